This design comes from an exercise in tuning for small area on the open sky130 flow, not from production work.
Function was checked by simulation only, so behaviour that the tests miss may differ from the original.
Order is by start time. A run may have started before the one above it ended, and the first run may already hold edits.
Some runs may be left out. An edit can pass the tests and still lose a function that they never use.
Power figures rest on the tool's default switching activity, not on a simulated workload.

==> design/flow/design.v <==
`timescale 1ns / 1ps
module top(input clk, rst, reset, start_stop, mode, edit_shift, inc, output reg buzzer, output [0:6] seg,output [3:0] digit,output reg [4:0] mode_value);
reg [1:0] edit_place;
reg [5:0] seconds,minutes;
reg [4:0] hours;
reg [5:0] seconds_temp,minutes_temp;
reg [4:0] hours_temp;
reg [5:0] al_minutes;
reg [4:0] al_hours;
reg [4:0] day_temp;
reg [3:0] month_temp;
wire [3:0] ones,tens,hundreds,thousands;
parameter clock = 0;
parameter edit =1;
parameter timer =2; 
parameter stop_watch=3;
parameter alarm=4;
parameter tm_stop=0;
parameter tm_start=1;
parameter sw_stop=0;
parameter sw_start=1;
parameter alarm_off=0;
parameter alarm_on=1;
reg tm_state, tm_nstate;
reg sw_state, sw_nstate;
reg alarm_state, alarm_nstate;
reg [2:0] state , nstate ;   
reg trigger;
reg sclk;
reg [6:0] count;
reg[31:0] scount;
reg[31:0] a_count;
digits digits_1(clk,reset,rst,state,seconds,minutes,hours,ones,tens,hundreds,thousands);
seven_seg seven_seg_1(clk,reset,rst,state,start_stop,inc,tm_state,sw_state,alarm_state,scount,edit_place,ones,tens,hundreds,thousands,seg,digit);
 always @(posedge clk) begin
     if(rst) begin
         count<=0;
         sclk<=1'b0;
     end
     else if(count==99) begin 
         count<=0;
         sclk<=~sclk;
     end 
     else count<=count+7'd1;
 end
 always @(posedge clk) begin
	if(rst) begin
		seconds_temp<=0;
		minutes_temp<=0;
		hours_temp<=0;
		buzzer<=0;
		a_count<=0;
	end
	else begin
	if(state==edit) begin
		if(edit_place==0 || edit_place==1) begin
			if (reset==1 && scount==31) begin
				hours_temp<=hours;
				minutes_temp<=minutes;
				seconds_temp<=seconds;
			end
			else if (inc==1 && scount==31) begin
				hours_temp<=hours;
				minutes_temp<=minutes;
			end
		end
	end
	if(sclk==1'b1 && count==0) begin  
		seconds_temp<=seconds_temp + 1; 
		if(seconds_temp==59) begin 
			seconds_temp<=0;  
			minutes_temp<=minutes_temp + 1;
			if(minutes_temp==59) begin 
				minutes_temp<=0; 
				hours_temp<=hours_temp + 1; 
			   if(hours_temp==23) begin  
					hours_temp<=0; 
				end 
			end
		end     
	end
	if(hours_temp==al_hours && minutes_temp==al_minutes && alarm_state==alarm_on) begin
		if(seconds_temp==0)
			buzzer<=1;
		else if(start_stop && buzzer==1) begin
			if(a_count<30)
				a_count<=a_count + 1;
			else if(start_stop && a_count==30) begin
				buzzer<=0;
				a_count<=a_count + 1;
			end
			else
				a_count<=a_count + 1;		
		end
		else
			a_count<=0;
	end
	else begin
		a_count<=0;
		buzzer<=0;
	end
	end
 end
always @(posedge clk) begin
    if(rst)
        mode_value<=5'b10000;
    else if(state==clock)
        mode_value<=5'b10000;
    else if(state==edit)
        mode_value<=5'b01000;
    else if(state==timer)
        mode_value<=5'b00100;
    else if(state==stop_watch)
        mode_value<=5'b00010;
	else if(state==alarm)
        mode_value<=5'b00001;
end
always@(posedge clk) begin
	if(rst) begin
		day_temp<=1;
		month_temp<=1;
	end
	else begin
	if(state==edit) begin
		if(edit_place==2 || edit_place==3) begin
			if (reset==1 && scount==31) begin
				day_temp<=hours;
				month_temp<=minutes;
			end
			else if (inc==1 && scount==31) begin
				day_temp<=hours;
				month_temp<=minutes;
			end
		end
	end
	if(seconds_temp==59 && minutes_temp==59 && hours_temp==23 && sclk==1 && count==99) begin
		day_temp<=day_temp + 1;
		if(month_temp==2 && day_temp==28) begin
			day_temp<=1;
			month_temp<=month_temp + 1;
		end
		else if(day_temp== (30+((month_temp & 1)^(month_temp>7)))) begin 
			day_temp<=1;
			month_temp<=month_temp + 1;
			if(month_temp==12) 
				month_temp<=1;
		end
	end
	end
end
always @(posedge(clk)) begin
	if(rst) begin
		state<=clock;
		nstate<=clock;
		trigger<=0;
		scount<=0;
		seconds<=0;
		minutes<=0;
		hours<=0;
		edit_place<=0;
		tm_state<=tm_stop;
		tm_nstate<=tm_stop;
		sw_state<=sw_stop;
		sw_nstate<=sw_stop;
		alarm_state<=alarm_off;
		alarm_nstate<=alarm_off;
		al_minutes<=0;
		al_hours<=0;
	end
	else
	case(state)
	clock: begin
		if(mode) begin
            if(scount<30)  
                scount<=scount+1;
            else begin
                if(mode && scount==30) begin  
			nstate<=edit;
			trigger<=1; 
                    	scount<=scount+1;
                end
                else begin
			nstate<=nstate;
                    	scount<=scount+1;
                end
            end
        end
		else if(alarm_state==alarm_on && start_stop) begin
			if(scount<30)
					scount<=scount + 1;
				else begin
					hours<=al_hours;
					minutes<=al_minutes;
				end
		end
		else if(inc) begin 
			if(scount<30)
				scount<=scount + 1;
			else begin
				hours<=day_temp;
				minutes<=month_temp;
			end
		end
		else begin
		    scount<=0;
			state<=nstate;
			hours<=hours_temp;
			minutes<=minutes_temp;
			seconds<=seconds_temp;
			alarm_state<=alarm_nstate;
		end
	end
	edit: begin
		if(trigger) begin
			edit_place<=0;
			trigger<=0;
		end
		if(reset) begin 
			if(scount<30)  
				scount<=scount+1;
			else begin
				if(reset && scount==30) begin  
					if(edit_place==0 || edit_place==1) begin
						seconds<=0;
						minutes<=0;
						hours<=0;
					end
					else begin
						hours<=1;
						minutes<=1;
					end
					scount<=scount+1;
				end
				else begin
					scount<=scount+1;
				end
			end
		end
		else if(mode) begin
			if(scount<30)  
				scount<=scount+1;
			else begin
				if(mode && scount==30) begin  
					nstate<=timer;
					scount<=scount+1;
				end
				else begin
					nstate<=nstate;
					scount<=scount+1;
					trigger<=1;
				end
			end
		end
		else if(edit_shift) begin
			if(scount<30)  
				scount<=scount+1;
			else begin
				if(edit_shift && scount==30) begin  
					scount<=scount+1;
					if(edit_place<3)
						edit_place<=edit_place + 1;
					else
						edit_place<=0;
				end
				else begin
					scount<=scount+1;
					edit_place<=edit_place;
				end
			end
		end
		else if(inc) begin
			if(scount<30)  
				scount<=scount+1;
			else begin
				if(inc && scount==30) begin  
					if(edit_place==0) begin  
						if(minutes<59)
							minutes<=minutes+1;
						else
							minutes<=0;
					end
					else if(edit_place==1) begin  
						if(hours<23)
							hours<=hours+1;
						else
							hours<=0;
					end 
					else if(edit_place==2) begin  
						if(minutes<12)
							minutes<=minutes + 1;
						else
							minutes<=1;
					end
					else if(edit_place==3) begin  
						if(minutes==2) begin
							if(hours<28)
								hours<=hours + 1;
							else
								hours<=1;
						end
						else begin
							if(hours < (30+((month_temp & 1)^(month_temp>7))))
								hours<=hours + 1;
							else
								hours<=1;
						end
					end
					scount<=scount+1;
				end
				else begin
					scount<=scount+1;
				end
			end
		end
		else begin
			if(edit_place==0 || edit_place==1) begin
				if(minutes!=minutes_temp || hours!=hours_temp) begin
					minutes<=minutes_temp;
					hours<=hours_temp;
				end
			end
			else begin
				if(minutes!=month_temp || hours!=day_temp) begin
					minutes<=month_temp;
					hours<=day_temp;
				end
			end
			scount<=0;
			if (nstate==timer)
				trigger<=1;
			state<=nstate;
		end
	  end
	timer: begin
		if(trigger) begin
			edit_place<=0;
			minutes<=0;
			seconds<=0;
			trigger<=0;
		end
		case(tm_state)
			tm_stop: begin
				if(reset == 1'b1) begin 
					if(scount<30)  
						scount<=scount+1;
					else begin
						if(reset && scount==30) begin  
							seconds<=0;
							minutes<=0;
							scount<=scount+1;
						end
						else begin
							seconds<=seconds;
							minutes<=minutes;
							scount<=scount+1;
						end
					end
				end
				else if(mode) begin
					if(scount<30)  
						scount<=scount+1;
					else begin
						if(mode && scount==30) begin   
							nstate<=stop_watch;
							trigger<=1;
							scount<=scount+1;
						end
						else begin
							nstate<=nstate;
							scount<=scount+1;
						end
					end
				end
				else if(inc) begin
					if(scount<30)  
						scount<=scount+1;
					else begin
						if(inc && scount==30) begin  
							if(edit_place==1) begin
								if(minutes<60)
									minutes<=minutes+1;
								else
									minutes<=0;
							end 
							else begin
								if(seconds<59)
									seconds<=seconds+1;
								else
									seconds<=0;
							end
							scount<=scount+1;
						end
						else begin
							scount<=scount+1;
							minutes<=minutes;
							seconds<=seconds;
						end
					end
				end
				else if(edit_shift) begin
					if(scount<30)  
						scount<=scount+1;
					else begin
						if(edit_shift && scount==30) begin  
							scount<=scount+1;
							if(edit_place<1)
								edit_place<=edit_place + 1;
							else
								edit_place<=0;
						end
						else begin
							edit_place<=edit_place;
							scount<=scount+1;
						end
					end
				end
				else if(start_stop) begin
					if(scount<30)  
						scount<=scount+1;
					else begin
						if(start_stop && scount==30) begin  
							tm_nstate<=tm_start;
							scount<=scount+1;
						end
						else begin
							tm_nstate<=tm_nstate;
							scount<=scount+1;
						end
					end
				end
				else begin
					scount<=0;
					if (nstate==stop_watch)
						trigger<=1;
					state<=nstate;
					tm_state<=tm_nstate;
				end
			end
			tm_start: begin
				if(start_stop) begin
					if(scount<30)  
						scount<=scount+1;
					else begin
						if(start_stop && scount==30) begin  
							tm_nstate<=tm_stop;
							scount<=scount+1;
						end
						else begin
							tm_nstate<=tm_nstate;
							scount<=scount+1;
						end
					end
				end
				else begin
					scount<=0;
					tm_state<=tm_nstate;
					if(sclk==1'b1 && count==0 && tm_nstate==tm_start) begin  
						if(minutes>0) begin
							if(seconds>0) 
								seconds<=seconds-1;
							else begin
								minutes<=minutes-1;
								seconds<=6'd59;
							end
						end
						else begin
							if(seconds==0) begin
							    tm_nstate<=tm_stop;
								seconds<=seconds;
								minutes<=minutes;
							end
							else
								seconds<=seconds-1;
						end		
					end
				end
			end
			default: begin
				tm_state<=tm_stop;
				seconds<=seconds;
				minutes<=minutes;
			end
		endcase
		end
		stop_watch: begin
			if(trigger) begin
				edit_place<=0;
				minutes<=0;
				seconds<=0;
				trigger<=0;
			end
			case(sw_state)
			sw_stop: begin
				if(reset == 1'b1) begin 
					if(scount<30)  
						scount<=scount+1;
					else begin
						if(reset && scount==30) begin  
							seconds<=0;
							minutes<=0;
							scount<=scount+1;
						end
						else begin
							seconds<=seconds;
							minutes<=minutes;
							scount<=scount+1;
						end
					end
				end
				else if(mode) begin
					if(scount<30)  
						scount<=scount+1;
					else begin
						if(mode && scount==30) begin   
							nstate<=alarm;
							scount<=scount+1;
						end
						else begin
							nstate<=nstate;
							scount<=scount+1;
							trigger<=1;
						end
					end
				end
				else if(start_stop) begin
					if(scount<30)  
						scount<=scount+1;
					else begin
						if(start_stop && scount==30) begin  
							sw_nstate<=sw_start;
							scount<=scount+1;
						end
						else begin
							sw_nstate<=sw_nstate;
							scount<=scount+1;
						end
					end
				end
				else begin
					scount<=0;
					if (nstate==alarm)
						trigger<=1;
					state<=nstate;
					sw_state<=sw_nstate;
				end
			end
			sw_start: begin
				if(start_stop) begin
					if(scount<30)  
						scount<=scount+1;
					else begin
						if(start_stop && scount==30) begin  
							sw_nstate<=sw_stop;
							scount<=scount+1;
						end
						else begin
							sw_nstate<=sw_nstate;
							scount<=scount+1;
						end
					end
				end
				else begin
					scount<=0;
					sw_state<=sw_nstate;
					if(sclk==1'b1 && count==0 && sw_nstate==sw_start) begin  
						if(minutes<59) begin
							if(seconds<59) 
								seconds<=seconds+1;
							else begin
								minutes<=minutes+1;
								seconds<=6'd00;
							end
						end
						else begin
							if(seconds==6'd59) begin
							    sw_nstate<=sw_stop;
								seconds<=seconds;
								minutes<=minutes;
							end
							else
								seconds<=seconds+1;
						end		
					end
				end
			end
			default: begin
				sw_state<=sw_stop;
				seconds<=seconds;
				minutes<=minutes;
			end
			endcase
		end
		alarm: begin
			if(trigger) begin
				edit_place<=0;
				minutes<=al_minutes;
				hours  <=al_hours;
				trigger<=0;
			end
			case(alarm_state)
				alarm_off: begin
					if(mode) begin
						if(scount<30)  
							scount<=scount+1;
						else begin
							if(mode && scount==30) begin   
								nstate<=clock;
								scount<=scount+1;
							end
							else begin
								nstate<=nstate;
								scount<=scount+1;
							end
						end
					end
					else if(start_stop) begin
						if(scount<30)  
							scount<=scount+1;
						else begin
							if(start_stop && scount==30) begin  
								alarm_nstate<=alarm_on;
								scount<=scount+1;
							end
							else begin
								alarm_nstate<=alarm_nstate;
								scount<=scount+1;
							end
						end
					end
					else if(inc) begin
						if(scount<30)  
							scount<=scount+1;
						else begin
							if(inc && scount==30) begin  
								if(edit_place==1) begin
									if(hours<23)
										hours<=hours+1;
									else
										hours<=0;
								end 
								else if(edit_place==0) begin
									if(minutes<59)
										minutes<=minutes+1;
									else
										minutes<=0;
								end
								scount<=scount+1;
							end
							else begin
								scount<=scount+1;
							end
						end
					end
					else if(edit_shift) begin
						if(scount<30)  
							scount<=scount+1;
						else begin
							if(edit_shift && scount==30) begin  
								scount<=scount+1;
								if(edit_place<1)
									edit_place<=edit_place + 1;
								else
									edit_place<=0;
							end
							else begin
								edit_place<=edit_place;
								scount<=scount+1;
							end
						end
					end
					else begin
						scount<=0;
						al_minutes<=minutes;
						al_hours<=hours;
						state<=nstate;
						alarm_state<=alarm_nstate;
					end
				end
				alarm_on: begin
					if(mode) begin
						if(scount<30)  
							scount<=scount+1;
						else begin
							if(mode && scount==30) begin   
								nstate<=clock;
								scount<=scount+1;
							end
							else begin
								nstate<=nstate;
								scount<=scount+1;
							end
						end
					end
					else if(start_stop) begin
						if(scount<30)  
							scount<=scount+1;
						else begin
							if(start_stop && scount==30) begin  
								alarm_nstate<=alarm_off;
								scount<=scount+1;
							end
							else begin
								alarm_nstate<=alarm_nstate;
								scount<=scount+1;
							end
						end
					end
					else begin
						scount<=0;
						state<=nstate;
						alarm_state<=alarm_nstate;
					end
				end
			endcase
		end
		default: begin
			state<=clock;
			seconds<=seconds;
			minutes<=minutes;
			hours<=hours;
		end
	endcase
end
endmodule
`timescale 1ns / 1ps
module digits(
    input clk,
    input reset,
    input rst,
	input [2:0] state,
    input [5:0] seconds, minutes,
    input [4:0] hours,
    output reg [3:0] ones,
    output reg [3:0] tens,
    output reg [3:0] hundreds,
    output reg [3:0] thousands
    );
    always @(posedge clk or posedge reset)
    begin
        if (reset) begin
            ones <= 0;
            tens <= 0;
            hundreds <= 0;
            thousands <= 0;
        end 
        else if (rst) begin
            ones <= 0;
            tens <= 0;
            hundreds <= 0;
            thousands <= 0;
        end
        else begin
			if(state==0 || state==1 || state==4) begin
				ones <= minutes % 10;
				tens <= minutes / 10;
				hundreds <= hours % 10;
				thousands <= hours / 10;
			end
			else if(state==2 || state==3) begin
				ones <= seconds % 10;
				tens <= seconds / 10;
				hundreds <= minutes % 10;
				thousands <= minutes / 10;
			end
        end
    end
endmodule
`timescale 1ns / 1ps
module seven_seg(
    input clk_100MHz,
    input reset,
    input rst,
    input [2:0] state,
    input start_stop,
    input inc,
    input tm_state,
	input sw_state,
	input alarm_state,
	input [31:0] scount,
    input [1:0] edit_place,
    input [3:0] ones,
    input [3:0] tens,
    input [3:0] hundreds,
    input [3:0] thousands,
    output reg [0:6] seg,       
    output reg [3:0] digit     
    );
    parameter ZERO  = 7'b000_0001;  
    parameter ONE   = 7'b100_1111;  
    parameter TWO   = 7'b001_0010;  
    parameter THREE = 7'b000_0110;  
    parameter FOUR  = 7'b100_1100;  
    parameter FIVE  = 7'b010_0100; 
    parameter SIX   = 7'b010_0000;  
    parameter SEVEN = 7'b000_1111;
    parameter EIGHT = 7'b000_0000;  
    parameter NINE  = 7'b000_0100;  
    reg [1:0] digit_select;      
    reg [1:0] digit_timer;      
     reg sclk;
     reg [5:0] count;
     always @(posedge clk_100MHz) begin
          if(rst) begin
              count<=0;
              sclk<=1'b0;
          end
          else if(count==49) begin 
              count<=0;
              sclk<=~sclk;
          end 
          else count<=count+6'd1;
     end
    always @(posedge clk_100MHz or posedge reset) begin
        if(reset) begin
            digit_select <= 0;
            digit_timer <= 0; 
        end
        else if(rst) begin
            digit_select <= 0;
            digit_timer <= 0;
        end
        else                                         
            if(digit_timer == 3 ) begin 
                digit_timer <= 0;                    
                digit_select <=  digit_select + 1;
            end
            else
                digit_timer <=  digit_timer + 1;
    end
    always @* begin
        case(digit_select) 
            2'b00 : digit = 4'b1110;  
            2'b01 : digit = 4'b1101;  
            2'b10 : digit = 4'b1011;  
            2'b11 : digit = 4'b0111;  
        endcase
    end
    always @*
        case(digit_select)
            2'b00 : begin 
						if(state==0 && alarm_state==1 && start_stop && scount>29) begin  
                            if(sclk==1'b0) begin
                                seg=7'b111_1111;
                            end
                            else begin
                                case(ones)
                                    4'b0000 : seg = ZERO;
                                    4'b0001 : seg = ONE;
                                    4'b0010 : seg = TWO;
                                    4'b0011 : seg = THREE;
                                    4'b0100 : seg = FOUR;
                                    4'b0101 : seg = FIVE;
                                    4'b0110 : seg = SIX;
                                    4'b0111 : seg = SEVEN;
                                    4'b1000 : seg = EIGHT;
                                    4'b1001 : seg = NINE;
                                default : seg = 7'b111_1111;
                                endcase
                            end
                        end
						else if(state==0 && inc && scount>29) begin  
                            if(sclk==1'b0) begin
                                seg=7'b111_1111;
                            end
                            else begin
                                case(ones)
                                    4'b0000 : seg = ZERO;
                                    4'b0001 : seg = ONE;
                                    4'b0010 : seg = TWO;
                                    4'b0011 : seg = THREE;
                                    4'b0100 : seg = FOUR;
                                    4'b0101 : seg = FIVE;
                                    4'b0110 : seg = SIX;
                                    4'b0111 : seg = SEVEN;
                                    4'b1000 : seg = EIGHT;
                                    4'b1001 : seg = NINE;
                                default : seg = 7'b111_1111;
                                endcase
                            end
                        end
                        else if(state==1  && edit_place==0) begin
                            if(sclk==1'b0) begin
                                seg=7'b111_1111;
                            end
                            else begin
                                case(ones)
                                    4'b0000 : seg = ZERO;
                                    4'b0001 : seg = ONE;
                                    4'b0010 : seg = TWO;
                                    4'b0011 : seg = THREE;
                                    4'b0100 : seg = FOUR;
                                    4'b0101 : seg = FIVE;
                                    4'b0110 : seg = SIX;
                                    4'b0111 : seg = SEVEN;
                                    4'b1000 : seg = EIGHT;
                                    4'b1001 : seg = NINE;
                                default : seg = 7'b111_1111;
                                endcase
                            end
                        end
                        else if(state==1  && edit_place==2) begin
                            if(sclk==1'b0) begin
                                seg=7'b111_1111;
                            end
                            else begin
                                case(ones)
                                    4'b0000 : seg = ZERO;
                                    4'b0001 : seg = ONE;
                                    4'b0010 : seg = TWO;
                                    4'b0011 : seg = THREE;
                                    4'b0100 : seg = FOUR;
                                    4'b0101 : seg = FIVE;
                                    4'b0110 : seg = SIX;
                                    4'b0111 : seg = SEVEN;
                                    4'b1000 : seg = EIGHT;
                                    4'b1001 : seg = NINE;
                                default : seg = 7'b111_1111;
                                endcase
                            end
                        end
                        else if(state==2 && tm_state==0 &&  edit_place==0) begin
                            if(sclk==1'b0) begin
                                seg=7'b111_1111;
                            end
                            else begin
                                case(ones)
                                    4'b0000 : seg = ZERO;
                                    4'b0001 : seg = ONE;
                                    4'b0010 : seg = TWO;
                                    4'b0011 : seg = THREE;
                                    4'b0100 : seg = FOUR;
                                    4'b0101 : seg = FIVE;
                                    4'b0110 : seg = SIX;
                                    4'b0111 : seg = SEVEN;
                                    4'b1000 : seg = EIGHT;
                                    4'b1001 : seg = NINE;
                                default : seg = 7'b111_1111;
                                endcase
                            end
                        end
						else if(state==3 && sw_state==0) begin
                            if(sclk==1'b0) begin
                                seg=7'b111_1111;
                            end
                            else begin
                                case(ones)
                                    4'b0000 : seg = ZERO;
                                    4'b0001 : seg = ONE;
                                    4'b0010 : seg = TWO;
                                    4'b0011 : seg = THREE;
                                    4'b0100 : seg = FOUR;
                                    4'b0101 : seg = FIVE;
                                    4'b0110 : seg = SIX;
                                    4'b0111 : seg = SEVEN;
                                    4'b1000 : seg = EIGHT;
                                    4'b1001 : seg = NINE;
                                default : seg = 7'b111_1111;
                                endcase
                            end
                        end
						else if(state==4 && alarm_state==0 &&  edit_place==0) begin
                            if(sclk==1'b0) begin
                                seg=7'b111_1111;
                            end
                            else begin
                                case(ones)
                                    4'b0000 : seg = ZERO;
                                    4'b0001 : seg = ONE;
                                    4'b0010 : seg = TWO;
                                    4'b0011 : seg = THREE;
                                    4'b0100 : seg = FOUR;
                                    4'b0101 : seg = FIVE;
                                    4'b0110 : seg = SIX;
                                    4'b0111 : seg = SEVEN;
                                    4'b1000 : seg = EIGHT;
                                    4'b1001 : seg = NINE;
                                default : seg = 7'b111_1111;
                                endcase
                            end
                        end
                        else begin
                            case(ones)
                                4'b0000 : seg = ZERO;
                                4'b0001 : seg = ONE;
                                4'b0010 : seg = TWO;
                                4'b0011 : seg = THREE;
                                4'b0100 : seg = FOUR;
                                4'b0101 : seg = FIVE;
                                4'b0110 : seg = SIX;
                                4'b0111 : seg = SEVEN;
                                4'b1000 : seg = EIGHT;
                                4'b1001 : seg = NINE;
                                default : seg = 7'b111_1111;
                            endcase
                        end
            end               
            2'b01 : begin      
						if(state==0 && alarm_state==1 && start_stop && scount>29) begin
                            if(sclk==1'b0) begin
                                seg=7'b111_1111;
                            end
                            else begin
                                case(tens)
                                    4'b0000 : seg = ZERO;
                                    4'b0001 : seg = ONE;
                                    4'b0010 : seg = TWO;
                                    4'b0011 : seg = THREE;
                                    4'b0100 : seg = FOUR;
                                    4'b0101 : seg = FIVE;
                                    4'b0110 : seg = SIX;
                                    4'b0111 : seg = SEVEN;
                                    4'b1000 : seg = EIGHT;
                                    4'b1001 : seg = NINE;
                                default : seg = 7'b111_1111;
                                endcase
                            end
                        end
						else if(state==0 && inc && scount>29) begin  
                            if(sclk==1'b0) begin
                                seg=7'b111_1111;
                            end
                            else begin
                                case(tens)
                                    4'b0000 : seg = ZERO;
                                    4'b0001 : seg = ONE;
                                    4'b0010 : seg = TWO;
                                    4'b0011 : seg = THREE;
                                    4'b0100 : seg = FOUR;
                                    4'b0101 : seg = FIVE;
                                    4'b0110 : seg = SIX;
                                    4'b0111 : seg = SEVEN;
                                    4'b1000 : seg = EIGHT;
                                    4'b1001 : seg = NINE;
                                default : seg = 7'b111_1111;
                                endcase
                            end
                        end
                        else if(state==1 && edit_place==0) begin
                            if(sclk==1'b0) begin
                                seg=7'b111_1111;
                            end
                            else begin
                                case(tens)
                                    4'b0000 : seg = ZERO;
                                    4'b0001 : seg = ONE;
                                    4'b0010 : seg = TWO;
                                    4'b0011 : seg = THREE;
                                    4'b0100 : seg = FOUR;
                                    4'b0101 : seg = FIVE;
                                    4'b0110 : seg = SIX;
                                    4'b0111 : seg = SEVEN;
                                    4'b1000 : seg = EIGHT;
                                    4'b1001 : seg = NINE;
                                default : seg = 7'b111_1111;
                                endcase
                            end
                        end
                        else if(state==1  && edit_place==2) begin
                            if(sclk==1'b0) begin
                                seg=7'b111_1111;
                            end
                            else begin
                                case(tens)
                                    4'b0000 : seg = ZERO;
                                    4'b0001 : seg = ONE;
                                    4'b0010 : seg = TWO;
                                    4'b0011 : seg = THREE;
                                    4'b0100 : seg = FOUR;
                                    4'b0101 : seg = FIVE;
                                    4'b0110 : seg = SIX;
                                    4'b0111 : seg = SEVEN;
                                    4'b1000 : seg = EIGHT;
                                    4'b1001 : seg = NINE;
                                default : seg = 7'b111_1111;
                                endcase
                            end
                        end
                        else if(state==2 && tm_state==0 && edit_place==0) begin
                            if(sclk==1'b0) begin
                                seg=7'b111_1111;
                            end
                            else begin
                                case(tens)
                                    4'b0000 : seg = ZERO;
                                    4'b0001 : seg = ONE;
                                    4'b0010 : seg = TWO;
                                    4'b0011 : seg = THREE;
                                    4'b0100 : seg = FOUR;
                                    4'b0101 : seg = FIVE;
                                    4'b0110 : seg = SIX;
                                    4'b0111 : seg = SEVEN;
                                    4'b1000 : seg = EIGHT;
                                    4'b1001 : seg = NINE;
                                default : seg = 7'b111_1111;
                                endcase
                            end
                        end
						else if(state==3 && sw_state==0) begin
                            if(sclk==1'b0) begin
                                seg=7'b111_1111;
                            end
                            else begin
                                case(tens)
                                    4'b0000 : seg = ZERO;
                                    4'b0001 : seg = ONE;
                                    4'b0010 : seg = TWO;
                                    4'b0011 : seg = THREE;
                                    4'b0100 : seg = FOUR;
                                    4'b0101 : seg = FIVE;
                                    4'b0110 : seg = SIX;
                                    4'b0111 : seg = SEVEN;
                                    4'b1000 : seg = EIGHT;
                                    4'b1001 : seg = NINE;
                                default : seg = 7'b111_1111;
                                endcase
                            end
                        end
						else if(state==4 && alarm_state==0 &&  edit_place==0) begin
                            if(sclk==1'b0) begin
                                seg=7'b111_1111;
                            end
                            else begin
                                case(tens)
                                    4'b0000 : seg = ZERO;
                                    4'b0001 : seg = ONE;
                                    4'b0010 : seg = TWO;
                                    4'b0011 : seg = THREE;
                                    4'b0100 : seg = FOUR;
                                    4'b0101 : seg = FIVE;
                                    4'b0110 : seg = SIX;
                                    4'b0111 : seg = SEVEN;
                                    4'b1000 : seg = EIGHT;
                                    4'b1001 : seg = NINE;
                                default : seg = 7'b111_1111;
                                endcase
                            end
                        end
                        else begin
                            case(tens)
                                4'b0000 : seg = ZERO;
                                4'b0001 : seg = ONE;
                                4'b0010 : seg = TWO;
                                4'b0011 : seg = THREE;
                                4'b0100 : seg = FOUR;
                                4'b0101 : seg = FIVE;
                                4'b0110 : seg = SIX;
                                4'b0111 : seg = SEVEN;
                                4'b1000 : seg = EIGHT;
                                4'b1001 : seg = NINE;
                                default : seg = 7'b111_1111;
                            endcase
                        end
                    end
            2'b10 : begin   
		    if(state==0 && alarm_state==1 && start_stop && scount>29) begin  
                            if(sclk==1'b0) begin
                                seg=7'b111_1111;
                            end
                            else begin
                                case(hundreds)
                                    4'b0000 : seg = ZERO;
                                    4'b0001 : seg = ONE;
                                    4'b0010 : seg = TWO;
                                    4'b0011 : seg = THREE;
                                    4'b0100 : seg = FOUR;
                                    4'b0101 : seg = FIVE;
                                    4'b0110 : seg = SIX;
                                    4'b0111 : seg = SEVEN;
                                    4'b1000 : seg = EIGHT;
                                    4'b1001 : seg = NINE;
                                default : seg = 7'b111_1111;
                                endcase
                            end
                        end
						else if(state==0 && inc && scount>29) begin  
                            if(sclk==1'b0) begin
                                seg=7'b111_1111;
                            end
                            else begin
                                case(hundreds)
                                    4'b0000 : seg = ZERO;
                                    4'b0001 : seg = ONE;
                                    4'b0010 : seg = TWO;
                                    4'b0011 : seg = THREE;
                                    4'b0100 : seg = FOUR;
                                    4'b0101 : seg = FIVE;
                                    4'b0110 : seg = SIX;
                                    4'b0111 : seg = SEVEN;
                                    4'b1000 : seg = EIGHT;
                                    4'b1001 : seg = NINE;
                                default : seg = 7'b111_1111;
                                endcase
                            end
                        end
                        else if(state==1  && edit_place==1) begin
                            if(sclk==1'b0) begin
                                seg=7'b111_1111;
                            end
                            else begin
                                case(hundreds)
                                    4'b0000 : seg = ZERO;
                                    4'b0001 : seg = ONE;
                                    4'b0010 : seg = TWO;
                                    4'b0011 : seg = THREE;
                                    4'b0100 : seg = FOUR;
                                    4'b0101 : seg = FIVE;
                                    4'b0110 : seg = SIX;
                                    4'b0111 : seg = SEVEN;
                                    4'b1000 : seg = EIGHT;
                                    4'b1001 : seg = NINE;
                                default : seg = 7'b111_1111;
                                endcase
                            end
                        end
                        else if(state==1  && edit_place==3) begin
                            if(sclk==1'b0) begin
                                seg=7'b111_1111;
                            end
                            else begin
                                case(hundreds)
                                    4'b0000 : seg = ZERO;
                                    4'b0001 : seg = ONE;
                                    4'b0010 : seg = TWO;
                                    4'b0011 : seg = THREE;
                                    4'b0100 : seg = FOUR;
                                    4'b0101 : seg = FIVE;
                                    4'b0110 : seg = SIX;
                                    4'b0111 : seg = SEVEN;
                                    4'b1000 : seg = EIGHT;
                                    4'b1001 : seg = NINE;
                                default : seg = 7'b111_1111;
                                endcase
                            end
                        end
                        else if(state==2 && tm_state==0 && edit_place==1) begin
                            if(sclk==1'b0) begin
                                seg=7'b111_1111;
                            end
                            else begin
                                case(hundreds)
                                    4'b0000 : seg = ZERO;
                                    4'b0001 : seg = ONE;
                                    4'b0010 : seg = TWO;
                                    4'b0011 : seg = THREE;
                                    4'b0100 : seg = FOUR;
                                    4'b0101 : seg = FIVE;
                                    4'b0110 : seg = SIX;
                                    4'b0111 : seg = SEVEN;
                                    4'b1000 : seg = EIGHT;
                                    4'b1001 : seg = NINE;
                                default : seg = 7'b111_1111;
                                endcase
                            end
                        end
			else if(state==3 && sw_state==0) begin
                            if(sclk==1'b0) begin
                                seg=7'b111_1111;
                            end
                            else begin
                                case(hundreds)
                                    4'b0000 : seg = ZERO;
                                    4'b0001 : seg = ONE;
                                    4'b0010 : seg = TWO;
                                    4'b0011 : seg = THREE;
                                    4'b0100 : seg = FOUR;
                                    4'b0101 : seg = FIVE;
                                    4'b0110 : seg = SIX;
                                    4'b0111 : seg = SEVEN;
                                    4'b1000 : seg = EIGHT;
                                    4'b1001 : seg = NINE;
                                default : seg = 7'b111_1111;
                                endcase
                            end
                        end
			else if(state==4 && alarm_state==0 && edit_place==1) begin
                            if(sclk==1'b0) begin
                                seg=7'b111_1111;
                            end
                            else begin
                                case(hundreds)
                                    4'b0000 : seg = ZERO;
                                    4'b0001 : seg = ONE;
                                    4'b0010 : seg = TWO;
                                    4'b0011 : seg = THREE;
                                    4'b0100 : seg = FOUR;
                                    4'b0101 : seg = FIVE;
                                    4'b0110 : seg = SIX;
                                    4'b0111 : seg = SEVEN;
                                    4'b1000 : seg = EIGHT;
                                    4'b1001 : seg = NINE;
                                default : seg = 7'b111_1111;
                                endcase
                            end
                        end
                        else begin
                            case(hundreds)
                                4'b0000 : seg = ZERO;
                                4'b0001 : seg = ONE;
                                4'b0010 : seg = TWO;
                                4'b0011 : seg = THREE;
                                4'b0100 : seg = FOUR;
                                4'b0101 : seg = FIVE;
                                4'b0110 : seg = SIX;
                                4'b0111 : seg = SEVEN;
                                4'b1000 : seg = EIGHT;
                                4'b1001 : seg = NINE;
                                default : seg = 7'b111_1111;
                            endcase
                        end
                    end
            2'b11 : begin     
			if(state==0 && alarm_state==1 && start_stop && scount>29) begin  
                            if(sclk==1'b0) begin
                                seg=7'b111_1111;
                            end
                            else begin
                                case(thousands)
                                    4'b0000 : seg = ZERO;
                                    4'b0001 : seg = ONE;
                                    4'b0010 : seg = TWO;
                                    4'b0011 : seg = THREE;
                                    4'b0100 : seg = FOUR;
                                    4'b0101 : seg = FIVE;
                                    4'b0110 : seg = SIX;
                                    4'b0111 : seg = SEVEN;
                                    4'b1000 : seg = EIGHT;
                                    4'b1001 : seg = NINE;
                                default : seg = 7'b111_1111;
                                endcase
                            end
                        end
			else if(state==0 && inc && scount>29) begin  
                            if(sclk==1'b0) begin
                                seg=7'b111_1111;
                            end
                            else begin
                                case(thousands)
                                    4'b0000 : seg = ZERO;
                                    4'b0001 : seg = ONE;
                                    4'b0010 : seg = TWO;
                                    4'b0011 : seg = THREE;
                                    4'b0100 : seg = FOUR;
                                    4'b0101 : seg = FIVE;
                                    4'b0110 : seg = SIX;
                                    4'b0111 : seg = SEVEN;
                                    4'b1000 : seg = EIGHT;
                                    4'b1001 : seg = NINE;
                                default : seg = 7'b111_1111;
                                endcase
                            end
                        end
                        else if(state==1  && edit_place==1) begin
                            if(sclk==1'b0) begin
                                seg=7'b111_1111;
                            end
                            else begin
                                case(thousands)
                                    4'b0000 : seg = ZERO;
                                    4'b0001 : seg = ONE;
                                    4'b0010 : seg = TWO;
                                    4'b0011 : seg = THREE;
                                    4'b0100 : seg = FOUR;
                                    4'b0101 : seg = FIVE;
                                    4'b0110 : seg = SIX;
                                    4'b0111 : seg = SEVEN;
                                    4'b1000 : seg = EIGHT;
                                    4'b1001 : seg = NINE;
                                default : seg = 7'b111_1111;
                                endcase
                            end
                        end
                        else if(state==1  && edit_place==3) begin
                            if(sclk==1'b0) begin
                                seg=7'b111_1111;
                            end
                            else begin
                                case(thousands)
                                    4'b0000 : seg = ZERO;
                                    4'b0001 : seg = ONE;
                                    4'b0010 : seg = TWO;
                                    4'b0011 : seg = THREE;
                                    4'b0100 : seg = FOUR;
                                    4'b0101 : seg = FIVE;
                                    4'b0110 : seg = SIX;
                                    4'b0111 : seg = SEVEN;
                                    4'b1000 : seg = EIGHT;
                                    4'b1001 : seg = NINE;
                                default : seg = 7'b111_1111;
                                endcase
                            end
                        end
                        else if(state==2 && tm_state==0 && edit_place==1) begin
                            if(sclk==1'b0) begin
                                seg=7'b111_1111;
                            end
                            else begin
                                case(thousands)
                                    4'b0000 : seg = ZERO;
                                    4'b0001 : seg = ONE;
                                    4'b0010 : seg = TWO;
                                    4'b0011 : seg = THREE;
                                    4'b0100 : seg = FOUR;
                                    4'b0101 : seg = FIVE;
                                    4'b0110 : seg = SIX;
                                    4'b0111 : seg = SEVEN;
                                    4'b1000 : seg = EIGHT;
                                    4'b1001 : seg = NINE;
                                default : seg = 7'b111_1111;
                                endcase
                            end
                        end
			else if(state==3 && sw_state==0) begin
                            if(sclk==1'b0) begin
                                seg=7'b111_1111;
                            end
                            else begin
                                case(thousands)
                                    4'b0000 : seg = ZERO;
                                    4'b0001 : seg = ONE;
                                    4'b0010 : seg = TWO;
                                    4'b0011 : seg = THREE;
                                    4'b0100 : seg = FOUR;
                                    4'b0101 : seg = FIVE;
                                    4'b0110 : seg = SIX;
                                    4'b0111 : seg = SEVEN;
                                    4'b1000 : seg = EIGHT;
                                    4'b1001 : seg = NINE;
                                default : seg = 7'b111_1111;
                                endcase
                            end
                        end
			else if(state==4 && alarm_state==0 && edit_place==1) begin
                            if(sclk==1'b0) begin
                                seg=7'b111_1111;
                            end
                            else begin
                                case(thousands)
                                    4'b0000 : seg = ZERO;
                                    4'b0001 : seg = ONE;
                                    4'b0010 : seg = TWO;
                                    4'b0011 : seg = THREE;
                                    4'b0100 : seg = FOUR;
                                    4'b0101 : seg = FIVE;
                                    4'b0110 : seg = SIX;
                                    4'b0111 : seg = SEVEN;
                                    4'b1000 : seg = EIGHT;
                                    4'b1001 : seg = NINE;
                                default : seg = 7'b111_1111;
                                endcase
                            end
                        end
                        else begin
                            case(thousands)
                                4'b0000 : seg = ZERO;
                                4'b0001 : seg = ONE;
                                4'b0010 : seg = TWO;
                                4'b0011 : seg = THREE;
                                4'b0100 : seg = FOUR;
                                4'b0101 : seg = FIVE;
                                4'b0110 : seg = SIX;
                                4'b0111 : seg = SEVEN;
                                4'b1000 : seg = EIGHT;
                                4'b1001 : seg = NINE;
                                default : seg = 7'b111_1111;
                            endcase
                        end
                    end
        endcase
endmodule
==> design/flow/run.sh <==
#!/bin/bash
# synth_recipe.tcl (not shown) runs the flow's synth.tcl, then flattens the netlist and writes it again
# the make line also repeats each setting of config.mk as NAME=value (left out here)
make -C /OpenROAD-flow-scripts/flow DESIGN_CONFIG=/design/flow/config.mk WORK_HOME=/design/flow/orfs CLKGATE_MAP_FILE= SYNTH_SCRIPT=/design/flow/synth_recipe.tcl finish
==> design/flow/config.mk <==
export PLATFORM = sky130hd
export DESIGN_NAME = top
export DESIGN_NICKNAME = top
export VERILOG_FILES = /design/flow/design.v
export SDC_FILE = /design/flow/constraint.sdc
export NUM_CORES = 4
export LEC_CHECK = 0
export CAP_MARGIN = 20
export CORE_MARGIN = 2
export CORE_UTILIZATION = 40
export SLEW_MARGIN = 20
==> design/flow/constraint.sdc <==
create_clock -name core_clock -period 10.0 [get_ports {clk}]
set_input_delay 2.0000 -clock core_clock [delete_from_list [all_inputs] [get_ports {clk}]]
set_output_delay 2.0000 -clock core_clock [all_outputs]
set_load 0.01 [all_outputs]
==> flow_metrics.env, run 1 <==
export IMPL_run_status="timing/DRC/antenna clean"
export IMPL_cts_htree_levels=4
export IMPL_fin_crit_sh_pct=75.83
export IMPL_synth_seq_cells=172
export IMPL_syn_cell_area_sq_um=14080
export IMPL_final_max_slew_viol_count=0
export IMPL_grt_antenna_before_repair=0
export IMPL_crit_path_slowest_cell="clkdlybuf4s50_1"
export IMPL_worstPathCellList="clkdlybuf4s50_1 > buf_4 > nand2_1 > nand2b_1 > o311a_1 > nor2_1 > a21oi_1 > a21o_1 > a221oi_1 > a22oi_1 > clkdlybuf4s50_1"
export IMPL_multi_input_area_sq_um=9699
export IMPL_p_per_area_nw_per_um2=102.6
export IMPL_drt_iter0_drc=1365
export IMPL_layout_area_overhead_vs_synth_pct=7.942
export IMPL_root_buffer_selected_by_cts="clkbuf_16"
export IMPL_routed_wire_length_per_instance_um=20.66
export IMPL_ioPinCount=24
export IMPL_tightestPinTransition_ns=1.088
export IMPL_vias=14770
export IMPL_slowest_delay_ns=0.57
export IMPL_placeableCoreArea_sq_um=34630
export IMPL_relSlewSlack_pct=26.78
export IMPL_drv_cap=0
export IMPL_grt_setup_unrepaired="false"
export IMPL_synth_cell_type_count=85
export IMPL_fmax_mhz=131.9
export IMPL_wl_mm=48.50
export IMPL_finClkSkew_ns=0.01364
export IMPL_insertedDiodeCount=0
export IMPL_postSynthNetCount=2031
export IMPL_hp_class="register to register"
export IMPL_clkLatencyLatePin_ns=0.47
export IMPL_detail_route_first_pass_iterations=5
export IMPL_hpwl_mm=34.98
export IMPL_sinks_on_clock_net=172
export IMPL_grt_overflow=0
export IMPL_post_layout_minimum_cycle_time_ns=7.583
export IMPL_cp_end_kind="primary output"
export IMPL_synth_main_ff_cell="dfxtp_1"
export IMPL_grtUsageTotal_pct=26.70
export IMPL_die_x_um=191.7
export IMPL_crit_buf_inv=3
export IMPL_number_of_warnings_issued_by_yosys=3
export IMPL_setup_repair_bufs_after_cts=0
export IMPL_holdWs_ns=0.4321
export IMPL_critical_path_startpoint_type="input pin"
export IMPL_regToRegSetupSlack_ns=5.88
export IMPL_power_ir_vdd_worst_mv=0.1213
export IMPL_setup_tns_ns=0
export IMPL_finalWeightedCongestion=0.9697
export IMPL_number_of_global_route_vias_before_repair=14000
export IMPL_final_layout_size_suffix_gt1_share_pct=5.335
export IMPL_chipHeight_um=191.7
export IMPL_critPathMostFrequentCell="clkdlybuf4s50_1"
export IMPL_final_setup_viol_count=0
export IMPL_die_area_sq_um=36730
export IMPL_antenna_left=0
export IMPL_initial_core_util_pct=40.67
export IMPL_clk_pin_slew_ns=0.07
export IMPL_placement_rows=68
export IMPL_tritoncts="done"
export IMPL_grt_pass1_wl_mm=77.58
export IMPL_asyncSetResetFlopFracSynth_pct=10.47
export IMPL_crit_required_ns=8.00
export IMPL_final_nets=1962
export IMPL_critPathArrivalTime_ns=5.58
export IMPL_power_static_leakage_nw=5.482
export IMPL_crit_type="input pin to primary output"
export IMPL_synth_cells=1950
export IMPL_syn_area_per_cell_sq_um=7.223
export IMPL_crit_path_max_fanout=22
export IMPL_cts_root_to_sink_buffers=2
export IMPL_ff_latch_area_sq_um=3533
export IMPL_cts_buffer_count=17
export IMPL_maximum_number_of_pins_on_one_net_before_global_route_repair=53
export IMPL_cts_repair_resized=0
export IMPL_finalHoldViolations=0
export IMPL_drt_vias_per_instance=6.291
export IMPL_post_route_drc_count=0
export IMPL_count_of_flip_flops_with_a_built_in_enable_after_synthesis=0
export IMPL_filler_cells=3523
export IMPL_cts_hold_fix_buffers=0
export IMPL_synth_sequential_area_ratio_pct=25.09
export IMPL_path_delay_family="buffers and inverters"
export IMPL_port_buffers=23
==> final timing paths <==
check,startpoint,end,cells after the start
max in group asynchronous,reset,digits_1.tens[1],4
worst min-delay path,seven_seg_1.digit_timer[0],seven_seg_1.digit_timer[0],1
worst min register to register,seven_seg_1.digit_timer[0],seven_seg_1.digit_timer[0],1
worst max-delay path,start_stop,seg[1],11
worst max register to register,scount[5],month_temp[3],7
min in group asynchronous,reset,digits_1.thousands[0],4
==> Yosys cell counts (all sizes together) (22+ instances only) <==
library cell,n,share of area (%)
xor2,49,3.0
o21ai,133,4.7
ha,74,6.6
a21oi,162,5.8
nand2,177,4.7
clkbuf,129,3.4
a31oi,41,1.8
mux2i,42,3.0
nor3,56,2.1
a211oi,22,1.2
nor2,234,6.3
o211ai,25,1.3
nand4,30,1.3
nand3,73,2.6
nor4,35,1.6
inv,80,2.1
dfxtp,154,22
xnor2,44,2.7
==> worst reg2reg max path, stage by stage, from the launching register on <==
cell	delay [ns]
dfxtp_1	0.37
nor4_1	0.42
nand4_1	0.69
or4b_2	1.03
nor2_1	0.81
mux2_2	0.42
a22oi_1	0.18
nor2_1	0.06
==> placed cells by master, fill, tap and decap left out, drive strengths merged, types with 8 or more instances in the layout <==
master	count
clkbuf	19
clkdlybuf4s50	22
nor2	234
o211ai	25
a211o	8
o2111ai	11
a31oi	41
a21o	12
a211oi	22
inv	84
a22oi	12
nor3	56
and2	15
nor3b	18
xor2	49
nor4	35
nand4	30
nand3	73
nand2	177
buf	32
dfrtp	18
o21ai	133
mux2i	42
o22ai	11
and4	8
xnor2	44
dfxtp	154
or2	14
or4	11
and3	21
or3	21
nor2b	15
ha	74
a221oi	12
o31ai	13
nand2b	17
a311oi	9
a21oi	162
==> sequential cells by signal, indices dropped and copies added (netlist names), 3 cells and up <==
| name | count |
|---|---|
| digits_1.ones | 4 |
| mode_value | 5 |
| scount | 32 |
| minutes | 6 |
| hours | 5 |
| digits_1.tens | 3 |
| day_temp | 5 |
| state | 3 |
| al_hours | 5 |
| digits_1.thousands | 3 |
| hours_temp | 5 |
| digits_1.hundreds | 4 |
| seconds | 6 |
| count | 7 |
| seconds_temp | 6 |
| month_temp | 4 |
| nstate | 3 |
| a_count | 32 |
| minutes_temp | 6 |
| seven_seg_1.count | 6 |
| al_minutes | 6 |
==> report_power, final <==
group | internal [mW] | switching (mW) | leakage [nW]
clock network | 0.427 | 0.310 | 0.305
registers | 0.691 | 0.00915 | 1.49
logic | 0.0422 | 0.0803 | 3.69
==> cell type report <==
| type | instances | share of cell area, % |
|---|---|---|
| clock buffers | 19 | 2.913 |
| inverters | 83 | 2.049 |
| multi-input cells | 1553 | 63.80 |
| well taps | 455 | 3.745 |
| clock inverters | 12 | 1.226 |
| flip-flops and latches | 172 | 23.24 |
| repair buffers | 54 | 3.029 |
==> per-stage QoR <==
| step | power [mW] | instances | util (%) | instance area [sq um] | setup slack, ns |
|---|---|---|---|---|---|
| final | 1.560 | 2348 | 43.90 | 15200 | 2.417 |
| after detailed placement | 0.8359 | 2317 | 42.09 | 14570 | 2.482 |
| after global placement | 0.8351 | 2317 | 42.09 | 14570 | 2.432 |
| after global routing | 1.608 | 2348 | 43.90 | 15200 | 2.132 |
| after CTS | 1.570 | 2348 | 43.90 | 15200 | 2.474 |
| after floorplan | 0.7929 | 1950 | - | 14080 | 4.154 |
==> layer usage <==
layer	global-route usage, %	up-vias	wire, um
met1	34.40	7043	20620
met2	43.27	645	22370
met4	13.55	0	2071
met3	4.075	128	3437
met5	0	-	0
li1	-	6955	-
==> cells by family (layout without fill, tap and decap cells) <==
family / count (synthesis) / count (layout) / synth area share, %
XOR/XNOR: 93 / 93 / 5.783
AO/OA/AOI/OAI: 565 / 565 / 25.98
multiplexers: 48 / 48 / 3.464
buffers and inverters: 225 / 168 / 6.121
AND/OR/NAND/NOR: 772 / 772 / 26.92
adder cells (fa/ha/maj): 75 / 75 / 6.645
flip-flops: 172 / 172 / 25.09
==> run 2: changes to the inputs <==
==> design/flow/design.v (replaced) <==
`timescale 1ns / 1ps
module top(input clk, rst, reset, start_stop, mode, edit_shift, inc, output reg buzzer, output [0:6] seg,output [3:0] digit,output [4:0] mode_value);
reg [1:0] edit_place;
reg [5:0] seconds,minutes;
reg [4:0] hours;
reg [5:0] seconds_temp,minutes_temp;
reg [4:0] hours_temp;
reg [5:0] al_minutes;
reg [4:0] al_hours;
reg [4:0] day_temp;
reg [3:0] month_temp;
parameter clock = 0;
parameter edit =1;
parameter timer =2; 
parameter stop_watch=3;
parameter alarm=4;
parameter tm_stop=0;
parameter tm_start=1;
parameter sw_stop=0;
parameter sw_start=1;
parameter alarm_off=0;
parameter alarm_on=1;
reg tm_state, tm_nstate;
reg sw_state, sw_nstate;
reg alarm_state, alarm_nstate;
reg [2:0] state;
reg adv, chg;
reg trigger;
wire [2:0] state_nx = (state==alarm) ? clock : state + 3'd1;
wire [2:0] nstate = adv ? state_nx : state;
wire [2:0] state_pv = (state==clock) ? alarm : state - 3'd1;
wire [2:0] mstate = chg ? state_pv : state;
assign mode_value = {mstate==clock, mstate==edit, mstate==timer, mstate==stop_watch, mstate==alarm};
reg sclk;
reg [6:0] count;
reg [5:0] scount;
wire [5:0] sc_inc = scount + {5'd0, ~scount[5]};
wire lt30 = scount < 6'd30;
wire eq30 = scount == 6'd30;
wire eq31 = scount == 6'd31;
reg [4:0] a_count;
wire [4:0] ac_inc = a_count + {4'd0, ~&a_count};
wire [5:0] lo, hi;
digits digits_1(clk,reset,rst,state[1],seconds,minutes,hours,lo,hi);
seven_seg seven_seg_1(clk,reset,rst,state,start_stop,inc,tm_state,sw_state,alarm_state,~lt30,edit_place,count,lo,hi,seg,digit);
 always @(posedge clk) begin
     if(rst) begin
         count<=0;
         sclk<=1'b0;
     end
     else if(count==99) begin
         count<=0;
         sclk<=~sclk;
     end 
     else count<=count+7'd1;
 end
 always @(posedge clk) begin
	if(rst) begin
		seconds_temp<=0;
		minutes_temp<=0;
		hours_temp<=0;
		buzzer<=0;
		a_count<=0;
	end
	else begin
	if(state==edit) begin
		if(edit_place==0 || edit_place==1) begin
			if (reset==1 && eq31) begin
				hours_temp<=hours;
				minutes_temp<=minutes;
				seconds_temp<=seconds;
			end
			else if (inc==1 && eq31) begin
				hours_temp<=hours;
				minutes_temp<=minutes;
			end
		end
	end
	if(sclk==1'b1 && count==0) begin  
		seconds_temp<=seconds_temp + 1; 
		if(seconds_temp==59) begin 
			seconds_temp<=0;  
			minutes_temp<=minutes_temp + 1;
			if(minutes_temp==59) begin 
				minutes_temp<=0; 
				hours_temp<=hours_temp + 1; 
			   if(hours_temp==23) begin  
					hours_temp<=0; 
				end 
			end
		end     
	end
	if(hours_temp==al_hours && minutes_temp==al_minutes && alarm_state==alarm_on) begin
		if(seconds_temp==0)
			buzzer<=1;
		else if(start_stop && buzzer==1) begin
			a_count<=ac_inc;
			if(a_count==30)
				buzzer<=0;
		end
		else
			a_count<=0;
	end
	else begin
		a_count<=0;
		buzzer<=0;
	end
	end
 end
always@(posedge clk) begin
	if(rst) begin
		day_temp<=1;
		month_temp<=1;
	end
	else begin
	if(state==edit) begin
		if(edit_place==2 || edit_place==3) begin
			if (reset==1 && eq31) begin
				day_temp<=hours;
				month_temp<=minutes;
			end
			else if (inc==1 && eq31) begin
				day_temp<=hours;
				month_temp<=minutes;
			end
		end
	end
	if(seconds_temp==59 && minutes_temp==59 && hours_temp==23 && sclk==1 && count==99) begin
		day_temp<=day_temp + 1;
		if(month_temp==2 && day_temp==28) begin
			day_temp<=1;
			month_temp<=month_temp + 1;
		end
		else if(day_temp== (30+((month_temp & 1)^(month_temp>7)))) begin 
			day_temp<=1;
			month_temp<=month_temp + 1;
			if(month_temp==12) 
				month_temp<=1;
		end
	end
	end
end
always @(posedge(clk)) begin
	if(rst) begin
		state<=clock;
		adv<=1'b0;
		chg<=1'b0;
		trigger<=0;
		scount<=0;
		seconds<=0;
		minutes<=0;
		hours<=0;
		edit_place<=0;
		tm_state<=tm_stop;
		tm_nstate<=tm_stop;
		sw_state<=sw_stop;
		sw_nstate<=sw_stop;
		alarm_state<=alarm_off;
		alarm_nstate<=alarm_off;
		al_minutes<=0;
		al_hours<=0;
	end
	else begin
	chg<=1'b0;
	case(state)
	clock: begin
		if(mode) begin
            if(lt30)  
                scount<=sc_inc;
            else begin
                if(eq30) begin  
			adv<=1'b1;
			trigger<=1; 
                    	scount<=sc_inc;
                end
                else begin
                    	scount<=sc_inc;
                end
            end
        end
		else if(alarm_state==alarm_on && start_stop) begin
			if(lt30)
					scount<=sc_inc;
				else begin
					hours<=al_hours;
					minutes<=al_minutes;
				end
		end
		else if(inc) begin 
			if(lt30)
				scount<=sc_inc;
			else begin
				hours<=day_temp;
				minutes<=month_temp;
			end
		end
		else begin
		    scount<=0;
			begin state<=nstate; chg<=adv; adv<=1'b0; end
			hours<=hours_temp;
			minutes<=minutes_temp;
			seconds<=seconds_temp;
			alarm_state<=alarm_nstate;
		end
	end
	edit: begin
		if(trigger) begin
			edit_place<=0;
			trigger<=0;
		end
		if(reset) begin 
			if(lt30)  
				scount<=sc_inc;
			else begin
				if(eq30) begin  
					if(edit_place==0 || edit_place==1) begin
						seconds<=0;
						minutes<=0;
						hours<=0;
					end
					else begin
						hours<=1;
						minutes<=1;
					end
					scount<=sc_inc;
				end
				else begin
					scount<=sc_inc;
				end
			end
		end
		else if(mode) begin
			if(lt30)  
				scount<=sc_inc;
			else begin
				if(eq30) begin  
					adv<=1'b1;
					scount<=sc_inc;
				end
				else begin
					scount<=sc_inc;
					trigger<=1;
				end
			end
		end
		else if(edit_shift) begin
			if(lt30)  
				scount<=sc_inc;
			else begin
				if(eq30) begin  
					scount<=sc_inc;
					if(edit_place<3)
						edit_place<=edit_place + 1;
					else
						edit_place<=0;
				end
				else begin
					scount<=sc_inc;
					edit_place<=edit_place;
				end
			end
		end
		else if(inc) begin
			if(lt30)  
				scount<=sc_inc;
			else begin
				if(eq30) begin  
					if(edit_place==0) begin  
						if(minutes<59)
							minutes<=minutes+1;
						else
							minutes<=0;
					end
					else if(edit_place==1) begin  
						if(hours<23)
							hours<=hours+1;
						else
							hours<=0;
					end 
					else if(edit_place==2) begin  
						if(minutes<12)
							minutes<=minutes + 1;
						else
							minutes<=1;
					end
					else if(edit_place==3) begin  
						if(minutes==2) begin
							if(hours<28)
								hours<=hours + 1;
							else
								hours<=1;
						end
						else begin
							if(hours < (30+((month_temp & 1)^(month_temp>7))))
								hours<=hours + 1;
							else
								hours<=1;
						end
					end
					scount<=sc_inc;
				end
				else begin
					scount<=sc_inc;
				end
			end
		end
		else begin
			if(edit_place==0 || edit_place==1) begin
				if(minutes!=minutes_temp || hours!=hours_temp) begin
					minutes<=minutes_temp;
					hours<=hours_temp;
				end
			end
			else begin
				if(minutes!=month_temp || hours!=day_temp) begin
					minutes<=month_temp;
					hours<=day_temp;
				end
			end
			scount<=0;
			if (adv)
				trigger<=1;
			begin state<=nstate; chg<=adv; adv<=1'b0; end
		end
	  end
	timer: begin
		if(trigger) begin
			edit_place<=0;
			minutes<=0;
			seconds<=0;
			trigger<=0;
		end
		case(tm_state)
			tm_stop: begin
				if(reset == 1'b1) begin 
					if(lt30)  
						scount<=sc_inc;
					else begin
						if(eq30) begin  
							seconds<=0;
							minutes<=0;
							scount<=sc_inc;
						end
						else begin
							seconds<=seconds;
							minutes<=minutes;
							scount<=sc_inc;
						end
					end
				end
				else if(mode) begin
					if(lt30)  
						scount<=sc_inc;
					else begin
						if(eq30) begin   
							adv<=1'b1;
							trigger<=1;
							scount<=sc_inc;
						end
						else begin
							scount<=sc_inc;
						end
					end
				end
				else if(inc) begin
					if(lt30)  
						scount<=sc_inc;
					else begin
						if(eq30) begin  
							if(edit_place==1) begin
								if(minutes<60)
									minutes<=minutes+1;
								else
									minutes<=0;
							end 
							else begin
								if(seconds<59)
									seconds<=seconds+1;
								else
									seconds<=0;
							end
							scount<=sc_inc;
						end
						else begin
							scount<=sc_inc;
							minutes<=minutes;
							seconds<=seconds;
						end
					end
				end
				else if(edit_shift) begin
					if(lt30)  
						scount<=sc_inc;
					else begin
						if(eq30) begin  
							scount<=sc_inc;
							if(edit_place<1)
								edit_place<=edit_place + 1;
							else
								edit_place<=0;
						end
						else begin
							edit_place<=edit_place;
							scount<=sc_inc;
						end
					end
				end
				else if(start_stop) begin
					if(lt30)  
						scount<=sc_inc;
					else begin
						if(eq30) begin  
							tm_nstate<=tm_start;
							scount<=sc_inc;
						end
						else begin
							tm_nstate<=tm_nstate;
							scount<=sc_inc;
						end
					end
				end
				else begin
					scount<=0;
					if (adv)
						trigger<=1;
					begin state<=nstate; chg<=adv; adv<=1'b0; end
					tm_state<=tm_nstate;
				end
			end
			tm_start: begin
				if(start_stop) begin
					if(lt30)  
						scount<=sc_inc;
					else begin
						if(eq30) begin  
							tm_nstate<=tm_stop;
							scount<=sc_inc;
						end
						else begin
							tm_nstate<=tm_nstate;
							scount<=sc_inc;
						end
					end
				end
				else begin
					scount<=0;
					tm_state<=tm_nstate;
					if(sclk==1'b1 && count==0 && tm_nstate==tm_start) begin  
						if(minutes>0) begin
							if(seconds>0) 
								seconds<=seconds-1;
							else begin
								minutes<=minutes-1;
								seconds<=6'd59;
							end
						end
						else begin
							if(seconds==0) begin
							    tm_nstate<=tm_stop;
								seconds<=seconds;
								minutes<=minutes;
							end
							else
								seconds<=seconds-1;
						end		
					end
				end
			end
			default: begin
				tm_state<=tm_stop;
				seconds<=seconds;
				minutes<=minutes;
			end
		endcase
		end
		stop_watch: begin
			if(trigger) begin
				edit_place<=0;
				minutes<=0;
				seconds<=0;
				trigger<=0;
			end
			case(sw_state)
			sw_stop: begin
				if(reset == 1'b1) begin 
					if(lt30)  
						scount<=sc_inc;
					else begin
						if(eq30) begin  
							seconds<=0;
							minutes<=0;
							scount<=sc_inc;
						end
						else begin
							seconds<=seconds;
							minutes<=minutes;
							scount<=sc_inc;
						end
					end
				end
				else if(mode) begin
					if(lt30)  
						scount<=sc_inc;
					else begin
						if(eq30) begin   
							adv<=1'b1;
							scount<=sc_inc;
						end
						else begin
							scount<=sc_inc;
							trigger<=1;
						end
					end
				end
				else if(start_stop) begin
					if(lt30)  
						scount<=sc_inc;
					else begin
						if(eq30) begin  
							sw_nstate<=sw_start;
							scount<=sc_inc;
						end
						else begin
							sw_nstate<=sw_nstate;
							scount<=sc_inc;
						end
					end
				end
				else begin
					scount<=0;
					if (adv)
						trigger<=1;
					begin state<=nstate; chg<=adv; adv<=1'b0; end
					sw_state<=sw_nstate;
				end
			end
			sw_start: begin
				if(start_stop) begin
					if(lt30)  
						scount<=sc_inc;
					else begin
						if(eq30) begin  
							sw_nstate<=sw_stop;
							scount<=sc_inc;
						end
						else begin
							sw_nstate<=sw_nstate;
							scount<=sc_inc;
						end
					end
				end
				else begin
					scount<=0;
					sw_state<=sw_nstate;
					if(sclk==1'b1 && count==0 && sw_nstate==sw_start) begin  
						if(minutes<59) begin
							if(seconds<59) 
								seconds<=seconds+1;
							else begin
								minutes<=minutes+1;
								seconds<=6'd00;
							end
						end
						else begin
							if(seconds==6'd59) begin
							    sw_nstate<=sw_stop;
								seconds<=seconds;
								minutes<=minutes;
							end
							else
								seconds<=seconds+1;
						end		
					end
				end
			end
			default: begin
				sw_state<=sw_stop;
				seconds<=seconds;
				minutes<=minutes;
			end
			endcase
		end
		alarm: begin
			if(trigger) begin
				edit_place<=0;
				minutes<=al_minutes;
				hours  <=al_hours;
				trigger<=0;
			end
			case(alarm_state)
				alarm_off: begin
					if(mode) begin
						if(lt30)  
							scount<=sc_inc;
						else begin
							if(eq30) begin   
								adv<=1'b1;
								scount<=sc_inc;
							end
							else begin
								scount<=sc_inc;
							end
						end
					end
					else if(start_stop) begin
						if(lt30)  
							scount<=sc_inc;
						else begin
							if(eq30) begin  
								alarm_nstate<=alarm_on;
								scount<=sc_inc;
							end
							else begin
								alarm_nstate<=alarm_nstate;
								scount<=sc_inc;
							end
						end
					end
					else if(inc) begin
						if(lt30)  
							scount<=sc_inc;
						else begin
							if(eq30) begin  
								if(edit_place==1) begin
									if(hours<23)
										hours<=hours+1;
									else
										hours<=0;
								end 
								else if(edit_place==0) begin
									if(minutes<59)
										minutes<=minutes+1;
									else
										minutes<=0;
								end
								scount<=sc_inc;
							end
							else begin
								scount<=sc_inc;
							end
						end
					end
					else if(edit_shift) begin
						if(lt30)  
							scount<=sc_inc;
						else begin
							if(eq30) begin  
								scount<=sc_inc;
								if(edit_place<1)
									edit_place<=edit_place + 1;
								else
									edit_place<=0;
							end
							else begin
								edit_place<=edit_place;
								scount<=sc_inc;
							end
						end
					end
					else begin
						scount<=0;
						al_minutes<=minutes;
						al_hours<=hours;
						begin state<=nstate; chg<=adv; adv<=1'b0; end
						alarm_state<=alarm_nstate;
					end
				end
				alarm_on: begin
					if(mode) begin
						if(lt30)  
							scount<=sc_inc;
						else begin
							if(eq30) begin   
								adv<=1'b1;
								scount<=sc_inc;
							end
							else begin
								scount<=sc_inc;
							end
						end
					end
					else if(start_stop) begin
						if(lt30)  
							scount<=sc_inc;
						else begin
							if(eq30) begin  
								alarm_nstate<=alarm_off;
								scount<=sc_inc;
							end
							else begin
								alarm_nstate<=alarm_nstate;
								scount<=sc_inc;
							end
						end
					end
					else begin
						scount<=0;
						begin state<=nstate; chg<=adv; adv<=1'b0; end
						alarm_state<=alarm_nstate;
					end
				end
			endcase
		end
		default: begin
			state<=clock;
			seconds<=seconds;
			minutes<=minutes;
			hours<=hours;
		end
	endcase
end
end
endmodule
`timescale 1ns / 1ps
module digits(
    input clk,
    input reset,
    input rst,
    input sel_sec,
    input [5:0] seconds, minutes,
    input [4:0] hours,
    output reg [5:0] lo,
    output reg [5:0] hi
    );
    always @(posedge clk or posedge reset)
    begin
        if (reset) begin
            lo <= 0;
            hi <= 0;
        end
        else if (rst) begin
            lo <= 0;
            hi <= 0;
        end
        else if (sel_sec) begin
            lo <= seconds;
            hi <= minutes;
        end
        else begin
            lo <= minutes;
            hi <= {1'b0, hours};
        end
    end
endmodule
`timescale 1ns / 1ps
module seven_seg(
    input clk_100MHz,
    input reset,
    input rst,
    input [2:0] state,
    input start_stop,
    input inc,
    input tm_state,
    input sw_state,
    input alarm_state,
    input held,
    input [1:0] edit_place,
    input [6:0] count,
    input [5:0] lo,
    input [5:0] hi,
    output reg [0:6] seg,
    output [3:0] digit
    );
    reg [1:0] digit_select;
    reg [1:0] digit_timer;
    wire sclk = count > 7'd49;
    always @(posedge clk_100MHz or posedge reset) begin
        if(reset) begin
            digit_select <= 0;
            digit_timer <= 0;
        end
        else if(rst) begin
            digit_select <= 0;
            digit_timer <= 0;
        end
        else
            {digit_select, digit_timer} <= {digit_select, digit_timer} + 4'd1;
    end
    assign digit = ~(4'b0001 << digit_select);
    wire [5:0] val = digit_select[1] ? hi : lo;
    wire [3:0] dv = digit_select[0] ? val / 10 : val % 10;
    wire left = digit_select[1];
    wire blink =
        (state==0 && alarm_state && start_stop && held) ||
        (state==0 && inc && held) ||
        (state==1 && edit_place[0]==left) ||
        (state==2 && !tm_state && edit_place=={1'b0,left}) ||
        (state==3 && !sw_state) ||
        (state==4 && !alarm_state && edit_place=={1'b0,left});
    always @* begin
        if (blink && !sclk)
            seg = 7'b111_1111;
        else
            case(dv)
                4'd0 : seg = 7'b000_0001;
                4'd1 : seg = 7'b100_1111;
                4'd2 : seg = 7'b001_0010;
                4'd3 : seg = 7'b000_0110;
                4'd4 : seg = 7'b100_1100;
                4'd5 : seg = 7'b010_0100;
                4'd6 : seg = 7'b010_0000;
                4'd7 : seg = 7'b000_1111;
                4'd8 : seg = 7'b000_0000;
                4'd9 : seg = 7'b000_0100;
                default : seg = 7'b111_1111;
            endcase
    end
endmodule
==> run 2 against run 1 <==
Effect of this change:
- still clean
- register-to-register slack got worse by 0.43 ns
- design area down 28%
- combinational power is 24% higher
- final cell count shrank 26%
- area after synthesis shrank 26%
- sequential power shrank 38%
==> flow_metrics.env, run 2 <==
export IMPL_run_status="timing/DRC/antenna clean"
export IMPL_maximum_number_of_pins_on_one_net_before_global_route_repair=58
export IMPL_hp_class="register to register"
export IMPL_asyncSetResetFlopFracSynth_pct=15.38
export IMPL_power_ir_vdd_worst_mv=0.09453
export IMPL_crit_type="register to primary output"
export IMPL_detail_route_first_pass_iterations=6
export IMPL_grtUsageTotal_pct=26.59
export IMPL_post_place_cells=1733
export IMPL_slowest_delay_ns=0.95
export IMPL_setup_tns_ns=0
export IMPL_filler_cells=2701
export IMPL_cts_htree_levels=3
export IMPL_intPower_mw=0.6752
export IMPL_cts_buffer_count=9
export IMPL_crit_path_slowest_cell="dfrtp_1"
export IMPL_routed_wire_length_per_instance_um=20.50
export IMPL_drv_cap=0
export IMPL_placed_cell_area_sq_um=10690
export IMPL_seq_power_share_pct=45.2
export IMPL_switching_share_pct=29.69
export IMPL_place_worst_setup_slack_ns=2.855
export IMPL_power_static_leakage_nw=3.954
export IMPL_synth_seq_cells=104
export IMPL_power_switching_mw=0.2851
export IMPL_utilization_pct=42.68
export IMPL_p_per_area_nw_per_um2=87.34
export IMPL_finalHoldViolations=0
export IMPL_placeableCoreArea_sq_um=25760
export IMPL_final_nets=1460
export IMPL_worstPathCellList="mux2i_4 > ha_1 > inv_1 > ha_1 > nand2b_1 > nor2_1 > a221oi_2 > a22oi_2 > and2_1 > a21oi_1 > inv_1 > ha_1 > o21ai_0 > o311ai_0 > o2111ai_1 > o21ai_0 > a32oi_1 > clkdlybuf4s50_1"
export IMPL_mostFrequentLayoutCell="nor2_1"
export IMPL_ioPinCount=24
export IMPL_critPathArrivalTime_ns=5.58
export IMPL_largest_register_ffs=7
export IMPL_synth_area_top_cells="dfxtp_1 17%, nor2_1 7.0%, a21oi_1 5.7%"
export IMPL_synth_sequential_area_ratio_pct=20.80
export IMPL_synth_cell_type_count=101
export IMPL_wl_mm=35.85
export IMPL_drt_vias_per_instance=6.309
export IMPL_vias=11030
export IMPL_crit_path_max_fanout=18
export IMPL_holdWs_ns=0.4571
export IMPL_grt_overflow=0
export IMPL_drt_iter0_drc=1265
export IMPL_fin_crit_sh_pct=75.80
export IMPL_multi_input_area_sq_um=7521
export IMPL_cts_root_to_sink_buffers=2
export IMPL_power_mw=0.9604
export IMPL_die_x_um=165.2
export IMPL_finalWeightedCongestion=0.9554
export IMPL_crit_required_ns=8.00
export IMPL_final_cell_mix="194 x nor2_1, 142 x nand2_1, 118 x a21oi_1"
export IMPL_cts_repair_resized=0
export IMPL_relSlewSlack_pct=27.50
export IMPL_fin_area_sq_um=11000
export IMPL_cts_hold_fix_buffers=0
export IMPL_critical_path_startpoint_type="register"
export IMPL_critPathMostFrequentCell="ha_1"
export IMPL_synthDominantCellAreaShare_pct=16.95
export IMPL_sinks_on_clock_net=104
export IMPL_count_of_flip_flops_with_a_built_in_enable_after_synthesis=0
export IMPL_post_route_drc_count=0
export IMPL_registers_top_by_ff_count="count"
export IMPL_fmax_mhz=131.9
export IMPL_die_area_sq_um=27300
export IMPL_grt_pass1_wl_mm=57.39
export IMPL_path_delay_family="compound AO/OA/AOI/OAI gates"
export IMPL_biggest_area_consumer_among_synthesized_cells="dfxtp_1"
export IMPL_initial_core_util_pct=40.35
export IMPL_placement_rows=59
export IMPL_tritoncts="done"
export IMPL_pwr_share_clk_pct=38.9
export IMPL_insertedDiodeCount=0
export IMPL_crit_buf_inv=3
export IMPL_final_setup_viol_count=0
export IMPL_postSynthNetCount=1533
export IMPL_final_max_slew_viol_count=0
export IMPL_grt_antenna_before_repair=0
export IMPL_port_buffers=23
export IMPL_finClkSkew_ns=0.01786
export IMPL_ys_top_cells_by_count="194 x nor2_1, 142 x nand2_1, 118 x a21oi_1"
export IMPL_synth_cells=1482
export IMPL_post_layout_minimum_cycle_time_ns=7.580
export IMPL_clkLatencyLatePin_ns=0.37
export IMPL_chipHeight_um=165.2
export IMPL_syn_area_per_cell_sq_um=7.015
export IMPL_antenna_left=0
export IMPL_synthMostInstantiatedCell="nor2_1"
export IMPL_ff_latch_area_sq_um=2162
export IMPL_final_cells=1749
export IMPL_synth_main_ff_cell="dfxtp_1"
export IMPL_root_buffer_selected_by_cts="clkbuf_16"
export IMPL_clk_pin_slew_ns=0.08
export IMPL_postLayoutSetupSlackWorst_ns=2.420
export IMPL_syn_cell_area_sq_um=10400
export IMPL_number_of_warnings_issued_by_yosys=3
export IMPL_final_layout_size_suffix_gt1_share_pct=6.082
export IMPL_number_of_global_route_vias_before_repair=10270
export IMPL_cp_end_kind="primary output"
export IMPL_layout_area_overhead_vs_synth_pct=5.764
export IMPL_tightestPinTransition_ns=1.085
export IMPL_pwr_share_comb_pct=15.9
export IMPL_grt_setup_unrepaired="false"
export IMPL_setup_repair_bufs_after_cts=0
export IMPL_hpwl_mm=25.61
==> run 2: cell count changes after synthesis, moves of 30 or more <==
cell / change
a21oi_1: -44
ha_1: -30
nand2_1: -35
o21ai_0: -33
dfxtp_1: -66
nor2_1: -39
inv_1: -30
==> run 2: worst register-to-register path, delay by kind of cell, from the launching register on <==
family | cells | cell delay (ns)
fa+ha+maj | 1 | 0.50
compound gates | 4 | 1.35
flops | 1 | 0.97
simple gates | 3 | 1.67
==> run 2: cells by family (layout without fill, tap and decap cells) <==
group,after synthesis,in the layout,share of synthesized area [%]
buf+inv,182,114,6.860
simple gates,591,591,27.03
flops,104,104,20.80
mux,60,60,6.403
compound gates,444,444,28.81
fa+ha+maj,44,44,5.295
xor+xnor,57,57,4.802
==> run 2: layout make-up <==
cell class | instances | share of cell area (%)
multi-input combinational | 1196 | 68.40
clock inverter | 5 | 0.4210
timing repair buffer | 42 | 3.368
sequential | 104 | 19.66
tap | 335 | 3.812
clock buffer | 11 | 2.401
inverter | 56 | 1.934
==> run 2: final timing paths <==
| path | start | endpoint | slack [ns] | depth (start not counted) |
|---|---|---|---|---|
| max | seven_seg_1.digit_select[1] | seg[4] | 2.42 | 18 |
| min | seven_seg_1.digit_timer[0] | seven_seg_1.digit_timer[0] | 0.46 | 1 |
| max reg2reg | state[1] | scount[3] | 5.45 | 8 |
| min reg2reg | seven_seg_1.digit_timer[0] | seven_seg_1.digit_timer[0] | 0.46 | 1 |
| max in group asynchronous | reset | digits_1.hi[5] | 7.34 | 4 |
| min in group asynchronous | reset | seven_seg_1.digit_select[1] | 2.36 | 4 |
==> run 2: routing by layer <==
layer  part of all wire, %  track usage [%]  vias up
li1                      -                -     5248
met1                    42            35.56     5185
met2                    45            41.80      510
met3                   8.8            5.370       91
met4                   3.9            10.83        0
met5                     0                0        -
==> run 2: power groups by stage <==
stage	Combinational, mW	Sequential [mW]	Clock, mW
2_1_floorplan	0.109	0.435	0
3_3_place_gp	0.149	0.443	0
3_5_place_dp	0.149	0.443	0
4_1_cts	0.150	0.434	0.383
5_1_grt	0.167	0.435	0.397
6_report	0.153	0.434	0.373
==> run 3: changes to the inputs <==
==> design/flow/design.v (replaced) <==
`timescale 1ns / 1ps
module top(input clk, rst, reset, start_stop, mode, edit_shift, inc, output reg buzzer, output [0:6] seg,output [3:0] digit,output [4:0] mode_value);
reg [5:0] seconds, minutes;
reg [4:0] hours;
reg [1:0] edit_place;
reg [5:0] seconds_temp, minutes_temp;
reg [4:0] hours_temp;
reg [4:0] day_temp;
reg [3:0] month_temp;
reg [5:0] al_minutes;
reg [4:0] al_hours;
reg tm_state, tm_nstate;
reg sw_state, sw_nstate;
reg alarm_state, alarm_nstate;
reg [2:0] state;
reg adv, chg;
reg trigger;
wire sC = ~(state[2] | state[1] | state[0]);
wire sE = ~state[1] & state[0];
wire sT = state[1] & ~state[0];
wire sW = state[1] & state[0];
wire sA = state[2];
wire [2:0] state_nx = sA ? 3'd0 : state + 3'd1;
wire [2:0] state_pv = sC ? 3'd4 : state - 3'd1;
wire [2:0] mstate = chg ? state_pv : state;
assign mode_value = {mstate==3'd0, mstate==3'd1, mstate==3'd2, mstate==3'd3, mstate==3'd4};
reg sclk;
reg [6:0] count;
wire tick = sclk & (count == 7'd0);
reg [5:0] scount;
wire [5:0] sc_inc = scount + {5'd0, ~scount[5]};
wire lt30 = scount < 6'd30;
wire eq30 = scount == 6'd30;
wire eq31 = scount == 6'd31;
wire gt30 = ~lt30 & ~eq30;
reg [4:0] a_count;
wire [4:0] ac_inc = a_count + {4'd0, ~&a_count};
wire [5:0] lo, hi;
digits digits_1(clk,reset,rst,state[1],seconds,minutes,hours,lo,hi);
seven_seg seven_seg_1(clk,reset,rst,state,start_stop,inc,tm_state,sw_state,alarm_state,~lt30,edit_place,count,lo,hi,seg,digit);
always @(posedge clk) begin
    if(rst) begin
        count<=0;
        sclk<=1'b0;
    end
    else if(count==99) begin
        count<=0;
        sclk<=~sclk;
    end
    else count<=count+7'd1;
end
always @(posedge clk) begin
    if(rst) begin
        seconds_temp<=0;
        minutes_temp<=0;
        hours_temp<=0;
        buzzer<=0;
        a_count<=0;
    end
    else begin
        if(sE && !edit_place[1] && eq31 && (reset || inc)) begin
            hours_temp<=hours;
            minutes_temp<=minutes;
            if (reset)
                seconds_temp<=seconds;
        end
        if(tick) begin
            seconds_temp<=seconds_temp + 1;
            if(seconds_temp==59) begin
                seconds_temp<=0;
                minutes_temp<=minutes_temp + 1;
                if(minutes_temp==59) begin
                    minutes_temp<=0;
                    hours_temp<=hours_temp + 1;
                    if(hours_temp==23)
                        hours_temp<=0;
                end
            end
        end
        if(hours_temp==al_hours && minutes_temp==al_minutes && alarm_state) begin
            if(seconds_temp==0)
                buzzer<=1;
            else if(start_stop && buzzer) begin
                a_count<=ac_inc;
                if(a_count==30)
                    buzzer<=0;
            end
            else
                a_count<=0;
        end
        else begin
            a_count<=0;
            buzzer<=0;
        end
    end
end
always@(posedge clk) begin
    if(rst) begin
        day_temp<=1;
        month_temp<=1;
    end
    else begin
        if(sE && edit_place[1] && eq31 && (reset || inc)) begin
            day_temp<=hours;
            month_temp<=minutes[3:0];
        end
        if(seconds_temp==59 && minutes_temp==59 && hours_temp==23 && sclk && count==99) begin
            day_temp<=day_temp + 1;
            if(month_temp==2 && day_temp==28) begin
                day_temp<=1;
                month_temp<=month_temp + 1;
            end
            else if(day_temp== (30+((month_temp & 1)^(month_temp>7)))) begin
                day_temp<=1;
                month_temp<=month_temp + 1;
                if(month_temp==12)
                    month_temp<=1;
            end
        end
    end
end
wire nb_all = ~reset & ~mode & ~edit_shift & ~inc & ~start_stop;
wire c_al   = ~mode & alarm_state & start_stop;
wire c_inc  = ~mode & ~(alarm_state & start_stop) & inc;
wire idle0  = ~mode & ~(alarm_state & start_stop) & ~inc;
wire e_rst  = reset;
wire e_es   = ~reset & ~mode & edit_shift;
wire e_inc  = ~reset & ~mode & ~edit_shift & inc;
wire idle1  = ~reset & ~mode & ~edit_shift & ~inc;
wire t_rst  = ~tm_state & reset;
wire t_inc  = ~tm_state & ~reset & ~mode & inc;
wire t_es   = ~tm_state & ~reset & ~mode & ~inc & edit_shift;
wire t_ss   = ~tm_state & ~reset & ~mode & ~inc & ~edit_shift & start_stop;
wire idle2  = tm_state ? ~start_stop : nb_all;
wire w_rst  = ~sw_state & reset;
wire w_ss   = ~sw_state & ~reset & ~mode & start_stop;
wire idle3  = sw_state ? ~start_stop : (~reset & ~mode & ~start_stop);
wire a_inc  = ~alarm_state & ~mode & ~start_stop & inc;
wire a_es   = ~alarm_state & ~mode & ~start_stop & ~inc & edit_shift;
wire idle4  = ~mode & ~start_stop & (alarm_state | (~inc & ~edit_shift));
wire idle = (sC & idle0) | (sE & idle1) | (sT & idle2) | (sW & idle3) | (sA & idle4);
wire leave = (sC & idle0) | (sE & idle1) | (sT & ~tm_state & nb_all) | (sW & ~sw_state & ~reset & ~mode & ~start_stop) | (sA & idle4);
wire mode_act = mode & (sC | sA | (~reset & (sE | (sT & ~tm_state) | (sW & ~sw_state))));
wire es_act = (sE & e_es) | (sT & t_es) | (sA & a_es);
wire cd = sT & tm_state & ~start_stop & tick & tm_nstate;
wire sw = sW & sw_state & ~start_stop & tick & sw_nstate;
wire min_zero = minutes == 6'd0;
wire sec_zero = seconds == 6'd0;
wire min_ge59 = minutes >= 6'd59;
wire sec_59 = seconds == 6'd59;
wire [4:0] dim = 5'd30 + {4'd0, month_temp[0] ^ (month_temp > 4'd7)};
always @(posedge clk) begin
    if (rst) begin
        scount<=0;
        state<=0;
        adv<=0;
        chg<=0;
        trigger<=0;
        edit_place<=0;
    end
    else begin
        if (idle)
            scount<=0;
        else if (!(sC && !mode && !lt30))
            scount<=sc_inc;
        chg<=leave & adv;
        if (leave) begin
            state<=adv ? state_nx : state;
            adv<=1'b0;
        end
        else if (mode_act && eq30)
            adv<=1'b1;
        if (sC) begin
            if (mode && eq30) trigger<=1'b1;
        end
        else if ((sE | (sW & ~sw_state)) && mode_act && gt30)
            trigger<=1'b1;
        else if (sT && mode_act && eq30)
            trigger<=1'b1;
        else if ((sE | (sT & ~tm_state) | (sW & ~sw_state)) && idle && adv)
            trigger<=1'b1;
        else
            trigger<=1'b0;
        if (es_act && eq30)
            edit_place<=sE ? edit_place + 2'd1 : {1'b0, edit_place==2'd0};
        else if (trigger && !sC && !(es_act && gt30))
            edit_place<=0;
    end
end
always @(posedge clk) begin
    if (rst) begin
        seconds<=0;
        minutes<=0;
        hours<=0;
        tm_state<=0;
        tm_nstate<=0;
        sw_state<=0;
        sw_nstate<=0;
        alarm_state<=0;
        alarm_nstate<=0;
        al_minutes<=0;
        al_hours<=0;
    end
    else begin
        if (sC) begin
            if (idle0) seconds<=seconds_temp;
        end
        else if (sE) begin
            if (e_rst && eq30 && !edit_place[1]) seconds<=0;
        end
        else if (sT) begin
            if ((t_rst || t_inc) && gt30) ;
            else if (t_rst && eq30) seconds<=0;
            else if (t_inc && eq30 && edit_place!=2'd1) seconds<=(seconds<59) ? seconds+6'd1 : 6'd0;
            else if (cd) seconds<=sec_zero ? (min_zero ? 6'd0 : 6'd59) : seconds-6'd1;
            else if (trigger) seconds<=0;
        end
        else if (sW) begin
            if (w_rst && gt30) ;
            else if (w_rst && eq30) seconds<=0;
            else if (sw) seconds<=(!min_ge59 && !(seconds<59)) ? 6'd0 : (min_ge59 && sec_59) ? seconds : seconds+6'd1;
            else if (trigger) seconds<=0;
        end
        if (sC) begin
            if (c_al && !lt30) minutes<=al_minutes;
            else if (c_inc && !lt30) minutes<={2'd0, month_temp};
            else if (idle0) minutes<=minutes_temp;
        end
        else if (sE) begin
            if (e_rst && eq30) minutes<={5'd0, edit_place[1]};
            else if (e_inc && eq30 && edit_place==2'd0) minutes<=(minutes<59) ? minutes+6'd1 : 6'd0;
            else if (e_inc && eq30 && edit_place==2'd2) minutes<=(minutes<12) ? minutes+6'd1 : 6'd1;
            else if (idle1) minutes<=edit_place[1] ? {2'd0, month_temp} : minutes_temp;
        end
        else if (sT) begin
            if ((t_rst || t_inc) && gt30) ;
            else if (t_rst && eq30) minutes<=0;
            else if (t_inc && eq30 && edit_place==2'd1) minutes<=(minutes<60) ? minutes+6'd1 : 6'd0;
            else if (cd && sec_zero) minutes<=min_zero ? minutes : minutes-6'd1;
            else if (trigger) minutes<=0;
        end
        else if (sW) begin
            if (w_rst && gt30) ;
            else if (w_rst && eq30) minutes<=0;
            else if (sw && !min_ge59 && !(seconds<59)) minutes<=minutes+6'd1;
            else if (sw && min_ge59 && sec_59) ;
            else if (trigger) minutes<=0;
        end
        else if (sA) begin
            if (a_inc && eq30 && edit_place==2'd0) minutes<=(minutes<59) ? minutes+6'd1 : 6'd0;
            else if (trigger) minutes<=al_minutes;
        end
        if (sC) begin
            if (c_al && !lt30) hours<=al_hours;
            else if (c_inc && !lt30) hours<=day_temp;
            else if (idle0) hours<=hours_temp;
        end
        else if (sE) begin
            if (e_rst && eq30) hours<={4'd0, edit_place[1]};
            else if (e_inc && eq30 && edit_place==2'd1) hours<=(hours<23) ? hours+5'd1 : 5'd0;
            else if (e_inc && eq30 && edit_place==2'd3) hours<=((minutes==2) ? (hours<28) : (hours<dim)) ? hours+5'd1 : 5'd1;
            else if (idle1) hours<=edit_place[1] ? day_temp : hours_temp;
        end
        else if (sA) begin
            if (a_inc && eq30 && edit_place==2'd1) hours<=(hours<23) ? hours+5'd1 : 5'd0;
            else if (trigger) hours<=al_hours;
        end
        if (sA && !alarm_state && idle4) begin
            al_minutes<=minutes;
            al_hours<=hours;
        end
        if (sT) begin
            if (t_ss && eq30) tm_nstate<=1'b1;
            else if (tm_state && start_stop && eq30) tm_nstate<=1'b0;
            else if (cd && min_zero && sec_zero) tm_nstate<=1'b0;
            if (idle2) tm_state<=tm_nstate;
        end
        if (sW) begin
            if (w_ss && eq30) sw_nstate<=1'b1;
            else if (sw_state && start_stop && eq30) sw_nstate<=1'b0;
            else if (sw && min_ge59 && sec_59) sw_nstate<=1'b0;
            if (idle3) sw_state<=sw_nstate;
        end
        if (sA && !mode && start_stop && eq30)
            alarm_nstate<=~alarm_state;
        if ((sC && idle0) || (sA && idle4))
            alarm_state<=alarm_nstate;
    end
end
endmodule
`timescale 1ns / 1ps
module digits(
    input clk,
    input reset,
    input rst,
    input sel_sec,
    input [5:0] seconds, minutes,
    input [4:0] hours,
    output reg [5:0] lo,
    output reg [5:0] hi
    );
    always @(posedge clk or posedge reset)
    begin
        if (reset) begin
            lo <= 0;
            hi <= 0;
        end
        else if (rst) begin
            lo <= 0;
            hi <= 0;
        end
        else if (sel_sec) begin
            lo <= seconds;
            hi <= minutes;
        end
        else begin
            lo <= minutes;
            hi <= {1'b0, hours};
        end
    end
endmodule
`timescale 1ns / 1ps
module seven_seg(
    input clk_100MHz,
    input reset,
    input rst,
    input [2:0] state,
    input start_stop,
    input inc,
    input tm_state,
    input sw_state,
    input alarm_state,
    input held,
    input [1:0] edit_place,
    input [6:0] count,
    input [5:0] lo,
    input [5:0] hi,
    output reg [0:6] seg,
    output [3:0] digit
    );
    reg [1:0] digit_select;
    reg [1:0] digit_timer;
    wire sclk = count > 7'd49;
    always @(posedge clk_100MHz or posedge reset) begin
        if(reset) begin
            digit_select <= 0;
            digit_timer <= 0;
        end
        else if(rst) begin
            digit_select <= 0;
            digit_timer <= 0;
        end
        else
            {digit_select, digit_timer} <= {digit_select, digit_timer} + 4'd1;
    end
    assign digit = ~(4'b0001 << digit_select);
    wire [5:0] val = digit_select[1] ? hi : lo;
    wire [3:0] dv = digit_select[0] ? val / 10 : val % 10;
    wire left = digit_select[1];
    wire blink =
        (state==0 && alarm_state && start_stop && held) ||
        (state==0 && inc && held) ||
        (state==1 && edit_place[0]==left) ||
        (state==2 && !tm_state && edit_place=={1'b0,left}) ||
        (state==3 && !sw_state) ||
        (state==4 && !alarm_state && edit_place=={1'b0,left});
    always @* begin
        if (blink && !sclk)
            seg = 7'b111_1111;
        else
            case(dv)
                4'd0 : seg = 7'b000_0001;
                4'd1 : seg = 7'b100_1111;
                4'd2 : seg = 7'b001_0010;
                4'd3 : seg = 7'b000_0110;
                4'd4 : seg = 7'b100_1100;
                4'd5 : seg = 7'b010_0100;
                4'd6 : seg = 7'b010_0000;
                4'd7 : seg = 7'b000_1111;
                4'd8 : seg = 7'b000_0000;
                4'd9 : seg = 7'b000_0100;
                default : seg = 7'b111_1111;
            endcase
    end
endmodule
--- a/design/flow/config.mk
+++ b/design/flow/config.mk
@@ -7,2 +7,3 @@
 export LEC_CHECK = 0
+export ABC_AREA = 1
 export CAP_MARGIN = 20
==> run 3 against run 2 <==
Effect of this change:
- still clean
- sequential share of layout area increased by 3.7 points
- combinational power rose by 6%
- synthesized cell count is 9.4% lower
- die area fell by 18%
- global-route usage down 1.6 points
- design area decreased by 16%
- final cell count decreased by 7.6%
- first-iteration DRC count is 38% lower
- sequential power up 2%
- critical path type is now input pin to primary output
==> flow_metrics.env, run 3 <==
export IMPL_worstPathCellList="clkdlybuf4s50_1 > inv_1 > o21ai_0 > nand3_1 > a31oi_1 > a41o_1 > nand3_1 > inv_1 > a21oi_4 > nand2_1 > clkdlybuf4s50_1"
export IMPL_holdCritStartpoint="seven_seg_1.digit_timer[0]"
export IMPL_root_buffer_selected_by_cts="clkbuf_16"
export IMPL_cts_repair_resized=0
export IMPL_synth_sequential_area_ratio_pct=25.36
export IMPL_asyncSetResetFlopFracSynth_pct=15.38
export IMPL_placement_rows=53
export IMPL_grtUsageTotal_pct=24.99
export IMPL_largest_register_ffs=7
export IMPL_biggest_area_consumer_among_synthesized_cells="dfxtp_1"
export IMPL_slowest_delay_ns=0.74
export IMPL_wl_mm=27.70
export IMPL_worst_hold_path_ep="seven_seg_1.digit_timer[0]"
export IMPL_die_x_um=150.0
export IMPL_cts_htree_levels=3
export IMPL_synth_main_ff_cell="dfxtp_1"
export IMPL_grt_setup_unrepaired="false"
export IMPL_drt_iter0_drc=788
export IMPL_synth_cells=1343
export IMPL_cts_hold_fix_buffers=0
export IMPL_ys_top_cells_by_count="263 x nand2_1, 171 x inv_1, 130 x a21oi_1"
export IMPL_path_delay_family="buffers and inverters"
export IMPL_die_area_sq_um=22500
export IMPL_cells_on_worst_hold_path=1
export IMPL_tightestPinTransition_ns=1.153
export IMPL_syn_cell_area_sq_um=8527
export IMPL_finalWeightedCongestion=0.9737
export IMPL_power_ir_vdd_worst_mv=0.07819
export IMPL_finClkSkew_ns=0.01421
export IMPL_number_of_global_route_vias_before_repair=8207
export IMPL_synth_area_top_cells="dfxtp_1 21%, nand2_1 12%, a21oi_1 7.6%"
export IMPL_count_of_flip_flops_with_a_built_in_enable_after_synthesis=0
export IMPL_grt_antenna_before_repair=0
export IMPL_tritoncts="done"
export IMPL_cts_root_to_sink_buffers=2
export IMPL_crit_buf_inv=4
export IMPL_cts_buffer_count=9
export IMPL_sinks_on_clock_net=104
export IMPL_routed_wire_length_per_instance_um=17.14
export IMPL_drv_cap=0
export IMPL_synthMostInstantiatedCell="nand2_1"
export IMPL_setup_tns_ns=0
export IMPL_synthDominantCellAreaShare_pct=20.66
export IMPL_synth_simple_area_share_pct=29.48
export IMPL_port_buffers=23
export IMPL_crit_path_slowest_cell="clkdlybuf4s50_1"
export IMPL_p_per_area_nw_per_um2=104.3
export IMPL_critical_path_reg2reg_startpoint="state[1]"
export IMPL_hp_class="register to register"
export IMPL_grt_pass1_wl_mm=43.76
export IMPL_registers_top_by_ff_count="count"
export IMPL_synth_top_family_by_area="simple AND/OR/NAND/NOR gates"
export IMPL_syn_area_per_cell_sq_um=6.349
export IMPL_critPathArrivalTime_ns=4.73
export IMPL_clkLatencyLatePin_ns=0.38
export IMPL_relSlewSlack_pct=22.52
export IMPL_final_cell_mix="263 x nand2_1, 171 x inv_1, 130 x a21oi_1"
export IMPL_vias=8944
export IMPL_insertedDiodeCount=0
export IMPL_worstReg2RegEnd="minutes[0]"
export IMPL_post_synth_fa_ha_maj_area_fraction_pct=6.456
export IMPL_chipHeight_um=150.0
export IMPL_fmax_mhz=148.6
export IMPL_crit_required_ns=8.00
export IMPL_drt_vias_per_instance=5.535
export IMPL_setup_repair_bufs_after_cts=0
export IMPL_clk_pin_slew_ns=0.07
export IMPL_placeableCoreArea_sq_um=20960
export IMPL_layout_area_overhead_vs_synth_pct=8.320
export IMPL_antenna_left=0
export IMPL_final_nets=1387
export IMPL_finalHoldViolations=0
export IMPL_final_setup_viol_count=0
export IMPL_hpwl_mm=20.74
export IMPL_synth_area_mux_share_pct=0
export IMPL_synth_compound_area_share_pct=24.70
export IMPL_grt_overflow=0
export IMPL_filler_cells=2243
export IMPL_ioPinCount=24
export IMPL_final_max_slew_viol_count=0
export IMPL_post_route_drc_count=0
export IMPL_power_static_leakage_nw=3.783
export IMPL_cp_end_kind="primary output"
export IMPL_run_status="timing/DRC/antenna clean"
export IMPL_crit_path_max_fanout=8
export IMPL_final_layout_size_suffix_gt1_share_pct=5.071
export IMPL_crit_path_start="start_stop"
export IMPL_postSynthNetCount=1394
export IMPL_post_layout_minimum_cycle_time_ns=6.730
export IMPL_synth_seq_cells=104
export IMPL_detail_route_first_pass_iterations=6
export IMPL_critical_path_startpoint_type="input pin"
export IMPL_r2r_cells=12
export IMPL_mostFrequentLayoutCell="nand2_1"
export IMPL_synthXorXnorAreaFrac_pct=3.595
export IMPL_regToRegSetupSlack_ns=6.22
export IMPL_utilization_pct=44.08
export IMPL_number_of_warnings_issued_by_yosys=3
export IMPL_crit_type="input pin to primary output"
export IMPL_synth_cell_type_count=57
export IMPL_fin_crit_sh_pct=67.30
export IMPL_initial_core_util_pct=40.69
export IMPL_maximum_number_of_pins_on_one_net_before_global_route_repair=60
## run 3: cell types whose count changed in the layout (fill, tap and decap cells not counted), sizes merged, moves of 33 or more
cell,change
nand3,+33
nor2,-71
nor3,-38
inv,+121
nand2,+143
mux2i,-51
## run 3: where the power goes
group | internal (mW) | leakage, nW | switching [mW] | total, mW
sequential | 0.424 | 0.931 | 0.0177 | 0.442
clock | 0.177 | 0.131 | 0.183 | 0.359
combinational | 0.0622 | 2.72 | 0.100 | 0.162
## run 3: routing by layer
layer / routed length, um / vias up / global-route usage [%] / share of wire [%]
li1: - / 4512 / - / -
met1: 12860 / 4055 / 33.49 / 46
met2: 12310 / 315 / 40.02 / 44
met3: 1638 / 62 / 4.390 / 5.9
met4: 892 / 0 / 9.575 / 3.2
met5: 0 / - / 0 / 0
## run 3: how the worst max path moves through the flow
stage                  end  slack, ns  depth (start not counted)
floorplan           seg[0]       4.90                         10
global placement    seg[0]       3.38                         11
detailed placement  seg[0]       3.32                         11
CTS                 seg[0]       3.30                         11
global route        seg[2]       3.03                         11
finish              seg[0]       3.27                         11
## run 3: cells by family (layout without fill, tap and decap cells)
| kind of cell | Yosys count | after routing |
|---|---|---|
| adders and majority gates | 44 | 44 |
| DFF | 104 | 104 |
| and+or+nand+nor | 566 | 566 |
| AOI/OAI and AO/OA | 363 | 363 |
| xor gates and xnor gates | 35 | 35 |
| buffers and inverters | 231 | 229 |
## run 3: worst register-to-register path: stages (launching register included)
cell and delay, ns:
dfxtp_1 0.93, ha_1 0.60, clkinv_1 0.40, nor2_1 0.36, inv_1 0.10, a211oi_1 0.24, nand3_1 0.16, nand2_1 0.13
a21oi_1 0.05, nand4_1 0.37, or2_2 0.20, nor2_1 0.05, a21oi_1 0.12
## run 3: final cells by class
cell class / instances / area (sq um) / share of cell area [%]
flip-flops and latches: 104 / 2162 / 23.41
clock inverters: 6 / 45.04 / 0.4877
clock buffers: 10 / 239.0 / 2.587
well taps: 275 / 344.1 / 3.725
multi-input cells: 1008 / 5477 / 59.29
inverters: 183 / 686.9 / 7.437
repair buffers: 30 / 282.8 / 3.061
## run 3: through the flow
stage | instances | instance area (sq um) | setup WS (ns) | hold slack, ns | total power [mW]
2_1_floorplan | 1343 | 8527 | 4.901 | 0.4234 | 0.5561
3_3_place_gp | 1600 | 8952 | 3.376 | 0.4377 | 0.6114
3_5_place_dp | 1600 | 8952 | 3.317 | 0.4432 | 0.6108
4_1_cts | 1616 | 9236 | 3.305 | 0.4524 | 0.9674
5_1_grt | 1616 | 9236 | 3.030 | 0.4707 | 1.007
6_report | 1616 | 9236 | 3.270 | 0.4495 | 0.9636
==> run 4: changes to the inputs <==
==> design/flow/flow/run.sh (new file) <==
#!/bin/bash
# Standard synthesis, then an area-oriented re-mapping of the combinational
# logic (registers untouched: same instances, names and cell types), then the
# standard layout from floorplan to finish.
set -euo pipefail
WORK=$(pwd)
R=$WORK/orfs/results/$FLOW_PLATFORM/top/base
bash standard.sh synth > $WORK/std_synth.log 2>&1
cp $R/1_2_yosys.v $WORK/std_1_2_yosys.v
LIB=$FLOW_HOME/platforms/$FLOW_PLATFORM/lib/sky130_fd_sc_hd__tt_025C_1v80.lib
DU=$(sed -n '/DONT_USE_CELLS += /,/^#/p' $FLOW_HOME/platforms/$FLOW_PLATFORM/config.mk | grep -o "sky130_fd_sc_hd__[a-z0-9_]*" | sed 's/^/-dont_use /' | tr '\n' ' ')
sed -e "s#@LIB@#$LIB#g" -e "s#@DU@#$DU#g" -e "s#@IN@#$WORK/std_1_2_yosys.v#g" -e "s#@OUT@#$WORK/reopt.v#g" -e "s#@ABC@#$WORK/flow/reopt.abc#g" $WORK/flow/reopt.ys > $WORK/reopt_run.ys
yosys -s $WORK/reopt_run.ys > $WORK/reopt.log 2>&1
cp $WORK/reopt.v $R/1_2_yosys.v
bash standard.sh > $WORK/std_layout.log 2>&1
==> design/flow/flow/reopt.abc (new file) <==
strash
&get -n
&deepsyn -T 60
&put
dch -f
amap
topo
==> design/flow/flow/reopt.ys (new file) <==
read_liberty -ignore_miss_func @LIB@
read_verilog @IN@
hierarchy -top top
setattr -mod -set keep_hierarchy 1 sky130_fd_sc_hd__df*
flatten
opt_clean
abc -liberty @LIB@ @DU@ -script @ABC@
opt_clean -purge
splitnets
hilomap -singleton -hicell sky130_fd_sc_hd__conb_1 HI -locell sky130_fd_sc_hd__conb_1 LO
insbuf -buf sky130_fd_sc_hd__buf_4 A X
select top
stat -liberty @LIB@
write_verilog -noattr -nohex -nodec -selected @OUT@
==> design/flow/standard.sh (new file) <==
#!/bin/bash
# synth_recipe.tcl (not shown) runs the flow's synth.tcl, then flattens the netlist and writes it again
# the make line also repeats each setting of config.mk as NAME=value (left out here)
make -C /OpenROAD-flow-scripts/flow DESIGN_CONFIG=/design/flow/config.mk WORK_HOME=/design/flow/orfs CLKGATE_MAP_FILE= SYNTH_SCRIPT=/design/flow/synth_recipe.tcl "${@:-finish}"
removed: design/flow/run.sh
==> run 4 against run 3 <==
Effect of this change:
- core utilization rose by 2.4 points
- clock skew fell by 0.0042 ns
- routed wire length fell by 31%
- worst setup slack got worse by 0.042 ns
- flip-flop and latch count did not move
- die area fell by 32%
- still clean on timing, DRC and antenna
- fmax fell by 0.62%
- critical endpoint is now seg[3]
- clock power fell by 4%
- largest power group unchanged
- synthesized cell count fell by 41%
==> flow_metrics.env, run 4 <==
export IMPL_filler_cells=1434
export IMPL_cts_root_to_sink_buffers=2
export IMPL_grt_setup_unrepaired="false"
export IMPL_fin_area_sq_um=6452
export IMPL_number_of_global_route_vias_before_repair=5802
export IMPL_worst_hold_path_ep="count[0]"
export IMPL_tritoncts="done"
export IMPL_placed_cell_area_sq_um=6170
export IMPL_crit_path_slowest_cell="clkdlybuf4s50_1"
export IMPL_placeableCoreArea_sq_um=13880
export IMPL_top_layer_used="met4"
export IMPL_grt_antenna_before_repair=1
export IMPL_finalWeightedCongestion=0.9472
export IMPL_power_static_leakage_nw=2.132
export IMPL_port_buffers=23
export IMPL_critical_path_reg2reg_startpoint="scount[3]"
export IMPL_postSynthNetCount=798
export IMPL_holdCritStartpoint="count[0]"
export IMPL_final_nets=834
export IMPL_detail_route_first_pass_iterations=6
export IMPL_finalHoldViolations=0
export IMPL_wl_mm=19.20
export IMPL_syn_cell_area_sq_um=5699
export IMPL_regToRegSetupSlack_ns=5.89
export IMPL_fmax_mhz=147.7
export IMPL_r2r_cells=11
export IMPL_post_route_drc_count=0
export IMPL_run_status="timing/DRC/antenna clean"
export IMPL_ioPinCount=24
export IMPL_relSlewSlack_pct=42.97
export IMPL_setup_tns_ns=0
export IMPL_worstPathCellList="clkdlybuf4s50_1 > clkinv_1 > o21ai_0 > a31oi_1 > nor3_1 > clkinv_1 > o31ai_1 > or3_1 > clkdlybuf4s50_1"
export IMPL_holdWs_ns=0.4410
export IMPL_insertedDiodeCount=0
export IMPL_multi_input_area_sq_um=3084
export IMPL_ff_latch_area_sq_um=2162
export IMPL_grtUsageTotal_pct=26.17
export IMPL_syn_area_per_cell_sq_um=7.205
export IMPL_die_area_sq_um=15220
export IMPL_power_mw=0.8724
export IMPL_clkLatencyLatePin_ns=0.36
export IMPL_registers_top_by_ff_count="count"
export IMPL_cp_end_kind="primary output"
export IMPL_post_layout_minimum_cycle_time_ns=6.772
export IMPL_placement_rows=43
export IMPL_final_setup_viol_count=0
export IMPL_hpwl_mm=14.64
export IMPL_drt_iter0_drc=730
export IMPL_crit_type="input pin to primary output"
export IMPL_tightestPinTransition_ns=0.8502
export IMPL_cts_repair_resized=0
export IMPL_utilization_pct=46.48
export IMPL_largest_register_ffs=7
export IMPL_sinks_on_clock_net=104
export IMPL_maximum_number_of_pins_on_one_net_before_global_route_repair=37
export IMPL_layout_area_overhead_vs_synth_pct=13.22
export IMPL_cts_hold_fix_buffers=0
export IMPL_drt_met1_wl_mm=8.643
export IMPL_chipHeight_um=123.4
export IMPL_met3_length_mm=1.367
export IMPL_vias=6233
export IMPL_initial_core_util_pct=41.06
export IMPL_slowest_delay_ns=0.56
export IMPL_finClkSkew_ns=0.01001
export IMPL_die_x_um=123.4
export IMPL_antenna_left=0
export IMPL_crit_required_ns=8.00
export IMPL_cts_htree_levels=3
export IMPL_number_of_warnings_issued_by_yosys=3
export IMPL_grt_pass1_wl_mm=30.62
export IMPL_cts_buffer_count=9
export IMPL_drt_vias_per_instance=6.159
export IMPL_root_buffer_selected_by_cts="clkbuf_16"
export IMPL_critical_path_startpoint_type="input pin"
export IMPL_critPathArrivalTime_ns=4.77
export IMPL_hp_class="register to register"
export IMPL_crit_path_max_fanout=12
export IMPL_final_layout_size_suffix_gt1_share_pct=2.043
export IMPL_mostFrequentLayoutCell="nor2_1"
export IMPL_met2_wirelength_mm=8.604
export IMPL_routed_wire_length_per_instance_um=18.97
export IMPL_synth_cells=791
export IMPL_p_per_area_nw_per_um2=135.2
export IMPL_clk_pin_slew_ns=0.08
export IMPL_final_max_slew_viol_count=0
export IMPL_worstReg2RegEnd="minutes[2]"
export IMPL_grt_overflow=0
export IMPL_power_ir_vdd_worst_mv=0.09668
export IMPL_final_cell_mix="150 x nor2_1, 121 x clkinv_1, 88 x dfxtp_1"
export IMPL_cells_on_worst_hold_path=1
export IMPL_setup_repair_bufs_after_cts=0
export IMPL_fin_crit_sh_pct=67.72
export IMPL_drv_cap=0
-- run 4: cell type report --
type | count | area share (%)
multi-input cells | 566 | 47.80
inverters | 121 | 7.039
clock buffers | 11 | 3.762
clock inverters | 5 | 0.6011
repair buffers | 25 | 3.801
well taps | 180 | 3.490
flip-flops and latches | 104 | 33.51
-- run 4: metal layers --
metal | global-route usage [%] | up-vias
met5 | 0 | -
met4 | 10.01 | 0
met3 | 4.382 | 56
met2 | 41.41 | 288
met1 | 35.64 | 2923
li1 | - | 2966
-- run 4: worst max-delay path by stage --
stage,from,to,cells past startpoint
finish,start_stop,seg[3],9
global route,start_stop,seg[3],9
CTS,start_stop,seg[3],9
detailed placement,start_stop,seg[3],9
global placement,start_stop,seg[3],9
floorplan,start_stop,seg[5],7
-- run 4: worst max-delay path, delay by kind of cell --
family          cells  cell delay (ns)
simple gates        2             0.46
compound gates      3             0.70
buf+inv             4             1.61
-- run 4: metrics by stage --
step,worst slack [ns],std cells
global placement,3.396,996
floorplan,4.735,791
finish,3.228,1012
detailed placement,3.311,996
CTS,3.296,1012
global route,2.988,1012
-- run 4: power breakdown --
part	internal [mW]	switching, mW	total [mW]
registers	0.424	0.00990	0.434
clock network	0.178	0.167	0.345
logic	0.0324	0.0612	0.0935
==> run 5: changes to the inputs <==
--- a/design/flow/flow/run.sh
+++ b/design/flow/flow/run.sh
@@ -14,2 +14,2 @@
 cp $WORK/reopt.v $R/1_2_yosys.v
-bash standard.sh > $WORK/std_layout.log 2>&1
+bash standard.sh "BUFFER_PORTS_ARGS=-buffer_cell sky130_fd_sc_hd__buf_1" "CTS_ARGS=-sink_clustering_enable -repair_clock_nets -dont_use_dummy_load -buf_list sky130_fd_sc_hd__clkbuf_8" finish > $WORK/std_layout.log 2>&1
==> run 5 against run 4 <==
Effect of this change:
- fmax grew 9.2%
- final cell count grew 2.8%
- highest routed layer unchanged
- critical path type unchanged
- combinational power shrank 11%
- first-iteration DRC count fell by 4.5%
- register-to-register slack worse by 0.43 ns
- clock power fell by 38%
- synthesized cell count rose by 4.3%
- flip-flop and latch count is the same
- largest power group unchanged
- design area is 3.1% lower
==> flow_metrics.env, run 5 <==
export IMPL_run_status="timing/DRC/antenna clean"
export IMPL_sinks_on_clock_net=104
export IMPL_setup_repair_bufs_after_cts=0
export IMPL_largest_register_ffs=7
export IMPL_final_cells=1040
export IMPL_grt_antenna_before_repair=0
export IMPL_post_place_cells=1031
export IMPL_port_buffers=23
export IMPL_cts_root_to_sink_buffers=2
export IMPL_fin_crit_sh_pct=62.01
export IMPL_final_setup_viol_count=0
export IMPL_crit_path_max_fanout=15
export IMPL_registers_top_by_ff_count="count"
export IMPL_mostFrequentLayoutCell="nor2_1"
export IMPL_grtUsageTotal_pct=23.12
export IMPL_power_mw=0.7306
export IMPL_holdWs_ns=0.4153
export IMPL_utilization_pct=44.68
export IMPL_clk_pin_slew_ns=0.09
export IMPL_grt_pass1_wl_mm=28.90
export IMPL_tightestPinTransition_ns=0.8929
export IMPL_vias=6127
export IMPL_die_x_um=124.3
export IMPL_hp_class="register to register"
export IMPL_cts_hold_fix_buffers=0
export IMPL_placement_rows=43
export IMPL_tritoncts="done"
export IMPL_cts_htree_levels=3
export IMPL_hpwl_mm=13.83
export IMPL_power_static_leakage_nw=2.041
export IMPL_crit_required_ns=8.00
export IMPL_place_worst_setup_slack_ns=3.599
export IMPL_layout_area_overhead_vs_synth_pct=8.047
export IMPL_post_layout_minimum_cycle_time_ns=6.201
export IMPL_initial_core_util_pct=41.35
export IMPL_cts_buffer_count=9
export IMPL_wl_mm=17.86
export IMPL_placeableCoreArea_sq_um=13990
export IMPL_critical_path_startpoint_type="input pin"
export IMPL_drt_vias_per_instance=5.891
export IMPL_use_met2_pct=34.10
export IMPL_relSlewSlack_pct=39.97
export IMPL_syn_area_per_cell_sq_um=7.011
export IMPL_postLayoutSetupSlackWorst_ns=3.799
export IMPL_insertedDiodeCount=0
export IMPL_fmax_mhz=161.3
export IMPL_globalRouteMet3Util_pct=4.682
export IMPL_routed_wire_length_per_instance_um=17.17
export IMPL_root_buffer_selected_by_cts="clkbuf_8"
export IMPL_chipHeight_um=124.3
export IMPL_synth_cells=825
export IMPL_power_ir_vdd_worst_mv=0.08560
export IMPL_cts_repair_resized=0
export IMPL_drt_iter0_drc=697
export IMPL_grt_overflow=0
export IMPL_setup_tns_ns=0
export IMPL_number_of_global_route_vias_before_repair=5530
export IMPL_syn_cell_area_sq_um=5784
export IMPL_clkLatencyLatePin_ns=0.39
export IMPL_crit_type="input pin to primary output"
export IMPL_postSynthNetCount=832
export IMPL_finalWeightedCongestion=0.9641
export IMPL_maximum_number_of_pins_on_one_net_before_global_route_repair=38
export IMPL_die_area_sq_um=15440
export IMPL_detail_route_first_pass_iterations=6
export IMPL_number_of_warnings_issued_by_yosys=3
export IMPL_fin_area_sq_um=6250
export IMPL_cp_end_kind="primary output"
export IMPL_critPathArrivalTime_ns=4.20
export IMPL_gr_usage_met1_pct=33.19
export IMPL_antenna_left=0
export IMPL_drv_cap=0
export IMPL_p_per_area_nw_per_um2=116.9
export IMPL_placed_cell_area_sq_um=6126
export IMPL_post_route_drc_count=0
export IMPL_ioPinCount=24
export IMPL_final_max_slew_viol_count=0
export IMPL_grt_setup_unrepaired="false"
export IMPL_finClkSkew_ns=0.02425
export IMPL_final_layout_size_suffix_gt1_share_pct=1.628
export IMPL_finalHoldViolations=0
export IMPL_final_nets=869
export IMPL_globalRoute_busiestLayer="met2"
export IMPL_final_cell_mix="166 x nor2_1, 138 x clkinv_1, 88 x dfxtp_1"
## run 5: where the power goes
part / leakage, nW / internal [mW] / switching (mW) / total (mW)
combinational: 1.05 / 0.0254 / 0.0582 / 0.0836
clock: 0.0647 / 0.0812 / 0.134 / 0.215
sequential: 0.930 / 0.423 / 0.00892 / 0.432
## run 5: per-layer routing
metal	routed length, um	share of wire [%]	vias up
li1	-	-	3051
met1	8293	46	2768
met2	7611	43	277
met3	1411	7.9	31
met4	541	3.0	0
met5	0	0	-
## run 5: worst paths after layout
path / startpoint / endpoint / slack [ns] / depth (start not counted)
worst min-delay path: count[0] / count[0] / 0.42 / 1
worst max register to register: scount[1] / minutes[0] / 5.46 / 15
worst max-delay path: start_stop / seg[0] / 3.80 / 10
max in group asynchronous: reset / digits_1.lo[2] / 7.81 / 2
worst min register to register: count[0] / count[0] / 0.42 / 1
min in group asynchronous: reset / digits_1.hi[4] / 1.79 / 2
## run 5: area by class of cell
type                    count  area (sq um)
multi-input cells         583          3110
inverters                 138         518.0
fillers                  1477          7739
clock buffers               9         123.9
flip-flops and latches    104          2162
repair buffers             26         110.1
well taps                 180         225.2
## run 5: worst max-delay path: stages
cell and delay, ns:
buf_1 0.21, clkinv_1 0.42, o21ai_0 0.34, nand3_1 0.13, o22a_1 0.27, nor3_1 0.25
clkinv_1 0.15, o21ai_0 0.13, or2_0 0.14, buf_1 0.15
==> run 6: changes to the inputs <==
--- a/design/flow/flow/run.sh
+++ b/design/flow/flow/run.sh
@@ -14,2 +14,2 @@
 cp $WORK/reopt.v $R/1_2_yosys.v
-bash standard.sh "BUFFER_PORTS_ARGS=-buffer_cell sky130_fd_sc_hd__buf_1" "CTS_ARGS=-sink_clustering_enable -repair_clock_nets -dont_use_dummy_load -buf_list sky130_fd_sc_hd__clkbuf_8" finish > $WORK/std_layout.log 2>&1
+bash standard.sh "BUFFER_PORTS_ARGS=-buffer_cell sky130_fd_sc_hd__buf_1" "CTS_ARGS=-sink_clustering_enable -repair_clock_nets -dont_use_dummy_load -buf_list {sky130_fd_sc_hd__clkbuf_4 sky130_fd_sc_hd__clkbuf_8} -sink_clustering_size 12" finish > $WORK/std_layout.log 2>&1
==> run 6 against run 5 <==
Effect of this change:
- flip-flop and latch count stayed put
- via count is 2.1% higher
- fmax is 3.7% higher
- count of clock-buffer cells in the layout stayed put
- die area is 1.4% lower
- largest power group unchanged
- core utilization is 0.37 points lower
- critical path depth is 4 higher
- synthesized cell count is 4.1% lower
- largest cell class unchanged
- total power is 1.1% higher
- worst hold slack better by 0.016 ns
- highest routed layer unchanged
- design area is 1.6% lower
- still clean
==> flow_metrics.env, run 6 <==
export IMPL_power_static_leakage_nw=2.004
export IMPL_critPathArrivalTime_ns=3.98
export IMPL_grt_setup_unrepaired="false"
export IMPL_placeableCoreArea_sq_um=13880
export IMPL_final_setup_viol_count=0
export IMPL_clkLatencyLatePin_ns=0.40
export IMPL_post_route_drc_count=0
export IMPL_mostFrequentLayoutCell="nor2_1"
export IMPL_fin_crit_sh_pct=59.77
export IMPL_hpwl_mm=14.41
export IMPL_drt_vias_per_instance=6.223
export IMPL_setup_tns_ns=0
export IMPL_tritoncts="done"
export IMPL_final_layout_size_suffix_gt1_share_pct=1.333
export IMPL_switching_share_pct=28.25
export IMPL_final_nets=834
export IMPL_intPower_mw=0.5302
export IMPL_final_max_slew_viol_count=0
export IMPL_layout_area_overhead_vs_synth_pct=7.925
export IMPL_cts_root_to_sink_buffers=2
export IMPL_run_status="timing/DRC/antenna clean"
export IMPL_ioPinCount=24
export IMPL_syn_cell_area_sq_um=5699
export IMPL_pwr_share_clk_pct=29.7
export IMPL_tightestPinTransition_ns=0.8653
export IMPL_slowest_delay_ns=0.59
export IMPL_placement_rows=43
export IMPL_grt_overflow=0
export IMPL_vias=6254
export IMPL_final_cells=1005
export IMPL_syn_area_per_cell_sq_um=7.205
export IMPL_finalWeightedCongestion=1.009
export IMPL_cts_hold_fix_buffers=0
export IMPL_fmax_mhz=167.3
export IMPL_clk_pin_slew_ns=0.09
export IMPL_wl_mm=18.77
export IMPL_maximum_number_of_pins_on_one_net_before_global_route_repair=37
export IMPL_cts_repair_resized=0
export IMPL_power_switching_mw=0.2088
export IMPL_pwr_share_comb_pct=11.6
export IMPL_crit_path_slowest_cell="dfrtp_1"
export IMPL_hp_class="register to register"
export IMPL_globalRoute_busiestLayer="met2"
export IMPL_use_met2_pct=39.70
export IMPL_crit_path_max_fanout=12
export IMPL_initial_core_util_pct=41.06
export IMPL_worstPathCellList="clkinv_1 > o32ai_1 > nor2_1 > or3b_1 > a31oi_1 > nor2_1 > nor2_1 > a221oi_1 > o22ai_1 > clkinv_1 > nor3_1 > nor2_1 > o31ai_1 > buf_1"
export IMPL_crit_type="register to primary output"
export IMPL_insertedDiodeCount=0
export IMPL_gr_usage_met1_pct=34.96
export IMPL_number_of_global_route_vias_before_repair=5682
export IMPL_largest_register_ffs=7
export IMPL_p_per_area_nw_per_um2=120.1
export IMPL_seq_power_share_pct=58.7
export IMPL_cp_end_kind="primary output"
export IMPL_grt_pass1_wl_mm=29.87
export IMPL_power_ir_vdd_worst_mv=0.07584
export IMPL_port_buffers=23
export IMPL_globalRouteMet3Util_pct=5.720
export IMPL_die_x_um=123.4
export IMPL_antenna_left=0
export IMPL_post_layout_minimum_cycle_time_ns=5.977
export IMPL_final_cell_mix="150 x nor2_1, 121 x clkinv_1, 88 x dfxtp_1"
export IMPL_routed_wire_length_per_instance_um=18.68
export IMPL_synth_cells=791
export IMPL_detail_route_first_pass_iterations=7
export IMPL_place_worst_setup_slack_ns=4.074
export IMPL_finalHoldViolations=0
export IMPL_chipHeight_um=123.4
export IMPL_setup_repair_bufs_after_cts=0
export IMPL_registers_top_by_ff_count="count"
export IMPL_drt_iter0_drc=809
export IMPL_number_of_warnings_issued_by_yosys=3
export IMPL_critical_path_startpoint_type="register"
export IMPL_root_buffer_selected_by_cts="clkbuf_8"
export IMPL_drv_cap=0
export IMPL_crit_required_ns=8.00
export IMPL_die_area_sq_um=15220
export IMPL_postLayoutSetupSlackWorst_ns=4.023
export IMPL_cts_htree_levels=3
export IMPL_postSynthNetCount=798
export IMPL_grtUsageTotal_pct=25.54
export IMPL_relSlewSlack_pct=41.96
export IMPL_critPathMostFrequentCell="nor2_1"
export IMPL_grt_antenna_before_repair=0
export IMPL_post_place_cells=996
export IMPL_sinks_on_clock_net=104
export IMPL_cts_buffer_count=9
export IMPL_finClkSkew_ns=0.03263
==> run 6: cell count changes in the layout (fill, tap and decap cells not counted), moves of 4 or more <==
| cell | before | now |
|---|---|---|
| a211oi_1 | 21 | 13 |
| a21oi_1 | 34 | 30 |
| a221oi_1 | 6 | 14 |
| and3_1 | 3 | 8 |
| clkinv_1 | 138 | 121 |
| nand2_1 | 69 | 64 |
| nor2_1 | 166 | 150 |
| nor3_1 | 48 | 42 |
| o21ai_0 | 38 | 49 |
| o22a_1 | 5 | 0 |
| o22ai_1 | 57 | 48 |
| or3_1 | 8 | 13 |
==> run 6: critical path: cells and delay by family, from the launching register on <==
family / cells / cell delay (ns)
AOI/OAI and AO/OA: 5 / 1.20
and+or+nand+nor: 6 / 1.06
buffers and inverters: 3 / 0.74
DFF: 1 / 0.59
==> run 6: final timing paths <==
check | slack [ns] | endpoint | cells after the start | startpoint
worst max-delay path | 4.02 | seg[6] | 14 | seven_seg_1.digit_select[1]
worst min-delay path | 0.43 | count[0] | 1 | count[0]
worst max register to register | 5.82 | minutes[0] | 12 | count[2]
worst min register to register | 0.43 | count[0] | 1 | count[0]
max in group asynchronous | 7.87 | seven_seg_1.digit_timer[1] | 2 | reset
min in group asynchronous | 1.73 | digits_1.lo[2] | 2 | reset
==> run 6: through the flow <==
step | utilization (%) | total power, mW | hold slack, ns | instance area (sq um)
5_1_grt | 44.31 | 0.7704 | 0.4789 | 6151
6_report | 44.31 | 0.7389 | 0.4315 | 6151
3_5_place_dp | 43.41 | 0.5266 | 0.4190 | 6026
2_1_floorplan | - | 0.4964 | 0.3984 | 5699
3_3_place_gp | 43.41 | 0.5252 | 0.4106 | 6026
4_1_cts | 44.30 | 0.7436 | 0.4347 | 6150
==> run 6: power groups by stage <==
stage / clock (mW) / combinational [mW] / sequential, mW
6_report: 0.219 / 0.0858 / 0.434
3_3_place_gp: 0 / 0.0824 / 0.443
3_5_place_dp: 0 / 0.0836 / 0.443
2_1_floorplan: 0 / 0.0566 / 0.440
5_1_grt: 0.240 / 0.0951 / 0.435
4_1_cts: 0.226 / 0.0840 / 0.434
==> run 6: final cells by class <==
cell class	count	area, sq um
Fill cell	1451	7730
Multi-Input combinational cell	566	3084
Sequential cell	104	2162
Inverter	121	454.2
Tap cell	180	225.2
Clock buffer	9	123.9
Timing Repair Buffer	25	101.3
==> run 6: per-layer routing <==
layer	part of all wire [%]	vias to the layer above	wire, um
met5	0	-	0
met4	2.7	0	501
met3	8.9	43	1677
met2	45	316	8377
met1	44	2935	8214
li1	-	2960	-
==> run 7: changes to the inputs <==
==> design/flow/flow/run.sh (replaced) <==
#!/bin/bash
# Standard synthesis; then an area-oriented re-synthesis of the combinational
# logic only (registers keep their instances, names and cell types), tried with
# a few random seeds of which the smallest is kept; then the standard layout
# from floorplan to finish, with the smallest buffers on the ports and
# mid-size clock buffers.
set -euo pipefail
WORK=$(pwd)
R=$WORK/orfs/results/$FLOW_PLATFORM/top/base
bash standard.sh synth > $WORK/std_synth.log 2>&1
cp $R/1_2_yosys.v $WORK/std_1_2_yosys.v
LIB=$FLOW_HOME/platforms/$FLOW_PLATFORM/lib/sky130_fd_sc_hd__tt_025C_1v80.lib
DU=$(sed -n '/DONT_USE_CELLS += /,/^#/p' $FLOW_HOME/platforms/$FLOW_PLATFORM/config.mk | grep -o "sky130_fd_sc_hd__[a-z0-9_]*" | sed 's/^/-dont_use /' | tr '\n' ' ')
for S in 1 2 3 4; do
  printf "strash\n&get -n\n&deepsyn -T 90 -S $S\n&put\ndch -f\namap -m -F 4 -A 10\ntopo\n" > $WORK/reopt_$S.abc
  sed -e "s#@LIB@#$LIB#g" -e "s#@DU@#$DU#g" -e "s#@IN@#$WORK/std_1_2_yosys.v#g" -e "s#@OUT@#$WORK/reopt_$S.v#g" -e "s#@ABC@#$WORK/reopt_$S.abc#g" $WORK/flow/reopt.ys > $WORK/reopt_$S.ys
  yosys -s $WORK/reopt_$S.ys > $WORK/reopt_$S.log 2>&1 &
done
wait
BEST=""; BA=""
for S in 1 2 3 4; do
  A=$(grep "Chip area for module" $WORK/reopt_$S.log | tail -1 | awk '{print $NF}')
  echo "seed $S: $A" >> $WORK/reopt_areas.txt
  if [[ -n "$A" && -s $WORK/reopt_$S.v ]] && { [[ -z "$BA" ]] || awk "BEGIN{exit !($A < $BA)}"; }; then BEST=$S; BA=$A; fi
done
echo "best: seed $BEST ($BA)" >> $WORK/reopt_areas.txt
cp $WORK/reopt_$BEST.v $R/1_2_yosys.v
bash standard.sh "BUFFER_PORTS_ARGS=-buffer_cell sky130_fd_sc_hd__buf_1" "CTS_ARGS=-sink_clustering_enable -repair_clock_nets -dont_use_dummy_load -buf_list {sky130_fd_sc_hd__clkbuf_4 sky130_fd_sc_hd__clkbuf_8} -sink_clustering_size 12" finish > $WORK/std_layout.log 2>&1
removed: design/flow/flow/reopt.abc
==> run 7 against run 6 <==
Effect of this change:
- still clean
- final cell count is 2.6% lower
- core utilization is 0.23 points lower
- clock power is 3% lower
- via count is 1.9% lower
- sequential power is 1% lower
- critical path type unchanged
- critical endpoint is now seg[0]
- largest cell class unchanged
- highest routed layer unchanged
==> flow_metrics.env, run 7 <==
export IMPL_tritoncts="done"
export IMPL_grtUsageTotal_pct=25.81
export IMPL_grt_overflow=0
export IMPL_grt_pass1_wl_mm=29.90
export IMPL_p_per_area_nw_per_um2=115.6
export IMPL_drt_iter0_drc=629
export IMPL_clkLatencyLatePin_ns=0.39
export IMPL_final_setup_viol_count=0
export IMPL_chipHeight_um=122.5
export IMPL_r2r_cells=19
export IMPL_fin_crit_sh_pct=64.67
export IMPL_post_route_drc_count=0
export IMPL_run_status="timing/DRC/antenna clean"
export IMPL_finalHoldViolations=0
export IMPL_crit_path_max_fanout=11
export IMPL_layout_area_overhead_vs_synth_pct=8.181
export IMPL_die_x_um=122.5
export IMPL_power_ir_vdd_worst_mv=0.07966
export IMPL_utilization_pct=44.09
export IMPL_insertedDiodeCount=0
export IMPL_hp_class="register to register"
export IMPL_cts_hold_fix_buffers=0
export IMPL_maximum_number_of_pins_on_one_net_before_global_route_repair=33
export IMPL_initial_core_util_pct=40.75
export IMPL_number_of_global_route_vias_before_repair=5703
export IMPL_syn_area_per_cell_sq_um=7.347
export IMPL_placed_cell_area_sq_um=5947
export IMPL_crit_type="register to primary output"
export IMPL_cp_end_kind="primary output"
export IMPL_setup_tns_ns=0
export IMPL_drv_cap=0
export IMPL_finClkSkew_ns=0.01866
export IMPL_place_worst_setup_slack_ns=3.664
export IMPL_cts_root_to_sink_buffers=2
export IMPL_cells_on_worst_hold_path=1
export IMPL_syn_cell_area_sq_um=5613
export IMPL_power_static_leakage_nw=1.936
export IMPL_root_buffer_selected_by_cts="clkbuf_8"
export IMPL_final_cell_mix="127 x clkinv_1, 120 x nor2_1, 88 x dfxtp_1"
export IMPL_port_buffers=23
export IMPL_postSynthNetCount=771
export IMPL_cts_repair_resized=0
export IMPL_grt_antenna_before_repair=0
export IMPL_drt_vias_per_instance=6.267
export IMPL_finalWeightedCongestion=0.9897
export IMPL_wl_mm=18.60
export IMPL_detail_route_first_pass_iterations=6
export IMPL_die_area_sq_um=15000
export IMPL_crit_required_ns=8.00
export IMPL_grt_setup_unrepaired="false"
export IMPL_ioPinCount=24
export IMPL_number_of_warnings_issued_by_yosys=3
export IMPL_synth_cells=764
export IMPL_postLayoutSetupSlackWorst_ns=3.533
export IMPL_routed_wire_length_per_instance_um=19.00
export IMPL_mostFrequentLayoutCell="clkinv_1"
export IMPL_largest_register_ffs=7
export IMPL_fin_area_sq_um=6072
export IMPL_worstPathCellList="clkinv_1 > o22ai_1 > clkinv_1 > nor2_1 > nor2_1 > o32ai_1 > clkinv_1 > nor2_1 > o21ai_0 > o21ai_0 > clkinv_1 > nor2_1 > or2_0 > o21ai_0 > o31a_1 > o21a_1 > buf_1"
export IMPL_placement_rows=43
export IMPL_registers_top_by_ff_count="count"
export IMPL_critical_path_startpoint_type="register"
export IMPL_fmax_mhz=154.6
export IMPL_clk_pin_slew_ns=0.09
export IMPL_relSlewSlack_pct=38.74
export IMPL_vias=6135
export IMPL_critPathArrivalTime_ns=4.47
export IMPL_hpwl_mm=14.22
export IMPL_tightestPinTransition_ns=0.9093
export IMPL_sinks_on_clock_net=104
export IMPL_setup_repair_bufs_after_cts=0
export IMPL_cts_htree_levels=3
export IMPL_antenna_left=0
export IMPL_cts_buffer_count=9
export IMPL_slowest_delay_ns=0.59
export IMPL_placeableCoreArea_sq_um=13770
export IMPL_post_layout_minimum_cycle_time_ns=6.467
export IMPL_crit_path_slowest_cell="dfrtp_1"
export IMPL_final_max_slew_viol_count=0
export IMPL_final_layout_size_suffix_gt1_share_pct=1.502
export IMPL_final_nets=808
-- run 7: metal layers --
metal | up-vias | routed length, um | global-route usage [%]
met1 | 2850 | 7732 | 32.26
met3 | 53 | 1549 | 6.273
met4 | 0 | 763 | 12.50
li1 | 2910 | - | -
met2 | 322 | 8554 | 41.67
met5 | - | 0 | 0
-- run 7: final timing paths --
path,from,to,slack [ns]
setup / recovery,seven_seg_1.digit_select[1],seg[0],3.53
hold / removal,count[0],count[0],0.43
setup reg to reg,state[0],minutes[5],5.09
hold reg to reg,count[0],count[0],0.43
max in group asynchronous,reset,digits_1.lo[1],7.77
min in group asynchronous,reset,seven_seg_1.digit_timer[1],1.86
-- run 7: layout make-up --
| type | count | area, sq um |
|---|---|---|
| Timing Repair Buffer | 26 | 108.9 |
| Fill cell | 1420 | 7701 |
| Multi-Input combinational cell | 533 | 2975 |
| Inverter | 127 | 476.7 |
| Sequential cell | 104 | 2162 |
| Tap cell | 180 | 225.2 |
| Clock buffer | 9 | 123.9 |
-- run 7: where the power goes --
group          total (mW)  switching (mW)  internal (mW)
combinational      0.0621          0.0448         0.0173
clock               0.212           0.131         0.0810
sequential          0.428         0.00643          0.421
-- run 7: stage by stage --
step                      total power [mW]  hold slack, ns  std cells
after floorplan                     0.4741          0.3984        764
after global placement              0.4967          0.4107        970
after detailed placement            0.4974          0.4201        970
after CTS                           0.7093          0.4381        979
after global routing                0.7320          0.4720        979
final                               0.7016          0.4327        979
-- run 7: critical path: cells and delay by family (launching register included) --
| family | cells | cell delay (ns) |
|---|---|---|
| and+or+nand+nor | 5 | 0.81 |
| AOI/OAI and AO/OA | 7 | 1.68 |
| buffers and inverters | 5 | 1.02 |
| DFF | 1 | 0.59 |
==> run 8: changes to the inputs <==
--- a/design/flow/flow/run.sh
+++ b/design/flow/flow/run.sh
@@ -27,2 +27,2 @@
 cp $WORK/reopt_$BEST.v $R/1_2_yosys.v
-bash standard.sh "BUFFER_PORTS_ARGS=-buffer_cell sky130_fd_sc_hd__buf_1" "CTS_ARGS=-sink_clustering_enable -repair_clock_nets -dont_use_dummy_load -buf_list {sky130_fd_sc_hd__clkbuf_4 sky130_fd_sc_hd__clkbuf_8} -sink_clustering_size 12" finish > $WORK/std_layout.log 2>&1
+bash standard.sh "BUFFER_PORTS_ARGS=-buffer_cell sky130_fd_sc_hd__buf_1" "CTS_ARGS=-sink_clustering_enable -repair_clock_nets -dont_use_dummy_load -buf_list sky130_fd_sc_hd__clkbuf_16 -sink_clustering_size 30 -sink_clustering_max_diameter 200" finish > $WORK/std_layout.log 2>&1
==> run 8 against run 7 <==
Effect of this change:
- die area unchanged
- critical path type is now input pin to primary output
- clock power up 41%
- critical path depth down 7
- still clean on timing, DRC and antenna
- area after synthesis unchanged
- worst setup slack better by 0.015 ns
- fmax up 0.23%
- combinational power about the same
- flip-flop and latch count unchanged
==> flow_metrics.env, run 8 <==
export IMPL_holdCritStartpoint="count[0]"
export IMPL_clk_pin_slew_ns=0.07
export IMPL_cts_repair_resized=0
export IMPL_final_max_slew_viol_count=0
export IMPL_post_layout_minimum_cycle_time_ns=6.452
export IMPL_fmax_mhz=155.0
export IMPL_fin_crit_sh_pct=64.52
export IMPL_worstReg2RegEnd="minutes[5]"
export IMPL_placed_cell_area_sq_um=5947
export IMPL_crit_path_slowest_cell="a311oi_1"
export IMPL_number_of_warnings_issued_by_yosys=3
export IMPL_r2r_cells=19
export IMPL_power_static_leakage_nw=1.982
export IMPL_cells_on_worst_hold_path=1
export IMPL_routed_wire_length_per_instance_um=18.94
export IMPL_final_cell_mix="127 x clkinv_1, 120 x nor2_1, 88 x dfxtp_1"
export IMPL_synth_cells=764
export IMPL_critical_path_startpoint_type="input pin"
export IMPL_slowest_delay_ns=0.55
export IMPL_syn_cell_area_sq_um=5613
export IMPL_final_nets=808
export IMPL_cp_end_kind="primary output"
export IMPL_grt_setup_unrepaired="false"
export IMPL_port_buffers=23
export IMPL_relSlewSlack_pct=35.79
export IMPL_ioPinCount=24
export IMPL_power_mw=0.7897
export IMPL_grt_antenna_before_repair=0
export IMPL_grt_overflow=0
export IMPL_fin_area_sq_um=6173
export IMPL_placeableCoreArea_sq_um=13770
export IMPL_detail_route_first_pass_iterations=6
export IMPL_post_place_cells=970
export IMPL_syn_area_per_cell_sq_um=7.347
export IMPL_grtUsageTotal_pct=25.83
export IMPL_final_setup_viol_count=0
export IMPL_cts_hold_fix_buffers=0
export IMPL_vias=6127
export IMPL_run_status="timing/DRC/antenna clean"
export IMPL_final_cells=979
export IMPL_post_route_drc_count=0
export IMPL_critPathArrivalTime_ns=4.45
export IMPL_die_area_sq_um=15000
export IMPL_chipHeight_um=122.5
export IMPL_registers_top_by_ff_count="count"
export IMPL_clkLatencyLatePin_ns=0.35
export IMPL_antenna_left=0
export IMPL_insertedDiodeCount=0
export IMPL_worst_hold_path_ep="count[0]"
export IMPL_drt_vias_per_instance=6.258
export IMPL_crit_type="input pin to primary output"
export IMPL_crit_path_max_fanout=9
export IMPL_power_ir_vdd_worst_mv=0.08643
export IMPL_crit_required_ns=8.00
export IMPL_cp_depth=10
export IMPL_postSynthNetCount=771
export IMPL_initial_core_util_pct=40.75
export IMPL_p_per_area_nw_per_um2=127.9
export IMPL_critical_path_reg2reg_startpoint="state[0]"
export IMPL_root_buffer_selected_by_cts="clkbuf_16"
export IMPL_crit_buf_inv=3
export IMPL_postLayoutSetupSlackWorst_ns=3.548
export IMPL_final_layout_size_suffix_gt1_share_pct=1.502
export IMPL_cts_htree_levels=3
export IMPL_finalWeightedCongestion=0.9897
export IMPL_drv_cap=0
export IMPL_sinks_on_clock_net=104
export IMPL_worstPathCellList="buf_1 > clkinv_1 > o21ai_0 > a31oi_1 > a311oi_1 > a31oi_1 > o21ai_0 > o31a_1 > o21a_1 > buf_1"
export IMPL_cts_buffer_count=9
export IMPL_largest_register_ffs=7
export IMPL_grt_pass1_wl_mm=29.95
export IMPL_die_x_um=122.5
export IMPL_finClkSkew_ns=0.01201
export IMPL_tightestPinTransition_ns=0.9530
export IMPL_hpwl_mm=14.22
export IMPL_regToRegSetupSlack_ns=5.13
export IMPL_finalHoldViolations=0
export IMPL_placement_rows=43
export IMPL_place_worst_setup_slack_ns=3.664
export IMPL_cts_root_to_sink_buffers=2
export IMPL_drt_iter0_drc=622
export IMPL_setup_repair_bufs_after_cts=0
export IMPL_layout_area_overhead_vs_synth_pct=9.987
export IMPL_mostFrequentLayoutCell="clkinv_1"
export IMPL_number_of_global_route_vias_before_repair=5726
export IMPL_path_delay_family="compound AO/OA/AOI/OAI gates"
export IMPL_hp_class="register to register"
export IMPL_maximum_number_of_pins_on_one_net_before_global_route_repair=33
export IMPL_wl_mm=18.55
export IMPL_tritoncts="done"
export IMPL_setup_tns_ns=0
run 8: worst max path at each step:
stage / start / end / slack, ns
after floorplan: start_stop / seg[0] / 4.36
after global placement: start_stop / seg[0] / 3.88
after detailed placement: start_stop / seg[0] / 3.66
after CTS: start_stop / seg[0] / 3.65
after global routing: seven_seg_1.digit_select[1] / seg[0] / 3.16
final: start_stop / seg[0] / 3.55
run 8: cell type report:
class / instances / area [sq um]
inverter: 127 / 476.7
timing repair buffer: 26 / 108.9
tap: 180 / 225.2
clock buffer: 9 / 225.2
sequential: 104 / 2162
fill: 1412 / 7600
multi-input combinational: 533 / 2975
run 8: report_power, final:
group / switching (mW) / internal (mW)
Clock: 0.140 / 0.159
Combinational: 0.0449 / 0.0173
Sequential: 0.00653 / 0.422
run 8: metrics by stage:
stage | hold WS [ns] | util, %
global placement | 0.4107 | 43.18
finish | 0.4353 | 44.82
floorplan | 0.3984 | -
global route | 0.4642 | 44.82
detailed placement | 0.4201 | 43.18
CTS | 0.4341 | 44.81
run 8: per-layer routing:
| metal | share of wire (%) | track usage (%) | vias to the layer above |
|---|---|---|---|
| met5 | 0 | 0 | - |
| met4 | 4.0 | 12.72 | 0 |
| met3 | 7.6 | 6.180 | 54 |
| met2 | 46 | 41.60 | 296 |
| met1 | 42 | 32.36 | 2863 |
| li1 | - | - | 2914 |
==> run 9: changes to the inputs <==
--- a/design/flow/design.v
+++ b/design/flow/design.v
@@ -15,4 +15,5 @@
 reg [2:0] state;
-reg adv, chg;
+reg adv;
 reg trigger;
+wire chg;
 wire sC = ~(state[2] | state[1] | state[0]);
@@ -35,4 +36,7 @@
 wire gt30 = ~lt30 & ~eq30;
+wire sc_zero = scount == 6'd0;
+assign chg = trigger & sc_zero;
 reg [4:0] a_count;
 wire [4:0] ac_inc = a_count + {4'd0, ~&a_count};
+wire alarm_match = hours_temp==al_hours && minutes_temp==al_minutes && alarm_state;
 wire [5:0] lo, hi;
@@ -57,3 +61,2 @@
         buzzer<=0;
-        a_count<=0;
     end
@@ -79,19 +82,20 @@
         end
-        if(hours_temp==al_hours && minutes_temp==al_minutes && alarm_state) begin
+        if(alarm_match) begin
             if(seconds_temp==0)
                 buzzer<=1;
-            else if(start_stop && buzzer) begin
-                a_count<=ac_inc;
-                if(a_count==30)
-                    buzzer<=0;
-            end
-            else
-                a_count<=0;
+            else if(start_stop && buzzer && a_count==30)
+                buzzer<=0;
         end
-        else begin
-            a_count<=0;
+        else
             buzzer<=0;
-        end
     end
 end
+always @(posedge clk) begin
+    if(alarm_match && seconds_temp==0)
+        a_count<=a_count;
+    else if(alarm_match && start_stop && buzzer)
+        a_count<=ac_inc;
+    else
+        a_count<=0;
+end
 always@(posedge clk) begin
@@ -156,3 +160,2 @@
         adv<=0;
-        chg<=0;
         trigger<=0;
@@ -165,3 +168,2 @@
             scount<=sc_inc;
-        chg<=leave & adv;
         if (leave) begin
@@ -172,5 +174,6 @@
             adv<=1'b1;
-        if (sC) begin
-            if (mode && eq30) trigger<=1'b1;
-        end
+        if (sC)
+            trigger<=(mode && eq30) || (trigger && !sc_zero);
+        else if (sA)
+            trigger<=idle4 && adv;
         else if ((sE | (sW & ~sw_state)) && mode_act && gt30)
@@ -213,3 +216,3 @@
             else if (t_rst && eq30) seconds<=0;
-            else if (t_inc && eq30 && edit_place!=2'd1) seconds<=(seconds<59) ? seconds+6'd1 : 6'd0;
+            else if (t_inc && eq30 && edit_place!=2'd1) seconds<=sec_59 ? 6'd0 : seconds+6'd1;
             else if (cd) seconds<=sec_zero ? (min_zero ? 6'd0 : 6'd59) : seconds-6'd1;
@@ -220,3 +223,3 @@
             else if (w_rst && eq30) seconds<=0;
-            else if (sw) seconds<=(!min_ge59 && !(seconds<59)) ? 6'd0 : (min_ge59 && sec_59) ? seconds : seconds+6'd1;
+            else if (sw) seconds<=sec_59 ? (min_ge59 ? seconds : 6'd0) : seconds+6'd1;
             else if (trigger) seconds<=0;
@@ -230,3 +233,3 @@
             if (e_rst && eq30) minutes<={5'd0, edit_place[1]};
-            else if (e_inc && eq30 && edit_place==2'd0) minutes<=(minutes<59) ? minutes+6'd1 : 6'd0;
+            else if (e_inc && eq30 && edit_place==2'd0) minutes<=(minutes!=6'd59) ? minutes+6'd1 : 6'd0;
             else if (e_inc && eq30 && edit_place==2'd2) minutes<=(minutes<12) ? minutes+6'd1 : 6'd1;
@@ -237,3 +240,3 @@
             else if (t_rst && eq30) minutes<=0;
-            else if (t_inc && eq30 && edit_place==2'd1) minutes<=(minutes<60) ? minutes+6'd1 : 6'd0;
+            else if (t_inc && eq30 && edit_place==2'd1) minutes<=(minutes!=6'd60) ? minutes+6'd1 : 6'd0;
             else if (cd && sec_zero) minutes<=min_zero ? minutes : minutes-6'd1;
@@ -244,3 +247,3 @@
             else if (w_rst && eq30) minutes<=0;
-            else if (sw && !min_ge59 && !(seconds<59)) minutes<=minutes+6'd1;
+            else if (sw && !min_ge59 && sec_59) minutes<=minutes+6'd1;
             else if (sw && min_ge59 && sec_59) ;
--- a/design/flow/flow/run.sh
+++ b/design/flow/flow/run.sh
@@ -27,2 +27,2 @@
 cp $WORK/reopt_$BEST.v $R/1_2_yosys.v
-bash standard.sh "BUFFER_PORTS_ARGS=-buffer_cell sky130_fd_sc_hd__buf_1" "CTS_ARGS=-sink_clustering_enable -repair_clock_nets -dont_use_dummy_load -buf_list sky130_fd_sc_hd__clkbuf_16 -sink_clustering_size 30 -sink_clustering_max_diameter 200" finish > $WORK/std_layout.log 2>&1
+bash standard.sh "BUFFER_PORTS_ARGS=-buffer_cell sky130_fd_sc_hd__buf_1" "CTS_ARGS=-sink_clustering_enable -repair_clock_nets -dont_use_dummy_load -buf_list {sky130_fd_sc_hd__clkbuf_4 sky130_fd_sc_hd__clkbuf_8} -sink_clustering_size 12" finish > $WORK/std_layout.log 2>&1
==> run 9 against run 8 <==
Effect of this change:
- the flow now stops in netlist read-in after synthesis (1_synth)
==> flow_metrics.env, run 9 <==
export IMPL_run_status="did not finish"
export IMPL_number_of_warnings_issued_by_yosys=3
export IMPL_error_line="[ERROR STA-0171] /design/flow/orfs/results/sky130hd/top/base/1_2_yosys.v line 681, syntax error"
export IMPL_last_stage_the_flow_got_to="netlist read-in after synthesis (1_synth)"
==> run 10: changes to the inputs <==
--- a/design/flow/flow/run.sh
+++ b/design/flow/flow/run.sh
@@ -14,3 +14,3 @@
 for S in 1 2 3 4; do
-  printf "strash\n&get -n\n&deepsyn -T 90 -S $S\n&put\ndch -f\namap -m -F 4 -A 10\ntopo\n" > $WORK/reopt_$S.abc
+  printf "strash\n&get -n\n&deepsyn -T 90 -S $S\n&deepsyn -T 90 -S $((S+10))\n&deepsyn -T 90 -S $((S+20))\n&put\ndch -f\namap -m -F 4 -A 10\ntopo\n" > $WORK/reopt_$S.abc
   sed -e "s#@LIB@#$LIB#g" -e "s#@DU@#$DU#g" -e "s#@IN@#$WORK/std_1_2_yosys.v#g" -e "s#@OUT@#$WORK/reopt_$S.v#g" -e "s#@ABC@#$WORK/reopt_$S.abc#g" $WORK/flow/reopt.ys > $WORK/reopt_$S.ys
@@ -23,2 +23,8 @@
   echo "seed $S: $A" >> $WORK/reopt_areas.txt
+  # keep only a netlist whose registers are exactly the standard synthesis's
+  NF=$(grep -cE "^ +sky130_fd_sc_hd__[a-z]*df[a-z0-9]*_[0-9]+ " $WORK/reopt_$S.v || true)
+  NS=$(grep -cE "^ +sky130_fd_sc_hd__[a-z]*df[a-z0-9]*_[0-9]+ " $WORK/std_1_2_yosys.v || true)
+  if grep -qE "^ *reg " $WORK/reopt_$S.v; then A=""; fi
+  if [[ "$NF" != "$NS" ]]; then A=""; fi
+  echo "seed $S: flops $NF/$NS area '$A'" >> $WORK/reopt_areas.txt
   if [[ -n "$A" && -s $WORK/reopt_$S.v ]] && { [[ -z "$BA" ]] || awk "BEGIN{exit !($A < $BA)}"; }; then BEST=$S; BA=$A; fi
@@ -26,3 +32,3 @@
 echo "best: seed $BEST ($BA)" >> $WORK/reopt_areas.txt
-cp $WORK/reopt_$BEST.v $R/1_2_yosys.v
+if [[ -n "$BEST" ]]; then cp $WORK/reopt_$BEST.v $R/1_2_yosys.v; fi
 bash standard.sh "BUFFER_PORTS_ARGS=-buffer_cell sky130_fd_sc_hd__buf_1" "CTS_ARGS=-sink_clustering_enable -repair_clock_nets -dont_use_dummy_load -buf_list {sky130_fd_sc_hd__clkbuf_4 sky130_fd_sc_hd__clkbuf_8} -sink_clustering_size 12" finish > $WORK/std_layout.log 2>&1
--- a/design/flow/flow/reopt.ys
+++ b/design/flow/flow/reopt.ys
@@ -3,3 +3,3 @@
 hierarchy -top top
-setattr -mod -set keep_hierarchy 1 sky130_fd_sc_hd__df*
+setattr -mod -set keep_hierarchy 1 sky130_fd_sc_hd__*df*
 flatten
==> run 10 against run 9 <==
Effect of this change:
- the run now finishes clean
==> flow_metrics.env, run 10 <==
export IMPL_ff_latch_area_sq_um=2192
export IMPL_layout_area_overhead_vs_synth_pct=8.190
export IMPL_final_cell_mix="130 x nor2_1, 118 x clkinv_1, 82 x dfxtp_1"
export IMPL_crit_path_slowest_cell="a311oi_1"
export IMPL_hp_class="register to register"
export IMPL_slowest_delay_ns=0.45
export IMPL_crit_path_max_fanout=5
export IMPL_wl_mm=17.85
export IMPL_final_layout_size_suffix_gt1_share_pct=1.519
export IMPL_final_cells=970
export IMPL_tritoncts="done"
export IMPL_grt_antenna_before_repair=0
export IMPL_chipHeight_um=122.2
export IMPL_placeableCoreArea_sq_um=13770
export IMPL_fin_area_sq_um=6050
export IMPL_drt_vias_per_instance=6.112
export IMPL_pwr_share_clk_pct=29.6
export IMPL_intPower_mw=0.5284
export IMPL_critPathArrivalTime_ns=4.25
export IMPL_postLayoutSetupSlackWorst_ns=3.748
export IMPL_number_of_global_route_vias_before_repair=5418
export IMPL_clk_pin_slew_ns=0.08
export IMPL_crit_required_ns=8.00
export IMPL_grt_setup_unrepaired="false"
export IMPL_synth_cells=755
export IMPL_grt_pass1_wl_mm=28.33
export IMPL_finClkSkew_ns=0.02680
export IMPL_multi_input_area_sq_um=2957
export IMPL_r2r_cells=17
export IMPL_placed_cell_area_sq_um=5926
export IMPL_finalWeightedCongestion=0.9378
export IMPL_antenna_left=0
export IMPL_filler_cells=1459
export IMPL_post_place_cells=961
export IMPL_clkLatencyLatePin_ns=0.40
export IMPL_drv_cap=0
export IMPL_syn_area_per_cell_sq_um=7.406
export IMPL_syn_cell_area_sq_um=5592
export IMPL_vias=5929
export IMPL_detail_route_first_pass_iterations=8
export IMPL_run_status="timing/DRC/antenna clean"
export IMPL_setup_repair_bufs_after_cts=0
export IMPL_die_x_um=122.2
export IMPL_holdWs_ns=0.4559
export IMPL_worstPathCellList="buf_1 > a21oi_1 > nor3_1 > a21oi_1 > o22a_1 > a311oi_1 > nor2_1 > a22oi_1 > a21boi_0 > buf_1"
export IMPL_seq_power_share_pct=59.0
export IMPL_relSlewSlack_pct=50.91
export IMPL_cp_end_kind="primary output"
export IMPL_hpwl_mm=13.56
export IMPL_power_static_leakage_nw=1.947
export IMPL_switching_share_pct=27.70
export IMPL_place_worst_setup_slack_ns=3.797
export IMPL_cts_htree_levels=3
export IMPL_mostFrequentLayoutCell="nor2_1"
export IMPL_sinks_on_clock_net=103
export IMPL_registers_top_by_ff_count="count"
export IMPL_power_switching_mw=0.2024
export IMPL_port_buffers=23
export IMPL_worst_setup_path_endpoint="seg[0]"
export IMPL_cts_buffer_count=9
export IMPL_fmax_mhz=160.0
export IMPL_p_per_area_nw_per_um2=120.8
export IMPL_number_of_warnings_issued_by_yosys=3
export IMPL_fin_crit_sh_pct=62.52
export IMPL_final_setup_viol_count=0
export IMPL_insertedDiodeCount=0
export IMPL_finalHoldViolations=0
export IMPL_routed_wire_length_per_instance_um=18.40
export IMPL_final_max_slew_viol_count=0
export IMPL_initial_core_util_pct=40.60
export IMPL_critical_path_startpoint_type="input pin"
export IMPL_pwr_share_comb_pct=11.3
export IMPL_critical_path_reg2reg_startpoint="count[2]"
export IMPL_crit_type="input pin to primary output"
export IMPL_post_route_drc_count=0
export IMPL_power_mw=0.7308
export IMPL_root_buffer_selected_by_cts="clkbuf_8"
export IMPL_cts_hold_fix_buffers=0
export IMPL_crit_path_start="start_stop"
export IMPL_cts_root_to_sink_buffers=2
export IMPL_final_nets=799
export IMPL_drt_iter0_drc=666
export IMPL_tightestPinTransition_ns=0.7296
export IMPL_postSynthNetCount=762
export IMPL_maximum_number_of_pins_on_one_net_before_global_route_repair=35
export IMPL_placement_rows=43
export IMPL_grtUsageTotal_pct=24.59
export IMPL_utilization_pct=43.92
export IMPL_cts_repair_resized=0
export IMPL_post_layout_minimum_cycle_time_ns=6.252
export IMPL_largest_register_ffs=7
export IMPL_setup_tns_ns=0
export IMPL_power_ir_vdd_worst_mv=0.08286
export IMPL_die_area_sq_um=14940
export IMPL_regToRegSetupSlack_ns=5.80
export IMPL_ioPinCount=24
export IMPL_worstReg2RegEnd="minutes[5]"
export IMPL_grt_overflow=0
run 10: worst min path at each step:
stage / from / endpoint / slack (ns) / depth (start not counted)
CTS: count[0] / count[0] / 0.46 / 1
floorplan: count[0] / count[0] / 0.42 / 1
global placement: count[0] / count[0] / 0.44 / 1
global route: sclk / sclk / 0.50 / 1
finish: count[0] / count[0] / 0.46 / 1
detailed placement: count[0] / count[0] / 0.44 / 1
run 10: area by class of cell:
class	instances	area share, %
sequential	103	36.24
tap	180	3.723
multi-input combinational	534	48.87
timing repair buffer	26	1.799
clock buffer	9	2.048
inverter	118	7.322
run 10: power by group through the flow:
stage	Clock, mW	Sequential [mW]	Combinational, mW
2_1_floorplan	0	0.438	0.0534
3_3_place_gp	0	0.440	0.0794
3_5_place_dp	0	0.440	0.0811
4_1_cts	0.223	0.431	0.0813
5_1_grt	0.241	0.433	0.0916
6_report	0.217	0.431	0.0828
run 10: worst max-delay path: cells and delay by family:
kind                   cells  cell delay, ns
AO/OA/AOI/OAI              6            1.45
buffers and inverters      2            0.46
AND/OR/NAND/NOR            2            0.33
run 10: layer usage:
| layer | track usage [%] | up-vias | share of wire [%] |
|---|---|---|---|
| met5 | 0 | - | 0 |
| met4 | 8.693 | 0 | 2.2 |
| met3 | 6.552 | 29 | 7.0 |
| met2 | 38.09 | 222 | 45 |
| met1 | 33.09 | 2800 | 46 |
| li1 | - | 2878 | - |
==> run 11: changes to the inputs <==
--- a/design/flow/design.v
+++ b/design/flow/design.v
@@ -41,5 +41,3 @@
 wire alarm_match = hours_temp==al_hours && minutes_temp==al_minutes && alarm_state;
-wire [5:0] lo, hi;
-digits digits_1(clk,reset,rst,state[1],seconds,minutes,hours,lo,hi);
-seven_seg seven_seg_1(clk,reset,rst,state,start_stop,inc,tm_state,sw_state,alarm_state,~lt30,edit_place,count,lo,hi,seg,digit);
+seven_seg seven_seg_1(clk,reset,rst,state,start_stop,inc,tm_state,sw_state,alarm_state,~lt30,edit_place,count>7'd49,seconds,minutes,hours,seg,digit);
 always @(posedge clk) begin
@@ -295,30 +293,11 @@
 module digits(
-    input clk,
-    input reset,
-    input rst,
     input sel_sec,
+    input [1:0] dsel,
     input [5:0] seconds, minutes,
     input [4:0] hours,
-    output reg [5:0] lo,
-    output reg [5:0] hi
+    output [3:0] dig
     );
-    always @(posedge clk or posedge reset)
-    begin
-        if (reset) begin
-            lo <= 0;
-            hi <= 0;
-        end
-        else if (rst) begin
-            lo <= 0;
-            hi <= 0;
-        end
-        else if (sel_sec) begin
-            lo <= seconds;
-            hi <= minutes;
-        end
-        else begin
-            lo <= minutes;
-            hi <= {1'b0, hours};
-        end
-    end
+    wire [5:0] val = dsel[1] ? (sel_sec ? minutes : {1'b0, hours})
+                             : (sel_sec ? seconds : minutes);
+    assign dig = dsel[0] ? val / 10 : val % 10;
 endmodule
@@ -337,5 +316,5 @@
     input [1:0] edit_place,
-    input [6:0] count,
-    input [5:0] lo,
-    input [5:0] hi,
+    input half,
+    input [5:0] seconds, minutes,
+    input [4:0] hours,
     output reg [0:6] seg,
@@ -345,3 +324,7 @@
     reg [1:0] digit_timer;
-    wire sclk = count > 7'd49;
+    reg [3:0] dig;
+    wire sclk = half;
+    wire [3:0] scan_nx = rst ? 4'd0 : {digit_select, digit_timer} + 4'd1;
+    wire [3:0] dig_nx;
+    digits digits_1(state[1], scan_nx[3:2], seconds, minutes, hours, dig_nx);
     always @(posedge clk_100MHz or posedge reset) begin
@@ -350,13 +333,10 @@
             digit_timer <= 0;
+            dig <= 0;
         end
-        else if(rst) begin
-            digit_select <= 0;
-            digit_timer <= 0;
+        else begin
+            {digit_select, digit_timer} <= scan_nx;
+            dig <= rst ? 4'd0 : dig_nx;
         end
-        else
-            {digit_select, digit_timer} <= {digit_select, digit_timer} + 4'd1;
     end
     assign digit = ~(4'b0001 << digit_select);
-    wire [5:0] val = digit_select[1] ? hi : lo;
-    wire [3:0] dv = digit_select[0] ? val / 10 : val % 10;
     wire left = digit_select[1];
@@ -373,3 +353,3 @@
         else
-            case(dv)
+            case(dig)
                 4'd0 : seg = 7'b000_0001;
==> run 11 against run 10 <==
Effect of this change:
- flip-flop and latch count shrank 8
- largest power group unchanged
- area after synthesis shrank 3.8%
- largest cell class unchanged
- first-iteration DRC count grew 3.0%
- clock skew shrank 0.0019 ns
- design area shrank 3.5%
- worst hold slack gained 0.0066 ns
- final cell count shrank 0.82%
==> flow_metrics.env, run 11 <==
export IMPL_mostFrequentLayoutCell="clkinv_1"
export IMPL_pwr_share_comb_pct=12.3
export IMPL_p_per_area_nw_per_um2=119.4
export IMPL_cts_root_to_sink_buffers=2
export IMPL_crit_type="input pin to primary output"
export IMPL_layout_area_overhead_vs_synth_pct=8.558
export IMPL_placement_rows=42
export IMPL_power_switching_mw=0.1997
export IMPL_r2r_cells=15
export IMPL_cts_buffer_count=9
export IMPL_antenna_left=0
export IMPL_drt_vias_per_instance=6.201
export IMPL_worstReg2RegEnd="minutes[5]"
export IMPL_slowest_delay_ns=0.47
export IMPL_grt_pass1_wl_mm=28.39
export IMPL_maximum_number_of_pins_on_one_net_before_global_route_repair=32
export IMPL_ioPinCount=24
export IMPL_root_buffer_selected_by_cts="clkbuf_8"
export IMPL_cts_htree_levels=3
export IMPL_utilization_pct=44.28
export IMPL_drv_cap=0
export IMPL_grt_antenna_before_repair=0
export IMPL_switching_share_pct=28.62
export IMPL_largest_register_ffs=7
export IMPL_postSynthNetCount=757
export IMPL_finClkSkew_ns=0.02490
export IMPL_vias=5965
export IMPL_wl_mm=17.96
export IMPL_tightestPinTransition_ns=1.017
export IMPL_initial_core_util_pct=40.79
export IMPL_number_of_global_route_vias_before_repair=5385
export IMPL_worstPathCellList="buf_1 > clkinv_1 > o21ai_0 > clkinv_1 > nand2_1 > a221oi_1 > o41a_1 > o211ai_1 > o21a_1 > o21a_1 > buf_1"
export IMPL_cts_repair_resized=0
export IMPL_insertedDiodeCount=0
export IMPL_tritoncts="done"
export IMPL_post_layout_minimum_cycle_time_ns=6.682
export IMPL_crit_path_slowest_cell="clkinv_1"
export IMPL_seq_power_share_pct=57.8
export IMPL_clkLatencyLatePin_ns=0.38
export IMPL_detail_route_first_pass_iterations=6
export IMPL_fmax_mhz=149.7
export IMPL_hp_class="register to register"
export IMPL_finalHoldViolations=0
export IMPL_power_ir_vdd_worst_mv=0.07687
export IMPL_postLayoutSetupSlackWorst_ns=3.318
export IMPL_crit_buf_inv=4
export IMPL_post_route_drc_count=0
export IMPL_placeableCoreArea_sq_um=13190
export IMPL_setup_repair_bufs_after_cts=0
export IMPL_cp_depth=11
export IMPL_routed_wire_length_per_instance_um=18.67
export IMPL_intPower_mw=0.4979
export IMPL_path_delay_family="compound AO/OA/AOI/OAI gates"
export IMPL_syn_cell_area_sq_um=5380
export IMPL_final_nets=795
export IMPL_die_x_um=120.0
export IMPL_cp_end_kind="primary output"
export IMPL_pwr_share_clk_pct=29.9
export IMPL_holdCritStartpoint="sw_nstate"
export IMPL_place_worst_setup_slack_ns=3.399
export IMPL_grtUsageTotal_pct=25.14
export IMPL_registers_top_by_ff_count="count"
export IMPL_run_status="timing/DRC/antenna clean"
export IMPL_critical_path_startpoint_type="input pin"
export IMPL_grt_setup_unrepaired="false"
export IMPL_cells_on_worst_hold_path=2
export IMPL_die_area_sq_um=14390
export IMPL_final_layout_size_suffix_gt1_share_pct=1.654
export IMPL_number_of_warnings_issued_by_yosys=2
export IMPL_hpwl_mm=13.85
export IMPL_port_buffers=23
export IMPL_crit_required_ns=8.00
export IMPL_final_max_slew_viol_count=0
export IMPL_fin_crit_sh_pct=66.82
export IMPL_drt_iter0_drc=686
export IMPL_power_static_leakage_nw=1.891
export IMPL_critical_path_reg2reg_startpoint="state[1]"
export IMPL_sinks_on_clock_net=95
export IMPL_final_setup_viol_count=0
export IMPL_clk_pin_slew_ns=0.09
export IMPL_worst_hold_path_ep="sw_state"
export IMPL_crit_path_max_fanout=13
export IMPL_syn_area_per_cell_sq_um=7.174
export IMPL_finalWeightedCongestion=0.9457
export IMPL_final_cell_mix="133 x clkinv_1, 119 x nor2_1, 82 x dfxtp_1"
export IMPL_synth_cells=750
export IMPL_critPathArrivalTime_ns=4.68
export IMPL_chipHeight_um=120.0
export IMPL_cts_hold_fix_buffers=0
export IMPL_regToRegSetupSlack_ns=5.48
export IMPL_relSlewSlack_pct=31.46
export IMPL_grt_overflow=0
export IMPL_setup_tns_ns=0
-- run 11: cell types whose count changed in the layout (fill, tap and decap cells not counted), sizes merged, moves of 7 or more --
cell	change
nand3	+12
o21ai	-7
nor3	+7
nand2	+10
nor2	-11
or3	-7
clkinv	+15
dfrtp	-8
o22ai	-11
-- run 11: cell type report --
| class | instances | area [sq um] |
|---|---|---|
| multi-input cells | 522 | 2889 |
| well taps | 176 | 220.2 |
| clock buffers | 9 | 123.9 |
| fillers | 1392 | 7350 |
| repair buffers | 27 | 116.4 |
| inverters | 133 | 499.2 |
| flip-flops and latches | 95 | 1992 |
-- run 11: per-layer routing --
metal,routed length [um],up-vias,global-route usage (%)
met2,8020,251,38.46
met5,0,-,0
met3,1201,40,4.373
met1,8205,2832,34.66
met4,531,0,11.10
li1,-,2842,-
-- run 11: worst max-delay path by stage --
| stage | startpoint | end |
|---|---|---|
| after floorplan | start_stop | seg[0] |
| after global placement | start_stop | seg[0] |
| after detailed placement | start_stop | seg[0] |
| after CTS | start_stop | seg[0] |
| after global routing | start_stop | seg[0] |
| final | start_stop | seg[0] |
-- run 11: power groups by stage --
stage | Combinational (mW) | Clock (mW) | Sequential (mW)
3_5_place_dp | 0.0837 | 0 | 0.412
4_1_cts | 0.0840 | 0.213 | 0.403
6_report | 0.0857 | 0.208 | 0.404
3_3_place_gp | 0.0822 | 0 | 0.412
2_1_floorplan | 0.0557 | 0 | 0.408
5_1_grt | 0.0940 | 0.230 | 0.405
-- run 11: worst register-to-register path, delay by kind of cell (launching register included) --
family / cells / cell delay, ns
compound gates: 5 / 1.41
buf+inv: 4 / 0.95
flops: 1 / 0.59
simple gates: 6 / 1.47
-- run 11: per-stage QoR --
step | power, mW | hold WS [ns] | area [sq um] | instances
floorplan | 0.4634 | 0.4195 | 5380 | 750
global placement | 0.4937 | 0.4417 | 5717 | 953
detailed placement | 0.4958 | 0.4472 | 5717 | 953
CTS | 0.7006 | 0.4683 | 5841 | 962
global route | 0.7290 | 0.4946 | 5841 | 962
finish | 0.6976 | 0.4625 | 5841 | 962
==> run 12: changes to the inputs <==
--- a/design/flow/design.v
+++ b/design/flow/design.v
@@ -91,3 +91,5 @@
 always @(posedge clk) begin
-    if(alarm_match && seconds_temp==0)
+    if(rst)
+        a_count<=0;
+    else if(alarm_match && seconds_temp==0)
         a_count<=a_count;
==> design/flow/flow/run.sh (replaced) <==
#!/bin/bash
# Standard synthesis; then an area-oriented re-synthesis of the combinational
# logic only (registers keep their instances, names and cell types): a few
# rounds of ABC's &deepsyn with four random seeds each, every round starting
# from the smallest result so far; then the standard layout from floorplan to
# finish, with the smallest buffers on the ports and mid-size clock buffers.
set -euo pipefail
WORK=$(pwd)
R=$WORK/orfs/results/$FLOW_PLATFORM/top/base
RO=$WORK/reopt
mkdir -p $RO
bash standard.sh synth > $WORK/std_synth.log 2>&1
cp $R/1_2_yosys.v $WORK/std_1_2_yosys.v
LIB=$FLOW_HOME/platforms/$FLOW_PLATFORM/lib/sky130_fd_sc_hd__tt_025C_1v80.lib
CELLS=$(sed -n '/DONT_USE_CELLS += /,/^#/p' $FLOW_HOME/platforms/$FLOW_PLATFORM/config.mk | grep -o "sky130_fd_sc_hd__[a-z0-9_]*")
DU=$(for c in $CELLS; do echo -n "-dont_use $c "; done)
XL=$(for c in $CELLS; do echo -n "-X $c "; done)
MAP="dch -f
amap -m -F 4 -A 10
topo"

# yosys run of the re-synthesis with ABC script $1, netlist to $2
ys() {
  sed -e "s#@LIB@#$LIB#g" -e "s#@DU@#$DU#g" -e "s#@IN@#$WORK/std_1_2_yosys.v#g" -e "s#@OUT@#$2#g" -e "s#@ABC@#$1#g" $WORK/flow/reopt.ys > $1.ys
  yosys -s $1.ys > $1.log 2>&1
}

# the combinational logic as an AIG with yosys's names
printf "strash\n&get -n\n&put\nwrite_aiger -s $RO/r0.aig\n" > $RO/r0.abc
ys $RO/r0.abc $RO/r0.v
CUR=$RO/r0.aig
for ROUND in 1 2 3; do
  for S in 1 2 3 4; do
    N=r${ROUND}_$S
    yosys-abc -c "read_lib -v $XL $LIB; read_aiger $CUR; &get -n; &deepsyn -T 90 -S $((ROUND*10+S)); &put; write_aiger -s $RO/$N.aig; $(echo "$MAP" | tr '\n' ';') print_stats" > $RO/$N.log 2>&1 &
  done
  wait
  BA=""
  for S in 1 2 3 4; do
    N=r${ROUND}_$S
    A=$(grep -o "area = *[0-9.]*" $RO/$N.log | tail -1 | grep -o "[0-9.]*$" || true)
    echo "round $ROUND seed $S: $A" >> $WORK/reopt_areas.txt
    if [[ -n "$A" && -s $RO/$N.aig ]] && { [[ -z "$BA" ]] || awk "BEGIN{exit !($A < $BA)}"; }; then BA=$A; CUR=$RO/$N.aig; fi
  done
  echo "round $ROUND: best $CUR ($BA)" >> $WORK/reopt_areas.txt
done

# map the best AIG back into the netlist
yosys-abc -c "read_aiger $CUR; write_blif $RO/best.blif" > $RO/best_blif.log 2>&1
sed -i '1,5s/^\.model .*/.model netlist/' $RO/best.blif
printf "read_blif $RO/best.blif\nstrash\n$MAP\n" > $RO/final.abc
ys $RO/final.abc $RO/final.v || true
# and a single-round fallback straight from the standard netlist
printf "strash\n&get -n\n&deepsyn -T 90 -S 1\n&put\n$MAP\n" > $RO/single.abc
ys $RO/single.abc $RO/single.v || true

# keep the smaller netlist whose registers are exactly the standard synthesis's
NS=$(grep -cE "^ +sky130_fd_sc_hd__[a-z]*df[a-z0-9]*_[0-9]+ " $WORK/std_1_2_yosys.v || true)
BEST=""; BA=""
for C in final single; do
  A=$(grep "Chip area for module" $RO/$C.abc.log 2>/dev/null | tail -1 | awk '{print $NF}' || true)
  NF=$(grep -cE "^ +sky130_fd_sc_hd__[a-z]*df[a-z0-9]*_[0-9]+ " $RO/$C.v 2>/dev/null || true)
  if [[ ! -s $RO/$C.v ]] || grep -qE "^ *reg " $RO/$C.v || [[ "$NF" != "$NS" ]]; then A=""; fi
  echo "$C: flops $NF/$NS area '$A'" >> $WORK/reopt_areas.txt
  if [[ -n "$A" ]] && { [[ -z "$BA" ]] || awk "BEGIN{exit !($A < $BA)}"; }; then BEST=$C; BA=$A; fi
done
echo "chosen: $BEST ($BA)" >> $WORK/reopt_areas.txt
if [[ -n "$BEST" ]]; then cp $RO/$BEST.v $R/1_2_yosys.v; fi
bash standard.sh "BUFFER_PORTS_ARGS=-buffer_cell sky130_fd_sc_hd__buf_1" "CTS_ARGS=-sink_clustering_enable -repair_clock_nets -dont_use_dummy_load -buf_list {sky130_fd_sc_hd__clkbuf_4 sky130_fd_sc_hd__clkbuf_8} -sink_clustering_size 12" finish > $WORK/std_layout.log 2>&1
--- a/design/flow/flow/reopt.ys
+++ b/design/flow/flow/reopt.ys
@@ -10,3 +10,3 @@
 hilomap -singleton -hicell sky130_fd_sc_hd__conb_1 HI -locell sky130_fd_sc_hd__conb_1 LO
-insbuf -buf sky130_fd_sc_hd__buf_4 A X
+insbuf -buf sky130_fd_sc_hd__buf_1 A X
 select top
==> run 12 against run 11 <==
Effect of this change:
- still clean on timing, DRC and antenna
- flip-flop and latch count is the same
- worst setup slack worse by 0.21 ns
- fmax fell by 3.0%
- synthesized cell count shrank 1.5%
- critical endpoint unchanged
==> flow_metrics.env, run 12 <==
export IMPL_final_cell_mix="124 x clkinv_1, 124 x nor2_1, 87 x dfxtp_1"
export IMPL_critical_path_reg2reg_startpoint="state[1]"
export IMPL_syn_area_per_cell_sq_um=7.189
export IMPL_finClkSkew_ns=0.02039
export IMPL_power_static_leakage_nw=1.861
export IMPL_drt_iter0_drc=468
export IMPL_crit_path_slowest_cell="o32ai_1"
export IMPL_worstReg2RegEnd="hours[2]"
export IMPL_grtUsageTotal_pct=24.99
export IMPL_run_status="timing/DRC/antenna clean"
export IMPL_relSlewSlack_pct=35.75
export IMPL_setup_repair_bufs_after_cts=0
export IMPL_holdWs_ns=0.4609
export IMPL_final_setup_viol_count=0
export IMPL_holdCritStartpoint="count[0]"
export IMPL_slowest_delay_ns=0.52
export IMPL_final_layout_size_suffix_gt1_share_pct=1.804
export IMPL_critical_path_startpoint_type="input pin"
export IMPL_cts_hold_fix_buffers=0
export IMPL_finalWeightedCongestion=0.9909
export IMPL_die_x_um=119.2
export IMPL_cp_end_kind="primary output"
export IMPL_final_nets=785
export IMPL_fmax_mhz=145.1
export IMPL_cts_htree_levels=3
export IMPL_detail_route_first_pass_iterations=7
export IMPL_crit_type="input pin to primary output"
export IMPL_fin_crit_sh_pct=68.90
export IMPL_crit_path_max_fanout=11
export IMPL_hp_class="register to register"
export IMPL_finalHoldViolations=0
export IMPL_placed_cell_area_sq_um=5657
export IMPL_registers_top_by_ff_count="count"
export IMPL_grt_antenna_before_repair=0
export IMPL_regToRegSetupSlack_ns=5.43
export IMPL_tightestPinTransition_ns=0.9550
export IMPL_insertedDiodeCount=0
export IMPL_placement_rows=42
export IMPL_sinks_on_clock_net=95
export IMPL_cts_root_to_sink_buffers=2
export IMPL_r2r_cells=19
export IMPL_path_delay_family="compound AO/OA/AOI/OAI gates"
export IMPL_maximum_number_of_pins_on_one_net_before_global_route_repair=33
export IMPL_routed_wire_length_per_instance_um=18.39
export IMPL_number_of_warnings_issued_by_yosys=2
export IMPL_clk_pin_slew_ns=0.09
export IMPL_wl_mm=17.51
export IMPL_synth_cells=739
export IMPL_largest_register_ffs=7
export IMPL_grt_setup_unrepaired="false"
export IMPL_chipHeight_um=119.2
export IMPL_drv_cap=0
export IMPL_filler_cells=1383
export IMPL_crit_buf_inv=4
export IMPL_final_max_slew_viol_count=0
export IMPL_postSynthNetCount=746
export IMPL_crit_path_start="start_stop"
export IMPL_syn_cell_area_sq_um=5313
export IMPL_power_ir_vdd_worst_mv=0.07739
export IMPL_initial_core_util_pct=40.60
export IMPL_p_per_area_nw_per_um2=118.2
export IMPL_die_area_sq_um=14220
export IMPL_hpwl_mm=13.27
export IMPL_fin_area_sq_um=5781
export IMPL_port_buffers=23
export IMPL_vias=5811
export IMPL_critPathArrivalTime_ns=4.89
export IMPL_grt_pass1_wl_mm=28.21
export IMPL_antenna_left=0
export IMPL_worstPathCellList="buf_1 > clkinv_1 > o21ai_0 > nor2_1 > o32ai_1 > a31oi_1 > o32ai_1 > clkinv_1 > o211ai_1 > o21a_1 > o21a_1 > buf_1"
export IMPL_ioPinCount=24
export IMPL_post_layout_minimum_cycle_time_ns=6.890
export IMPL_clkLatencyLatePin_ns=0.39
export IMPL_cts_repair_resized=0
export IMPL_placeableCoreArea_sq_um=13090
export IMPL_grt_overflow=0
export IMPL_cts_buffer_count=9
export IMPL_tritoncts="done"
export IMPL_setup_tns_ns=0
export IMPL_number_of_global_route_vias_before_repair=5560
export IMPL_drt_vias_per_instance=6.104
export IMPL_root_buffer_selected_by_cts="clkbuf_8"
export IMPL_crit_required_ns=8.00
export IMPL_worst_hold_path_ep="count[0]"
export IMPL_post_route_drc_count=0
export IMPL_layout_area_overhead_vs_synth_pct=8.808
export IMPL_cells_on_worst_hold_path=1
==> run 12: worst max path at each step <==
stage | end | slack (ns) | cells after the start
4_1_cts | seg[0] | 3.18 | 12
3_5_place_dp | seg[0] | 3.24 | 12
6_report | seg[0] | 3.11 | 12
5_1_grt | seg[0] | 2.87 | 12
3_3_place_gp | seg[0] | 3.43 | 12
2_1_floorplan | seg[0] | 4.01 | 10
==> run 12: layout make-up <==
class / count / area (sq um) / share of cell area (%)
inverters: 124 / 465.4 / 8.052
well taps: 176 / 220.2 / 3.810
repair buffers: 28 / 123.9 / 2.143
clock buffers: 9 / 123.9 / 2.143
multi-input cells: 520 / 2905 / 50.26
flip-flops and latches: 95 / 1942 / 33.59
==> run 12: stage by stage <==
step | worst slack [ns] | cells | util, % | power [mW]
final | 3.110 | 952 | 44.18 | 0.6834
after global routing | 2.872 | 952 | 44.18 | 0.7127
after CTS | 3.181 | 952 | 44.18 | 0.6874
after detailed placement | 3.242 | 943 | 43.23 | 0.4811
after global placement | 3.433 | 943 | 43.23 | 0.4797
after floorplan | 4.010 | 739 | - | 0.4522
==> run 12: where the power goes <==
group | switching, mW | internal, mW
logic | 0.0562 | 0.0242
registers | 0.00858 | 0.386
clock network | 0.127 | 0.0809
total | 0.192 | 0.491
==> run 12: routing by layer <==
layer	GRT usage, %	vias to the layer above	wire length (um)
met4	10.64	0	458
li1	-	2812	-
met3	3.831	36	1218
met2	41.38	239	8243
met1	32.35	2724	7588
met5	0	-	0
==> run 13: changes to the inputs <==
--- a/design/flow/design.v
+++ b/design/flow/design.v
@@ -27,27 +27,36 @@
 assign mode_value = {mstate==3'd0, mstate==3'd1, mstate==3'd2, mstate==3'd3, mstate==3'd4};
-reg sclk;
-reg [6:0] count;
-wire tick = sclk & (count == 7'd0);
+reg sclk, half;
+reg [5:0] c50;
+wire c50_first = c50 == 6'b000001;
+wire c50_last  = c50 == 6'b011010;
+wire tick = sclk & ~half & c50_first;
+localparam [5:0] SC0 = 6'b000001;
 reg [5:0] scount;
-wire [5:0] sc_inc = scount + {5'd0, ~scount[5]};
-wire lt30 = scount < 6'd30;
-wire eq30 = scount == 6'd30;
-wire eq31 = scount == 6'd31;
-wire gt30 = ~lt30 & ~eq30;
-wire sc_zero = scount == 6'd0;
+wire eq30 = scount == 6'b110010;
+wire eq31 = scount == 6'b100100;
+wire eq32 = scount == 6'b001001;
+wire [5:0] sc_inc = eq32 ? scount : {scount[4:0], scount[5] ^ scount[4]};
+wire lt30 = ~(eq30 | eq31 | eq32);
+wire gt30 = eq31 | eq32;
+wire sc_zero = scount == SC0;
 assign chg = trigger & sc_zero;
+localparam [4:0] AC0 = 5'b00001;
 reg [4:0] a_count;
-wire [4:0] ac_inc = a_count + {4'd0, ~&a_count};
+wire ac_eq30 = a_count == 5'b10000;
+wire [4:0] ac_inc = ac_eq30 ? 5'd0 : {a_count[3:0], a_count[4] ^ a_count[2]};
 wire alarm_match = hours_temp==al_hours && minutes_temp==al_minutes && alarm_state;
-seven_seg seven_seg_1(clk,reset,rst,state,start_stop,inc,tm_state,sw_state,alarm_state,~lt30,edit_place,count>7'd49,seconds,minutes,hours,seg,digit);
+seven_seg seven_seg_1(clk,reset,rst,state,start_stop,inc,tm_state,sw_state,alarm_state,~lt30,edit_place,half,seconds,minutes,hours,seg,digit);
 always @(posedge clk) begin
     if(rst) begin
-        count<=0;
+        c50<=6'b000001;
+        half<=1'b0;
         sclk<=1'b0;
     end
-    else if(count==99) begin
-        count<=0;
-        sclk<=~sclk;
+    else if(c50_last) begin
+        c50<=6'b000001;
+        half<=~half;
+        if(half)
+            sclk<=~sclk;
     end
-    else count<=count+7'd1;
+    else c50<={c50[4:0], c50[5] ^ c50[4]};
 end
@@ -83,3 +92,3 @@
                 buzzer<=1;
-            else if(start_stop && buzzer && a_count==30)
+            else if(start_stop && buzzer && ac_eq30)
                 buzzer<=0;
@@ -92,3 +101,3 @@
     if(rst)
-        a_count<=0;
+        a_count<=AC0;
     else if(alarm_match && seconds_temp==0)
@@ -98,3 +107,3 @@
     else
-        a_count<=0;
+        a_count<=AC0;
 end
@@ -110,3 +119,3 @@
         end
-        if(seconds_temp==59 && minutes_temp==59 && hours_temp==23 && sclk && count==99) begin
+        if(seconds_temp==59 && minutes_temp==59 && hours_temp==23 && sclk && half && c50_last) begin
             day_temp<=day_temp + 1;
@@ -157,3 +166,3 @@
     if (rst) begin
-        scount<=0;
+        scount<=SC0;
         state<=0;
@@ -165,3 +174,3 @@
         if (idle)
-            scount<=0;
+            scount<=SC0;
         else if (!(sC && !mode && !lt30))
--- a/design/flow/config.mk
+++ b/design/flow/config.mk
@@ -11,2 +11,3 @@
 export CORE_UTILIZATION = 40
+export GPL_TIMING_DRIVEN = 0
 export SLEW_MARGIN = 20
==> run 13 against run 12 <==
Effect of this change:
- worst setup slack better by 0.096 ns
- register-to-register slack got worse by 0.74 ns
- sequential power is 2% higher
- final cell count is 0.32% higher
- area after synthesis is 0.12% lower
- routed wire length is 0.18% higher
- largest cell class unchanged
==> flow_metrics.env, run 13 <==
export IMPL_grt_pass1_wl_mm=28.72
export IMPL_crit_path_max_fanout=11
export IMPL_finalWeightedCongestion=0.9323
export IMPL_final_cell_mix="133 x clkinv_1, 114 x nor2_1, 87 x dfxtp_1"
export IMPL_holdCritStartpoint="c50[2]"
export IMPL_final_nets=788
export IMPL_switching_share_pct=29.34
export IMPL_drv_cap=0
export IMPL_finalHoldViolations=0
export IMPL_relSlewSlack_pct=31.51
export IMPL_syn_cell_area_sq_um=5306
export IMPL_cells_on_worst_hold_path=2
export IMPL_number_of_warnings_issued_by_yosys=2
export IMPL_cts_htree_levels=3
export IMPL_cp_end_kind="primary output"
export IMPL_detail_route_first_pass_iterations=8
export IMPL_drt_vias_per_instance=6.160
export IMPL_sinks_on_clock_net=95
export IMPL_mostFrequentLayoutCell="clkinv_1"
export IMPL_wl_mm=17.54
export IMPL_die_area_sq_um=14200
export IMPL_critical_path_reg2reg_startpoint="c50[5]"
export IMPL_post_route_drc_count=0
export IMPL_hpwl_mm=13.41
export IMPL_cts_buffer_count=9
export IMPL_power_static_leakage_nw=1.781
export IMPL_crit_path_start="start_stop"
export IMPL_layout_area_overhead_vs_synth_pct=8.229
export IMPL_finClkSkew_ns=0.01773
export IMPL_drt_iter0_drc=544
export IMPL_cts_root_to_sink_buffers=2
export IMPL_p_per_area_nw_per_um2=122.9
export IMPL_critical_path_startpoint_type="input pin"
export IMPL_run_status="timing/DRC/antenna clean"
export IMPL_post_layout_minimum_cycle_time_ns=6.794
export IMPL_number_of_global_route_vias_before_repair=5560
export IMPL_vias=5883
export IMPL_final_max_slew_viol_count=0
export IMPL_final_setup_viol_count=0
export IMPL_port_buffers=23
export IMPL_pwr_share_comb_pct=13.6
export IMPL_maximum_number_of_pins_on_one_net_before_global_route_repair=31
export IMPL_synth_cells=747
export IMPL_ioPinCount=24
export IMPL_grt_antenna_before_repair=0
export IMPL_root_buffer_selected_by_cts="clkbuf_8"
export IMPL_syn_area_per_cell_sq_um=7.104
export IMPL_crit_type="input pin to primary output"
export IMPL_r2r_cells=17
export IMPL_setup_tns_ns=0
export IMPL_final_layout_size_suffix_gt1_share_pct=1.412
export IMPL_grt_setup_unrepaired="false"
export IMPL_grt_overflow=0
export IMPL_fmax_mhz=147.2
export IMPL_postSynthNetCount=754
export IMPL_crit_required_ns=8.00
export IMPL_cts_repair_resized=0
export IMPL_clkLatencyLatePin_ns=0.38
export IMPL_hp_class="register to register"
export IMPL_antenna_left=0
export IMPL_setup_repair_bufs_after_cts=0
export IMPL_routed_wire_length_per_instance_um=18.37
export IMPL_power_ir_vdd_worst_mv=0.04899
export IMPL_die_x_um=119.2
export IMPL_utilization_pct=43.89
export IMPL_placeableCoreArea_sq_um=13090
export IMPL_cts_hold_fix_buffers=0
export IMPL_seq_power_share_pct=56.8
export IMPL_tightestPinTransition_ns=1.021
export IMPL_tritoncts="done"
export IMPL_pwr_share_clk_pct=29.7
export IMPL_initial_core_util_pct=40.55
export IMPL_intPower_mw=0.4987
export IMPL_chipHeight_um=119.2
export IMPL_power_switching_mw=0.2071
export IMPL_insertedDiodeCount=0
export IMPL_clk_pin_slew_ns=0.07
export IMPL_grtUsageTotal_pct=25.42
export IMPL_placement_rows=42
export IMPL_fin_crit_sh_pct=67.94
export IMPL_critPathArrivalTime_ns=4.79
## run 13: layer usage
| layer | wire, um | up-vias | global-route usage [%] |
|---|---|---|---|
| li1 | - | 2817 | - |
| met1 | 7890 | 2772 | 34.47 |
| met2 | 7940 | 260 | 40.41 |
| met3 | 1340 | 34 | 3.975 |
| met4 | 368 | 0 | 10.27 |
| met5 | 0 | - | 0 |
## run 13: through the flow
step	hold slack, ns	total power, mW	setup slack, ns	cells	instance area (sq um)
after floorplan	0.4115	0.4695	4.274	747	5306
after global placement	0.4259	0.5007	3.366	946	5613
after detailed placement	0.4382	0.5030	3.327	946	5614
after CTS	0.4497	0.7106	3.314	955	5738
after global routing	0.4740	0.7402	2.954	955	5743
final	0.4491	0.7058	3.206	955	5743
## run 13: final timing paths
check	endpoint	slack (ns)
worst min register to register	c50[3]	0.45
worst max register to register	minutes[5]	4.69
max in group asynchronous	seven_seg_1.dig[3]	7.92
min in group asynchronous	seven_seg_1.digit_select[1]	1.82
worst max-delay path	seg[0]	3.21
worst min-delay path	c50[3]	0.45
## run 13: final cells by class
| class | instances | area (sq um) |
|---|---|---|
| clock buffer | 9 | 123.9 |
| fill | 1389 | 7342 |
| timing repair buffer | 23 | 87.58 |
| tap | 176 | 220.2 |
| multi-input combinational | 519 | 2870 |
| sequential | 95 | 1942 |
| inverter | 133 | 499.2 |
## run 13: worst max-delay path, stage by stage
cell and delay [ns]:
buf_1 0.32, clkinv_1 0.44, o21ai_0 0.42, nor2_1 0.13, nor2_1 0.20, a21oi_1 0.13, o21ai_0 0.40, clkinv_1 0.15
o211ai_1 0.15, o21a_1 0.18, o21a_1 0.12, buf_1 0.16
## run 13: power groups by stage
| stage | Clock [mW] | Sequential (mW) | Combinational [mW] |
|---|---|---|---|
| final | 0.209 | 0.401 | 0.0957 |
| after global routing | 0.230 | 0.402 | 0.108 |
| after CTS | 0.216 | 0.400 | 0.0941 |
| after detailed placement | 0 | 0.409 | 0.0938 |
| after global placement | 0 | 0.409 | 0.0919 |
| after floorplan | 0 | 0.406 | 0.0639 |
==> run 14: changes to the inputs <==
--- a/design/flow/flow/run.sh
+++ b/design/flow/flow/run.sh
@@ -68,2 +68,2 @@
 if [[ -n "$BEST" ]]; then cp $RO/$BEST.v $R/1_2_yosys.v; fi
-bash standard.sh "BUFFER_PORTS_ARGS=-buffer_cell sky130_fd_sc_hd__buf_1" "CTS_ARGS=-sink_clustering_enable -repair_clock_nets -dont_use_dummy_load -buf_list {sky130_fd_sc_hd__clkbuf_4 sky130_fd_sc_hd__clkbuf_8} -sink_clustering_size 12" finish > $WORK/std_layout.log 2>&1
+bash standard.sh "BUFFER_PORTS_ARGS=-buffer_cell sky130_fd_sc_hd__buf_1" "CTS_ARGS=-sink_clustering_enable -repair_clock_nets -dont_use_dummy_load -buf_list sky130_fd_sc_hd__clkbuf_16 -root_buf sky130_fd_sc_hd__clkbuf_16 -sink_clustering_size 35 -sink_clustering_max_diameter 400 -sink_clustering_levels 1" finish > $WORK/std_layout.log 2>&1
==> run 14 against run 13 <==
Effect of this change:
- critical path depth decreased by 1
- design area increased by 1.3%
- clock skew decreased by 0.0048 ns
- register-to-register slack got worse by 0.23 ns
- total power increased by 12%
- count of clock-buffer cells in the layout unchanged
- via count decreased by 3.0%
- critical endpoint unchanged
- largest power group unchanged
==> flow_metrics.env, run 14 <==
export IMPL_run_status="timing/DRC/antenna clean"
export IMPL_sinks_on_clock_net=95
export IMPL_wl_mm=17.68
export IMPL_p_per_area_nw_per_um2=135.5
export IMPL_grt_overflow=0
export IMPL_final_layout_size_suffix_gt1_share_pct=1.673
export IMPL_power_static_leakage_nw=1.848
export IMPL_clk_pin_slew_ns=0.07
export IMPL_relSlewSlack_pct=42.02
export IMPL_cts_root_to_sink_buffers=2
export IMPL_post_layout_minimum_cycle_time_ns=6.154
export IMPL_drt_iter0_drc=523
export IMPL_grtUsageTotal_pct=25.44
export IMPL_ff_latch_area_sq_um=1942
export IMPL_placement_rows=41
export IMPL_final_max_slew_viol_count=0
export IMPL_cells_on_worst_hold_path=2
export IMPL_finalWeightedCongestion=0.9432
export IMPL_critical_path_startpoint_type="input pin"
export IMPL_cts_htree_levels=3
export IMPL_maximum_number_of_pins_on_one_net_before_global_route_repair=31
export IMPL_holdWs_ns=0.4494
export IMPL_power_ir_vdd_worst_mv=0.1021
export IMPL_vias=5709
export IMPL_syn_cell_area_sq_um=5270
export IMPL_worstReg2RegEnd="minutes[5]"
export IMPL_crit_required_ns=8.00
export IMPL_final_cell_mix="136 x clkinv_1, 126 x nor2_1, 87 x dfxtp_1"
export IMPL_clkLatencyLatePin_ns=0.35
export IMPL_postSynthNetCount=751
export IMPL_r2r_cells=16
export IMPL_cts_hold_fix_buffers=0
export IMPL_worst_hold_path_ep="c50[2]"
export IMPL_post_route_drc_count=0
export IMPL_cts_buffer_count=9
export IMPL_crit_type="input pin to primary output"
export IMPL_fin_area_sq_um=5819
export IMPL_critical_path_reg2reg_startpoint="state[1]"
export IMPL_grt_setup_unrepaired="false"
export IMPL_hp_class="register to register"
export IMPL_syn_area_per_cell_sq_um=7.083
export IMPL_multi_input_area_sq_um=2831
export IMPL_final_setup_viol_count=0
export IMPL_synth_cells=744
export IMPL_placeableCoreArea_sq_um=12720
export IMPL_grt_antenna_before_repair=0
export IMPL_number_of_warnings_issued_by_yosys=2
export IMPL_tritoncts="done"
export IMPL_detail_route_first_pass_iterations=5
export IMPL_tightestPinTransition_ns=0.8618
export IMPL_drt_vias_per_instance=6.009
export IMPL_ioPinCount=24
export IMPL_fmax_mhz=162.5
export IMPL_power_mw=0.7887
export IMPL_routed_wire_length_per_instance_um=18.61
export IMPL_regToRegSetupSlack_ns=4.46
export IMPL_die_area_sq_um=14110
export IMPL_initial_core_util_pct=41.42
export IMPL_chipHeight_um=118.8
export IMPL_setup_repair_bufs_after_cts=0
export IMPL_mostFrequentLayoutCell="clkinv_1"
export IMPL_cp_end_kind="primary output"
export IMPL_placed_cell_area_sq_um=5584
export IMPL_antenna_left=0
export IMPL_port_buffers=23
export IMPL_crit_path_max_fanout=9
export IMPL_hpwl_mm=13.59
export IMPL_number_of_global_route_vias_before_repair=5363
export IMPL_setup_tns_ns=0
export IMPL_fin_crit_sh_pct=61.54
export IMPL_postLayoutSetupSlackWorst_ns=3.846
export IMPL_layout_area_overhead_vs_synth_pct=10.42
export IMPL_drv_cap=0
export IMPL_die_x_um=118.8
export IMPL_place_worst_setup_slack_ns=3.648
export IMPL_finalHoldViolations=0
export IMPL_finClkSkew_ns=0.01291
export IMPL_root_buffer_selected_by_cts="clkbuf_16"
export IMPL_cts_repair_resized=0
export IMPL_critPathArrivalTime_ns=4.15
export IMPL_grt_pass1_wl_mm=28.21
export IMPL_filler_cells=1347
export IMPL_holdCritStartpoint="c50[1]"
export IMPL_final_nets=786
run 14: metrics by stage:
step	util, %	cells
after floorplan	-	744
after global placement	43.79	939
after detailed placement	43.89	940
after CTS	45.66	949
after global routing	45.72	949
final	45.74	950
run 14: layout make-up:
cell class | instances | share of cell area (%)
diodes | 1 | 0.04300
clock buffers | 9 | 3.870
inverters | 136 | 8.772
multi-input cells | 513 | 48.66
flip-flops and latches | 95 | 33.37
well taps | 172 | 3.698
repair buffers | 24 | 1.591
run 14: report_power, final:
group	total, mW	switching (mW)	internal (mW)
Combinational	0.0945	0.0658	0.0287
Clock	0.294	0.135	0.159
Sequential	0.400	0.0106	0.389
Total	0.789	0.212	0.577
run 14: routing by layer:
metal / global-route usage (%) / up-vias / part of all wire [%]
met3: 5.550 / 33 / 7.0
met2: 40.73 / 217 / 46
met5: 0 / - / 0
met4: 9.449 / 0 / 2.6
met1: 33.50 / 2682 / 44
li1: - / 2777 / -
run 14: critical path: stages:
cell and delay [ns]:
buf_1 0.27, clkinv_1 0.34, nor2_1 0.21, nor2_1 0.10, o21a_1 0.24, o21ai_0 0.24
clkinv_1 0.16, o21ai_0 0.15, o21a_1 0.17, o21a_1 0.12, buf_1 0.14
run 14: worst max path at each step:
stage,start,end,slack (ns),depth (start not counted)
floorplan,start_stop,seg[0],4.55,9
global placement,rst,seven_seg_1.dig[2],2.67,16
detailed placement,rst,seven_seg_1.dig[2],3.65,16
CTS,start_stop,seg[0],3.89,11
global route,rst,seven_seg_1.dig[2],3.52,16
finish,start_stop,seg[0],3.85,11
==> run 15: changes to the inputs <==
--- a/design/flow/flow/run.sh
+++ b/design/flow/flow/run.sh
@@ -31,3 +31,3 @@
 CUR=$RO/r0.aig
-for ROUND in 1 2 3; do
+for ROUND in 1 2 3 4 5; do
   for S in 1 2 3 4; do
@@ -68,2 +68,2 @@
 if [[ -n "$BEST" ]]; then cp $RO/$BEST.v $R/1_2_yosys.v; fi
-bash standard.sh "BUFFER_PORTS_ARGS=-buffer_cell sky130_fd_sc_hd__buf_1" "CTS_ARGS=-sink_clustering_enable -repair_clock_nets -dont_use_dummy_load -buf_list sky130_fd_sc_hd__clkbuf_16 -root_buf sky130_fd_sc_hd__clkbuf_16 -sink_clustering_size 35 -sink_clustering_max_diameter 400 -sink_clustering_levels 1" finish > $WORK/std_layout.log 2>&1
+bash standard.sh "BUFFER_PORTS_ARGS=-buffer_cell sky130_fd_sc_hd__buf_1" "CTS_ARGS=-sink_clustering_enable -repair_clock_nets -dont_use_dummy_load -buf_list {sky130_fd_sc_hd__clkbuf_4 sky130_fd_sc_hd__clkbuf_8} -sink_clustering_size 12" finish > $WORK/std_layout.log 2>&1
==> run 15 against run 14 <==
Effect of this change:
- sequential share of layout area grew 0.98 points
- largest power group unchanged
- fmax shrank 2.6%
- flip-flop and latch count is the same
- register-to-register slack gained 1.1 ns
- worst setup slack lost 0.16 ns
- synthesized cell count shrank 0.40%
- core utilization shrank 1.1 points
==> flow_metrics.env, run 15 <==
export IMPL_vias=5768
export IMPL_grtUsageTotal_pct=24.95
export IMPL_run_status="timing/DRC/antenna clean"
export IMPL_sinks_on_clock_net=95
export IMPL_cp_end_kind="primary output"
export IMPL_chipHeight_um=118.3
export IMPL_root_buffer_selected_by_cts="clkbuf_8"
export IMPL_wl_mm=17.08
export IMPL_drv_cap=0
export IMPL_initial_core_util_pct=41.25
export IMPL_finalHoldViolations=0
export IMPL_drt_vias_per_instance=6.104
export IMPL_grt_pass1_wl_mm=27.79
export IMPL_power_ir_vdd_worst_mv=0.05181
export IMPL_cts_buffer_count=9
export IMPL_synth_cells=741
export IMPL_fin_area_sq_um=5653
export IMPL_cts_repair_resized=0
export IMPL_grt_overflow=0
export IMPL_number_of_warnings_issued_by_yosys=2
export IMPL_ioPinCount=24
export IMPL_syn_area_per_cell_sq_um=7.053
export IMPL_crit_type="input pin to primary output"
export IMPL_detail_route_first_pass_iterations=6
export IMPL_port_buffers=23
export IMPL_critical_path_startpoint_type="input pin"
export IMPL_multi_input_area_sq_um=2770
export IMPL_post_route_drc_count=0
export IMPL_crit_path_max_fanout=9
export IMPL_antenna_left=0
export IMPL_postSynthNetCount=748
export IMPL_finClkSkew_ns=0.01715
export IMPL_holdWs_ns=0.4267
export IMPL_p_per_area_nw_per_um2=122.4
export IMPL_routed_wire_length_per_instance_um=18.08
export IMPL_finalWeightedCongestion=0.9740
export IMPL_cts_htree_levels=3
export IMPL_relSlewSlack_pct=26.75
export IMPL_layout_area_overhead_vs_synth_pct=8.164
export IMPL_clkLatencyLatePin_ns=0.39
export IMPL_final_layout_size_suffix_gt1_share_pct=1.294
export IMPL_clk_pin_slew_ns=0.09
export IMPL_grt_setup_unrepaired="false"
export IMPL_crit_required_ns=8.00
export IMPL_final_cell_mix="137 x clkinv_1, 108 x nor2_1, 87 x dfxtp_1"
export IMPL_die_x_um=118.3
export IMPL_cts_root_to_sink_buffers=2
export IMPL_hp_class="register to register"
export IMPL_mostFrequentLayoutCell="clkinv_1"
export IMPL_fmax_mhz=158.3
export IMPL_maximum_number_of_pins_on_one_net_before_global_route_repair=29
export IMPL_place_worst_setup_slack_ns=3.752
export IMPL_postLayoutSetupSlackWorst_ns=3.683
export IMPL_critPathArrivalTime_ns=4.32
export IMPL_hpwl_mm=13.13
export IMPL_tritoncts="done"
export IMPL_setup_tns_ns=0
export IMPL_die_area_sq_um=14000
export IMPL_syn_cell_area_sq_um=5226
export IMPL_filler_cells=1353
export IMPL_final_nets=782
export IMPL_power_static_leakage_nw=1.732
export IMPL_drt_iter0_drc=586
export IMPL_tightestPinTransition_ns=1.092
export IMPL_post_layout_minimum_cycle_time_ns=6.317
export IMPL_placed_cell_area_sq_um=5529
export IMPL_placement_rows=41
export IMPL_insertedDiodeCount=0
export IMPL_utilization_pct=44.61
export IMPL_final_setup_viol_count=0
export IMPL_setup_repair_bufs_after_cts=0
export IMPL_cts_hold_fix_buffers=0
export IMPL_final_max_slew_viol_count=0
export IMPL_ff_latch_area_sq_um=1942
export IMPL_grt_antenna_before_repair=0
export IMPL_fin_crit_sh_pct=63.17
export IMPL_number_of_global_route_vias_before_repair=5335
export IMPL_placeableCoreArea_sq_um=12670
==> run 15: power by group <==
part | total (mW) | switching, mW | internal (mW)
logic | 0.0843 | 0.0599 | 0.0243
clock network | 0.209 | 0.129 | 0.0810
registers | 0.398 | 0.0105 | 0.388
total | 0.692 | 0.199 | 0.493
==> run 15: worst max-delay path, cell delays in order <==
cell      delay [ns]
buf_1           0.19
clkinv_1        0.34
o21ai_0         0.36
clkinv_1        0.13
nand2_1         0.14
a311oi_1        0.16
o21ai_0         0.31
clkinv_1        0.18
o31ai_1         0.11
o21ai_0         0.15
o21ai_0         0.08
buf_1           0.17
==> run 15: cell type report <==
type,instances,share of cell area [%]
sequential,95,34.35
tap,172,3.807
inverter,137,9.097
multi-input combinational,509,49.00
timing repair buffer,23,1.549
clock buffer,9,2.191
==> run 15: per-layer routing <==
| layer | track usage [%] | share of wire, % | vias to the layer above | wire (um) |
|---|---|---|---|---|
| li1 | - | - | 2748 | - |
| met1 | 33.25 | 46 | 2706 | 7787 |
| met2 | 38.58 | 43 | 268 | 7373 |
| met3 | 4.102 | 6.9 | 46 | 1176 |
| met4 | 13.25 | 4.4 | 0 | 744 |
| met5 | 0 | 0 | - | 0 |
==> run 15: per-stage QoR <==
| stage | power, mW | cells |
|---|---|---|
| 2_1_floorplan | 0.4596 | 741 |
| 3_3_place_gp | 0.4871 | 936 |
| 3_5_place_dp | 0.4892 | 936 |
| 4_1_cts | 0.6965 | 945 |
| 5_1_grt | 0.7264 | 945 |
| 6_report | 0.6921 | 945 |
==> run 15: path summary, 6_finish.rpt <==
path	depth (start not counted)	slack, ns	start	to
worst max register to register	18	5.60	state[0]	minutes[5]
worst min register to register	2	0.43	c50[2]	c50[3]
worst max-delay path	12	3.68	start_stop	seg[3]
worst min-delay path	2	0.43	c50[2]	c50[3]
min in group asynchronous	2	1.71	reset	seven_seg_1.digit_timer[1]
max in group asynchronous	2	8.00	reset	seven_seg_1.digit_select[0]
==> run 16: changes to the inputs <==
--- a/design/flow/flow/run.sh
+++ b/design/flow/flow/run.sh
@@ -31,3 +31,3 @@
 CUR=$RO/r0.aig
-for ROUND in 1 2 3 4 5; do
+for ROUND in 1 2 3 4 5 6 7 8; do
   for S in 1 2 3 4; do
==> run 16 against run 15 <==
Effect of this change:
- via count grew 2.2%
- worst setup slack got worse by 0.13 ns
- flip-flop and latch count is the same
- clock skew rose by 0.0066 ns
- register-to-register slack gained 0.30 ns
- fmax decreased by 2.1%
- combinational power up 13%
==> flow_metrics.env, run 16 <==
export IMPL_wl_mm=17.57
export IMPL_fin_crit_sh_pct=64.50
export IMPL_holdWs_ns=0.4424
export IMPL_filler_cells=1406
export IMPL_tightestPinTransition_ns=0.9788
export IMPL_setup_tns_ns=0
export IMPL_final_cells=968
export IMPL_mostFrequentLayoutCell="clkinv_1"
export IMPL_syn_cell_area_sq_um=5321
export IMPL_cts_buffer_count=9
export IMPL_fmax_mhz=155.0
export IMPL_final_cell_mix="137 x clkinv_1, 130 x nor2_1, 87 x dfxtp_1"
export IMPL_chipHeight_um=119.3
export IMPL_grt_setup_unrepaired="false"
export IMPL_number_of_warnings_issued_by_yosys=2
export IMPL_power_mw=0.7021
export IMPL_worstPathCellList="buf_1 > clkinv_1 > o21ai_0 > nor2_1 > nor2_1 > a21oi_1 > o22ai_1 > clkinv_1 > nand3_1 > a21boi_0 > o21bai_1 > buf_1"
export IMPL_power_static_leakage_nw=1.835
export IMPL_final_setup_viol_count=0
export IMPL_slowest_delay_ns=0.41
export IMPL_relSlewSlack_pct=34.34
export IMPL_crit_type="input pin to primary output"
export IMPL_routed_wire_length_per_instance_um=18.15
export IMPL_finalHoldViolations=0
export IMPL_crit_required_ns=8.00
export IMPL_top_layer_used="met4"
export IMPL_grtUsageTotal_pct=25.19
export IMPL_hp_class="register to register"
export IMPL_setup_repair_bufs_after_cts=0
export IMPL_post_route_drc_count=0
export IMPL_postSynthNetCount=766
export IMPL_p_per_area_nw_per_um2=121.2
export IMPL_clk_pin_slew_ns=0.09
export IMPL_post_layout_minimum_cycle_time_ns=6.450
export IMPL_initial_core_util_pct=40.50
export IMPL_root_buffer_selected_by_cts="clkbuf_8"
export IMPL_met3_length_mm=1.237
export IMPL_power_ir_vdd_worst_mv=0.05728
export IMPL_critical_path_startpoint_type="input pin"
export IMPL_drt_iter0_drc=532
export IMPL_final_nets=801
export IMPL_sinks_on_clock_net=95
export IMPL_cts_hold_fix_buffers=0
export IMPL_grt_overflow=0
export IMPL_clkLatencyLatePin_ns=0.39
export IMPL_vias=5894
export IMPL_finalWeightedCongestion=0.9677
export IMPL_crit_buf_inv=4
export IMPL_ioPinCount=24
export IMPL_hpwl_mm=13.57
export IMPL_synth_cells=759
export IMPL_die_x_um=119.3
export IMPL_post_place_cells=959
export IMPL_drt_vias_per_instance=6.089
export IMPL_cp_end_kind="primary output"
export IMPL_finClkSkew_ns=0.02372
export IMPL_drv_cap=0
export IMPL_crit_path_max_fanout=9
export IMPL_grt_pass1_wl_mm=28.14
export IMPL_insertedDiodeCount=0
export IMPL_critPathArrivalTime_ns=4.45
export IMPL_crit_path_slowest_cell="o21ai_0"
export IMPL_met2_wirelength_mm=8.164
export IMPL_layout_area_overhead_vs_synth_pct=8.841
export IMPL_port_buffers=23
export IMPL_maximum_number_of_pins_on_one_net_before_global_route_repair=26
export IMPL_number_of_global_route_vias_before_repair=5420
export IMPL_path_delay_family="compound AO/OA/AOI/OAI gates"
export IMPL_placeableCoreArea_sq_um=13140
export IMPL_ff_latch_area_sq_um=1942
export IMPL_run_status="timing/DRC/antenna clean"
export IMPL_tritoncts="done"
export IMPL_final_layout_size_suffix_gt1_share_pct=1.641
export IMPL_final_max_slew_viol_count=0
export IMPL_syn_area_per_cell_sq_um=7.011
export IMPL_die_area_sq_um=14240
export IMPL_placement_rows=42
export IMPL_grt_antenna_before_repair=0
export IMPL_cts_htree_levels=3
export IMPL_detail_route_first_pass_iterations=6
export IMPL_multi_input_area_sq_um=2877
export IMPL_antenna_left=0
export IMPL_drt_met1_wl_mm=7.791
export IMPL_cts_repair_resized=0
export IMPL_cts_root_to_sink_buffers=2
run 16: power breakdown:
part | leakage [nW] | switching [mW] | internal (mW) | total (mW)
Clock | 0.0647 | 0.128 | 0.0810 | 0.209
Sequential | 0.813 | 0.00940 | 0.389 | 0.398
Combinational | 0.957 | 0.0667 | 0.0282 | 0.0949
Total | 1.84 | 0.204 | 0.498 | 0.702
run 16: path summary, 6_finish.rpt:
| path | startpoint | end | slack [ns] | cells past startpoint |
|---|---|---|---|---|
| worst max register to register | state[1] | hours[4] | 5.90 | 15 |
| max in group asynchronous | reset | seven_seg_1.dig[0] | 7.98 | 2 |
| worst max-delay path | start_stop | seg[3] | 3.55 | 12 |
| min in group asynchronous | reset | seven_seg_1.digit_timer[1] | 1.69 | 2 |
| worst min-delay path | c50[2] | c50[3] | 0.44 | 2 |
| worst min register to register | c50[2] | c50[3] | 0.44 | 2 |
run 16: stage by stage:
| stage | util [%] | cell area (sq um) | setup WS [ns] |
|---|---|---|---|
| final | 44.09 | 5792 | 3.550 |
| after global routing | 44.09 | 5792 | 3.307 |
| after floorplan | - | 5321 | 4.358 |
| after CTS | 44.00 | 5781 | 3.653 |
| after detailed placement | 43.06 | 5657 | 3.515 |
| after global placement | 42.84 | 5628 | 1.987 |
run 16: final cells by class:
cell class,count,share of cell area (%)
Clock buffer,9,2.139
Inverter,137,8.879
Multi-Input combinational cell,527,49.67
Sequential cell,95,33.53
Tap cell,176,3.802
Timing Repair Buffer,24,1.987
run 16: tightest hold or removal path: stages, from the launching register on:
cell and delay [ns]:
dfxtp_1 0.31, clkinv_1 0.06, nor2_1 0.04
run 16: per-layer routing:
metal  vias up  global-route usage, %
li1       2832                      -
met1      2799                  34.24
met2       238                  40.23
met3        25                  4.598
met4         0                  8.750
met5         -                      0
==> run 17: changes to the inputs <==
--- a/design/flow/flow/run.sh
+++ b/design/flow/flow/run.sh
@@ -31,3 +31,4 @@
 CUR=$RO/r0.aig
-for ROUND in 1 2 3 4 5 6 7 8; do
+BA=""
+for ROUND in 1 2 3 4 5 6; do
   for S in 1 2 3 4; do
@@ -37,3 +38,3 @@
   wait
-  BA=""
+  # keep the smallest result of all rounds so far
   for S in 1 2 3 4; do
@@ -44,3 +45,3 @@
   done
-  echo "round $ROUND: best $CUR ($BA)" >> $WORK/reopt_areas.txt
+  echo "round $ROUND: best so far $CUR ($BA)" >> $WORK/reopt_areas.txt
 done
==> run 17 against run 16 <==
Effect of this change:
- still clean on timing, DRC and antenna
- design area decreased by 1.9%
- fmax fell by 2.9%
- first-iteration DRC count grew 11%
- worst hold slack worse by 0.014 ns
- global-route usage shrank 1.6 points
- routed wire length decreased by 6.4%
- flip-flop and latch count unchanged
- combinational power decreased by 19%
- total power is 3.4% lower
- worst setup slack got worse by 0.19 ns
- highest routed layer unchanged
==> flow_metrics.env, run 17 <==
export IMPL_crit_path_max_fanout=10
export IMPL_final_layout_size_suffix_gt1_share_pct=1.560
export IMPL_worstPathCellList="buf_1 > clkinv_1 > o21ai_0 > nor2_1 > o41ai_1 > clkinv_1 > o31ai_1 > o21ai_0 > o21ai_0 > buf_1"
export IMPL_place_worst_setup_slack_ns=3.424
export IMPL_vias=5779
export IMPL_power_static_leakage_nw=1.761
export IMPL_initial_core_util_pct=41.22
export IMPL_relSlewSlack_pct=24.15
export IMPL_filler_cells=1346
export IMPL_detail_route_first_pass_iterations=5
export IMPL_drt_vias_per_instance=6.141
export IMPL_critical_path_startpoint_type="input pin"
export IMPL_root_buffer_selected_by_cts="clkbuf_8"
export IMPL_fin_crit_sh_pct=66.41
export IMPL_clkLatencyLatePin_ns=0.38
export IMPL_placement_rows=41
export IMPL_die_area_sq_um=14040
export IMPL_utilization_pct=44.68
export IMPL_postLayoutSetupSlackWorst_ns=3.359
export IMPL_final_cell_mix="140 x clkinv_1, 95 x nor2_1, 87 x dfxtp_1"
export IMPL_sinks_on_clock_net=95
export IMPL_run_status="timing/DRC/antenna clean"
export IMPL_post_route_drc_count=0
export IMPL_insertedDiodeCount=0
export IMPL_cts_repair_resized=0
export IMPL_ff_latch_area_sq_um=1942
export IMPL_number_of_warnings_issued_by_yosys=2
export IMPL_grt_antenna_before_repair=0
export IMPL_slowest_delay_ns=0.49
export IMPL_finalWeightedCongestion=0.9073
export IMPL_synth_cells=737
export IMPL_multi_input_area_sq_um=2790
export IMPL_grtUsageTotal_pct=23.55
export IMPL_ioPinCount=24
export IMPL_finClkSkew_ns=0.02736
export IMPL_routed_wire_length_per_instance_um=17.49
export IMPL_syn_cell_area_sq_um=5244
export IMPL_die_x_um=118.5
export IMPL_final_max_slew_viol_count=0
export IMPL_cp_end_kind="primary output"
export IMPL_postSynthNetCount=744
export IMPL_setup_repair_bufs_after_cts=0
export IMPL_maximum_number_of_pins_on_one_net_before_global_route_repair=29
export IMPL_power_ir_vdd_worst_mv=0.07316
export IMPL_cts_hold_fix_buffers=0
export IMPL_p_per_area_nw_per_um2=119.4
export IMPL_tightestPinTransition_ns=1.126
export IMPL_drt_iter0_drc=590
export IMPL_cts_buffer_count=9
export IMPL_post_layout_minimum_cycle_time_ns=6.641
export IMPL_fmax_mhz=150.6
export IMPL_grt_setup_unrepaired="false"
export IMPL_chipHeight_um=118.5
export IMPL_clk_pin_slew_ns=0.10
export IMPL_crit_required_ns=8.00
export IMPL_drv_cap=0
export IMPL_finalHoldViolations=0
export IMPL_wl_mm=16.46
export IMPL_grt_overflow=0
export IMPL_hp_class="register to register"
export IMPL_final_setup_viol_count=0
export IMPL_final_nets=778
export IMPL_mostFrequentLayoutCell="clkinv_1"
export IMPL_critPathMostFrequentCell="o21ai_0"
export IMPL_cts_htree_levels=3
export IMPL_cts_root_to_sink_buffers=2
export IMPL_crit_path_slowest_cell="o41ai_1"
export IMPL_port_buffers=23
export IMPL_critPathArrivalTime_ns=4.64
export IMPL_layout_area_overhead_vs_synth_pct=8.399
export IMPL_holdWs_ns=0.4285
export IMPL_tritoncts="done"
export IMPL_setup_tns_ns=0
export IMPL_crit_type="input pin to primary output"
export IMPL_number_of_global_route_vias_before_repair=5168
export IMPL_placeableCoreArea_sq_um=12720
export IMPL_hpwl_mm=12.71
export IMPL_grt_pass1_wl_mm=26.52
export IMPL_syn_area_per_cell_sq_um=7.115
export IMPL_antenna_left=0
run 17: cell count changes in the layout (fill, tap and decap cells not counted), moves of 5 or more:
cell and change:
nand4_1 -7, o211ai_1 +6, nor2_1 -35, nand2_1 +9
o21ai_0 +7, o221ai_1 -5
run 17: layout make-up:
cell class                 instances  area share [%]
tap                              172           3.786
clock buffer                       9           2.179
inverter                         140           9.245
timing repair buffer              23           1.541
multi-input combinational        502           49.09
sequential                        95           34.16
run 17: per-stage QoR:
stage                     instances  area (sq um)  total power, mW
after global placement          932          5545           0.4790
after CTS                       941          5677           0.6825
final                           941          5684           0.6785
after global routing            941          5684           0.7064
after floorplan                 737          5244           0.4526
after detailed placement        932          5553           0.4802
run 17: worst paths after layout:
path	startpoint	to	slack (ns)	cells past startpoint
max	start_stop	seg[3]	3.36	10
min	c50[2]	c50[3]	0.43	2
max reg2reg	scount[4]	hours[4]	4.13	18
min reg2reg	c50[2]	c50[3]	0.43	2
max in group asynchronous	reset	seven_seg_1.digit_timer[0]	8.10	2
min in group asynchronous	reset	seven_seg_1.dig[0]	1.62	2
run 17: metal layers:
| metal | wire length, um | vias up | track usage [%] |
|---|---|---|---|
| met5 | 0 | - | 0 |
| met4 | 525 | 0 | 11.09 |
| met3 | 1522 | 42 | 5.309 |
| met2 | 7239 | 294 | 35.22 |
| met1 | 7169 | 2671 | 32.12 |
| li1 | - | 2772 | - |
run 17: report_power, final:
part	leakage, nW	internal, mW	total [mW]	switching [mW]
registers	0.812	0.387	0.396	0.00922
clock network	0.0647	0.0809	0.205	0.124
logic	0.884	0.0221	0.0771	0.0550
total	1.76	0.490	0.679	0.189
run 17: critical path, delay by kind of cell:
family | cells | cell delay [ns]
AND/OR/NAND/NOR | 1 | 0.17
AO/OA/AOI/OAI | 5 | 1.28
buffers and inverters | 4 | 1.20

[static timing again, ports no longer ideal]
How much do the figures lean on ideal ports? The routed layouts below were timed once more, with nothing changed but the port constraints.
Step 1 (the two cells are an assumption about what drives the block):
set clk [get_ports {clk}]
set_driving_cell -lib_cell sky130_fd_sc_hd__clkbuf_16 $clk
set_driving_cell -lib_cell sky130_fd_sc_hd__buf_2 [delete_from_list [all_inputs] $clk]
Step 2, shift: input delay + t, output delay - t, t = (earliest + latest rising clock arrival at the registers) / 2. This alone moves slack from input paths to output paths.
Three values: ideal ports, drivers, drivers and shift; two values: the first two.
run	t (ns)	setup slack, ns	worst hold slack (ns)	slew at the worst register clock pin (ns)
run 1	0.514	2.417 / 2.392 / 2.392	0.432 / 0.432 / 0.432	0.08 / 0.08
run 2	0.407	2.420 / 2.370 / 2.777	0.457 / 0.457 / 0.457	0.08 / 0.08
run 3	0.418	3.270 / 3.241 / 3.241	0.450 / 0.450 / 0.450	0.08 / 0.08
run 4	0.398	3.228 / 3.203 / 3.203	0.441 / 0.441 / 0.441	0.08 / 0.08
run 5	0.418	3.799 / 3.778 / 3.553	0.415 / 0.415 / 0.415	0.10 / 0.10
run 6	0.416	4.023 / 3.986 / 4.008	0.432 / 0.432 / 0.432	0.11 / 0.11
run 7	0.420	3.533 / 3.493 / 3.513	0.433 / 0.433 / 0.433	0.10 / 0.10
run 8	0.393	3.548 / 3.526 / 3.526	0.435 / 0.435 / 0.435	0.07 / 0.07
run 10	0.422	3.748 / 3.723 / 3.723	0.456 / 0.456 / 0.456	0.11 / 0.11
run 11	0.408	3.318 / 3.296 / 3.296	0.463 / 0.463 / 0.463	0.10 / 0.10
run 12	0.411	3.110 / 3.086 / 3.086	0.461 / 0.461 / 0.461	0.09 / 0.09
run 13	0.411	3.206 / 3.184 / 3.184	0.449 / 0.449 / 0.449	0.09 / 0.09
run 14	0.384	3.846 / 3.822 / 3.558	0.449 / 0.449 / 0.449	0.07 / 0.07
run 15	0.413	3.683 / 3.661 / 3.661	0.427 / 0.427 / 0.427	0.09 / 0.09
run 16	0.418	3.550 / 3.526 / 3.381	0.442 / 0.442 / 0.442	0.10 / 0.10
run 17	0.404	3.359 / 3.336 / 3.095	0.428 / 0.428 / 0.428	0.10 / 0.10
After both steps setup and hold are still met in every run listed. For run 14, which loses most, drivers alone change the setup slack by -0.024 ns; drivers and shift together by -0.288 ns.
